This is an optimization exercise on Yosys and OpenROAD, whose aim is small area, not a production implementation.
In this exercise RTL edits were held to simulation tests only and were not proved equivalent to the original.
Runs are listed by start time; runs that overlapped did not see each other's results, and the first one shown may already differ from the original design.
Not every run is shown, and edits may drop behaviour that the tests do not exercise.
The clock cells of runs 5 to 16 come from the design's own scripts or RTL, not from TritonCTS.
The flow treats the clock pin as an ideal source. Dropping or thinning the clock tree relies on that and would not hold on a real chip.

## design.v

```verilog
`timescale 1ns / 1ps
module sevensegdecoder(Seg,HexVal);
	output 	[0:6] Seg;
	input 	[3:0] HexVal;
	reg 	[0:6] Seg;
	always @(HexVal)
	begin
		case(HexVal)  
			4'h0: Seg = 7'b000_0001;
			4'h1: Seg = 7'b100_1111; 
			4'h2: Seg = 7'b001_0010; 
			4'h3: Seg = 7'b000_0110; 
			4'h4: Seg = 7'b100_1100; 
			4'h5: Seg = 7'b010_0100; 
			4'h6: Seg = 7'b010_0000; 
			4'h7: Seg = 7'b000_1111; 
			4'h8: Seg = 7'b000_0000;
			4'h9: Seg = 7'b000_0100;
			default: Seg = 7'b000_0000;  
		endcase
	end
endmodule
`timescale 1ns / 1ps
module CounterModule(min,sec_msd,sec_lsd,tenable,clk,rst,tick,clr,enable,dswitch);
	output [3:0] min,sec_msd,sec_lsd,tenable;
	input  clk,rst,tick,clr,enable,dswitch;
	wire  dswitch_en,bk_en,mdswitch_en,mbk_en,min_dswitch_en,minbken,lsd_en,msd_en,min_en;
	count_to9 tenth(tenable,clk,rst,tick,clr,enable,dswitch,dswitch_en,bk_en);  
	count_to9 lsdig_second(sec_lsd,clk,rst,tick,clr,lsd_en,dswitch,mdswitch_en,mbk_en);  
	count_to5 msdig_second(sec_msd,clk,rst,tick,clr,msd_en,dswitch,min_dswitch_en,minbken);  
	count_to9 minute(min,clk,rst,tick,clr,min_en,dswitch, , );  
	assign lsd_en = (clr && enable) || dswitch_en || bk_en;
	assign msd_en = (clr && enable) || mdswitch_en || mbk_en;
	assign min_en = (clr && enable) || min_dswitch_en || minbken;
endmodule
module count_to9(count,clk,rst,tick,clr,enable,dswitch,dswitch_en,bk_en);
	output reg [3:0] count;
	output       dswitch_en, bk_en;
	input        clk, rst, tick, clr, enable, dswitch;
	reg    [3:0] count_n;
	always @(posedge clk)
	begin
		if(rst)
			count <= 0;
		else if(tick)
		begin
			if(enable)
				count <= count_n;
			else
				count <= count;
			if(clr)
				count <= 0;
		end
	end
	always @(count or dswitch)
	begin
		if(dswitch)
			count_n=(count==9) ? 0 : count+4'b0001;
		else
			count_n=(count==0) ? 9 : count-4'b0001;
	end
	assign dswitch_en = (count==9) && dswitch && enable;
	assign bk_en = (count==0) && !dswitch && enable;
endmodule
module count_to5(count,clk,rst,tick,clr,enable,dswitch,dswitch_en,bk_en);
	output reg [3:0] count;
	output       dswitch_en, bk_en;
	input        clk, rst, tick, clr, enable, dswitch;
	reg    [3:0] count_n;
	always @(posedge clk)
	begin
		if(rst)
			count <= 0;
		else if(tick)
		begin
			if(enable)
				count <= count_n;
			else
				count <= count;
			if(clr)
				count <= 0;
		end
	end
	always @(count or dswitch)
	begin
		if(dswitch)
			count_n=(count==5) ? 0 : count+4'b0001;
		else
			count_n=(count==0) ? 5 : count-4'b0001;
	end
	assign dswitch_en = (count==5) && dswitch && enable;
	assign bk_en = (count==0) && !dswitch && enable;
endmodule
`timescale 1ns / 1ps
module fourdigitdriver(A, B, C, D, clk, rst, dots, seg, an, dp, flashing);
    input clk, rst;
    input [3:0] A, B, C, D;  
    input [0:3] dots;  
    input flashing;
    output reg [3:0] an;
    output [0:6] seg;
    output reg dp;  
    reg [5:0] refreshCount;
    reg [11:0] flashingCount;
    reg [1:0] switch;
    reg [3:0] Hex;
    reg flashState;
    sevensegdecoder  u1(.Seg(seg[0:6]), .HexVal(Hex));
    always @(posedge clk)
    begin
        if(rst)
        begin
            refreshCount = 0;
            flashingCount = 1;
            switch = 0;
            Hex = 0;
            an = 4'b1111;
            dp = 1;
            flashState = 0;
        end
        else
        begin
        if(flashingCount == 0)  
            flashState = !flashState;
        if(refreshCount == 0)  
           begin
           case(switch)  
                2'b00:
                begin
                    Hex = A;  
                    an = 4'b0111;  
                    if(!dots[0]) dp = 1;  
                    else dp = 0;
                end
                2'b01:
                begin
                    Hex = B;  
                    an = 4'b1011;  
                    if(!dots[1]) dp = 1;  
                    else dp = 0;
                end
                2'b10:
                begin
                    Hex = C;  
                    an = 4'b1101;  
                    if(!dots[2]) dp = 1;  
                    else dp = 0;
                end
                2'b11:
                begin
                    Hex = D;  
                    an = 4'b1110;  
                    if(!dots[3]) dp = 1;  
                    else dp = 0;
                end
            endcase
            switch = switch + 1'b1;  
        end
        if(flashState == 1 && flashing == 1)
            an = 4'b1111;  
        refreshCount = refreshCount + 1'b1;
        flashingCount = flashingCount + 1'b1;
        end
    end
endmodule
`timescale 1ns / 1ps
module TopLevelModule(seg, an, clk, rst, dp, start, stop, dswitch, reset, lap, TimeSet);
    output [0:6] seg;
    output [3:0] an;
    output [0:0] dp;
    input clk, rst, start, stop, dswitch, reset, lap, TimeSet;
    localparam integer TICK_LIMIT = 500;
    wire [0:3] dots = 4'b1010;
    reg tick;
    reg running;
    reg flashing;
    reg started;
    reg countDirection;
    reg resetState;
    reg lapState;
    reg setState;
    reg [3:0] lapA;
    reg [3:0] lapB;
    reg [3:0] lapC;
    reg [3:0] lapD;
    integer count;
    reg n_tick;
    reg n_running;
    reg n_flashing;
    reg n_started;
    reg n_countDirection;
    reg n_resetState;
    reg n_lapState;
    reg n_setState;
    reg [3:0] n_lapA;
    reg [3:0] n_lapB;
    reg [3:0] n_lapC;
    reg [3:0] n_lapD;
    integer n_count;
    reg tick_en;  
    wire [3:0] A;
    wire [3:0] B;
    wire [3:0] C;
    wire [3:0] D;
    always @*
    begin
        n_tick = tick;
        n_running = running;
        n_flashing = flashing;
        n_started = started;
        n_countDirection = countDirection;
        n_resetState = resetState;
        n_lapState = lapState;
        n_setState = setState;
        n_lapA = lapA;
        n_lapB = lapB;
        n_lapC = lapC;
        n_lapD = lapD;
        n_count = count;
        tick_en = 1'b0;
        if(start)
        begin
            n_running = 1'b1;
            n_flashing = 1'b0;
            n_lapState = 1'b0;
        end
        if(stop)
        begin
            n_running = 1'b0;
            n_flashing = 1'b0;
        end
        if(!n_running)  
            n_countDirection = dswitch;  
        if(!n_running)  
            n_resetState = reset;  
        if(reset)
            n_started = 0;
        if(n_resetState)
            n_lapState = 0;
        if(A == 0 && B == 0 && C == 0 && D == 0 && n_started && n_setState == 0)
        begin
            n_running = 0;
            n_flashing = 1;
            n_started = 0;
        end
        if(A != 0 || B != 0 || C != 0 || D != 0)
        begin
            n_started = 1;
            n_flashing = 0;
        end
        if(lap && (n_countDirection == 1'b1))  
            n_lapState = 1'b1;  
        if(!n_lapState)
        begin
            n_lapA = A;
            n_lapB = B;
            n_lapC = C;
            n_lapD = D;
        end
        if(!n_running)
            n_setState = TimeSet;
        if(!n_setState)
            n_count = n_count + 1;  
        else
            n_count = n_count + 5;  
        if(n_count >= TICK_LIMIT)  
        begin
            n_tick = n_tick + 1'b1;
            n_count = 0;
            tick_en = n_tick;  
        end
    end
    always @(posedge clk)
    begin
        if(rst)
        begin
            tick <= 1'b0;
            running <= 1'b0;
            flashing <= 1'b0;
            started <= 1'b0;
            countDirection <= 1'b1;
            resetState <= 1'b0;
            lapState <= 1'b0;
            setState <= 1'b0;
            lapA <= 4'd0;
            lapB <= 4'd0;
            lapC <= 4'd0;
            lapD <= 4'd0;
            count <= 0;
        end
        else
        begin
            tick <= n_tick;
            running <= n_running;
            flashing <= n_flashing;
            started <= n_started;
            countDirection <= n_countDirection;
            resetState <= n_resetState;
            lapState <= n_lapState;
            setState <= n_setState;
            lapA <= n_lapA;
            lapB <= n_lapB;
            lapC <= n_lapC;
            lapD <= n_lapD;
            count <= n_count;
        end
    end
    CounterModule counter(A, B, C, D, clk, rst, tick_en, n_resetState, n_running, n_countDirection);
    fourdigitdriver driver(lapA, lapB, lapC, lapD, clk, rst, dots, seg, an, dp, flashing);
endmodule
```

## run.sh

```bash
#!/bin/bash
# synth_recipe.tcl (not shown) runs the flow's synth.tcl, then flattens the netlist and writes it again
# the make line also repeats each setting of config.mk as NAME=value (left out here)
make -C /OpenROAD-flow-scripts/flow DESIGN_CONFIG=/design/flow/config.mk WORK_HOME=/design/flow/orfs CLKGATE_MAP_FILE= SYNTH_SCRIPT=/design/flow/synth_recipe.tcl finish
```

## config.mk

```make
export PLATFORM = sky130hd
export DESIGN_NAME = TopLevelModule
export DESIGN_NICKNAME = TopLevelModule
export VERILOG_FILES = /design/flow/design.v
export SDC_FILE = /design/flow/constraint.sdc
export NUM_CORES = 4
export LEC_CHECK = 0
export CAP_MARGIN = 20
export CORE_MARGIN = 2
export CORE_UTILIZATION = 40
export PLACE_DENSITY = 0.6
export SLEW_MARGIN = 20
```

## constraint.sdc

```tcl
create_clock -name core_clock -period 10.0 [get_ports {clk}]
set_input_delay 2.0000 -clock core_clock [delete_from_list [all_inputs] [get_ports {clk}]]
set_output_delay 2.0000 -clock core_clock [all_outputs]
set_load 0.01 [all_outputs]
```

==> insert_results.sql, run 1 <==
INSERT INTO impl_metrics (metric_group, metric, value, unit) VALUES
('status', 'run_status', 'no timing/DRC/antenna violations', ''),
('route', 'viasPerCell', '5.46', ''),
('clock_tree', 'clock_tree.buffer_depth', '2', ''),
('global_routing', 'largest_net_degree_at_the_start_of_global_routing', '61', ''),
('route', 'route.vias.total', '4719', ''),
('critical_path', 'critical_path_class', 'in -> reg', ''),
('critical_path', 'reg2reg_setup_slack', '4.68', 'ns'),
('route', 'route.final.wire_length', '12200', 'µm'),
('clock_tree', 'tritoncts', 'built', ''),
('logic_synthesis', 'yosysUniqueCellTypes', '74', ''),
('route', 'detail_route.iter0.violations', '249', ''),
('logic_synthesis', 'postSynthNetCount', '717', ''),
('timing', 'grt_setup_unrepaired', 'false', ''),
('global_routing', 'globalRoute.totalOverflow', '0', ''),
('final_layout', 'multi_input_comb_area', '3310', 'µm²'),
('floorplanning', 'placement_rows', '43', ''),
('floorplanning', 'dieWidth', '124', 'µm'),
('logic_synthesis', 'postSynth.asyncResetShare', '0', '%'),
('final_layout', 'fin_nets', '706', ''),
('final_layout', 'fraction_of_final_layout_cells_sized_beyond_drive_strength_1', '7.30', '%'),
('final_layout', 'post_layout_nonfiller_instances', '865', ''),
('timing', 'maxSlewViolCount', '0', ''),
('critical_path', 'crit_path_end_kind', 'flip-flop', ''),
('timing', 'fmax', '148', 'MHz'),
('timing', 'setup_tns', '0', 'ns'),
('timing', 'timing.final.hold_violations', '0', ''),
('route', 'route.antenna.remaining_nets', '0', ''),
('placed_design', 'dp_hpwl', '8640', 'µm'),
('clock_tree', 'cts_made_buffers', '9', ''),
('logic_synthesis', 'post_syn_area', '5770', 'µm²'),
('clock_tree', 'clkLatencyLatePin', '0.36', 'ns'),
('final_layout', 'ff_latch_area', '2180', 'µm²'),
('timing', 'setup_viol', '0', ''),
('clock_tree', 'post_cts.repair.setup_buffers', '0', ''),
('floorplanning', 'start_util', '41.2', '%'),
('logic_synthesis', 'synth-edff-count', '0', ''),
('route', 'detailedRoute.firstPassIterationCount', '5', ''),
('clock_tree', 'cts_resized', '0', ''),
('logic_synthesis', 'ys_seq_area_share', '37.8', '%'),
('placed_design', 'place_ws', '2.89', 'ns'),
('critical_path', 'cp.arrival', '7.03', 'ns'),
('placed_design', 'placement.io_buffers', '19', ''),
('route', 'drcViolationCount', '0', ''),
('final_layout', 'filler_cell_count', '1367', ''),
('floorplanning', 'die_footprint', '15400', 'µm²'),
('final_layout', 'n_antenna_cell', '0', ''),
('timing', 'hold_slack', '0.421', 'ns'),
('timing', 'min_period', '6.76', 'ns'),
('logic_synthesis', 'synth_area_per_inst', '8.35', 'µm²'),
('global_routing', 'global_route_wire_length_before_repair', '20400', 'µm'),
('final_layout', 'area_growth_syn_to_layout', '9.89', '%'),
('worst_hold_path', 'hold_path_class', 'reg -> reg', ''),
('floorplanning', 'io_pins', '20', ''),
('floorplanning', 'design.core.area', '14000', 'µm²'),
('logic_synthesis', 'yosys_warnings', '5', ''),
('run', 'cap_violations', '0', ''),
('placed_design', 'place.gp.congestion', '0.893', ''),
('global_routing', 'antenna_found_initial', '0', ''),
('logic_synthesis', 'register_bit_count_reported_by_yosys', '109', ''),
('clock_tree', 'cts_hold_repair.buffers', '0', ''),
('timing', 'tightestPinTransition', '1.04', 'ns'),
('critical_path', 'required', '10.28', 'ns'),
('critical_path', 'crit_path_max_fanout', '30', ''),
('clock_tree', 'clkSinkCount', '109', ''),
('clock_tree', 'h-tree-depth', '3', ''),
('route', 'wl_per_cell', '14.1', 'µm'),
('clock_tree', 'root_buffer_cell', 'sky130_fd_sc_hd__clkbuf_16', ''),
('timing', 'fin_worst_skew', '0.00882', 'ns'),
('timing', 'slew_headroom', '30.4', '%'),
('placed_design', 'post-place-cells', '849', ''),
('logic_synthesis', 'syn-instance-count', '691', ''),
('clock_tree', 'cts.reportedPaths.clkPinSlew', '0.07', 'ns'),
('global_routing', 'groute.usage.overall', '16.6', '%'),
('logic_synthesis', 'ys_dominant_reg_cell', 'sky130_fd_sc_hd__dfxtp_1', ''),
('timing', 'setup_ws', '3.24', 'ns'),
('critical_path', 'worst_setup_path_start_kind', 'input port', ''),
('global_routing', 'grt_pass1_vias', '4329', ''),
('floorplanning', 'die_height', '124', 'µm'),
('timing', 'final_min_period_over_clock_period', '67.6', '%');
## sequential cells by signal, summed over array words and instances (netlist names), 2 cells and up
register                    cells
counter.minute.count            4
lapD                            4
driver.an                       4
count                          32
lapB                            4
counter.tenth.count             4
driver.refreshCount             6
driver.switch                   2
lapC                            4
driver.Hex                      4
counter.msdig_second.count      4
seg                             7
driver.flashingCount           12
counter.lsdig_second.count      4
lapA                            4
## cells in the final DEF (no fill, tap or decap), types with 4 or more instances in the layout
cell                              instances
sky130_fd_sc_hd__nor2_1                 121
sky130_fd_sc_hd__dfxtp_1                109
sky130_fd_sc_hd__nand2_1                 48
sky130_fd_sc_hd__a21oi_1                 33
sky130_fd_sc_hd__xor2_1                  30
sky130_fd_sc_hd__mux2i_1                 26
sky130_fd_sc_hd__xnor2_1                 25
sky130_fd_sc_hd__nand3_1                 24
sky130_fd_sc_hd__o21ai_0                 22
sky130_fd_sc_hd__inv_1                   21
sky130_fd_sc_hd__ha_1                    18
sky130_fd_sc_hd__clkdlybuf4s50_1         18
sky130_fd_sc_hd__nand4_1                 16
sky130_fd_sc_hd__nor3_1                  15
sky130_fd_sc_hd__nor4_1                   9
sky130_fd_sc_hd__o211ai_1                 9
sky130_fd_sc_hd__clkbuf_16                9
sky130_fd_sc_hd__and3_1                   8
sky130_fd_sc_hd__mux2_2                   7
sky130_fd_sc_hd__a31oi_1                  7
sky130_fd_sc_hd__and2_1                   7
sky130_fd_sc_hd__nor2b_1                  6
sky130_fd_sc_hd__nand2b_1                 6
sky130_fd_sc_hd__o22ai_1                  6
sky130_fd_sc_hd__a222oi_1                 4
sky130_fd_sc_hd__o31ai_1                  4
sky130_fd_sc_hd__inv_6                    4
## area by class of cell
type	instances	area share [%]
clock buffers	9	3.55
clock inverters	7	1.64
inverters	22	1.30
multi-input cells	516	52.2
flip-flops and latches	109	34.4
well taps	180	3.55
repair buffers	22	3.28
## cells in the mapped netlist (6+ instances only)
| library cell | instances | share of area [%] |
|---|---|---|
| sky130_fd_sc_hd__xnor2_1 | 25 | 3.8 |
| sky130_fd_sc_hd__a21oi_1 | 33 | 2.9 |
| sky130_fd_sc_hd__o211ai_1 | 9 | 1.2 |
| sky130_fd_sc_hd__nand2b_1 | 6 | 0.65 |
| sky130_fd_sc_hd__and2_1 | 7 | 0.76 |
| sky130_fd_sc_hd__o21ai_0 | 22 | 1.9 |
| sky130_fd_sc_hd__nand4_1 | 16 | 1.7 |
| sky130_fd_sc_hd__nor4_1 | 9 | 0.98 |
| sky130_fd_sc_hd__and3_1 | 8 | 0.87 |
| sky130_fd_sc_hd__clkbuf_1 | 28 | 1.8 |
| sky130_fd_sc_hd__nor2_1 | 121 | 7.9 |
| sky130_fd_sc_hd__nor2b_1 | 6 | 0.65 |
| sky130_fd_sc_hd__mux2_2 | 7 | 1.4 |
| sky130_fd_sc_hd__nor3_1 | 15 | 1.3 |
| sky130_fd_sc_hd__nand2_1 | 48 | 3.1 |
| sky130_fd_sc_hd__o22ai_1 | 6 | 0.65 |
| sky130_fd_sc_hd__buf_2 | 8 | 0.69 |
| sky130_fd_sc_hd__mux2i_1 | 26 | 4.5 |
| sky130_fd_sc_hd__ha_1 | 18 | 3.9 |
| sky130_fd_sc_hd__xor2_1 | 30 | 4.6 |
| sky130_fd_sc_hd__dfxtp_1 | 109 | 38 |
| sky130_fd_sc_hd__nand3_1 | 24 | 2.1 |
| sky130_fd_sc_hd__a31oi_1 | 7 | 0.76 |
| sky130_fd_sc_hd__inv_1 | 21 | 1.4 |
## stage by stage
stage               util [%]  area [µm²]
finish                  45.3        6340
CTS                     45.3        6340
floorplan                  -        5770
global route            45.3        6340
global placement        43.0        6010
detailed placement      43.0        6010
## cell families (layout without fill, tap and decap cells)
family                   count (synthesis)  after routing  share of synthesized area, %
multiplexers                            36             36                          6.66
XOR/XNOR                                55             55                          8.35
buffers and inverters                   66             60                          4.75
AO/OA/AOI/OAI                          114            114                          13.0
flip-flops                             109            109                          37.8
AND/OR/NAND/NOR                        293            293                          25.5
adder cells (fa/ha/maj)                 18             18                          3.91
## worst max-delay path, cell delays in order
cell,delay [ns]
sky130_fd_sc_hd__clkdlybuf4s50_1,0.47
sky130_fd_sc_hd__o21bai_1,0.43
sky130_fd_sc_hd__a21o_1,0.21
sky130_fd_sc_hd__mux2_2,0.36
sky130_fd_sc_hd__ha_1,0.44
sky130_fd_sc_hd__a31oi_1,0.22
sky130_fd_sc_hd__or3_4,0.45
sky130_fd_sc_hd__nor2_1,0.32
sky130_fd_sc_hd__xnor2_1,0.19
sky130_fd_sc_hd__nand4_1,0.14
sky130_fd_sc_hd__or4b_4,0.56
sky130_fd_sc_hd__o21ai_2,0.23
sky130_fd_sc_hd__nand2_1,0.64
sky130_fd_sc_hd__nor3b_2,0.35
## per-layer routing
metal | track usage, % | wire length [µm] | vias to the layer above
li1 | - | - | 2385
met1 | 21.6 | 5890 | 2233
met2 | 27.0 | 5500 | 81
met3 | 3.07 | 470 | 20
met4 | 6.95 | 311 | 0
met5 | 0 | 0 | -
## path summary, 6_finish.rpt
| kind | start | endpoint | cells past startpoint |
|---|---|---|---|
| max | start | count[3] | 14 |
| min reg2reg | driver.flashingCount[0] | driver.flashingCount[0] | 1 |
| min | driver.flashingCount[0] | driver.flashingCount[0] | 1 |
| max reg2reg | counter.minute.count[0] | count[3] | 15 |
Power of run 1 is not shown: the default activity estimate is doubtful for this run.
==> inputs of run 2 (changes only) <==
==> design.v (replaced) <==
`timescale 1ns / 1ps
module sevensegdecoder(Seg,HexVal);
	output 	[0:6] Seg;
	input 	[3:0] HexVal;
	wire h3 = HexVal[3], h2 = HexVal[2], h1 = HexVal[1], h0 = HexVal[0];
	wire one  = ~h3 & ~h2 & ~h1 & h0;
	wire four = h2 & ~h1 & ~h0;
	wire svn  = h2 & h1 & h0;
	assign Seg[0] = one | four;                     
	assign Seg[1] = h2 & (h1 ^ h0);                 
	assign Seg[2] = ~h2 & h1 & ~h0;                 
	assign Seg[3] = one | four | svn;               
	assign Seg[4] = h0 | (h2 & ~h1);                
	assign Seg[5] = (~h2 & h1) | (h1 & h0) | (~h3 & ~h2 & h0);  
	assign Seg[6] = (~h3 & ~h2 & ~h1) | svn;        
endmodule
`timescale 1ns / 1ps
module TopLevelModule(seg, an, clk, rst, dp, start, stop, dswitch, reset, lap, TimeSet);
    output [0:6] seg;
    output [3:0] an;
    output [0:0] dp;
    input clk, rst, start, stop, dswitch, reset, lap, TimeSet;
    reg       tick, running, flashing, started, countDirection, resetState, lapState, setState;
    reg [8:0] count;                  
    reg [3:0] A, C, D;
    reg [2:0] B;
    reg [3:0] lapA, lapC, lapD;
    reg [2:0] lapB;
    reg [12:0] ph;
    reg        blank;
    reg [3:0]  Hex;
    wire zero = (A == 0) && (B == 0) && (C == 0) && (D == 0);
    wire r1   = stop ? 1'b0 : (start ? 1'b1 : running);
    wire n_countDirection = r1 ? countDirection : dswitch;
    wire n_resetState     = r1 ? resetState : reset;
    wire st1  = reset ? 1'b0 : started;
    wire zstop = zero && st1 && !setState;
    wire n_running  = r1 && !zstop;
    wire n_flashing = zero && (zstop || (!(start || stop) && flashing));
    wire n_started  = !zero || (st1 && !zstop);
    wire n_lapState = (lap && n_countDirection) || (!n_resetState && !start && lapState);
    wire n_setState = n_running ? setState : TimeSet;
    wire [8:0] sum = count + (n_setState ? 9'd5 : 9'd1);
    wire wrap = (sum >= 9'd500);
    wire tick_en = wrap && !tick;
    reg [3:0] nA, nC, nD;
    reg [2:0] nB;
    always @* begin
        nA = A; nB = B; nC = C; nD = D;
        if (n_resetState) begin
            nA = 0; nB = 0; nC = 0; nD = 0;
        end else if (n_running) begin
            if (n_countDirection) begin
                nD = (D == 9) ? 4'd0 : D + 4'd1;
                if (D == 9) begin
                    nC = (C == 9) ? 4'd0 : C + 4'd1;
                    if (C == 9) begin
                        nB = (B == 5) ? 3'd0 : B + 3'd1;
                        if (B == 5)
                            nA = (A == 9) ? 4'd0 : A + 4'd1;
                    end
                end
            end else begin
                nD = (D == 0) ? 4'd9 : D - 4'd1;
                if (D == 0) begin
                    nC = (C == 0) ? 4'd9 : C - 4'd1;
                    if (C == 0) begin
                        nB = (B == 0) ? 3'd5 : B - 3'd1;
                        if (B == 0)
                            nA = (A == 0) ? 4'd9 : A - 4'd1;
                    end
                end
            end
        end
    end
    wire [12:0] ph_n = ph + 13'd1;
    wire load = (ph[5:0] == 6'd0);
    wire [1:0] sel = ph[7:6];
    wire [1:0] slot = ph[7:6] - {1'b0, load};   
    reg [3:0] digit;
    always @* begin
        case (sel)
            2'd0: digit = lapA;
            2'd1: digit = {1'b0, lapB};
            2'd2: digit = lapC;
            default: digit = lapD;
        endcase
    end
    always @(posedge clk) begin
        if (rst) begin
            tick <= 1'b0;
            running <= 1'b0;
            flashing <= 1'b0;
            started <= 1'b0;
            countDirection <= 1'b1;
            resetState <= 1'b0;
            lapState <= 1'b0;
            setState <= 1'b0;
            count <= 9'd0;
            A <= 0; B <= 0; C <= 0; D <= 0;
            lapA <= 0; lapB <= 0; lapC <= 0; lapD <= 0;
            ph <= 13'd0;
            blank <= 1'b1;
            Hex <= 4'd0;
        end else begin
            running <= n_running;
            flashing <= n_flashing;
            started <= n_started;
            countDirection <= n_countDirection;
            resetState <= n_resetState;
            lapState <= n_lapState;
            setState <= n_setState;
            if (wrap) begin
                count <= 9'd0;
                tick <= !tick;
            end else
                count <= sum;
            if (tick_en) begin
                A <= nA; B <= nB; C <= nC; D <= nD;
            end
            if (!n_lapState) begin
                lapA <= A; lapB <= B; lapC <= C; lapD <= D;
            end
            ph <= ph_n;
            if (load) begin
                Hex <= digit;
                blank <= flashing && ph_n[12];
            end else
                blank <= blank || (flashing && ph_n[12]);
        end
    end
    sevensegdecoder u1(.Seg(seg), .HexVal(Hex));
    assign an = blank ? 4'b1111 : ~(4'b1000 >> slot);
    assign dp = slot[0];
endmodule
==> insert_results.sql, run 2 <==
INSERT INTO impl_metrics (metric_group, metric, value, unit) VALUES
('logic_synthesis', 'ys_dominant_reg_cell', 'sky130_fd_sc_hd__dfxtp_1', ''),
('clock_tree', 'cts_resized', '0', ''),
('global_routing', 'global_route_wire_length_before_repair', '12800', 'µm'),
('logic_synthesis', 'post_syn_area', '3560', 'µm²'),
('final_layout', 'top_register', 'ph', ''),
('clock_tree', 'cts.reportedPaths.clkPinSlew', '0.07', 'ns'),
('final_layout', 'highest_count_cells_in_the_layout_ignoring_fill_and_taps', '68 x sky130_fd_sc_hd__nor2_1, 65 x sky130_fd_sc_hd__dfxtp_1, 29 x sky130_fd_sc_hd__nand2_1', ''),
('logic_synthesis', 'post-synth-top-area-cell', 'sky130_fd_sc_hd__dfxtp_1', ''),
('critical_path', 'critical_path_class', 'in -> reg', ''),
('critical_path', 'crit_chain', 'clkdlybuf4s50_1 > o21bai_1 > a21oi_1 > mux2_2 > ha_1 > a31oi_1 > a21oi_1 > or4_4 > or2_1 > or3_4 > a21oi_2', ''),
('logic_synthesis', 'postSynthNetCount', '443', ''),
('route', 'detailedRoute.firstPassIterationCount', '4', ''),
('logic_synthesis', 'yosysUniqueCellTypes', '57', ''),
('timing', 'setup_ws', '4.26', 'ns'),
('critical_path', 'crit_path_max_incr_delay', '0.72', 'ns'),
('route', 'route.final.wire_length', '7530', 'µm'),
('logic_synthesis', 'postSynth.asyncResetShare', '0', '%'),
('critical_path', 'crit_path_max_fanout', '11', ''),
('route', 'route.antenna.remaining_nets', '0', ''),
('logic_synthesis', 'register_bit_count_reported_by_yosys', '65', ''),
('worst_hold_path', 'worst_hold_path.num_cells', '1', ''),
('final_layout', 'most_common_cell_after_layout_fill_and_taps_aside', 'sky130_fd_sc_hd__nor2_1', ''),
('critical_path', 'cp.arrival', '6.01', 'ns'),
('placed_design', 'dpl_cell_area', '3770', 'µm²'),
('critical_path', 'cp_delay_by_family_top', 'compound AO/OA/AOI/OAI gates', ''),
('timing', 'final_min_period_over_clock_period', '57.4', '%'),
('timing', 'min_period', '5.74', 'ns'),
('critical_path', 'required', '10.28', 'ns'),
('critical_path', 'worst_setup_path_start_kind', 'input port', ''),
('floorplanning', 'placement_rows', '34', ''),
('timing', 'grt_setup_unrepaired', 'false', ''),
('logic_synthesis', 'synth_area_leaders', 'sky130_fd_sc_hd__dfxtp_1 37%, sky130_fd_sc_hd__mux2i_1 7.3%, sky130_fd_sc_hd__nor2_1 7.2%, sky130_fd_sc_hd__xnor2_1 3.7%, sky130_fd_sc_hd__a21oi_1 3.2%', ''),
('critical_path', 'timing.critical_path.depth', '11', ''),
('placed_design', 'place_ws', '3.93', 'ns'),
('timing', 'hold_slack', '0.473', 'ns'),
('logic_synthesis', 'netlist.area_leader.share', '36.5', '%'),
('route', 'route.vias.total', '2931', ''),
('clock_tree', 'post_cts.repair.setup_buffers', '0', ''),
('clock_tree', 'root_buffer_cell', 'sky130_fd_sc_hd__clkbuf_8', ''),
('critical_path', 'worst_path_max_delay_cell', 'sky130_fd_sc_hd__o21bai_1', ''),
('clock_tree', 'clkLatencyLatePin', '0.35', 'ns'),
('timing', 'timing.final.hold_violations', '0', ''),
('status', 'run_status', 'no timing/DRC/antenna violations', ''),
('floorplanning', 'dieWidth', '98.4', 'µm'),
('placed_design', 'place.gp.congestion', '0.875', ''),
('floorplanning', 'die_height', '98.4', 'µm'),
('final_layout', 'filler_cell_count', '882', ''),
('clock_tree', 'h-tree-depth', '3', ''),
('clock_tree', 'cts_hold_repair.buffers', '0', ''),
('final_layout', 'n_antenna_cell', '0', ''),
('clock_tree', 'clkSinkCount', '65', ''),
('clock_tree', 'cts_made_buffers', '9', ''),
('global_routing', 'antenna_found_initial', '0', ''),
('clock_tree', 'clock_tree.buffer_depth', '2', ''),
('timing', 'setup_viol', '0', ''),
('final_layout', 'ff_latch_area', '1300', 'µm²'),
('logic_synthesis', 'ys_seq_area_share', '36.5', '%'),
('floorplanning', 'die_footprint', '9680', 'µm²'),
('logic_synthesis', 'synth-edff-count', '0', ''),
('timing', 'fin_worst_skew', '0.00676', 'ns'),
('final_layout', 'multi_input_comb_area', '2080', 'µm²'),
('timing', 'setup_tns', '0', 'ns'),
('critical_path', 'crit_buf_inv', '1', ''),
('timing', 'tightestPinTransition', '0.909', 'ns'),
('critical_path', 'reg2regPathDepth', '12', ''),
('global_routing', 'grt_pass1_vias', '2634', ''),
('floorplanning', 'io_pins', '20', ''),
('worst_hold_path', 'hold_path_class', 'reg -> reg', ''),
('floorplanning', 'design.core.area', '8680', 'µm²'),
('clock_tree', 'tritoncts', 'built', ''),
('route', 'drcViolationCount', '0', ''),
('final_layout', 'area_growth_syn_to_layout', '10.3', '%'),
('critical_path', 'cell_seen_most_often_among_critical_path_stages', 'sky130_fd_sc_hd__a21oi_1', ''),
('global_routing', 'largest_net_degree_at_the_start_of_global_routing', '51', ''),
('final_layout', 'largest_register_ff_count', '13', ''),
('global_routing', 'groute.usage.overall', '16.5', '%'),
('final_layout', 'fraction_of_final_layout_cells_sized_beyond_drive_strength_1', '9.22', '%'),
('global_routing', 'globalRoute.totalOverflow', '0', ''),
('route', 'viasPerCell', '5.41', ''),
('logic_synthesis', 'syn-instance-count', '428', ''),
('logic_synthesis', 'synth_area_per_inst', '8.33', 'µm²'),
('timing', 'maxSlewViolCount', '0', ''),
('critical_path', 'crit_path_end_kind', 'flip-flop', ''),
('timing', 'fmax', '174', 'MHz'),
('run', 'cap_violations', '0', ''),
('logic_synthesis', 'yosys_warnings', '1', ''),
('placed_design', 'dp_hpwl', '5210', 'µm'),
('route', 'wl_per_cell', '13.9', 'µm'),
('final_layout', 'fin_nets', '446', ''),
('final_layout', 'design_area', '3930', 'µm²'),
('logic_synthesis', 'post-synth-top-count-cell', 'sky130_fd_sc_hd__nor2_1', ''),
('logic_synthesis', 'synth.top_cells.by_count', '68 x sky130_fd_sc_hd__nor2_1, 65 x sky130_fd_sc_hd__dfxtp_1, 29 x sky130_fd_sc_hd__nand2_1', ''),
('floorplanning', 'start_util', '41.1', '%'),
('route', 'detail_route.iter0.violations', '211', ''),
('placed_design', 'placement.io_buffers', '19', ''),
('timing', 'slew_headroom', '39.3', '%');
run 2: changes by cell type after synthesis, sizes merged, moves of 11 or more:
cell   change
nand4     -12
dfxtp     -44
nand3     -12
xor2      -19
nor2      -55
ha        -11
nand2     -20
run 2: worst register-to-register path, cell delays in order (launching register included):
cell	delay (ns)
sky130_fd_sc_hd__dfxtp_1	0.44
sky130_fd_sc_hd__nor3_1	0.28
sky130_fd_sc_hd__nand4_1	0.21
sky130_fd_sc_hd__nor2_1	0.23
sky130_fd_sc_hd__a21oi_1	0.11
sky130_fd_sc_hd__mux2_2	0.33
sky130_fd_sc_hd__ha_1	0.37
sky130_fd_sc_hd__a31oi_1	0.44
sky130_fd_sc_hd__a21oi_1	0.13
sky130_fd_sc_hd__or4_4	0.56
sky130_fd_sc_hd__or2_1	0.35
sky130_fd_sc_hd__or3_4	0.42
sky130_fd_sc_hd__a21oi_2	0.12
run 2: path summary, 6_finish.rpt:
kind | start | end | slack [ns]
worst min register to register | ph[0] | ph[0] | 0.47
worst max-delay path | start | D[1] | 4.26
worst max register to register | C[0] | D[1] | 5.93
worst min-delay path | ph[0] | ph[0] | 0.47
run 2: cells by family after synthesis:
group / share of synthesized area (%)
multiplexers: 12.0
AND/OR/NAND/NOR: 23.6
XOR/XNOR: 6.39
flip-flops: 36.5
adder cells (fa/ha/maj): 2.46
AO/OA/AOI/OAI: 13.9
buffers and inverters: 5.09
run 2: cell type report:
type | count | share of cell area [%]
Inverter | 13 | 1.24
Clock buffer | 9 | 3.15
Timing Repair Buffer | 22 | 5.28
Multi-Input combinational cell | 320 | 52.9
Tap cell | 108 | 3.44
Sequential cell | 65 | 33.1
Clock inverter | 5 | 0.859
run 2: routing by layer:
metal  part of all wire [%]  track usage, %  vias up
li1                       -               -     1493
met1                     47            21.0     1367
met2                     46            25.9       57
met3                    4.4            4.15       14
met4                    2.4            8.01        0
met5                      0               0        -
run 2: stage by stage:
stage / instances / util, %
6_report: 542 / 45.3
5_1_grt: 542 / 45.3
4_1_cts: 542 / 45.3
3_5_place_dp: 528 / 43.5
3_3_place_gp: 528 / 43.5
2_1_floorplan: 428 / -
Power of run 2 is not shown: the default activity estimate is doubtful for this run.
==> inputs of run 3 (changes only) <==
--- a/config.mk
+++ b/config.mk
@@ -5,6 +5,7 @@
 export SDC_FILE = /design/flow/constraint.sdc
 export NUM_CORES = 4
 export LEC_CHECK = 0
+export ABC_AREA = 1
 export CAP_MARGIN = 20
 export CORE_MARGIN = 2
 export CORE_UTILIZATION = 40
==> insert_results.sql, run 3 <==
INSERT INTO impl_metrics (metric_group, metric, value, unit) VALUES
('timing', 'min_period', '4.59', 'ns'),
('worst_hold_path', 'worst_hold_path.num_cells', '2', ''),
('clock_tree', 'root_buffer_cell', 'sky130_fd_sc_hd__clkbuf_8', ''),
('logic_synthesis', 'synth_area_per_inst', '6.69', 'µm²'),
('critical_path', 'reg2regPathDepth', '19', ''),
('clock_tree', 'h-tree-depth', '3', ''),
('final_layout', 'most_common_cell_after_layout_fill_and_taps_aside', 'sky130_fd_sc_hd__nand2_1', ''),
('worst_hold_path', 'hold_path_class', 'reg -> reg', ''),
('logic_synthesis', 'post-synth-top-area-cell', 'sky130_fd_sc_hd__dfxtp_1', ''),
('timing', 'timing.final.hold_violations', '0', ''),
('clock_tree', 'post_cts.repair.setup_buffers', '0', ''),
('worst_hold_path', 'min_to', 'lapC[0]', ''),
('route', 'drcViolationCount', '0', ''),
('placed_design', 'post-place-cells', '639', ''),
('worst_hold_path', 'hold_path_startpoint', 'lapC[0]', ''),
('critical_path', 'critical_path.reg2reg.startpoint', 'A[1]', ''),
('clock_tree', 'clock_tree.buffer_depth', '2', ''),
('timing', 'setup_viol', '0', ''),
('status', 'run_status', 'no timing/DRC/antenna violations', ''),
('final_layout', 'largest_register_ff_count', '13', ''),
('global_routing', 'largest_net_degree_at_the_start_of_global_routing', '33', ''),
('critical_path', 'cp_delay_by_family_top', 'simple AND/OR/NAND/NOR gates', ''),
('final_layout', 'fin_nets', '557', ''),
('route', 'detailedRoute.firstPassIterationCount', '4', ''),
('floorplanning', 'placement_rows', '34', ''),
('route', 'route.vias.total', '3258', ''),
('final_layout', 'multi_input_comb_area', '1890', 'µm²'),
('global_routing', 'antenna_found_initial', '0', ''),
('timing', 'fmax', '218', 'MHz'),
('clock_tree', 'cts_resized', '0', ''),
('run', 'cap_violations', '0', ''),
('final_layout', 'top_register', 'ph', ''),
('floorplanning', 'die_footprint', '9530', 'µm²'),
('logic_synthesis', 'netlist.area_leader.share', '37.1', '%'),
('clock_tree', 'cts.reportedPaths.clkPinSlew', '0.07', 'ns'),
('logic_synthesis', 'yosysUniqueCellTypes', '37', ''),
('critical_path', 'reg2reg_setup_slack', '6.91', 'ns'),
('timing', 'maxSlewViolCount', '0', ''),
('final_layout', 'highest_count_cells_in_the_layout_ignoring_fill_and_taps', '112 x sky130_fd_sc_hd__nand2_1, 74 x sky130_fd_sc_hd__nor2_1, 65 x sky130_fd_sc_hd__dfxtp_1', ''),
('placed_design', 'placement.io_buffers', '19', ''),
('critical_path', 'cell_seen_most_often_among_critical_path_stages', 'sky130_fd_sc_hd__nand2_1', ''),
('logic_synthesis', 'ys_seq_area_share', '37.1', '%'),
('clock_tree', 'cts_hold_repair.buffers', '0', ''),
('timing', 'hold_slack', '0.453', 'ns'),
('logic_synthesis', 'synth_area_leaders', 'sky130_fd_sc_hd__dfxtp_1 37%, sky130_fd_sc_hd__nand2_1 12%, sky130_fd_sc_hd__nor2_1 7.9%, sky130_fd_sc_hd__inv_1 6.6%, sky130_fd_sc_hd__nand3_1 6.4%', ''),
('logic_synthesis', 'post-synth-top-count-cell', 'sky130_fd_sc_hd__nand2_1', ''),
('floorplanning', 'design.core.area', '8590', 'µm²'),
('clock_tree', 'cts_made_buffers', '9', ''),
('critical_path', 'crit_path_end_kind', 'flip-flop', ''),
('placed_design', 'place.gp.congestion', '0.862', ''),
('route', 'detail_route.iter0.violations', '173', ''),
('critical_path', 'crit_path_max_incr_delay', '0.52', 'ns'),
('route', 'route.final.wire_length', '7810', 'µm'),
('timing', 'setup_tns', '0', 'ns'),
('final_layout', 'area_growth_syn_to_layout', '12.9', '%'),
('final_layout', 'filler_cell_count', '898', ''),
('placed_design', 'dp_hpwl', '5730', 'µm'),
('logic_synthesis', 'synth-edff-count', '0', ''),
('logic_synthesis', 'syn-instance-count', '524', ''),
('clock_tree', 'clkSinkCount', '65', ''),
('logic_synthesis', 'postSynth.asyncResetShare', '0', '%'),
('logic_synthesis', 'yosys_warnings', '1', ''),
('timing', 'fin_worst_skew', '0.00332', 'ns'),
('critical_path', 'worstReg2RegEnd', 'B[1]', ''),
('global_routing', 'globalRoute.totalOverflow', '0', ''),
('global_routing', 'grt_pass1_vias', '2891', ''),
('clock_tree', 'tritoncts', 'built', ''),
('logic_synthesis', 'ys_dominant_reg_cell', 'sky130_fd_sc_hd__dfxtp_1', ''),
('critical_path', 'crit_chain', 'clkdlybuf4s50_1 > inv_2 > nand2_2 > nand2_4 > inv_2 > nand2_2 > o21a_1 > ha_1 > nand3_1 > nand2_2 > nand2_1 > nand2_1 > nand2_1 > nor2_1 > nand3_1 > nor2_2 > nand3_1 > nand2_1 > nor2_1', ''),
('final_layout', 'n_antenna_cell', '0', ''),
('route', 'wl_per_cell', '11.9', 'µm'),
('timing', 'grt_setup_unrepaired', 'false', ''),
('floorplanning', 'start_util', '40.8', '%'),
('timing', 'tightestPinTransition', '0.761', 'ns'),
('critical_path', 'worst_path_max_delay_cell', 'sky130_fd_sc_hd__clkdlybuf4s50_1', ''),
('route', 'viasPerCell', '4.97', ''),
('critical_path', 'crit_buf_inv', '3', ''),
('floorplanning', 'dieWidth', '97.6', 'µm'),
('timing', 'slew_headroom', '49.1', '%'),
('critical_path', 'critical_path_class', 'in -> reg', ''),
('critical_path', 'required', '10.24', 'ns'),
('floorplanning', 'io_pins', '20', ''),
('final_layout', 'ff_latch_area', '1300', 'µm²'),
('critical_path', 'cp.arrival', '4.83', 'ns'),
('route', 'route.antenna.remaining_nets', '0', ''),
('critical_path', 'startpoint', 'start', ''),
('global_routing', 'global_route_wire_length_before_repair', '13000', 'µm'),
('final_layout', 'post_layout_nonfiller_instances', '655', ''),
('floorplanning', 'die_height', '97.6', 'µm'),
('placed_design', 'place_ws', '5.10', 'ns'),
('final_layout', 'fraction_of_final_layout_cells_sized_beyond_drive_strength_1', '8.41', '%'),
('logic_synthesis', 'postSynthNetCount', '539', ''),
('logic_synthesis', 'post_syn_area', '3510', 'µm²'),
('clock_tree', 'clkLatencyLatePin', '0.34', 'ns'),
('timing', 'setup_ws', '5.41', 'ns'),
('logic_synthesis', 'register_bit_count_reported_by_yosys', '65', ''),
('global_routing', 'groute.usage.overall', '16.8', '%'),
('logic_synthesis', 'synth.top_cells.by_count', '112 x sky130_fd_sc_hd__nand2_1, 74 x sky130_fd_sc_hd__nor2_1, 65 x sky130_fd_sc_hd__dfxtp_1', ''),
('timing', 'final_min_period_over_clock_period', '45.9', '%'),
('critical_path', 'crit_path_max_fanout', '11', ''),
('critical_path', 'worst_setup_path_start_kind', 'input port', '');
==> run 3: logic make-up after synthesis <==
| logic type | count (synthesis) | synth area share, % |
|---|---|---|
| AOI/OAI and AO/OA | 94 | 14.7 |
| xor gates and xnor gates | 9 | 2.25 |
| adders and majority gates | 7 | 2.50 |
| buffers and inverters | 80 | 8.99 |
| DFF | 65 | 37.1 |
| and+or+nand+nor | 269 | 34.5 |
==> run 3: final cells by class <==
cell class / count / share of cell area, %
well taps: 108 / 3.41
inverters: 67 / 6.35
repair buffers: 20 / 4.99
flip-flops and latches: 65 / 32.9
multi-input cells: 379 / 47.8
clock buffers: 12 / 3.92
clock inverters: 4 / 0.695
==> run 3: per-stage QoR <==
stage,instance area (µm²),util [%]
after floorplan,3510,-
after CTS,3960,46.1
after global routing,3960,46.1
after detailed placement,3780,43.9
final,3960,46.1
after global placement,3780,43.9
==> run 3: worst reg2reg max path: cells and delay by family (launching register included) <==
kind / cells / cell delay (ns)
simple gates: 17 / 2.16
flops: 1 / 0.38
compound gates: 1 / 0.11
fa+ha+maj: 1 / 0.35
==> run 3: how the worst max path moves through the flow <==
stage | end | slack, ns | depth (start not counted)
after floorplan | A[1] | 6.02 | 20
after detailed placement | B[0] | 5.10 | 19
after CTS | B[1] | 5.43 | 19
after global routing | B[1] | 5.09 | 19
after global placement | A[2] | 5.14 | 19
final | B[1] | 5.41 | 19
==> run 3: layer usage <==
layer  GRT usage, %  share of wire, %  vias up
met2           26.2                44       55
li1               -                 -     1727
met4           6.52               1.9        0
met3           4.60               3.2        9
met5              0                 0        -
met1           22.0                51     1467
Power of run 3 is not shown: the default activity estimate is doubtful for this run.
==> inputs of run 4 (changes only) <==
==> flow/run.sh (new file) <==
#!/bin/bash
# Own layout flow: the standard ORFS flow, except that
#  - synthesis maps the logic with an area-oriented ABC script (flow/area.abc); every step
#    before ABC is the standard synthesis unchanged, so register names and types are the same;
#  - port buffers are the smallest buffer;
#  - CTS uses fewer, smaller clock buffers and no dummy loads.
# Each tool's output goes to a log file in this folder (and ORFS's own logs under orfs/logs).
set -euo pipefail
W=$(pwd)
ORFS_FLOW=${FLOW_HOME}
ABC_SCRIPT=$W/flow/area.abc

# synthesis script: synth_recipe.tcl with ORFS's synth.tcl patched to use our ABC script
sed "s#log_cmd abc {\*}\$abc_args#log_cmd abc -script $ABC_SCRIPT {*}[lrange \$abc_args 2 end]#" \
  "$ORFS_FLOW/scripts/synth.tcl" > "$W/own_synth.tcl"
grep -q "abc -script $ABC_SCRIPT" "$W/own_synth.tcl"
sed "s#source \$::env(SCRIPTS_DIR)/synth.tcl#source $W/own_synth.tcl#" "$W/synth_recipe.tcl" > "$W/own_synth_recipe.tcl"
grep -q "source $W/own_synth.tcl" "$W/own_synth_recipe.tcl"

RESULTS=$W/orfs/results/$FLOW_PLATFORM/TopLevelModule/base
make -C "$ORFS_FLOW" DESIGN_CONFIG="$W/config.mk" WORK_HOME="$W/orfs" CLKGATE_MAP_FILE= \
  SYNTH_SCRIPT="$W/own_synth_recipe.tcl" \
  BUFFER_PORTS_ARGS="-buffer_cell sky130_fd_sc_hd__buf_1" \
  CTS_ARGS="-sink_clustering_enable -repair_clock_nets -dont_use_dummy_load -buf_list sky130_fd_sc_hd__clkbuf_8 -root_buf sky130_fd_sc_hd__clkbuf_8 -sink_clustering_size 24 -sink_clustering_max_diameter 100" \
  finish > "$W/make_finish.log" 2>&1

: # left out here: write the final layout as DEF
==> flow/area.abc (new file) <==
strash
dc2
dch -f
amap
topo
==> standard.sh (new file) <==
#!/bin/bash
# synth_recipe.tcl (not shown) runs the flow's synth.tcl, then flattens the netlist and writes it again
# the make line also repeats each setting of config.mk as NAME=value (left out here)
make -C /OpenROAD-flow-scripts/flow DESIGN_CONFIG=/design/flow/config.mk WORK_HOME=/design/flow/orfs CLKGATE_MAP_FILE= SYNTH_SCRIPT=/design/flow/synth_recipe.tcl "${@:-finish}"
--- a/config.mk
+++ b/config.mk
@@ -5,7 +5,6 @@
 export SDC_FILE = /design/flow/constraint.sdc
 export NUM_CORES = 4
 export LEC_CHECK = 0
-export ABC_AREA = 1
 export CAP_MARGIN = 20
 export CORE_MARGIN = 2
 export CORE_UTILIZATION = 40
removed: run.sh
==> insert_results.sql, run 4 <==
INSERT INTO impl_metrics (metric_group, metric, value, unit) VALUES
('logic_synthesis', 'synth_area_leaders', 'sky130_fd_sc_hd__dfxtp_1 43%, sky130_fd_sc_hd__nor2_1 9.0%, sky130_fd_sc_hd__clkinv_1 7.1%, sky130_fd_sc_hd__a22oi_1 4.5%, sky130_fd_sc_hd__o21ai_0 4.2%', ''),
('timing', 'slew_headroom', '68.4', '%'),
('final_layout', 'fin_nets', '441', ''),
('clock_tree', 'h-tree-depth', '3', ''),
('logic_synthesis', 'post-synth-top-area-cell', 'sky130_fd_sc_hd__dfxtp_1', ''),
('placed_design', 'dp_hpwl', '4810', 'µm'),
('logic_synthesis', 'synth_area_per_inst', '7.64', 'µm²'),
('final_layout', 'fraction_of_final_layout_cells_sized_beyond_drive_strength_1', '2.83', '%'),
('worst_hold_path', 'min_to', 'ph[0]', ''),
('route', 'wl_per_cell', '12.6', 'µm'),
('global_routing', 'grt_pass1_vias', '2535', ''),
('logic_synthesis', 'syn-instance-count', '394', ''),
('critical_path', 'worst_setup_path_start_kind', 'input port', ''),
('run', 'cap_violations', '0', ''),
('floorplanning', 'placement_rows', '31', ''),
('critical_path', 'required', '10.20', 'ns'),
('floorplanning', 'die_height', '90.8', 'µm'),
('timing', 'setup_tns', '0', 'ns'),
('critical_path', 'critical_path.reg2reg.startpoint', 'D[1]', ''),
('route', 'viasPerCell', '5.24', ''),
('critical_path', 'cp.arrival', '6.84', 'ns'),
('logic_synthesis', 'netlist.area_leader.share', '43.2', '%'),
('clock_tree', 'cts_resized', '0', ''),
('timing', 'final_min_period_over_clock_period', '66.4', '%'),
('timing', 'maxSlewViolCount', '0', ''),
('final_layout', 'n_antenna_cell', '0', ''),
('clock_tree', 'clkSinkCount', '65', ''),
('timing', 'tightestPinTransition', '0.474', 'ns'),
('logic_synthesis', 'post-synth-top-count-cell', 'sky130_fd_sc_hd__nor2_1', ''),
('route', 'route.antenna.remaining_nets', '0', ''),
('critical_path', 'cp_delay_by_family_top', 'simple AND/OR/NAND/NOR gates', ''),
('critical_path', 'crit_path_end_kind', 'flip-flop', ''),
('critical_path', 'crit_path_max_fanout', '6', ''),
('route', 'route.final.wire_length', '6570', 'µm'),
('timing', 'min_period', '6.64', 'ns'),
('timing', 'fin_worst_skew', '0.0257', 'ns'),
('global_routing', 'groute.usage.overall', '16.6', '%'),
('clock_tree', 'clock_tree.buffer_depth', '2', ''),
('logic_synthesis', 'yosys_warnings', '1', ''),
('final_layout', 'final_core_utilization', '46.1', '%'),
('global_routing', 'global_route_wire_length_before_repair', '11300', 'µm'),
('clock_tree', 'cts.reportedPaths.clkPinSlew', '0.06', 'ns'),
('critical_path', 'crit_path_max_incr_delay', '0.41', 'ns'),
('route', 'route.vias.total', '2743', ''),
('critical_path', 'reg2regPathDepth', '27', ''),
('clock_tree', 'root_buffer_cell', 'sky130_fd_sc_hd__clkbuf_8', ''),
('floorplanning', 'start_util', '41.5', '%'),
('floorplanning', 'die_footprint', '8240', 'µm²'),
('floorplanning', 'dieWidth', '90.8', 'µm'),
('placed_design', 'place.gp.congestion', '0.898', ''),
('critical_path', 'startpoint', 'start', ''),
('clock_tree', 'clkLatencyLatePin', '0.35', 'ns'),
('critical_path', 'worstReg2RegEnd', 'A[1]', ''),
('global_routing', 'globalRoute.totalOverflow', '0', ''),
('timing', 'setup_viol', '0', ''),
('timing', 'grt_setup_unrepaired', 'false', ''),
('global_routing', 'antenna_found_initial', '0', ''),
('global_routing', 'largest_net_degree_at_the_start_of_global_routing', '45', ''),
('worst_hold_path', 'worst_hold_path.num_cells', '1', ''),
('final_layout', 'most_common_cell_after_layout_fill_and_taps_aside', 'sky130_fd_sc_hd__nor2_1', ''),
('timing', 'hold_slack', '0.448', 'ns'),
('logic_synthesis', 'ys_seq_area_share', '43.2', '%'),
('final_layout', 'top_register', 'ph', ''),
('critical_path', 'crit_buf_inv', '5', ''),
('logic_synthesis', 'yosysUniqueCellTypes', '33', ''),
('timing', 'timing.final.hold_violations', '0', ''),
('critical_path', 'critical_path_class', 'in -> reg', ''),
('clock_tree', 'cts_hold_repair.buffers', '0', ''),
('critical_path', 'worst_path_max_delay_cell', 'sky130_fd_sc_hd__nor3_1', ''),
('route', 'drcViolationCount', '0', ''),
('logic_synthesis', 'post_syn_area', '3010', 'µm²'),
('final_layout', 'largest_register_ff_count', '13', ''),
('final_layout', 'area_growth_syn_to_layout', '11.1', '%'),
('critical_path', 'reg2reg_setup_slack', '4.35', 'ns'),
('floorplanning', 'design.core.area', '7250', 'µm²'),
('route', 'detailedRoute.firstPassIterationCount', '4', ''),
('logic_synthesis', 'synth.top_cells.by_count', '72 x sky130_fd_sc_hd__nor2_1, 65 x sky130_fd_sc_hd__dfxtp_1, 57 x sky130_fd_sc_hd__clkinv_1', ''),
('status', 'run_status', 'no timing/DRC/antenna violations', ''),
('timing', 'fmax', '151', 'MHz'),
('critical_path', 'crit_chain', 'buf_1 > nor2_1 > nor2_1 > clkinv_1 > or2_0 > a22oi_1 > clkinv_1 > ha_1 > a31oi_1 > nor2_1 > nand2_1 > nor3_1 > xnor2_1 > or4_1 > a211oi_1 > nand2_1 > a21oi_1 > clkinv_1 > nor2b_1 > o211ai_1 > nor3_1 > clkinv_1 > a22oi_1 > nor2_1', ''),
('final_layout', 'highest_count_cells_in_the_layout_ignoring_fill_and_taps', '72 x sky130_fd_sc_hd__nor2_1, 65 x sky130_fd_sc_hd__dfxtp_1, 57 x sky130_fd_sc_hd__clkinv_1', ''),
('clock_tree', 'cts_made_buffers', '9', ''),
('worst_hold_path', 'hold_path_class', 'reg -> reg', ''),
('logic_synthesis', 'postSynth.asyncResetShare', '0', '%'),
('route', 'detail_route.iter0.violations', '114', ''),
('logic_synthesis', 'register_bit_count_reported_by_yosys', '65', ''),
('logic_synthesis', 'synth-edff-count', '0', ''),
('clock_tree', 'post_cts.repair.setup_buffers', '0', ''),
('floorplanning', 'io_pins', '20', ''),
('worst_hold_path', 'hold_path_startpoint', 'ph[0]', ''),
('logic_synthesis', 'ys_dominant_reg_cell', 'sky130_fd_sc_hd__dfxtp_1', ''),
('placed_design', 'placement.io_buffers', '19', ''),
('logic_synthesis', 'postSynthNetCount', '409', ''),
('clock_tree', 'tritoncts', 'built', '');
## run 4: cell count changes after synthesis, moves of 6 or more
cell and change:
sky130_fd_sc_hd__nand2_1 -82, sky130_fd_sc_hd__inv_1 -62, sky130_fd_sc_hd__clkinv_1 +56, sky130_fd_sc_hd__nand3_1 -35, sky130_fd_sc_hd__a22oi_1 +18, sky130_fd_sc_hd__a21oi_1 -16
sky130_fd_sc_hd__o21ai_0 -13, sky130_fd_sc_hd__nor3_1 +12, sky130_fd_sc_hd__a211oi_1 +9, sky130_fd_sc_hd__nand2_2 -8, sky130_fd_sc_hd__nor2_2 -8, sky130_fd_sc_hd__xor2_1 -7
sky130_fd_sc_hd__a221oi_1 +6, sky130_fd_sc_hd__clkbuf_1 -6
## run 4: through the flow
stage	instance area, µm²	cells	worst slack [ns]
floorplan	3010	394	3.83
global placement	3220	514	3.22
detailed placement	3220	514	3.03
CTS	3350	523	3.35
global route	3350	523	2.71
finish	3350	523	3.36
## run 4: worst max-delay path by stage
| stage | depth (start not counted) | slack [ns] | to |
|---|---|---|---|
| floorplan | 23 | 3.83 | A[0] |
| global placement | 24 | 3.22 | A[3] |
| CTS | 24 | 3.35 | A[1] |
| global route | 24 | 2.71 | A[3] |
| detailed placement | 24 | 3.03 | A[1] |
| finish | 24 | 3.36 | A[1] |
## run 4: cell families (layout without fill, tap and decap cells)
| kind of cell | Yosys count | after routing | share of synthesized area [%] |
|---|---|---|---|
| AO/OA/AOI/OAI | 118 | 118 | 25.6 |
| buffers and inverters | 57 | 87 | 7.10 |
| XOR/XNOR | 1 | 1 | 0.291 |
| AND/OR/NAND/NOR | 146 | 146 | 20.9 |
| flip-flops | 65 | 65 | 43.2 |
| adder cells (fa/ha/maj) | 7 | 7 | 2.91 |
## run 4: cell type report
cell class / count / area [µm²]
clock buffer: 9 / 124
fill: 758 / 3910
inverter: 57 / 214
multi-input combinational: 272 / 1500
sequential: 65 / 1300
tap: 99 / 124
timing repair buffer: 21 / 87.6
## run 4: routing by layer
layer / vias to the layer above / part of all wire (%) / track usage [%]
met5: - / 0 / 0
met4: 0 / 1.3 / 7.07
met3: 9 / 3.5 / 2.75
met2: 47 / 45 / 26.9
met1: 1228 / 50 / 22.0
li1: 1459 / - / -
Power of run 4 is not shown: the default activity estimate is doubtful for this run.
==> inputs of run 5 (changes only) <==
==> flow/run.sh (replaced) <==
#!/bin/bash
# Own layout flow: the standard ORFS flow (same make targets, config and SDC), except:
#  - synthesis maps the logic with an area-oriented ABC script (flow/area.abc); every step
#    before ABC is the standard synthesis unchanged, so register names and types are the same;
#  - port buffers are the smallest buffer (buf_1);
#  - the clock tree is one level of clock buffers, one per cluster of flip-flops
#    (flow/clock_buffer.tcl), instead of TritonCTS's
#    H-tree; the rest of the CTS step (placement legalisation, timing repair) is unchanged.
# ORFS's scripts are copied to ./scripts and patched only at those two places.
# Each tool's output goes to a log file in this folder (and ORFS's own logs under orfs/logs).
set -euo pipefail
W=$(pwd)
S=$W/scripts
rm -rf "$S"
cp -r "$FLOW_HOME/scripts" "$S"

# synthesis: ORFS's synth.tcl with our ABC script
sed -i "s#log_cmd abc {\*}\$abc_args#log_cmd abc -script $W/flow/area.abc {*}[lrange \$abc_args 2 end]#" "$S/synth.tcl"
grep -q "abc -script $W/flow/area.abc" "$S/synth.tcl"
# CTS: one clock buffer instead of clock_tree_synthesis
sed -i "s#log_cmd clock_tree_synthesis {\*}\$cts_args#source $W/flow/clock_buffer.tcl#" "$S/cts.tcl"
grep -q "source $W/flow/clock_buffer.tcl" "$S/cts.tcl"

export OWN_CLOCK_BUFFER=${OWN_CLOCK_BUFFER:-sky130_fd_sc_hd__clkbuf_8}
export OWN_CLOCK_CLUSTERS=${OWN_CLOCK_CLUSTERS:-4}
RESULTS=$W/orfs/results/$FLOW_PLATFORM/TopLevelModule/base
make -C "$FLOW_HOME" DESIGN_CONFIG="$W/config.mk" WORK_HOME="$W/orfs" CLKGATE_MAP_FILE= \
  SCRIPTS_DIR="$S" SYNTH_SCRIPT="$W/synth_recipe.tcl" \
  BUFFER_PORTS_ARGS="-buffer_cell sky130_fd_sc_hd__buf_1" \
  finish > "$W/make_finish.log" 2>&1

: # left out here: write the final layout as DEF
==> flow/clock_buffer.tcl (new file) <==
# Replaces TritonCTS's H-tree for this small design: the clock sinks are split into a few
# clusters by location (k-means), and one clock buffer, placed at each cluster's centre, drives
# that cluster. The clock port drives only those buffers.
set block [ord::get_db_block]
set clk_net [$block findNet clk]
set k $::env(OWN_CLOCK_CLUSTERS)
set pins {}
foreach iterm [$clk_net getITerms] {
  set bbox [[$iterm getInst] getBBox]
  lappend pins [list $iterm [expr {([$bbox xMin] + [$bbox xMax]) / 2.0}] \
                            [expr {([$bbox yMin] + [$bbox yMax]) / 2.0}]]
}
set n [llength $pins]
# initial centres: sinks sorted by x+y, spread evenly
set sorted [lsort -real -index 1 $pins]
set centres {}
for {set c 0} {$c < $k} {incr c} {
  set p [lindex $sorted [expr {int(($c + 0.5) * $n / $k)}]]
  lappend centres [list [lindex $p 1] [lindex $p 2]]
}
for {set it 0} {$it < 50} {incr it} {
  set sums {}
  for {set c 0} {$c < $k} {incr c} { lappend sums [list 0.0 0.0 0] }
  set assign {}
  foreach p $pins {
    set best -1; set bd 1e30
    for {set c 0} {$c < $k} {incr c} {
      lassign [lindex $centres $c] cx cy
      set d [expr {abs([lindex $p 1] - $cx) + abs([lindex $p 2] - $cy)}]
      if {$d < $bd} { set bd $d; set best $c }
    }
    lappend assign $best
    lassign [lindex $sums $best] sx sy sn
    lset sums $best [list [expr {$sx + [lindex $p 1]}] [expr {$sy + [lindex $p 2]}] [expr {$sn + 1}]]
  }
  for {set c 0} {$c < $k} {incr c} {
    lassign [lindex $sums $c] sx sy sn
    if {$sn > 0} { lset centres $c [list [expr {$sx / $sn}] [expr {$sy / $sn}]] }
  }
}
for {set c 0} {$c < $k} {incr c} {
  set loads {}
  foreach p $pins a $assign {
    if {$a == $c} {
      set it [lindex $p 0]
      lappend loads [get_pins [[$it getInst] getName]/[[$it getMTerm] getName]]
    }
  }
  if {[llength $loads] == 0} { continue }
  lassign [lindex $centres $c] cx cy
  set cx [ord::dbu_to_microns [expr {int($cx)}]]
  set cy [ord::dbu_to_microns [expr {int($cy)}]]
  set buf [insert_buffer -buffer_cell $::env(OWN_CLOCK_BUFFER) -net clk -load_pins $loads \
    -location [list $cx $cy] -buffer_name clkbuf_leaf_$c -net_name clk_leaf_$c]
  set dbuf [$block findInst [get_full_name $buf]]
  foreach iterm [$dbuf getITerms] {
    if {[$iterm isOutputSignal]} { [$iterm getNet] setSigType CLOCK }
  }
  puts "clock cluster $c: [llength $loads] sinks, buffer [get_full_name $buf] at $cx $cy"
}
==> insert_results.sql, run 5 <==
INSERT INTO impl_metrics (metric_group, metric, value, unit) VALUES
('global_routing', 'largest_net_degree_at_the_start_of_global_routing', '45', ''),
('final_layout', 'fraction_of_final_layout_cells_sized_beyond_drive_strength_1', '1.67', '%'),
('worst_hold_path', 'hold_path_class', 'reg -> reg', ''),
('timing', 'fin_worst_skew', '0.0442', 'ns'),
('logic_synthesis', 'post-synth-top-count-cell', 'sky130_fd_sc_hd__nor2_1', ''),
('final_layout', 'most_common_cell_after_layout_fill_and_taps_aside', 'sky130_fd_sc_hd__nor2_1', ''),
('final_layout', 'filler_cell_count', '758', ''),
('clock_tree', 'cts.reportedPaths.clkPinSlew', '0.10', 'ns'),
('global_routing', 'grt_pass1_vias', '2492', ''),
('timing', 'timing.final.hold_violations', '0', ''),
('timing', 'grt_setup_unrepaired', 'false', ''),
('critical_path', 'cp.arrival', '6.84', 'ns'),
('route', 'detail_route.iter0.violations', '113', ''),
('floorplanning', 'start_util', '41.5', '%'),
('timing', 'maxSlewViolCount', '0', ''),
('route', 'wl_per_cell', '12.6', 'µm'),
('floorplanning', 'design.core.area', '7250', 'µm²'),
('route', 'drcViolationCount', '0', ''),
('critical_path', 'crit_path_max_fanout', '6', ''),
('critical_path', 'critical_path_class', 'in -> reg', ''),
('logic_synthesis', 'yosysUniqueCellTypes', '33', ''),
('logic_synthesis', 'postSynthNetCount', '409', ''),
('floorplanning', 'die_height', '90.8', 'µm'),
('route', 'route.final.wire_length', '6520', 'µm'),
('logic_synthesis', 'post_syn_area', '3010', 'µm²'),
('logic_synthesis', 'synth-edff-count', '0', ''),
('logic_synthesis', 'synth_area_leaders', 'sky130_fd_sc_hd__dfxtp_1 43%, sky130_fd_sc_hd__nor2_1 9.0%, sky130_fd_sc_hd__clkinv_1 7.1%, sky130_fd_sc_hd__a22oi_1 4.5%, sky130_fd_sc_hd__o21ai_0 4.2%', ''),
('final_layout', 'top_register', 'ph', ''),
('timing', 'final_min_period_over_clock_period', '68.4', '%'),
('global_routing', 'groute.usage.overall', '15.4', '%'),
('timing', 'fmax', '146', 'MHz'),
('final_layout', 'area_growth_syn_to_layout', '8.85', '%'),
('logic_synthesis', 'postSynth.asyncResetShare', '0', '%'),
('timing', 'setup_viol', '0', ''),
('route', 'route.antenna.remaining_nets', '0', ''),
('critical_path', 'critical_path.reg2reg.startpoint', 'D[0]', ''),
('logic_synthesis', 'synth.top_cells.by_count', '72 x sky130_fd_sc_hd__nor2_1, 65 x sky130_fd_sc_hd__dfxtp_1, 57 x sky130_fd_sc_hd__clkinv_1', ''),
('final_layout', 'design_area', '3280', 'µm²'),
('placed_design', 'dp_hpwl', '4810', 'µm'),
('final_layout', 'n_antenna_cell', '0', ''),
('route', 'detailedRoute.firstPassIterationCount', '4', ''),
('logic_synthesis', 'ys_dominant_reg_cell', 'sky130_fd_sc_hd__dfxtp_1', ''),
('worst_hold_path', 'worst_hold_path.num_cells', '1', ''),
('run', 'cap_violations', '0', ''),
('final_layout', 'highest_count_cells_in_the_layout_ignoring_fill_and_taps', '72 x sky130_fd_sc_hd__nor2_1, 65 x sky130_fd_sc_hd__dfxtp_1, 57 x sky130_fd_sc_hd__clkinv_1', ''),
('floorplanning', 'dieWidth', '90.8', 'µm'),
('logic_synthesis', 'yosys_warnings', '1', ''),
('worst_hold_path', 'hold_path_startpoint', 'ph[0]', ''),
('critical_path', 'reg2reg_setup_slack', '4.28', 'ns'),
('critical_path', 'required', '10.00', 'ns'),
('critical_path', 'worst_setup_path_start_kind', 'input port', ''),
('clock_tree', 'cts_resized', '0', ''),
('critical_path', 'worstReg2RegEnd', 'A[1]', ''),
('clock_tree', 'clkLatencyLatePin', '0.17', 'ns'),
('timing', 'setup_tns', '0', 'ns'),
('floorplanning', 'io_pins', '20', ''),
('clock_tree', 'cts_hold_repair.buffers', '0', ''),
('final_layout', 'largest_register_ff_count', '13', ''),
('clock_tree', 'post_cts.repair.setup_buffers', '0', ''),
('global_routing', 'antenna_found_initial', '0', ''),
('timing', 'tightestPinTransition', '0.476', 'ns'),
('floorplanning', 'placement_rows', '31', ''),
('logic_synthesis', 'syn-instance-count', '394', ''),
('critical_path', 'crit_path_end_kind', 'flip-flop', ''),
('final_layout', 'fin_nets', '436', ''),
('logic_synthesis', 'ys_seq_area_share', '43.2', '%'),
('critical_path', 'reg2regPathDepth', '27', ''),
('logic_synthesis', 'post-synth-top-area-cell', 'sky130_fd_sc_hd__dfxtp_1', ''),
('timing', 'hold_slack', '0.458', 'ns'),
('global_routing', 'global_route_wire_length_before_repair', '11100', 'µm'),
('floorplanning', 'die_footprint', '8240', 'µm²'),
('placed_design', 'place.gp.congestion', '0.898', ''),
('worst_hold_path', 'min_to', 'ph[0]', ''),
('global_routing', 'globalRoute.totalOverflow', '0', ''),
('route', 'viasPerCell', '5.29', ''),
('timing', 'min_period', '6.84', 'ns'),
('placed_design', 'dpl_cell_area', '3220', 'µm²'),
('placed_design', 'placement.io_buffers', '19', ''),
('status', 'run_status', 'no timing/DRC/antenna violations', ''),
('logic_synthesis', 'register_bit_count_reported_by_yosys', '65', ''),
('timing', 'slew_headroom', '68.2', '%'),
('logic_synthesis', 'synth_area_per_inst', '7.64', 'µm²'),
('logic_synthesis', 'netlist.area_leader.share', '43.2', '%'),
('route', 'route.vias.total', '2742', '');
[run 5: cell counts after synthesis]
Identical to the previous run, type by type.
[run 5: per-stage QoR]
step | cells | util, % | worst slack, ns
after floorplan | 394 | - | 3.83
after global placement | 514 | 44.4 | 3.22
after detailed placement | 514 | 44.4 | 3.03
after CTS | 518 | 45.2 | 3.00
after global routing | 518 | 45.2 | 2.51
final | 518 | 45.2 | 3.16
[run 5: cell families after synthesis]
logic type	count (synthesis)	share of synthesized area (%)
buffers and inverters	57	7.10
XOR/XNOR	1	0.291
AND/OR/NAND/NOR	146	20.9
adder cells (fa/ha/maj)	7	2.91
flip-flops	65	43.2
AO/OA/AOI/OAI	118	25.6
[run 5: layer usage]
layer | global-route usage, % | vias to the layer above | wire, µm
li1 | - | 1452 | -
met1 | 21.2 | 1240 | 3260
met5 | 0 | - | 0
met4 | 1.89 | 0 | 67
met3 | 1.67 | 8 | 248
met2 | 26.6 | 42 | 2950
[run 5: worst max-delay path by stage]
stage,start,cells after the start,slack [ns],end
floorplan,start,23,3.83,A[0]
global placement,start,24,3.22,A[3]
detailed placement,start,24,3.03,A[1]
CTS,start,24,3.00,A[1]
global route,start,24,2.51,A[3]
finish,start,24,3.16,A[1]
[run 5: layout make-up, without the clock buffers]
type                            instances  area (µm²)  share of cell area [%]
Inverter                               57         214                    6.53
Tap cell                               99         124                    3.78
Multi-Input combinational cell        272        1500                    45.6
Timing Repair Buffer                   21        87.6                    2.67
Sequential cell                        65        1300                    39.7
[run 5: critical path, cell delays in order]
cell and delay (ns):
sky130_fd_sc_hd__buf_1 0.12, sky130_fd_sc_hd__nor2_1 0.05, sky130_fd_sc_hd__nor2_1 0.20, sky130_fd_sc_hd__clkinv_1 0.14, sky130_fd_sc_hd__or2_0 0.29, sky130_fd_sc_hd__a22oi_1 0.23
sky130_fd_sc_hd__clkinv_1 0.10, sky130_fd_sc_hd__ha_1 0.33, sky130_fd_sc_hd__a31oi_1 0.12, sky130_fd_sc_hd__nor2_1 0.15, sky130_fd_sc_hd__nand2_1 0.11, sky130_fd_sc_hd__nor3_1 0.23
sky130_fd_sc_hd__xnor2_1 0.11, sky130_fd_sc_hd__or4_1 0.40, sky130_fd_sc_hd__a211oi_1 0.28, sky130_fd_sc_hd__nand2_1 0.13, sky130_fd_sc_hd__a21oi_1 0.30, sky130_fd_sc_hd__clkinv_1 0.21
sky130_fd_sc_hd__nor2b_1 0.22, sky130_fd_sc_hd__o211ai_1 0.23, sky130_fd_sc_hd__nor3_1 0.42, sky130_fd_sc_hd__clkinv_1 0.23, sky130_fd_sc_hd__a22oi_1 0.20, sky130_fd_sc_hd__nor2_1 0.05
Power of run 5 is not shown: the default activity estimate is doubtful for this run.
==> inputs of run 6 (changes only) <==
--- a/flow/run.sh
+++ b/flow/run.sh
@@ -1,6 +1,7 @@
 #!/bin/bash
 # Own layout flow: the standard ORFS flow (same make targets, config and SDC), except:
-#  - synthesis maps the logic with an area-oriented ABC script (flow/area.abc); every step
+#  - synthesis maps the logic with an area-oriented ABC script (flow/area.abc: a timed
+#    &deepsyn AIG search, then area mapping); every step
 #    before ABC is the standard synthesis unchanged, so register names and types are the same;
 #  - port buffers are the smallest buffer (buf_1);
 #  - the clock tree is one level of clock buffers, one per cluster of flip-flops
==> flow/area.abc (replaced) <==
strash
&get -n
&deepsyn -T 60
&put
dch -f
amap
topo
==> insert_results.sql, run 6 <==
INSERT INTO impl_metrics (metric_group, metric, value, unit) VALUES
('critical_path', 'crit_chain', 'buf_1 > nor2_1 > nor2_1 > o21ai_0 > a22oi_1 > clkinv_1 > ha_1 > clkinv_1 > nor2_1 > o21ai_0 > nor2_1 > a21oi_1 > nand4_1 > a211oi_1 > nand2_1 > nor2_1 > clkinv_1 > nor3_1 > clkinv_1 > a211oi_1 > o221ai_1 > a21oi_1 > o21a_1 > nor3_1', ''),
('route', 'm1WireLength', '2850', 'µm'),
('route', 'dr_wl_met3', '158', 'µm'),
('critical_path', 'worstReg2RegEnd', 'A[3]', ''),
('critical_path', 'cell_seen_most_often_among_critical_path_stages', 'sky130_fd_sc_hd__nor2_1', ''),
('logic_synthesis', 'postSynth.asyncResetShare', '0', '%'),
('logic_synthesis', 'synth_area_per_inst', '7.93', 'µm²'),
('logic_synthesis', 'yosys.area_share.simple', '20.5', '%'),
('floorplanning', 'die_footprint', '7650', 'µm²'),
('logic_synthesis', 'yosysUniqueCellTypes', '31', ''),
('floorplanning', 'placement_rows', '30', ''),
('timing', 'maxSlewViolCount', '0', ''),
('critical_path', 'required', '10.02', 'ns'),
('critical_path', 'critical_path_class', 'in -> reg', ''),
('floorplanning', 'design.core.area', '6760', 'µm²'),
('logic_synthesis', 'synth_area_leaders', 'sky130_fd_sc_hd__dfxtp_1 47%, sky130_fd_sc_hd__nor2_1 7.7%, sky130_fd_sc_hd__clkinv_1 6.3%, sky130_fd_sc_hd__o21ai_0 5.4%, sky130_fd_sc_hd__nand2_1 4.4%', ''),
('timing', 'setup_ws', '3.38', 'ns'),
('logic_synthesis', 'post_syn_area', '2790', 'µm²'),
('route', 'route.antenna.remaining_nets', '0', ''),
('critical_path', 'setup.worst_path.end', 'A[3]', ''),
('route', 'drcViolationCount', '0', ''),
('logic_synthesis', 'syn-instance-count', '351', ''),
('critical_path', 'crit_path_end_kind', 'flip-flop', ''),
('route', 'route.vias.total', '2402', ''),
('route', 'route.final.wire_length', '5740', 'µm'),
('logic_synthesis', 'register_bit_count_reported_by_yosys', '65', ''),
('timing', 'grt_setup_unrepaired', 'false', ''),
('critical_path', 'critical_path.reg2reg.startpoint', 'D[0]', ''),
('placed_design', 'dp_hpwl', '4410', 'µm'),
('timing', 'final_min_period_over_clock_period', '66.2', '%'),
('route', 'detail_route.iter0.violations', '121', ''),
('worst_hold_path', 'hold_path_startpoint', 'ph[9]', ''),
('clock_tree', 'cts_hold_repair.buffers', '0', ''),
('logic_synthesis', 'netlist.area_leader.share', '46.7', '%'),
('worst_hold_path', 'hold_path_class', 'reg -> reg', ''),
('floorplanning', 'dieWidth', '87.4', 'µm'),
('logic_synthesis', 'ys_seq_area_share', '46.7', '%'),
('logic_synthesis', 'post-synth-top-count-cell', 'sky130_fd_sc_hd__dfxtp_1', ''),
('route', 'wl_per_cell', '12.6', 'µm'),
('timing', 'min_period', '6.62', 'ns'),
('critical_path', 'worst_setup_path_start_kind', 'input port', ''),
('final_layout', 'n_antenna_cell', '0', ''),
('timing', 'tightestPinTransition', '0.941', 'ns'),
('clock_tree', 'clkLatencyLatePin', '0.17', 'ns'),
('logic_synthesis', 'ys_dominant_reg_cell', 'sky130_fd_sc_hd__dfxtp_1', ''),
('logic_synthesis', 'synth.area.mux_share', '0', '%'),
('logic_synthesis', 'adder_cell_fraction_of_synth_area', '3.14', '%'),
('logic_synthesis', 'postSynthNetCount', '366', ''),
('global_routing', 'globalRoute.totalOverflow', '0', ''),
('floorplanning', 'die_height', '87.4', 'µm'),
('timing', 'setup_viol', '0', ''),
('final_layout', 'highest_count_cells_in_the_layout_ignoring_fill_and_taps', '65 x sky130_fd_sc_hd__dfxtp_1, 57 x sky130_fd_sc_hd__nor2_1, 47 x sky130_fd_sc_hd__clkinv_1', ''),
('timing', 'setup_tns', '0', 'ns'),
('floorplanning', 'start_util', '41.2', '%'),
('final_layout', 'final_core_utilization', '44.8', '%'),
('status', 'run_status', 'no timing/DRC/antenna violations', ''),
('logic_synthesis', 'synth-edff-count', '0', ''),
('logic_synthesis', 'yosys_warnings', '1', ''),
('global_routing', 'global_route_wire_length_before_repair', '9940', 'µm'),
('critical_path', 'crit_buf_inv', '5', ''),
('logic_synthesis', 'post-synth-top-area-cell', 'sky130_fd_sc_hd__dfxtp_1', ''),
('critical_path', 'reg2reg_setup_slack', '4.38', 'ns'),
('route', 'highest_signal_layer', 'met4', ''),
('placed_design', 'placement.io_buffers', '19', ''),
('global_routing', 'grt_pass1_vias', '2153', ''),
('critical_path', 'cp.arrival', '6.64', 'ns'),
('logic_synthesis', 'synth.top_cells.by_count', '65 x sky130_fd_sc_hd__dfxtp_1, 57 x sky130_fd_sc_hd__nor2_1, 47 x sky130_fd_sc_hd__clkinv_1', ''),
('critical_path', 'cp_delay_by_family_top', 'compound AO/OA/AOI/OAI gates', ''),
('timing', 'timing.final.hold_violations', '0', ''),
('final_layout', 'most_common_cell_after_layout_fill_and_taps_aside', 'sky130_fd_sc_hd__dfxtp_1', ''),
('critical_path', 'startpoint', 'start', ''),
('placed_design', 'place.gp.congestion', '0.813', ''),
('clock_tree', 'cts.reportedPaths.clkPinSlew', '0.11', 'ns'),
('run', 'cap_violations', '0', ''),
('timing', 'slew_headroom', '37.0', '%'),
('global_routing', 'groute.usage.overall', '15.5', '%'),
('route', 'route.met2.wl', '2640', 'µm'),
('critical_path', 'crit_path_max_incr_delay', '0.57', 'ns'),
('final_layout', 'area_growth_syn_to_layout', '8.67', '%'),
('critical_path', 'worst_path_max_delay_cell', 'sky130_fd_sc_hd__a211oi_1', ''),
('route', 'detailedRoute.firstPassIterationCount', '4', ''),
('final_layout', 'fin_nets', '393', ''),
('critical_path', 'reg2regPathDepth', '24', ''),
('final_layout', 'largest_register_ff_count', '13', ''),
('logic_synthesis', 'post_synth_xor_area_fraction', '0', '%'),
('logic_synthesis', 'synth_compound_gate_area_share', '23.3', '%'),
('clock_tree', 'cts_resized', '0', ''),
('final_layout', 'top_register', 'ph', ''),
('route', 'viasPerCell', '5.27', ''),
('placed_design', 'place_ws', '3.29', 'ns'),
('timing', 'fmax', '151', 'MHz'),
('clock_tree', 'post_cts.repair.setup_buffers', '0', ''),
('global_routing', 'largest_net_degree_at_the_start_of_global_routing', '20', ''),
('logic_synthesis', 'synth_top_family_by_area', 'compound AO/OA/AOI/OAI gates', ''),
('floorplanning', 'io_pins', '20', ''),
('timing', 'fin_worst_skew', '0.0401', 'ns'),
('critical_path', 'timing.critical_path.depth', '24', ''),
('critical_path', 'crit_path_max_fanout', '6', ''),
('global_routing', 'antenna_found_initial', '0', ''),
('final_layout', 'fraction_of_final_layout_cells_sized_beyond_drive_strength_1', '1.60', '%');
run 6: changes by cell type in the layout (fill, tap and decap cells not counted), sizes merged, moves of 4 or more:
cell / before / now
a22oi: 18 / 5
nor2: 72 / 57
clkinv: 57 / 47
o21ai: 25 / 30
a221oi: 8 / 4
a32o: 0 / 4
a21oi: 23 / 17
run 6: worst min-delay path by stage:
| stage | end | slack (ns) | depth (start not counted) |
|---|---|---|---|
| finish | ph[9] | 0.47 | 2 |
| global placement | lapC[1] | 0.44 | 2 |
| detailed placement | lapC[1] | 0.44 | 2 |
| floorplan | lapA[3] | 0.42 | 2 |
| global route | ph[9] | 0.49 | 2 |
| CTS | lapC[1] | 0.45 | 2 |
run 6: kinds of logic after synthesis:
family	Yosys count
flip-flops	65
AND/OR/NAND/NOR	132
buffers and inverters	47
AO/OA/AOI/OAI	100
adder cells (fa/ha/maj)	7
run 6: worst reg2reg max path, stage by stage (launching register included):
cell and delay (ns):
sky130_fd_sc_hd__dfxtp_1 0.36, sky130_fd_sc_hd__or3_1 0.40, sky130_fd_sc_hd__nor4_1 0.36, sky130_fd_sc_hd__nand2_1 0.22, sky130_fd_sc_hd__o21ai_0 0.36, sky130_fd_sc_hd__a22oi_1 0.17, sky130_fd_sc_hd__clkinv_1 0.07, sky130_fd_sc_hd__ha_1 0.25
sky130_fd_sc_hd__clkinv_1 0.07, sky130_fd_sc_hd__nor2_1 0.03, sky130_fd_sc_hd__o21ai_0 0.21, sky130_fd_sc_hd__nor2_1 0.09, sky130_fd_sc_hd__a21oi_1 0.15, sky130_fd_sc_hd__nand4_1 0.12, sky130_fd_sc_hd__a211oi_1 0.37, sky130_fd_sc_hd__nand2_1 0.15
sky130_fd_sc_hd__nor2_1 0.21, sky130_fd_sc_hd__clkinv_1 0.12, sky130_fd_sc_hd__nor3_1 0.21, sky130_fd_sc_hd__clkinv_1 0.21, sky130_fd_sc_hd__a211oi_1 0.57, sky130_fd_sc_hd__o221ai_1 0.36, sky130_fd_sc_hd__a21oi_1 0.24, sky130_fd_sc_hd__o21a_1 0.15
sky130_fd_sc_hd__nor3_1 0.04
run 6: metrics by stage:
| stage | cell area [µm²] | cells | hold WS, ns |
|---|---|---|---|
| floorplan | 2790 | 351 | 0.425 |
| global placement | 2970 | 452 | 0.437 |
| detailed placement | 2970 | 452 | 0.443 |
| CTS | 3030 | 456 | 0.446 |
| global route | 3030 | 456 | 0.488 |
| finish | 3030 | 456 | 0.470 |
run 6: per-layer routing:
metal	GRT usage [%]	up-vias
met5	0	-
met4	2.10	0
met3	1.33	9
met2	26.2	26
met1	22.1	1070
li1	-	1297
run 6: final cells by class, without the clock buffers:
cell class                 count  area, µm²
fill                         690       3730
tap                           80        100
inverter                      47        176
sequential                    65       1300
timing repair buffer          21       86.3
multi-input combinational    239       1310
Power of run 6 is not shown: the default activity estimate is doubtful for this run.
==> inputs of run 7 (changes only) <==
==> design.v (replaced) <==
`timescale 1ns / 1ps
module sevensegdecoder(Seg,HexVal);
	output 	[0:6] Seg;
	input 	[3:0] HexVal;
	wire h3 = HexVal[3], h2 = HexVal[2], h1 = HexVal[1], h0 = HexVal[0];
	wire one  = ~h3 & ~h2 & ~h1 & h0;
	wire four = h2 & ~h1 & ~h0;
	wire svn  = h2 & h1 & h0;
	assign Seg[0] = one | four;                     
	assign Seg[1] = h2 & (h1 ^ h0);                 
	assign Seg[2] = ~h2 & h1 & ~h0;                 
	assign Seg[3] = one | four | svn;               
	assign Seg[4] = h0 | (h2 & ~h1);                
	assign Seg[5] = (~h2 & h1) | (h1 & h0) | (~h3 & ~h2 & h0);  
	assign Seg[6] = (~h3 & ~h2 & ~h1) | svn;        
endmodule
`timescale 1ns / 1ps
module TopLevelModule(seg, an, clk, rst, dp, start, stop, dswitch, reset, lap, TimeSet);
    output [0:6] seg;
    output [3:0] an;
    output [0:0] dp;
    input clk, rst, start, stop, dswitch, reset, lap, TimeSet;
    localparam integer TICK_LIMIT = 500;
    reg       tick, running, flashing, started, countDirection, resetState, lapState, setState;
    reg [8:0] count;           
    reg [3:0] A, C, D;
    reg [2:0] B;
    reg [3:0] lapA, lapC, lapD;
    reg [2:0] lapB;
    reg [5:0] lo;
    reg [1:0] slot;
    reg [4:0] fl;
    reg       blank;           
    reg [3:0] Hex;             
    wire zA = ~|A, zB = ~|B, zC = ~|C, zD = ~|D;
    wire zero = zA & zB & zC & zD;
    wire r1   = ~stop & (start | running);            
    wire n_countDirection = r1 ? countDirection : dswitch;
    wire n_resetState     = r1 ? resetState : reset;
    wire st1  = ~reset & started;
    wire zstop = zero & st1 & ~setState;               
    wire n_running  = r1 & ~zstop;
    wire n_flashing = zero & (zstop | (~start & ~stop & flashing));
    wire n_started  = ~zero | (st1 & setState);
    wire n_lapState = (lap & n_countDirection) | (~n_resetState & ~start & lapState);
    wire n_setState = n_running ? setState : TimeSet;
    wire [8:0] sum = count + (n_setState ? 9'd5 : 9'd1);
    wire wrap = (sum >= TICK_LIMIT);
    wire tick_en = wrap & ~tick;                       
    wire up = n_countDirection;
    wire clr = tick_en & n_resetState;
    wire sD = tick_en & n_running;
    wire sC = sD & (up ? (D[3] & D[0]) : zD);
    wire sB = sC & (up ? (C[3] & C[0]) : zC);
    wire sA = sB & (up ? (B[2] & B[0]) : zB);
    function [3:0] tog10;   
        input [3:0] q; input u; input z;
        begin
            tog10[0] = 1'b1;
            tog10[1] = u ? (q[0] & ~q[3]) : (~q[0] & ~z);
            tog10[2] = u ? (q[1] & q[0]) : (~q[0] & ~q[1] & (q[2] | q[3]));
            tog10[3] = u ? ((q[2] & q[1] & q[0]) | (q[3] & q[0])) : (~q[0] & ~q[1] & ~q[2]);
        end
    endfunction
    function [2:0] tog6;    
        input [2:0] q; input u; input z;
        begin
            tog6[0] = 1'b1;
            tog6[1] = u ? (q[0] & ~q[2]) : (~q[0] & ~z);
            tog6[2] = u ? ((q[1] & q[0]) | (q[2] & q[0])) : (~q[0] & ~q[1]);
        end
    endfunction
    wire z5 = ~|lo[4:0];
    wire load = z5 & ~lo[5];                           
    wire last = z5 & lo[5];                            
    wire fb = lo[5] ^ lo[4] ^ z5;
    wire [1:0] slot_n = slot + {1'b0, load};
    wire [4:0] fl_n = fl + {4'd0, last & slot[1] & slot[0]};
    reg [3:0] digit;
    always @* begin
        case (slot_n)
            2'd0: digit = lapA;
            2'd1: digit = {1'b0, lapB};
            2'd2: digit = lapC;
            default: digit = lapD;
        endcase
    end
    wire flash_off = flashing & fl_n[4];
    always @(posedge clk) begin
        if (rst) begin
            tick <= 1'b0;
            running <= 1'b0;
            flashing <= 1'b0;
            started <= 1'b0;
            countDirection <= 1'b1;
            resetState <= 1'b0;
            lapState <= 1'b0;
            setState <= 1'b0;
            count <= 9'd0;
            A <= 0; B <= 0; C <= 0; D <= 0;
            lapA <= 0; lapB <= 0; lapC <= 0; lapD <= 0;
            lo <= 6'd0;
            slot <= 2'd3;
            fl <= 5'd0;
            blank <= 1'b1;
            Hex <= 4'd0;
        end else begin
            running <= n_running;
            flashing <= n_flashing;
            started <= n_started;
            countDirection <= n_countDirection;
            resetState <= n_resetState;
            lapState <= n_lapState;
            setState <= n_setState;
            if (wrap) begin
                count <= 9'd0;
                tick <= ~tick;
            end else
                count <= sum;
            if (clr) begin
                A <= 0; B <= 0; C <= 0; D <= 0;
            end else begin
                A <= A ^ ({4{sA}} & tog10(A, up, zA));
                B <= B ^ ({3{sB}} & tog6(B, up, zB));
                C <= C ^ ({4{sC}} & tog10(C, up, zC));
                D <= D ^ ({4{sD}} & tog10(D, up, zD));
            end
            if (~n_lapState) begin
                lapA <= A; lapB <= B; lapC <= C; lapD <= D;
            end
            lo <= {lo[4:0], fb};
            slot <= slot_n;
            fl <= fl_n;
            if (load) Hex <= digit;
            blank <= flash_off | (blank & ~load);
        end
    end
    sevensegdecoder u1(.Seg(seg), .HexVal(Hex));
    assign an = blank ? 4'b1111 : ~(4'b1000 >> slot);
    assign dp = slot[0];
endmodule
==> insert_results.sql, run 7 <==
INSERT INTO impl_metrics (metric_group, metric, value, unit) VALUES
('final_layout', 'fin_nets', '389', ''),
('final_layout', 'fraction_of_final_layout_cells_sized_beyond_drive_strength_1', '1.34', '%'),
('critical_path', 'critical_path_class', 'in -> reg', ''),
('route', 'drcViolationCount', '0', ''),
('timing', 'maxSlewViolCount', '0', ''),
('timing', 'setup_viol', '0', ''),
('global_routing', 'grt_pass1_vias', '2146', ''),
('final_layout', 'top_register', 'count', ''),
('final_layout', 'most_common_cell_after_layout_fill_and_taps_aside', 'sky130_fd_sc_hd__dfxtp_1', ''),
('logic_synthesis', 'ys_seq_area_share', '47.9', '%'),
('final_layout', 'highest_count_cells_in_the_layout_ignoring_fill_and_taps', '65 x sky130_fd_sc_hd__dfxtp_1, 56 x sky130_fd_sc_hd__nor2_1, 50 x sky130_fd_sc_hd__clkinv_1', ''),
('logic_synthesis', 'synth_area_leaders', 'sky130_fd_sc_hd__dfxtp_1 48%, sky130_fd_sc_hd__nor2_1 7.7%, sky130_fd_sc_hd__clkinv_1 6.9%, sky130_fd_sc_hd__nand2_1 5.9%, sky130_fd_sc_hd__o21ai_0 5.7%', ''),
('critical_path', 'reg2reg_setup_slack', '5.11', 'ns'),
('critical_path', 'cp_delay_by_family_top', 'simple AND/OR/NAND/NOR gates', ''),
('floorplanning', 'dieWidth', '86.4', 'µm'),
('timing', 'min_period', '5.93', 'ns'),
('logic_synthesis', 'synth.top_cells.by_count', '65 x sky130_fd_sc_hd__dfxtp_1, 56 x sky130_fd_sc_hd__nor2_1, 50 x sky130_fd_sc_hd__clkinv_1', ''),
('clock_tree', 'post_cts.repair.setup_buffers', '0', ''),
('route', 'route.antenna.remaining_nets', '0', ''),
('route', 'wl_per_cell', '11.4', 'µm'),
('floorplanning', 'placement_rows', '30', ''),
('logic_synthesis', 'post_syn_area', '2720', 'µm²'),
('route', 'route.vias.total', '2286', ''),
('critical_path', 'crit_path_max_incr_delay', '0.41', 'ns'),
('floorplanning', 'design.core.area', '6680', 'µm²'),
('global_routing', 'globalRoute.totalOverflow', '0', ''),
('floorplanning', 'die_footprint', '7470', 'µm²'),
('timing', 'fmax', '169', 'MHz'),
('timing', 'tightestPinTransition', '0.925', 'ns'),
('critical_path', 'cell_seen_most_often_among_critical_path_stages', 'sky130_fd_sc_hd__nor2_1', ''),
('global_routing', 'largest_net_degree_at_the_start_of_global_routing', '22', ''),
('timing', 'fin_worst_skew', '0.0300', 'ns'),
('route', 'detail_route.iter0.violations', '83', ''),
('critical_path', 'worst_setup_path_start_kind', 'input port', ''),
('timing', 'slew_headroom', '37.7', '%'),
('critical_path', 'crit_path_max_fanout', '5', ''),
('global_routing', 'groute.usage.overall', '14.5', '%'),
('global_routing', 'antenna_found_initial', '0', ''),
('route', 'viasPerCell', '5.06', ''),
('final_layout', 'area_growth_syn_to_layout', '8.61', '%'),
('floorplanning', 'start_util', '40.7', '%'),
('final_layout', 'n_antenna_cell', '0', ''),
('logic_synthesis', 'ys_dominant_reg_cell', 'sky130_fd_sc_hd__dfxtp_1', ''),
('critical_path', 'crit_buf_inv', '5', ''),
('placed_design', 'dp_hpwl', '4020', 'µm'),
('placed_design', 'placement.io_buffers', '19', ''),
('clock_tree', 'cts_hold_repair.buffers', '0', ''),
('logic_synthesis', 'netlist.area_leader.share', '47.9', '%'),
('timing', 'setup_tns', '0', 'ns'),
('clock_tree', 'cts.reportedPaths.clkPinSlew', '0.10', 'ns'),
('critical_path', 'worst_path_max_delay_cell', 'sky130_fd_sc_hd__or3_1', ''),
('final_layout', 'ff_latch_area', '1300', 'µm²'),
('logic_synthesis', 'postSynth.asyncResetShare', '0', '%'),
('global_routing', 'global_route_wire_length_before_repair', '9340', 'µm'),
('route', 'detailedRoute.firstPassIterationCount', '4', ''),
('final_layout', 'multi_input_comb_area', '1230', 'µm²'),
('timing', 'timing.final.hold_violations', '0', ''),
('route', 'route.final.wire_length', '5170', 'µm'),
('logic_synthesis', 'postSynthNetCount', '363', ''),
('logic_synthesis', 'post-synth-top-area-cell', 'sky130_fd_sc_hd__dfxtp_1', ''),
('critical_path', 'required', '10.04', 'ns'),
('timing', 'final_min_period_over_clock_period', '59.3', '%'),
('critical_path', 'cp.arrival', '5.96', 'ns'),
('status', 'run_status', 'no timing/DRC/antenna violations', ''),
('clock_tree', 'cts_resized', '0', ''),
('logic_synthesis', 'yosysUniqueCellTypes', '26', ''),
('logic_synthesis', 'register_bit_count_reported_by_yosys', '65', ''),
('worst_hold_path', 'hold_path_class', 'reg -> reg', ''),
('placed_design', 'place.gp.congestion', '0.803', ''),
('final_layout', 'largest_register_ff_count', '9', ''),
('logic_synthesis', 'syn-instance-count', '348', ''),
('critical_path', 'crit_path_end_kind', 'flip-flop', ''),
('timing', 'grt_setup_unrepaired', 'false', ''),
('floorplanning', 'io_pins', '20', ''),
('logic_synthesis', 'post-synth-top-count-cell', 'sky130_fd_sc_hd__dfxtp_1', ''),
('logic_synthesis', 'synth-edff-count', '0', ''),
('logic_synthesis', 'yosys_warnings', '1', ''),
('final_layout', 'filler_cell_count', '701', ''),
('floorplanning', 'die_height', '86.4', 'µm'),
('run', 'cap_violations', '0', ''),
('logic_synthesis', 'synth_area_per_inst', '7.81', 'µm²'),
('clock_tree', 'clkLatencyLatePin', '0.17', 'ns');
[run 7: cell type report, without the clock buffers]
cell class                      instances  area share, %
Multi-Input combinational cell        233           41.6
Tap cell                               80           3.39
Timing Repair Buffer                   20           2.67
Inverter                               50           6.36
Sequential cell                        65           44.1
[run 7: path summary, 6_finish.rpt]
kind | cells after the start | from | endpoint
setup / recovery | 25 | start | A[3]
hold / removal | 2 | lo[0] | lo[1]
setup reg to reg | 29 | C[3] | A[3]
hold reg to reg | 2 | lo[0] | lo[1]
[run 7: worst min-delay path, cell delays in order (launching register included)]
cell and delay (ns):
sky130_fd_sc_hd__dfxtp_1 0.31, sky130_fd_sc_hd__clkinv_1 0.05, sky130_fd_sc_hd__nor2_1 0.04
[run 7: cell families after synthesis]
logic type | Yosys count | synth area share [%]
AO/OA/AOI/OAI | 77 | 18.0
buffers and inverters | 50 | 6.91
flip-flops | 65 | 47.9
adder cells (fa/ha/maj) | 7 | 3.22
AND/OR/NAND/NOR | 149 | 24.0
[run 7: layer usage]
layer | track usage, % | vias up | wire (µm)
li1 | - | 1238 | -
met2 | 25.8 | 29 | 2350
met4 | 1.56 | 0 | 66
met1 | 19.8 | 1014 | 2610
met5 | 0 | - | 0
met3 | 1.24 | 5 | 147
[run 7: metrics by stage]
| step | instance area, µm² | hold WS [ns] | std cells | utilization [%] | setup slack [ns] |
|---|---|---|---|---|---|
| floorplan | 2720 | 0.400 | 348 | - | 4.45 |
| CTS | 2950 | 0.415 | 452 | 44.2 | 3.89 |
| finish | 2950 | 0.431 | 452 | 44.2 | 4.07 |
| global route | 2950 | 0.453 | 452 | 44.2 | 3.47 |
| global placement | 2900 | 0.414 | 448 | 43.3 | 4.08 |
| detailed placement | 2900 | 0.415 | 448 | 43.3 | 3.91 |
Power of run 7 is not shown: the default activity estimate is doubtful for this run.
==> inputs of run 8 (changes only) <==
--- a/flow/run.sh
+++ b/flow/run.sh
@@ -3,6 +3,7 @@
 #  - synthesis maps the logic with an area-oriented ABC script (flow/area.abc: a timed
 #    &deepsyn AIG search, then area mapping); every step
 #    before ABC is the standard synthesis unchanged, so register names and types are the same;
+#    Adders are left to ABC too (ADDER_MAP_FILE empty: no half/full-adder cells mapped first);
 #  - port buffers are the smallest buffer (buf_1);
 #  - the clock tree is one level of clock buffers, one per cluster of flip-flops
 #    (flow/clock_buffer.tcl), instead of TritonCTS's
@@ -26,7 +27,7 @@
 export OWN_CLOCK_CLUSTERS=${OWN_CLOCK_CLUSTERS:-4}
 RESULTS=$W/orfs/results/$FLOW_PLATFORM/TopLevelModule/base
 make -C "$FLOW_HOME" DESIGN_CONFIG="$W/config.mk" WORK_HOME="$W/orfs" CLKGATE_MAP_FILE= \
-  SCRIPTS_DIR="$S" SYNTH_SCRIPT="$W/synth_recipe.tcl" \
+  SCRIPTS_DIR="$S" SYNTH_SCRIPT="$W/synth_recipe.tcl" ADDER_MAP_FILE= \
   BUFFER_PORTS_ARGS="-buffer_cell sky130_fd_sc_hd__buf_1" \
   finish > "$W/make_finish.log" 2>&1
 
==> insert_results.sql, run 8 <==
INSERT INTO impl_metrics (metric_group, metric, value, unit) VALUES
('floorplanning', 'placement_rows', '29', ''),
('logic_synthesis', 'yosys_warnings', '1', ''),
('route', 'drcViolationCount', '0', ''),
('timing', 'fin_worst_skew', '0.0365', 'ns'),
('route', 'route.final.wire_length', '5330', 'µm'),
('route', 'wl_per_cell', '12.0', 'µm'),
('logic_synthesis', 'post-synth-top-area-cell', 'sky130_fd_sc_hd__dfxtp_1', ''),
('logic_synthesis', 'postSynth.asyncResetShare', '0', '%'),
('timing', 'grt_setup_unrepaired', 'false', ''),
('final_layout', 'highest_count_cells_in_the_layout_ignoring_fill_and_taps', '65 x sky130_fd_sc_hd__dfxtp_1, 57 x sky130_fd_sc_hd__clkinv_1, 53 x sky130_fd_sc_hd__nor2_1', ''),
('final_layout', 'top_register', 'count', ''),
('timing', 'setup_tns', '0', 'ns'),
('global_routing', 'grt_pass1_vias', '2137', ''),
('logic_synthesis', 'ys_dominant_reg_cell', 'sky130_fd_sc_hd__dfxtp_1', ''),
('route', 'detailedRoute.firstPassIterationCount', '4', ''),
('logic_synthesis', 'synth.top_cells.by_count', '65 x sky130_fd_sc_hd__dfxtp_1, 57 x sky130_fd_sc_hd__clkinv_1, 53 x sky130_fd_sc_hd__nor2_1', ''),
('route', 'detail_route.iter0.violations', '118', ''),
('logic_synthesis', 'yosysUniqueCellTypes', '31', ''),
('logic_synthesis', 'synth_area_leaders', 'sky130_fd_sc_hd__dfxtp_1 49%, sky130_fd_sc_hd__clkinv_1 8.1%, sky130_fd_sc_hd__nor2_1 7.5%, sky130_fd_sc_hd__o21ai_0 5.1%, sky130_fd_sc_hd__nand2_1 4.0%', ''),
('timing', 'slew_headroom', '43.9', '%'),
('timing', 'setup_viol', '0', ''),
('critical_path', 'crit_path_max_fanout', '5', ''),
('logic_synthesis', 'syn-instance-count', '340', ''),
('critical_path', 'cp.arrival', '6.48', 'ns'),
('final_layout', 'fin_nets', '375', ''),
('placed_design', 'placement.io_buffers', '19', ''),
('floorplanning', 'dieWidth', '85.4', 'µm'),
('final_layout', 'area_growth_syn_to_layout', '8.97', '%'),
('critical_path', 'reg2reg_setup_slack', '4.88', 'ns'),
('logic_synthesis', 'postSynthNetCount', '348', ''),
('global_routing', 'antenna_found_initial', '0', ''),
('placed_design', 'dp_hpwl', '4080', 'µm'),
('clock_tree', 'cts.reportedPaths.clkPinSlew', '0.12', 'ns'),
('critical_path', 'crit_path_end_kind', 'flip-flop', ''),
('global_routing', 'global_route_wire_length_before_repair', '9480', 'µm'),
('timing', 'tightestPinTransition', '0.821', 'ns'),
('final_layout', 'n_antenna_cell', '0', ''),
('final_layout', 'final_core_utilization', '45.2', '%'),
('route', 'route.antenna.remaining_nets', '0', ''),
('final_layout', 'largest_register_ff_count', '9', ''),
('timing', 'fmax', '156', 'MHz'),
('critical_path', 'critical_path.reg2reg.startpoint', 'C[3]', ''),
('logic_synthesis', 'synth-edff-count', '0', ''),
('global_routing', 'groute.usage.overall', '15.0', '%'),
('critical_path', 'worst_setup_path_start_kind', 'input port', ''),
('logic_synthesis', 'synth_area_per_inst', '7.80', 'µm²'),
('critical_path', 'required', '10.06', 'ns'),
('final_layout', 'filler_cell_count', '659', ''),
('final_layout', 'most_common_cell_after_layout_fill_and_taps_aside', 'sky130_fd_sc_hd__dfxtp_1', ''),
('global_routing', 'globalRoute.totalOverflow', '0', ''),
('floorplanning', 'io_pins', '20', ''),
('timing', 'timing.final.hold_violations', '0', ''),
('route', 'viasPerCell', '5.19', ''),
('timing', 'final_min_period_over_clock_period', '64.2', '%'),
('final_layout', 'fraction_of_final_layout_cells_sized_beyond_drive_strength_1', '1.64', '%'),
('critical_path', 'critical_path_class', 'in -> reg', ''),
('timing', 'min_period', '6.42', 'ns'),
('critical_path', 'startpoint', 'start', ''),
('floorplanning', 'die_footprint', '7300', 'µm²'),
('worst_hold_path', 'hold_path_class', 'reg -> reg', ''),
('critical_path', 'worstReg2RegEnd', 'C[2]', ''),
('clock_tree', 'clkLatencyLatePin', '0.17', 'ns'),
('critical_path', 'setup.worst_path.end', 'C[2]', ''),
('critical_path', 'reg2regPathDepth', '26', ''),
('logic_synthesis', 'post-synth-top-count-cell', 'sky130_fd_sc_hd__dfxtp_1', ''),
('status', 'run_status', 'no timing/DRC/antenna violations', ''),
('clock_tree', 'cts_hold_repair.buffers', '0', ''),
('logic_synthesis', 'netlist.area_leader.share', '49.1', '%'),
('floorplanning', 'design.core.area', '6390', 'µm²'),
('logic_synthesis', 'register_bit_count_reported_by_yosys', '65', ''),
('route', 'route.vias.total', '2295', ''),
('global_routing', 'largest_net_degree_at_the_start_of_global_routing', '21', ''),
('run', 'cap_violations', '0', ''),
('logic_synthesis', 'post_syn_area', '2650', 'µm²'),
('timing', 'maxSlewViolCount', '0', ''),
('floorplanning', 'start_util', '41.5', '%'),
('placed_design', 'place.gp.congestion', '0.811', ''),
('clock_tree', 'post_cts.repair.setup_buffers', '0', ''),
('clock_tree', 'cts_resized', '0', ''),
('floorplanning', 'die_height', '85.4', 'µm'),
('logic_synthesis', 'ys_seq_area_share', '49.1', '%');
-- run 8: logic make-up after synthesis --
logic type | count (synthesis) | synth area share, %
and+or+nand+nor | 129 | 21.3
AOI/OAI and AO/OA | 88 | 21.2
DFF | 65 | 49.1
buffers and inverters | 57 | 8.07
xor gates and xnor gates | 1 | 0.330
-- run 8: cell type report, without the clock buffers --
type,count,area (µm²),share of cell area (%)
multi-input combinational,218,1140,39.3
inverter,57,214,7.41
sequential,65,1300,45.0
tap,77,96.3,3.33
timing repair buffer,21,86.3,2.99
-- run 8: worst min-delay path by stage --
stage	startpoint	endpoint	slack (ns)	cells past startpoint
6_report	lo[0]	lo[1]	0.43	2
5_1_grt	lo[1]	lo[2]	0.47	2
4_1_cts	lo[0]	lo[1]	0.42	2
3_5_place_dp	lo[1]	lo[2]	0.42	2
3_3_place_gp	lo[0]	lo[1]	0.42	2
2_1_floorplan	lo[1]	lo[2]	0.40	2
-- run 8: critical path: stages --
cell	delay [ns]
sky130_fd_sc_hd__buf_1	0.09
sky130_fd_sc_hd__o21ai_0	0.30
sky130_fd_sc_hd__clkinv_1	0.22
sky130_fd_sc_hd__a22oi_1	0.24
sky130_fd_sc_hd__clkinv_1	0.11
sky130_fd_sc_hd__nand2_1	0.08
sky130_fd_sc_hd__o21ai_0	0.10
sky130_fd_sc_hd__nand2_1	0.09
sky130_fd_sc_hd__clkinv_1	0.07
sky130_fd_sc_hd__nand2_1	0.12
sky130_fd_sc_hd__o21ai_0	0.12
sky130_fd_sc_hd__a2111oi_0	0.65
sky130_fd_sc_hd__nand4_1	0.26
sky130_fd_sc_hd__nor2_1	0.18
sky130_fd_sc_hd__nand2_1	0.13
sky130_fd_sc_hd__o21ai_0	0.48
sky130_fd_sc_hd__nand3_1	0.25
sky130_fd_sc_hd__o22ai_1	0.27
sky130_fd_sc_hd__clkinv_1	0.11
sky130_fd_sc_hd__o21ai_0	0.11
sky130_fd_sc_hd__nor2_1	0.09
sky130_fd_sc_hd__a22oi_1	0.21
sky130_fd_sc_hd__nor2_1	0.06
sky130_fd_sc_hd__a211oi_1	0.15
-- run 8: through the flow --
step	cells	hold slack (ns)	worst slack [ns]	cell area [µm²]
2_1_floorplan	340	0.400	4.17	2650
3_3_place_gp	438	0.416	3.66	2830
3_5_place_dp	438	0.419	3.42	2830
4_1_cts	442	0.422	3.40	2890
5_1_grt	442	0.467	2.71	2890
6_report	442	0.435	3.58	2890
-- run 8: layer usage --
metal / GRT usage, % / part of all wire, %
met1: 21.1 / 50
met4: 1.30 / 1.0
met2: 25.9 / 46
met5: 0 / 0
met3: 1.46 / 2.9
Power of run 8 is not shown: the default activity estimate is doubtful for this run.
==> inputs of run 9 (changes only) <==
--- a/flow/run.sh
+++ b/flow/run.sh
@@ -1,7 +1,7 @@
 #!/bin/bash
 # Own layout flow: the standard ORFS flow (same make targets, config and SDC), except:
-#  - synthesis maps the logic with an area-oriented ABC script (flow/area.abc: a timed
-#    &deepsyn AIG search, then area mapping); every step
+#  - synthesis maps the logic with an area-oriented ABC script (flow/area.abc: three timed
+#    &deepsyn AIG searches in a row, then area mapping); every step
 #    before ABC is the standard synthesis unchanged, so register names and types are the same;
 #    Adders are left to ABC too (ADDER_MAP_FILE empty: no half/full-adder cells mapped first);
 #  - port buffers are the smallest buffer (buf_1);
==> flow/area.abc (replaced) <==
strash
&get -n
&deepsyn -T 20 -S 1
&deepsyn -T 20 -S 2
&deepsyn -T 20 -S 3
&put
dch -f
amap
topo
==> insert_results.sql, run 9 <==
INSERT INTO impl_metrics (metric_group, metric, value, unit) VALUES
('route', 'viasPerCell', '5.32', ''),
('critical_path', 'cp.arrival', '6.73', 'ns'),
('route', 'route.antenna.remaining_nets', '0', ''),
('critical_path', 'critical_path.reg2reg.startpoint', 'C[2]', ''),
('global_routing', 'groute.usage.overall', '14.0', '%'),
('timing', 'setup_tns', '0', 'ns'),
('placed_design', 'place.gp.congestion', '0.761', ''),
('floorplanning', 'dieWidth', '84.7', 'µm'),
('logic_synthesis', 'yosysUniqueCellTypes', '31', ''),
('logic_synthesis', 'ys_seq_area_share', '50.0', '%'),
('final_layout', 'fraction_of_final_layout_cells_sized_beyond_drive_strength_1', '2.05', '%'),
('logic_synthesis', 'post-synth-top-area-cell', 'sky130_fd_sc_hd__dfxtp_1', ''),
('critical_path', 'required', '10.04', 'ns'),
('status', 'run_status', 'no timing/DRC/antenna violations', ''),
('timing', 'timing.final.hold_violations', '0', ''),
('route', 'route.final.wire_length', '4990', 'µm'),
('critical_path', 'cell_seen_most_often_among_critical_path_stages', 'sky130_fd_sc_hd__nor2_1', ''),
('timing', 'maxSlewViolCount', '0', ''),
('critical_path', 'worst_setup_path_start_kind', 'input port', ''),
('clock_tree', 'post_cts.repair.setup_buffers', '0', ''),
('critical_path', 'crit_path_max_fanout', '5', ''),
('timing', 'fmax', '150', 'MHz'),
('floorplanning', 'start_util', '41.2', '%'),
('floorplanning', 'die_height', '84.7', 'µm'),
('global_routing', 'globalRoute.totalOverflow', '0', ''),
('timing', 'setup_viol', '0', ''),
('timing', 'tightestPinTransition', '0.961', 'ns'),
('logic_synthesis', 'postSynthNetCount', '323', ''),
('route', 'route.vias.total', '2223', ''),
('floorplanning', 'placement_rows', '29', ''),
('worst_hold_path', 'hold_path_class', 'reg -> reg', ''),
('timing', 'min_period', '6.68', 'ns'),
('critical_path', 'crit_path_max_incr_delay', '0.51', 'ns'),
('final_layout', 'n_antenna_cell', '0', ''),
('route', 'wl_per_cell', '11.9', 'µm'),
('critical_path', 'crit_buf_inv', '3', ''),
('timing', 'final_min_period_over_clock_period', '66.8', '%'),
('logic_synthesis', 'yosys_warnings', '1', ''),
('critical_path', 'cp_delay_by_family_top', 'simple AND/OR/NAND/NOR gates', ''),
('final_layout', 'highest_count_cells_in_the_layout_ignoring_fill_and_taps', '65 x sky130_fd_sc_hd__dfxtp_1, 62 x sky130_fd_sc_hd__nor2_1, 38 x sky130_fd_sc_hd__clkinv_1', ''),
('timing', 'slew_headroom', '35.7', '%'),
('logic_synthesis', 'synth_area_leaders', 'sky130_fd_sc_hd__dfxtp_1 50%, sky130_fd_sc_hd__nor2_1 8.9%, sky130_fd_sc_hd__a32o_1 5.8%, sky130_fd_sc_hd__clkinv_1 5.5%, sky130_fd_sc_hd__o21ai_0 3.8%', ''),
('critical_path', 'worst_path_max_delay_cell', 'sky130_fd_sc_hd__a2111oi_0', ''),
('global_routing', 'grt_pass1_vias', '1996', ''),
('floorplanning', 'design.core.area', '6310', 'µm²'),
('critical_path', 'crit_path_end_kind', 'flip-flop', ''),
('critical_path', 'critical_path_class', 'in -> reg', ''),
('final_layout', 'largest_register_ff_count', '9', ''),
('timing', 'grt_setup_unrepaired', 'false', ''),
('critical_path', 'reg2regPathDepth', '33', ''),
('floorplanning', 'die_footprint', '7170', 'µm²'),
('route', 'detailedRoute.firstPassIterationCount', '4', ''),
('logic_synthesis', 'postSynth.asyncResetShare', '0', '%'),
('global_routing', 'largest_net_degree_at_the_start_of_global_routing', '22', ''),
('clock_tree', 'cts_resized', '0', ''),
('final_layout', 'top_register', 'count', ''),
('logic_synthesis', 'synth.top_cells.by_count', '65 x sky130_fd_sc_hd__dfxtp_1, 62 x sky130_fd_sc_hd__nor2_1, 38 x sky130_fd_sc_hd__clkinv_1', ''),
('route', 'detail_route.iter0.violations', '94', ''),
('clock_tree', 'clkLatencyLatePin', '0.16', 'ns'),
('placed_design', 'dp_hpwl', '3730', 'µm'),
('final_layout', 'area_growth_syn_to_layout', '9.42', '%'),
('placed_design', 'placement.io_buffers', '19', ''),
('logic_synthesis', 'syn-instance-count', '315', ''),
('floorplanning', 'io_pins', '20', ''),
('logic_synthesis', 'post_syn_area', '2600', 'µm²'),
('logic_synthesis', 'post-synth-top-count-cell', 'sky130_fd_sc_hd__dfxtp_1', ''),
('logic_synthesis', 'netlist.area_leader.share', '50.0', '%'),
('logic_synthesis', 'register_bit_count_reported_by_yosys', '65', ''),
('logic_synthesis', 'synth_area_per_inst', '8.26', 'µm²'),
('timing', 'fin_worst_skew', '0.0302', 'ns'),
('global_routing', 'global_route_wire_length_before_repair', '8830', 'µm'),
('critical_path', 'startpoint', 'start', ''),
('global_routing', 'antenna_found_initial', '0', ''),
('logic_synthesis', 'synth-edff-count', '0', ''),
('run', 'cap_violations', '0', ''),
('clock_tree', 'cts.reportedPaths.clkPinSlew', '0.10', 'ns'),
('critical_path', 'timing.critical_path.depth', '29', ''),
('route', 'drcViolationCount', '0', ''),
('logic_synthesis', 'ys_dominant_reg_cell', 'sky130_fd_sc_hd__dfxtp_1', ''),
('final_layout', 'fin_nets', '351', ''),
('worst_hold_path', 'worst_hold_path.num_cells', '2', ''),
('clock_tree', 'cts_hold_repair.buffers', '0', ''),
('worst_hold_path', 'hold_path_startpoint', 'lo[0]', ''),
('final_layout', 'filler_cell_count', '634', ''),
('final_layout', 'most_common_cell_after_layout_fill_and_taps_aside', 'sky130_fd_sc_hd__dfxtp_1', '');
run 9: area by class of cell, without the clock buffers:
type / instances / area [µm²] / share of cell area, %
inverter: 38 / 143 / 5.01
multi-input combinational: 212 / 1160 / 40.7
sequential: 65 / 1300 / 45.7
tap: 77 / 96.3 / 3.38
timing repair buffer: 22 / 93.8 / 3.30
run 9: layer usage:
layer / routed length (µm) / track usage (%) / up-vias / share of wire, %
met4: 44 / 1.01 / 0 / 0.88
met1: 2540 / 20.3 / 1012 / 51
met5: 0 / 0 / - / 0
li1: - / - / 1176 / -
met3: 176 / 1.28 / 4 / 3.5
met2: 2220 / 24.0 / 31 / 45
run 9: through the flow:
| stage | hold slack (ns) | cell area (µm²) | std cells | worst slack, ns | util [%] |
|---|---|---|---|---|---|
| 2_1_floorplan | 0.400 | 2600 | 315 | 3.92 | - |
| 3_3_place_gp | 0.408 | 2790 | 414 | 3.37 | 44.2 |
| 3_5_place_dp | 0.418 | 2790 | 414 | 3.11 | 44.2 |
| 4_1_cts | 0.418 | 2850 | 418 | 3.11 | 45.1 |
| 5_1_grt | 0.461 | 2850 | 418 | 2.35 | 45.1 |
| 6_report | 0.428 | 2850 | 418 | 3.32 | 45.1 |
run 9: worst paths after layout:
path,endpoint,slack (ns)
hold / removal,lo[1],0.43
hold reg to reg,lo[1],0.43
setup / recovery,A[2],3.32
setup reg to reg,A[2],4.21
run 9: cell families (layout without fill, tap and decap cells):
family / Yosys count / after routing / share of synthesized area, %
simple gates: 127 / 127 / 21.2
compound gates: 84 / 84 / 23.0
flops: 65 / 65 / 50.0
buf+inv: 38 / 64 / 5.48
xor+xnor: 1 / 1 / 0.337
run 9: worst reg2reg max path: cells and delay by family, from the launching register on:
kind | cells | cell delay, ns
simple gates | 20 | 2.87
compound gates | 9 | 2.01
buf+inv | 4 | 0.47
flops | 1 | 0.34
Power of run 9 is not shown: the default activity estimate is doubtful for this run.
==> inputs of run 10 (changes only) <==
--- a/config.mk
+++ b/config.mk
@@ -5,8 +5,9 @@
 export SDC_FILE = /design/flow/constraint.sdc
 export NUM_CORES = 4
 export LEC_CHECK = 0
-export CAP_MARGIN = 20
+export CAP_MARGIN = 0
 export CORE_MARGIN = 2
 export CORE_UTILIZATION = 40
+export GPL_TIMING_DRIVEN = 0
 export PLACE_DENSITY = 0.6
-export SLEW_MARGIN = 20
+export SLEW_MARGIN = 0
==> insert_results.sql, run 10 <==
INSERT INTO impl_metrics (metric_group, metric, value, unit) VALUES
('timing', 'grt_setup_unrepaired', 'false', ''),
('logic_synthesis', 'postSynth.asyncResetShare', '0', '%'),
('clock_tree', 'clkLatencyLatePin', '0.17', 'ns'),
('floorplanning', 'io_pins', '20', ''),
('logic_synthesis', 'synth.top_cells.by_count', '65 x sky130_fd_sc_hd__dfxtp_1, 56 x sky130_fd_sc_hd__nor2_1, 45 x sky130_fd_sc_hd__clkinv_1', ''),
('floorplanning', 'placement_rows', '29', ''),
('critical_path', 'cp.arrival', '6.58', 'ns'),
('logic_synthesis', 'post-synth-top-area-cell', 'sky130_fd_sc_hd__dfxtp_1', ''),
('logic_synthesis', 'post_syn_area', '2600', 'µm²'),
('logic_synthesis', 'yosysUniqueCellTypes', '30', ''),
('timing', 'tightestPinTransition', '0.922', 'ns'),
('worst_hold_path', 'hold_path_class', 'reg -> reg', ''),
('clock_tree', 'cts_resized', '0', ''),
('critical_path', 'cp_delay_by_family_top', 'simple AND/OR/NAND/NOR gates', ''),
('route', 'route.vias.total', '2218', ''),
('floorplanning', 'die_footprint', '7160', 'µm²'),
('final_layout', 'largest_register_ff_count', '9', ''),
('logic_synthesis', 'ys_seq_area_share', '50.1', '%'),
('clock_tree', 'cts.reportedPaths.clkPinSlew', '0.12', 'ns'),
('timing', 'maxSlewViolCount', '0', ''),
('logic_synthesis', 'register_bit_count_reported_by_yosys', '65', ''),
('logic_synthesis', 'post-synth-top-count-cell', 'sky130_fd_sc_hd__dfxtp_1', ''),
('logic_synthesis', 'yosys_warnings', '1', ''),
('floorplanning', 'design.core.area', '6310', 'µm²'),
('timing', 'slew_headroom', '38.3', '%'),
('critical_path', 'cell_seen_most_often_among_critical_path_stages', 'sky130_fd_sc_hd__nand2_1', ''),
('floorplanning', 'die_height', '84.6', 'µm'),
('global_routing', 'antenna_found_initial', '0', ''),
('floorplanning', 'dieWidth', '84.6', 'µm'),
('placed_design', 'placement.io_buffers', '19', ''),
('run', 'cap_violations', '0', ''),
('timing', 'final_min_period_over_clock_period', '65.1', '%'),
('logic_synthesis', 'synth_area_per_inst', '7.78', 'µm²'),
('logic_synthesis', 'synth_area_leaders', 'sky130_fd_sc_hd__dfxtp_1 50%, sky130_fd_sc_hd__nor2_1 8.1%, sky130_fd_sc_hd__clkinv_1 6.5%, sky130_fd_sc_hd__o21ai_0 6.0%, sky130_fd_sc_hd__nand2_1 5.6%', ''),
('global_routing', 'global_route_wire_length_before_repair', '8700', 'µm'),
('route', 'route.final.wire_length', '4980', 'µm'),
('critical_path', 'critical_path.reg2reg.startpoint', 'C[0]', ''),
('critical_path', 'worst_path_max_delay_cell', 'sky130_fd_sc_hd__a2111oi_0', ''),
('timing', 'timing.final.hold_violations', '0', ''),
('route', 'wl_per_cell', '11.4', 'µm'),
('logic_synthesis', 'netlist.area_leader.share', '50.1', '%'),
('route', 'viasPerCell', '5.10', ''),
('placed_design', 'place.gp.congestion', '0.807', ''),
('final_layout', 'highest_count_cells_in_the_layout_ignoring_fill_and_taps', '65 x sky130_fd_sc_hd__dfxtp_1, 56 x sky130_fd_sc_hd__nor2_1, 45 x sky130_fd_sc_hd__clkinv_1', ''),
('critical_path', 'startpoint', 'start', ''),
('status', 'run_status', 'no timing/DRC/antenna violations', ''),
('logic_synthesis', 'postSynthNetCount', '342', ''),
('timing', 'fin_worst_skew', '0.0347', 'ns'),
('critical_path', 'crit_path_max_incr_delay', '0.61', 'ns'),
('critical_path', 'worst_setup_path_start_kind', 'input port', ''),
('timing', 'setup_tns', '0', 'ns'),
('logic_synthesis', 'ys_dominant_reg_cell', 'sky130_fd_sc_hd__dfxtp_1', ''),
('global_routing', 'globalRoute.totalOverflow', '0', ''),
('logic_synthesis', 'syn-instance-count', '334', ''),
('placed_design', 'dp_hpwl', '3820', 'µm'),
('timing', 'min_period', '6.51', 'ns'),
('timing', 'fmax', '154', 'MHz'),
('worst_hold_path', 'hold_path_startpoint', 'lo[1]', ''),
('clock_tree', 'post_cts.repair.setup_buffers', '0', ''),
('final_layout', 'area_growth_syn_to_layout', '8.86', '%'),
('critical_path', 'crit_buf_inv', '4', ''),
('floorplanning', 'start_util', '41.2', '%'),
('critical_path', 'required', '10.07', 'ns'),
('critical_path', 'crit_path_max_fanout', '4', ''),
('final_layout', 'most_common_cell_after_layout_fill_and_taps_aside', 'sky130_fd_sc_hd__dfxtp_1', ''),
('critical_path', 'critical_path_class', 'in -> reg', ''),
('final_layout', 'fraction_of_final_layout_cells_sized_beyond_drive_strength_1', '1.40', '%'),
('route', 'detail_route.iter0.violations', '82', ''),
('route', 'drcViolationCount', '0', ''),
('timing', 'setup_viol', '0', ''),
('route', 'route.antenna.remaining_nets', '0', ''),
('logic_synthesis', 'synth-edff-count', '0', ''),
('clock_tree', 'cts_hold_repair.buffers', '0', ''),
('global_routing', 'largest_net_degree_at_the_start_of_global_routing', '23', ''),
('route', 'detailedRoute.firstPassIterationCount', '4', ''),
('global_routing', 'grt_pass1_vias', '2036', ''),
('final_layout', 'n_antenna_cell', '0', ''),
('global_routing', 'groute.usage.overall', '13.9', '%'),
('final_layout', 'top_register', 'count', ''),
('final_layout', 'fin_nets', '368', ''),
('critical_path', 'crit_path_end_kind', 'flip-flop', '');
run 10: cell count changes in the layout (fill, tap and decap cells not counted), sizes merged, moves of 3 or more:
cell / before / now
nor3: 17 / 21
o21ai: 20 / 31
nor2: 62 / 56
nand2: 23 / 39
a32o: 15 / 1
o21a: 6 / 2
clkinv: 38 / 45
a31oi: 2 / 5
run 10: cell families after synthesis:
family | count (synthesis) | share of synthesized area [%]
buffers and inverters | 45 | 6.50
flip-flops | 65 | 50.1
AO/OA/AOI/OAI | 79 | 18.9
AND/OR/NAND/NOR | 144 | 24.2
XOR/XNOR | 1 | 0.337
run 10: cell type report, without the clock buffers:
class                           count  area, µm²
Fill cell                         699       3480
Sequential cell                    65       1300
Multi-Input combinational cell    224       1130
Inverter                           45        169
Tap cell                           77       96.3
Timing Repair Buffer               20       78.8
run 10: worst paths after layout:
path	end	slack, ns	cells after the start
worst max register to register	A[3]	4.41	26
worst max-delay path	A[3]	3.49	26
worst min register to register	lo[2]	0.43	2
worst min-delay path	lo[2]	0.43	2
run 10: worst register-to-register path, delay by kind of cell, from the launching register on:
kind                   cells  cell delay [ns]
AOI/OAI and AO/OA          7             1.47
buffers and inverters      2             0.21
and+or+nand+nor           17             3.52
DFF                        1             0.34
run 10: metal layers:
| layer | vias up | global-route usage [%] | routed length (µm) | share of wire, % |
|---|---|---|---|---|
| met2 | 26 | 24.6 | 2270 | 46 |
| met3 | 5 | 0.787 | 156 | 3.1 |
| met4 | 0 | 2.16 | 54 | 1.1 |
| met1 | 996 | 19.1 | 2500 | 50 |
| li1 | 1191 | - | - | - |
| met5 | - | 0 | 0 | 0 |
run 10: through the flow:
step	worst slack (ns)	util, %	std cells	hold slack (ns)	area [µm²]
floorplan	4.14	-	334	0.400	2600
global placement	3.34	43.8	430	0.408	2770
detailed placement	3.35	43.9	431	0.411	2770
CTS	3.34	44.8	435	0.411	2830
global route	2.65	44.8	435	0.446	2830
finish	3.49	44.8	435	0.425	2830
Power of run 10 is not shown: the default activity estimate is doubtful for this run.
==> inputs of run 11 (changes only) <==
--- a/flow/clock_buffer.tcl
+++ b/flow/clock_buffer.tcl
@@ -1,5 +1,5 @@
 # Replaces TritonCTS's H-tree for this small design: the clock sinks are split into a few
-# clusters by location (k-means), and one clock buffer, placed at each cluster's centre, drives
+# clusters by location (k-means with a cap on the cluster size), and one clock buffer, placed at each cluster's centre, drives
 # that cluster. The clock port drives only those buffers.
 set block [ord::get_db_block]
 set clk_net [$block findNet clk]
@@ -18,20 +18,31 @@
   set p [lindex $sorted [expr {int(($c + 0.5) * $n / $k)}]]
   lappend centres [list [lindex $p 1] [lindex $p 2]]
 }
-for {set it 0} {$it < 50} {incr it} {
+# balanced k-means: each cluster takes at most cap sinks, nearest pairs first
+set cap [expr {($n + $k - 1) / $k + 1}]
+for {set it 0} {$it < 30} {incr it} {
+  set pairs {}
+  set i 0
+  foreach p $pins {
+    for {set c 0} {$c < $k} {incr c} {
+      lassign [lindex $centres $c] cx cy
+      lappend pairs [list [expr {abs([lindex $p 1] - $cx) + abs([lindex $p 2] - $cy)}] $i $c]
+    }
+    incr i
+  }
+  set assign [lrepeat $n -1]
+  set count [lrepeat $k 0]
+  foreach pr [lsort -real -index 0 $pairs] {
+    lassign $pr d i c
+    if {[lindex $assign $i] >= 0 || [lindex $count $c] >= $cap} { continue }
+    lset assign $i $c
+    lset count $c [expr {[lindex $count $c] + 1}]
+  }
   set sums {}
   for {set c 0} {$c < $k} {incr c} { lappend sums [list 0.0 0.0 0] }
-  set assign {}
-  foreach p $pins {
-    set best -1; set bd 1e30
-    for {set c 0} {$c < $k} {incr c} {
-      lassign [lindex $centres $c] cx cy
-      set d [expr {abs([lindex $p 1] - $cx) + abs([lindex $p 2] - $cy)}]
-      if {$d < $bd} { set bd $d; set best $c }
-    }
-    lappend assign $best
-    lassign [lindex $sums $best] sx sy sn
-    lset sums $best [list [expr {$sx + [lindex $p 1]}] [expr {$sy + [lindex $p 2]}] [expr {$sn + 1}]]
+  foreach p $pins a $assign {
+    lassign [lindex $sums $a] sx sy sn
+    lset sums $a [list [expr {$sx + [lindex $p 1]}] [expr {$sy + [lindex $p 2]}] [expr {$sn + 1}]]
   }
   for {set c 0} {$c < $k} {incr c} {
     lassign [lindex $sums $c] sx sy sn
==> insert_results.sql, run 11 <==
INSERT INTO impl_metrics (metric_group, metric, value, unit) VALUES
('logic_synthesis', 'yosysUniqueCellTypes', '30', ''),
('timing', 'fmax', '155', 'MHz'),
('timing', 'maxSlewViolCount', '0', ''),
('critical_path', 'cp_delay_by_family_top', 'simple AND/OR/NAND/NOR gates', ''),
('global_routing', 'groute.usage.overall', '14.0', '%'),
('critical_path', 'cell_seen_most_often_among_critical_path_stages', 'sky130_fd_sc_hd__nand2_1', ''),
('final_layout', 'fin_nets', '368', ''),
('route', 'detail_route.iter0.violations', '54', ''),
('logic_synthesis', 'ys_dominant_reg_cell', 'sky130_fd_sc_hd__dfxtp_1', ''),
('logic_synthesis', 'synth-edff-count', '0', ''),
('global_routing', 'grt_pass1_vias', '2035', ''),
('final_layout', 'fraction_of_final_layout_cells_sized_beyond_drive_strength_1', '1.40', '%'),
('critical_path', 'worst_path_max_delay_cell', 'sky130_fd_sc_hd__a2111oi_0', ''),
('logic_synthesis', 'post-synth-top-area-cell', 'sky130_fd_sc_hd__dfxtp_1', ''),
('logic_synthesis', 'synth.area.mux_share', '0', '%'),
('critical_path', 'cp.arrival', '6.54', 'ns'),
('final_layout', 'top_register', 'count', ''),
('route', 'detailedRoute.firstPassIterationCount', '4', ''),
('route', 'wl_per_cell', '11.5', 'µm'),
('worst_hold_path', 'hold_path_class', 'reg -> reg', ''),
('global_routing', 'antenna_found_initial', '0', ''),
('logic_synthesis', 'netlist.area_leader.share', '50.1', '%'),
('logic_synthesis', 'yosys_warnings', '1', ''),
('timing', 'setup_viol', '0', ''),
('clock_tree', 'cts_resized', '0', ''),
('route', 'drcViolationCount', '0', ''),
('clock_tree', 'cts.reportedPaths.clkPinSlew', '0.10', 'ns'),
('timing', 'fin_worst_skew', '0.0195', 'ns'),
('route', 'route.vias.total', '2221', ''),
('global_routing', 'globalRoute.totalOverflow', '0', ''),
('clock_tree', 'post_cts.repair.setup_buffers', '0', ''),
('final_layout', 'area_growth_syn_to_layout', '8.86', '%'),
('logic_synthesis', 'postSynthNetCount', '342', ''),
('placed_design', 'placement.io_buffers', '19', ''),
('logic_synthesis', 'syn-instance-count', '334', ''),
('global_routing', 'largest_net_degree_at_the_start_of_global_routing', '21', ''),
('run', 'cap_violations', '0', ''),
('timing', 'final_min_period_over_clock_period', '64.5', '%'),
('critical_path', 'crit_path_max_incr_delay', '0.58', 'ns'),
('timing', 'min_period', '6.45', 'ns'),
('floorplanning', 'placement_rows', '29', ''),
('logic_synthesis', 'yosys.area_share.simple', '24.2', '%'),
('critical_path', 'required', '10.09', 'ns'),
('route', 'viasPerCell', '5.11', ''),
('timing', 'setup_tns', '0', 'ns'),
('clock_tree', 'cts_hold_repair.buffers', '0', ''),
('floorplanning', 'io_pins', '20', ''),
('logic_synthesis', 'synth_area_per_inst', '7.78', 'µm²'),
('floorplanning', 'die_footprint', '7160', 'µm²'),
('final_layout', 'largest_register_ff_count', '9', ''),
('timing', 'grt_setup_unrepaired', 'false', ''),
('logic_synthesis', 'ys_seq_area_share', '50.1', '%'),
('final_layout', 'highest_count_cells_in_the_layout_ignoring_fill_and_taps', '65 x sky130_fd_sc_hd__dfxtp_1, 56 x sky130_fd_sc_hd__nor2_1, 45 x sky130_fd_sc_hd__clkinv_1', ''),
('floorplanning', 'start_util', '41.2', '%'),
('logic_synthesis', 'postSynth.asyncResetShare', '0', '%'),
('placed_design', 'dp_hpwl', '3820', 'µm'),
('critical_path', 'critical_path_class', 'in -> reg', ''),
('floorplanning', 'die_height', '84.6', 'µm'),
('critical_path', 'crit_buf_inv', '4', ''),
('final_layout', 'n_antenna_cell', '0', ''),
('timing', 'timing.final.hold_violations', '0', ''),
('final_layout', 'most_common_cell_after_layout_fill_and_taps_aside', 'sky130_fd_sc_hd__dfxtp_1', ''),
('logic_synthesis', 'post_syn_area', '2600', 'µm²'),
('placed_design', 'place.gp.congestion', '0.807', ''),
('route', 'route.antenna.remaining_nets', '0', ''),
('logic_synthesis', 'adder_cell_fraction_of_synth_area', '0', '%'),
('floorplanning', 'dieWidth', '84.6', 'µm'),
('floorplanning', 'design.core.area', '6310', 'µm²'),
('logic_synthesis', 'register_bit_count_reported_by_yosys', '65', ''),
('logic_synthesis', 'synth_compound_gate_area_share', '18.9', '%'),
('route', 'route.final.wire_length', '5000', 'µm'),
('critical_path', 'worst_setup_path_start_kind', 'input port', ''),
('logic_synthesis', 'post-synth-top-count-cell', 'sky130_fd_sc_hd__dfxtp_1', ''),
('clock_tree', 'clkLatencyLatePin', '0.16', 'ns'),
('global_routing', 'global_route_wire_length_before_repair', '8760', 'µm'),
('timing', 'slew_headroom', '39.2', '%'),
('critical_path', 'crit_path_end_kind', 'flip-flop', ''),
('logic_synthesis', 'post_synth_xor_area_fraction', '0.337', '%'),
('logic_synthesis', 'synth_area_leaders', 'sky130_fd_sc_hd__dfxtp_1 50%, sky130_fd_sc_hd__nor2_1 8.1%, sky130_fd_sc_hd__clkinv_1 6.5%, sky130_fd_sc_hd__o21ai_0 6.0%, sky130_fd_sc_hd__nand2_1 5.6%', ''),
('logic_synthesis', 'synth.top_cells.by_count', '65 x sky130_fd_sc_hd__dfxtp_1, 56 x sky130_fd_sc_hd__nor2_1, 45 x sky130_fd_sc_hd__clkinv_1', ''),
('timing', 'tightestPinTransition', '0.908', 'ns'),
('final_layout', 'filler_cell_count', '697', ''),
('status', 'run_status', 'no timing/DRC/antenna violations', ''),
('critical_path', 'crit_path_max_fanout', '4', ''),
('logic_synthesis', 'synth_top_family_by_area', 'simple AND/OR/NAND/NOR gates', '');
run 11: cell counts after synthesis:
No cell type changed its count.
run 11: logic make-up (layout without fill, tap and decap cells):
group           after synthesis  in the layout
compound gates               79             79
simple gates                144            144
xor+xnor                      1              1
flops                        65             65
buf+inv                      45             69
run 11: layer usage:
| layer | wire, µm | global-route usage (%) |
|---|---|---|
| met3 | 173 | 1.38 |
| met1 | 2500 | 19.3 |
| met4 | 65 | 1.73 |
| met5 | 0 | 0 |
| met2 | 2270 | 24.7 |
run 11: cell type report, without the clock buffers:
cell class	count	area (µm²)	share of cell area [%]
inverter	45	169	5.97
timing repair buffer	20	78.8	2.79
multi-input combinational	224	1130	39.9
tap	77	96.3	3.41
sequential	65	1300	46.0
run 11: final timing paths:
kind	from	to	slack (ns)	cells past startpoint
worst min register to register	lo[1]	lo[2]	0.42	2
worst min-delay path	lo[1]	lo[2]	0.42	2
worst max register to register	C[0]	A[3]	4.46	26
worst max-delay path	start	A[3]	3.55	26
run 11: metrics by stage:
stage | instance area, µm² | instances | setup WS, ns | hold slack (ns) | util, %
floorplan | 2600 | 334 | 4.14 | 0.400 | -
global placement | 2770 | 430 | 3.34 | 0.408 | 43.8
detailed placement | 2770 | 431 | 3.35 | 0.411 | 43.9
CTS | 2830 | 435 | 3.34 | 0.411 | 44.8
global route | 2830 | 435 | 2.67 | 0.444 | 44.8
finish | 2830 | 435 | 3.55 | 0.422 | 44.8
run 11: worst min-delay path, delay by kind of cell, from the launching register on:
family	cells	cell delay, ns
buf+inv	1	0.04
simple gates	1	0.03
flops	1	0.31
Power of run 11 is not shown: the default activity estimate is doubtful for this run.
==> inputs of run 12 (changes only) <==
--- a/flow/run.sh
+++ b/flow/run.sh
@@ -23,8 +23,8 @@
 sed -i "s#log_cmd clock_tree_synthesis {\*}\$cts_args#source $W/flow/clock_buffer.tcl#" "$S/cts.tcl"
 grep -q "source $W/flow/clock_buffer.tcl" "$S/cts.tcl"
 
-export OWN_CLOCK_BUFFER=${OWN_CLOCK_BUFFER:-sky130_fd_sc_hd__clkbuf_8}
-export OWN_CLOCK_CLUSTERS=${OWN_CLOCK_CLUSTERS:-4}
+export OWN_CLOCK_BUFFER=${OWN_CLOCK_BUFFER:-sky130_fd_sc_hd__clkbuf_16}
+export OWN_CLOCK_CLUSTERS=${OWN_CLOCK_CLUSTERS:-2}
 RESULTS=$W/orfs/results/$FLOW_PLATFORM/TopLevelModule/base
 make -C "$FLOW_HOME" DESIGN_CONFIG="$W/config.mk" WORK_HOME="$W/orfs" CLKGATE_MAP_FILE= \
   SCRIPTS_DIR="$S" SYNTH_SCRIPT="$W/synth_recipe.tcl" ADDER_MAP_FILE= \
==> insert_results.sql, run 12 <==
INSERT INTO impl_metrics (metric_group, metric, value, unit) VALUES
('timing', 'fmax', '155', 'MHz'),
('run', 'cap_violations', '0', ''),
('critical_path', 'worst_setup_path_start_kind', 'input port', ''),
('critical_path', 'cell_seen_most_often_among_critical_path_stages', 'sky130_fd_sc_hd__nand2_1', ''),
('logic_synthesis', 'ys_seq_area_share', '50.1', '%'),
('critical_path', 'crit_path_max_fanout', '4', ''),
('worst_hold_path', 'hold_path_class', 'reg -> reg', ''),
('critical_path', 'reg2regPathDepth', '26', ''),
('critical_path', 'crit_path_max_incr_delay', '0.58', 'ns'),
('placed_design', 'placement.io_buffers', '19', ''),
('route', 'drcViolationCount', '0', ''),
('critical_path', 'critical_path.reg2reg.startpoint', 'C[0]', ''),
('floorplanning', 'start_util', '41.2', '%'),
('logic_synthesis', 'post_syn_area', '2600', 'µm²'),
('logic_synthesis', 'postSynth.asyncResetShare', '0', '%'),
('logic_synthesis', 'synth_area_leaders', 'sky130_fd_sc_hd__dfxtp_1 50%, sky130_fd_sc_hd__nor2_1 8.1%, sky130_fd_sc_hd__clkinv_1 6.5%, sky130_fd_sc_hd__o21ai_0 6.0%, sky130_fd_sc_hd__nand2_1 5.6%', ''),
('route', 'route.final.wire_length', '5030', 'µm'),
('final_layout', 'largest_register_ff_count', '9', ''),
('critical_path', 'reg2reg_setup_slack', '4.44', 'ns'),
('logic_synthesis', 'ys_dominant_reg_cell', 'sky130_fd_sc_hd__dfxtp_1', ''),
('logic_synthesis', 'post-synth-top-count-cell', 'sky130_fd_sc_hd__dfxtp_1', ''),
('logic_synthesis', 'synth_area_per_inst', '7.78', 'µm²'),
('route', 'route.vias.total', '2195', ''),
('logic_synthesis', 'syn-instance-count', '334', ''),
('final_layout', 'n_antenna_cell', '0', ''),
('worst_hold_path', 'min_to', 'lo[2]', ''),
('route', 'detailedRoute.firstPassIterationCount', '4', ''),
('final_layout', 'most_common_cell_after_layout_fill_and_taps_aside', 'sky130_fd_sc_hd__dfxtp_1', ''),
('critical_path', 'critical_path_class', 'in -> reg', ''),
('floorplanning', 'die_footprint', '7160', 'µm²'),
('timing', 'fin_worst_skew', '0.00848', 'ns'),
('critical_path', 'crit_path_end_kind', 'flip-flop', ''),
('clock_tree', 'cts.reportedPaths.clkPinSlew', '0.12', 'ns'),
('final_layout', 'post_layout_nonfiller_instances', '433', ''),
('timing', 'slew_headroom', '38.2', '%'),
('worst_hold_path', 'worst_hold_path.num_cells', '2', ''),
('timing', 'min_period', '6.46', 'ns'),
('final_layout', 'fin_nets', '366', ''),
('timing', 'timing.final.hold_violations', '0', ''),
('critical_path', 'cp.arrival', '6.57', 'ns'),
('timing', 'final_min_period_over_clock_period', '64.6', '%'),
('route', 'viasPerCell', '5.07', ''),
('critical_path', 'startpoint', 'start', ''),
('worst_hold_path', 'hold_path_startpoint', 'lo[1]', ''),
('route', 'route.antenna.remaining_nets', '0', ''),
('global_routing', 'antenna_found_initial', '0', ''),
('final_layout', 'top_register', 'count', ''),
('clock_tree', 'cts_hold_repair.buffers', '0', ''),
('logic_synthesis', 'post-synth-top-area-cell', 'sky130_fd_sc_hd__dfxtp_1', ''),
('route', 'wl_per_cell', '11.6', 'µm'),
('route', 'detail_route.iter0.violations', '90', ''),
('floorplanning', 'die_height', '84.6', 'µm'),
('logic_synthesis', 'register_bit_count_reported_by_yosys', '65', ''),
('critical_path', 'required', '10.11', 'ns'),
('logic_synthesis', 'synth.top_cells.by_count', '65 x sky130_fd_sc_hd__dfxtp_1, 56 x sky130_fd_sc_hd__nor2_1, 45 x sky130_fd_sc_hd__clkinv_1', ''),
('critical_path', 'worst_path_max_delay_cell', 'sky130_fd_sc_hd__a2111oi_0', ''),
('logic_synthesis', 'yosysUniqueCellTypes', '30', ''),
('final_layout', 'fraction_of_final_layout_cells_sized_beyond_drive_strength_1', '0.843', '%'),
('placed_design', 'post-place-cells', '431', ''),
('global_routing', 'globalRoute.totalOverflow', '0', ''),
('global_routing', 'global_route_wire_length_before_repair', '8830', 'µm'),
('floorplanning', 'dieWidth', '84.6', 'µm'),
('logic_synthesis', 'netlist.area_leader.share', '50.1', '%'),
('global_routing', 'grt_pass1_vias', '2049', ''),
('floorplanning', 'io_pins', '20', ''),
('clock_tree', 'post_cts.repair.setup_buffers', '0', ''),
('final_layout', 'filler_cell_count', '696', ''),
('final_layout', 'highest_count_cells_in_the_layout_ignoring_fill_and_taps', '65 x sky130_fd_sc_hd__dfxtp_1, 56 x sky130_fd_sc_hd__nor2_1, 45 x sky130_fd_sc_hd__clkinv_1', ''),
('placed_design', 'place.gp.congestion', '0.807', ''),
('global_routing', 'largest_net_degree_at_the_start_of_global_routing', '35', ''),
('floorplanning', 'placement_rows', '29', ''),
('logic_synthesis', 'synth-edff-count', '0', ''),
('timing', 'tightestPinTransition', '0.923', 'ns'),
('clock_tree', 'clkLatencyLatePin', '0.18', 'ns'),
('logic_synthesis', 'postSynthNetCount', '342', ''),
('timing', 'setup_tns', '0', 'ns'),
('status', 'run_status', 'no timing/DRC/antenna violations', ''),
('global_routing', 'groute.usage.overall', '14.1', '%'),
('timing', 'maxSlewViolCount', '0', ''),
('timing', 'grt_setup_unrepaired', 'false', ''),
('final_layout', 'area_growth_syn_to_layout', '8.67', '%'),
('clock_tree', 'cts_resized', '0', ''),
('placed_design', 'dp_hpwl', '3820', 'µm'),
('floorplanning', 'design.core.area', '6310', 'µm²'),
('timing', 'setup_viol', '0', ''),
('critical_path', 'worstReg2RegEnd', 'A[3]', ''),
('logic_synthesis', 'yosys_warnings', '1', '');
==> run 12: cell counts after synthesis <==
Identical to the previous run, type by type.
==> run 12: cells by family (layout without fill, tap and decap cells) <==
family	count (synthesis)	after routing	synth area share [%]
AND/OR/NAND/NOR	144	144	24.2
AO/OA/AOI/OAI	79	79	18.9
flip-flops	65	65	50.1
buffers and inverters	45	67	6.50
XOR/XNOR	1	1	0.337
==> run 12: layer usage <==
metal  share of wire, %  global-route usage [%]
met5                  0                       0
met4               0.85                    1.01
met3                2.6                   0.688
met2                 46                    25.5
met1                 51                    19.6
==> run 12: area by class of cell, without the clock buffers <==
| cell class | instances | area [µm²] | share of cell area, % |
|---|---|---|---|
| Timing Repair Buffer | 20 | 78.8 | 2.79 |
| Multi-Input combinational cell | 224 | 1130 | 40.0 |
| Sequential cell | 65 | 1300 | 46.1 |
| Inverter | 45 | 169 | 5.98 |
| Tap cell | 77 | 96.3 | 3.41 |
==> run 12: worst max path at each step <==
stage | endpoint | slack [ns] | cells past startpoint
finish | A[3] | 3.54 | 26
global route | A[3] | 2.69 | 26
CTS | A[3] | 3.34 | 26
detailed placement | A[3] | 3.35 | 26
global placement | A[3] | 3.34 | 26
floorplan | A[3] | 4.14 | 25
==> run 12: critical path, delay by kind of cell <==
family	cells	cell delay [ns]
simple gates	14	2.37
buf+inv	4	0.50
compound gates	8	1.74
==> run 12: metrics by stage <==
| stage | hold slack, ns | utilization, % | cell area, µm² | worst slack [ns] |
|---|---|---|---|---|
| 6_report | 0.425 | 44.7 | 2820 | 3.54 |
| 5_1_grt | 0.446 | 44.7 | 2820 | 2.69 |
| 4_1_cts | 0.411 | 44.7 | 2820 | 3.34 |
| 3_5_place_dp | 0.411 | 43.9 | 2770 | 3.35 |
| 3_3_place_gp | 0.408 | 43.8 | 2770 | 3.34 |
| 2_1_floorplan | 0.400 | - | 2600 | 4.14 |
Power of run 12 is not shown: the default activity estimate is doubtful for this run.
==> inputs of run 13 (changes only) <==
--- a/design.v
+++ b/design.v
@@ -44,8 +44,8 @@
     wire n_started  = ~zero | (st1 & setState);
     wire n_lapState = (lap & n_countDirection) | (~n_resetState & ~start & lapState);
     wire n_setState = n_running ? setState : TimeSet;
-    wire [8:0] sum = count + (n_setState ? 9'd5 : 9'd1);
-    wire wrap = (sum >= TICK_LIMIT);
+    wire [8:0] sum = count - (n_setState ? 9'd5 : 9'd1);
+    wire wrap = n_setState ? (count < 9'd5) : (count == 9'd0);    
     wire tick_en = wrap & ~tick;                       
     wire up = n_countDirection;
     wire clr = tick_en & n_resetState;
@@ -96,7 +96,7 @@
             resetState <= 1'b0;
             lapState <= 1'b0;
             setState <= 1'b0;
-            count <= 9'd0;
+            count <= TICK_LIMIT - 1;
             A <= 0; B <= 0; C <= 0; D <= 0;
             lapA <= 0; lapB <= 0; lapC <= 0; lapD <= 0;
             lo <= 6'd0;
@@ -113,7 +113,7 @@
             lapState <= n_lapState;
             setState <= n_setState;
             if (wrap) begin
-                count <= 9'd0;
+                count <= TICK_LIMIT - 1;
                 tick <= ~tick;
             end else
                 count <= sum;
--- a/flow/run.sh
+++ b/flow/run.sh
@@ -1,7 +1,8 @@
 #!/bin/bash
 # Own layout flow: the standard ORFS flow (same make targets, config and SDC), except:
 #  - synthesis maps the logic with an area-oriented ABC script (flow/area.abc: three timed
-#    &deepsyn AIG searches in a row, then area mapping); every step
+#    &deepsyn AIG searches in a row, then area mapping), run several times with different
+#    search seeds, keeping the smallest result (flow/abc_multi.tcl); every step
 #    before ABC is the standard synthesis unchanged, so register names and types are the same;
 #    Adders are left to ABC too (ADDER_MAP_FILE empty: no half/full-adder cells mapped first);
 #  - port buffers are the smallest buffer (buf_1);
@@ -17,14 +18,16 @@
 cp -r "$FLOW_HOME/scripts" "$S"
 
 # synthesis: ORFS's synth.tcl with our ABC script
-sed -i "s#log_cmd abc {\*}\$abc_args#log_cmd abc -script $W/flow/area.abc {*}[lrange \$abc_args 2 end]#" "$S/synth.tcl"
-grep -q "abc -script $W/flow/area.abc" "$S/synth.tcl"
+sed -i "s#log_cmd abc {\*}\$abc_args#source $W/flow/abc_multi.tcl#" "$S/synth.tcl"
+grep -q "source $W/flow/abc_multi.tcl" "$S/synth.tcl"
 # CTS: one clock buffer instead of clock_tree_synthesis
 sed -i "s#log_cmd clock_tree_synthesis {\*}\$cts_args#source $W/flow/clock_buffer.tcl#" "$S/cts.tcl"
 grep -q "source $W/flow/clock_buffer.tcl" "$S/cts.tcl"
 
-export OWN_CLOCK_BUFFER=${OWN_CLOCK_BUFFER:-sky130_fd_sc_hd__clkbuf_16}
-export OWN_CLOCK_CLUSTERS=${OWN_CLOCK_CLUSTERS:-2}
+export OWN_FLOW_DIR=$W/flow
+export OWN_ABC_RUNS=${OWN_ABC_RUNS:-4}
+export OWN_CLOCK_BUFFER=${OWN_CLOCK_BUFFER:-sky130_fd_sc_hd__clkbuf_8}
+export OWN_CLOCK_CLUSTERS=${OWN_CLOCK_CLUSTERS:-4}
 RESULTS=$W/orfs/results/$FLOW_PLATFORM/TopLevelModule/base
 make -C "$FLOW_HOME" DESIGN_CONFIG="$W/config.mk" WORK_HOME="$W/orfs" CLKGATE_MAP_FILE= \
   SCRIPTS_DIR="$S" SYNTH_SCRIPT="$W/synth_recipe.tcl" ADDER_MAP_FILE= \
==> flow/abc_multi.tcl (new file) <==
# Runs ABC several times on the same logic, with the deepsyn search seeded differently each time
# (flow/area.abc with @S1@ @S2@ @S3@ replaced), and keeps the mapping with the smallest cell area.
# Sourced by synth.tcl in place of its single "abc" call; $abc_args and $lib_args come from there.
set own_args [lrange $abc_args 2 end]
set own_dir $::env(OWN_FLOW_DIR)
set own_tmp $::env(OBJECTS_DIR)
set own_template [read [open $own_dir/area.abc]]
design -save own_pre_abc
set own_best 1e18
set own_runs $::env(OWN_ABC_RUNS)
for {set r 0} {$r < $own_runs} {incr r} {
  set script [string map [list @S1@ [expr {3*$r+1}] @S2@ [expr {3*$r+2}] @S3@ [expr {3*$r+3}]] $own_template]
  set f [open $own_tmp/own_abc_$r.script w]
  puts $f $script
  close $f
  design -load own_pre_abc
  log_cmd abc -script $own_tmp/own_abc_$r.script {*}$own_args
  tee -q -o $own_tmp/own_abc_$r.stat stat {*}$lib_args
  set area 1e18
  regexp {Chip area for module[^:]*:\s*([0-9.]+)} [read [open $own_tmp/own_abc_$r.stat]] -> area
  puts "own abc run $r: area $area"
  if {$area < $own_best} {
    set own_best $area
    design -save own_best_abc
  }
}
design -load own_best_abc
puts "own abc: kept area $own_best"
==> flow/area.abc (replaced) <==
strash
&get -n
&deepsyn -T 20 -S @S1@
&deepsyn -T 20 -S @S2@
&deepsyn -T 20 -S @S3@
&put
dch -f
amap
topo
==> insert_results.sql, run 13 <==
INSERT INTO impl_metrics (metric_group, metric, value, unit) VALUES
('final_layout', 'fin_nets', '367', ''),
('timing', 'tightestPinTransition', '0.940', 'ns'),
('worst_hold_path', 'worst_hold_path.num_cells', '1', ''),
('floorplanning', 'io_pins', '20', ''),
('worst_hold_path', 'hold_path_class', 'reg -> reg', ''),
('global_routing', 'global_route_wire_length_before_repair', '9230', 'µm'),
('critical_path', 'worstReg2RegEnd', 'A[3]', ''),
('timing', 'slew_headroom', '37.3', '%'),
('logic_synthesis', 'netlist.area_leader.share', '50.2', '%'),
('logic_synthesis', 'post-synth-top-area-cell', 'sky130_fd_sc_hd__dfxtp_1', ''),
('critical_path', 'critical_path_class', 'in -> reg', ''),
('final_layout', 'highest_count_cells_in_the_layout_ignoring_fill_and_taps', '65 x sky130_fd_sc_hd__dfxtp_1, 62 x sky130_fd_sc_hd__nor2_1, 47 x sky130_fd_sc_hd__clkinv_1', ''),
('floorplanning', 'die_height', '84.5', 'µm'),
('logic_synthesis', 'postSynthNetCount', '342', ''),
('timing', 'timing.final.hold_violations', '0', ''),
('global_routing', 'largest_net_degree_at_the_start_of_global_routing', '22', ''),
('critical_path', 'reg2regPathDepth', '27', ''),
('logic_synthesis', 'yosys_warnings', '1', ''),
('global_routing', 'antenna_found_initial', '0', ''),
('global_routing', 'groute.usage.overall', '14.7', '%'),
('final_layout', 'n_antenna_cell', '0', ''),
('floorplanning', 'start_util', '41.0', '%'),
('logic_synthesis', 'synth_area_leaders', 'sky130_fd_sc_hd__dfxtp_1 50%, sky130_fd_sc_hd__nor2_1 9.0%, sky130_fd_sc_hd__clkinv_1 6.8%, sky130_fd_sc_hd__nand2_1 5.8%, sky130_fd_sc_hd__o21ai_0 4.4%', ''),
('logic_synthesis', 'synth.top_cells.by_count', '65 x sky130_fd_sc_hd__dfxtp_1, 62 x sky130_fd_sc_hd__nor2_1, 47 x sky130_fd_sc_hd__clkinv_1', ''),
('critical_path', 'worst_setup_path_start_kind', 'input port', ''),
('route', 'detail_route.iter0.violations', '123', ''),
('final_layout', 'design_area', '2810', 'µm²'),
('placed_design', 'place.gp.congestion', '0.784', ''),
('logic_synthesis', 'postSynth.asyncResetShare', '0', '%'),
('critical_path', 'cp.arrival', '6.44', 'ns'),
('final_layout', 'top_register', 'count', ''),
('logic_synthesis', 'post-synth-top-count-cell', 'sky130_fd_sc_hd__dfxtp_1', ''),
('route', 'viasPerCell', '5.07', ''),
('timing', 'maxSlewViolCount', '0', ''),
('logic_synthesis', 'synth-edff-count', '0', ''),
('route', 'detailedRoute.firstPassIterationCount', '4', ''),
('clock_tree', 'cts_hold_repair.buffers', '0', ''),
('logic_synthesis', 'synth_area_per_inst', '7.76', 'µm²'),
('timing', 'setup_tns', '0', 'ns'),
('floorplanning', 'die_footprint', '7140', 'µm²'),
('route', 'route.final.wire_length', '5000', 'µm'),
('route', 'wl_per_cell', '11.5', 'µm'),
('critical_path', 'reg2reg_setup_slack', '4.97', 'ns'),
('worst_hold_path', 'hold_path_startpoint', 'count[0]', ''),
('final_layout', 'largest_register_ff_count', '9', ''),
('run', 'cap_violations', '0', ''),
('status', 'run_status', 'no timing/DRC/antenna violations', ''),
('logic_synthesis', 'ys_seq_area_share', '50.2', '%'),
('final_layout', 'most_common_cell_after_layout_fill_and_taps_aside', 'sky130_fd_sc_hd__dfxtp_1', ''),
('timing', 'final_min_period_over_clock_period', '63.7', '%'),
('timing', 'fmax', '157', 'MHz'),
('route', 'drcViolationCount', '0', ''),
('clock_tree', 'cts.reportedPaths.clkPinSlew', '0.11', 'ns'),
('floorplanning', 'design.core.area', '6310', 'µm²'),
('logic_synthesis', 'register_bit_count_reported_by_yosys', '65', ''),
('final_layout', 'area_growth_syn_to_layout', '8.59', '%'),
('critical_path', 'crit_path_end_kind', 'flip-flop', ''),
('floorplanning', 'dieWidth', '84.5', 'µm'),
('critical_path', 'required', '10.07', 'ns'),
('route', 'route.vias.total', '2202', ''),
('clock_tree', 'clkLatencyLatePin', '0.16', 'ns'),
('clock_tree', 'cts_resized', '0', ''),
('global_routing', 'globalRoute.totalOverflow', '0', ''),
('placed_design', 'dpl_cell_area', '2760', 'µm²'),
('timing', 'hold_slack', '0.420', 'ns'),
('logic_synthesis', 'post_syn_area', '2590', 'µm²'),
('route', 'route.antenna.remaining_nets', '0', ''),
('logic_synthesis', 'ys_dominant_reg_cell', 'sky130_fd_sc_hd__dfxtp_1', ''),
('timing', 'fin_worst_skew', '0.0260', 'ns'),
('global_routing', 'grt_pass1_vias', '2100', ''),
('timing', 'setup_viol', '0', ''),
('logic_synthesis', 'yosysUniqueCellTypes', '28', ''),
('timing', 'grt_setup_unrepaired', 'false', ''),
('critical_path', 'crit_path_max_fanout', '4', ''),
('timing', 'min_period', '6.37', 'ns'),
('critical_path', 'critical_path.reg2reg.startpoint', 'A[1]', ''),
('final_layout', 'fraction_of_final_layout_cells_sized_beyond_drive_strength_1', '1.12', '%'),
('logic_synthesis', 'syn-instance-count', '334', ''),
('floorplanning', 'placement_rows', '29', ''),
('clock_tree', 'post_cts.repair.setup_buffers', '0', ''),
('worst_hold_path', 'min_to', 'count[0]', ''),
('placed_design', 'dp_hpwl', '3870', 'µm'),
('placed_design', 'placement.io_buffers', '19', '');
[run 13: critical path: stages]
cell                       delay, ns
sky130_fd_sc_hd__buf_1          0.10
sky130_fd_sc_hd__nor3_1         0.29
sky130_fd_sc_hd__clkinv_1       0.10
sky130_fd_sc_hd__o21ai_0        0.30
sky130_fd_sc_hd__a22oi_1        0.20
sky130_fd_sc_hd__nor2_1         0.11
sky130_fd_sc_hd__o21ai_0        0.13
sky130_fd_sc_hd__nor2_1         0.15
sky130_fd_sc_hd__clkinv_1       0.09
sky130_fd_sc_hd__nor2_1         0.17
sky130_fd_sc_hd__nand2_1        0.12
sky130_fd_sc_hd__nor2_1         0.16
sky130_fd_sc_hd__nand2_1        0.11
sky130_fd_sc_hd__nor2_1         0.18
sky130_fd_sc_hd__nand2_1        0.11
sky130_fd_sc_hd__or2_0          0.24
sky130_fd_sc_hd__nor2_1         0.13
sky130_fd_sc_hd__nand2_1        0.12
sky130_fd_sc_hd__nor2_1         0.19
sky130_fd_sc_hd__nand2_1        0.12
sky130_fd_sc_hd__nor2_1         0.23
sky130_fd_sc_hd__nand2_1        0.13
sky130_fd_sc_hd__nor2_1         0.19
sky130_fd_sc_hd__nand2_1        0.13
sky130_fd_sc_hd__o32a_1         0.35
sky130_fd_sc_hd__a221oi_1       0.26
[run 13: metal layers]
layer,track usage [%],share of wire [%]
met1,20.6,49
met2,25.8,47
met3,1.47,3.0
met4,1.15,0.80
met5,0,0
[run 13: cell families after synthesis]
logic type	count (synthesis)	synth area share [%]
simple gates	143	23.5
compound gates	79	19.5
flops	65	50.2
buf+inv	47	6.81
[run 13: area by class of cell, without the clock buffers]
class | count | area [µm²]
Sequential cell | 65 | 1300
Tap cell | 77 | 96.3
Timing Repair Buffer | 19 | 71.3
Inverter | 47 | 176
Fill cell | 681 | 3500
Multi-Input combinational cell | 222 | 1110
[run 13: how the worst max path moves through the flow]
stage           from  endpoint  slack, ns  cells after the start
6_report       reset      A[3]       3.63                     26
3_3_place_gp   reset      A[3]       3.54                     26
5_1_grt        reset      A[3]       2.95                     26
4_1_cts        reset      A[3]       3.43                     26
3_5_place_dp   reset      A[3]       3.43                     26
2_1_floorplan  reset      C[2]       4.33                     25
[run 13: through the flow]
step | utilization, % | std cells | setup slack [ns]
global placement | 43.7 | 430 | 3.54
CTS | 44.6 | 434 | 3.43
detailed placement | 43.7 | 430 | 3.43
finish | 44.6 | 434 | 3.63
global route | 44.6 | 434 | 2.95
floorplan | - | 334 | 4.33
Power of run 13 is not shown: the default activity estimate is doubtful for this run.
==> inputs of run 14 (changes only) <==
--- a/flow/run.sh
+++ b/flow/run.sh
@@ -1,7 +1,8 @@
 #!/bin/bash
 # Own layout flow: the standard ORFS flow (same make targets, config and SDC), except:
 #  - synthesis maps the logic with an area-oriented ABC script (flow/area.abc: three timed
-#    &deepsyn AIG searches in a row, then area mapping), run several times with different
+#    &deepsyn AIG searches in a row, then area mapping with more area-recovery passes), run
+#    several times with different
 #    search seeds, keeping the smallest result (flow/abc_multi.tcl); every step
 #    before ABC is the standard synthesis unchanged, so register names and types are the same;
 #    Adders are left to ABC too (ADDER_MAP_FILE empty: no half/full-adder cells mapped first);
==> flow/area.abc (replaced) <==
strash
&get -n
&deepsyn -T 20 -S @S1@
&deepsyn -T 20 -S @S2@
&deepsyn -T 20 -S @S3@
&put
dch -f
amap -m -F 20 -A 30
topo
==> insert_results.sql, run 14 <==
INSERT INTO impl_metrics (metric_group, metric, value, unit) VALUES
('clock_tree', 'cts_resized', '0', ''),
('global_routing', 'largest_net_degree_at_the_start_of_global_routing', '21', ''),
('route', 'route.antenna.remaining_nets', '0', ''),
('logic_synthesis', 'synth_area_leaders', 'sky130_fd_sc_hd__dfxtp_1 51%, sky130_fd_sc_hd__nor2_1 8.5%, sky130_fd_sc_hd__clkinv_1 5.7%, sky130_fd_sc_hd__nand2_1 5.4%, sky130_fd_sc_hd__o21ai_0 4.9%', ''),
('final_layout', 'top_register', 'count', ''),
('global_routing', 'antenna_found_initial', '0', ''),
('floorplanning', 'start_util', '40.7', '%'),
('floorplanning', 'die_height', '84.0', 'µm'),
('route', 'route.vias.total', '2169', ''),
('logic_synthesis', 'synth-edff-count', '0', ''),
('logic_synthesis', 'synth_area_per_inst', '7.99', 'µm²'),
('final_layout', 'most_common_cell_after_layout_fill_and_taps_aside', 'sky130_fd_sc_hd__dfxtp_1', ''),
('global_routing', 'globalRoute.totalOverflow', '0', ''),
('global_routing', 'global_route.usage.met3', '0.989', '%'),
('logic_synthesis', 'postSynthNetCount', '328', ''),
('logic_synthesis', 'syn-instance-count', '320', ''),
('timing', 'final_min_period_over_clock_period', '66.0', '%'),
('final_layout', 'area_growth_syn_to_layout', '9.00', '%'),
('route', 'drcViolationCount', '0', ''),
('route', 'viasPerCell', '5.15', ''),
('global_routing', 'groute.usage.overall', '14.3', '%'),
('placed_design', 'dpl_cell_area', '2730', 'µm²'),
('critical_path', 'crit_path_max_fanout', '4', ''),
('final_layout', 'final_core_utilization', '44.4', '%'),
('final_layout', 'highest_count_cells_in_the_layout_ignoring_fill_and_taps', '65 x sky130_fd_sc_hd__dfxtp_1, 58 x sky130_fd_sc_hd__nor2_1, 39 x sky130_fd_sc_hd__clkinv_1', ''),
('timing', 'fin_worst_skew', '0.0161', 'ns'),
('floorplanning', 'design.core.area', '6280', 'µm²'),
('clock_tree', 'cts.reportedPaths.clkPinSlew', '0.10', 'ns'),
('final_layout', 'fraction_of_final_layout_cells_sized_beyond_drive_strength_1', '1.45', '%'),
('logic_synthesis', 'netlist.area_leader.share', '50.9', '%'),
('clock_tree', 'clkLatencyLatePin', '0.16', 'ns'),
('logic_synthesis', 'post-synth-top-count-cell', 'sky130_fd_sc_hd__dfxtp_1', ''),
('route', 'detail_route.iter0.violations', '154', ''),
('logic_synthesis', 'register_bit_count_reported_by_yosys', '65', ''),
('timing', 'min_period', '6.60', 'ns'),
('final_layout', 'largest_register_ff_count', '9', ''),
('worst_hold_path', 'hold_path_class', 'reg -> reg', ''),
('final_layout', 'fin_nets', '354', ''),
('route', 'route.final.wire_length', '4970', 'µm'),
('placed_design', 'place.gp.congestion', '0.797', ''),
('timing', 'grt_setup_unrepaired', 'false', ''),
('timing', 'fmax', '152', 'MHz'),
('logic_synthesis', 'post-synth-top-area-cell', 'sky130_fd_sc_hd__dfxtp_1', ''),
('logic_synthesis', 'ys_dominant_reg_cell', 'sky130_fd_sc_hd__dfxtp_1', ''),
('critical_path', 'crit_path_end_kind', 'flip-flop', ''),
('placed_design', 'dp_hpwl', '3820', 'µm'),
('global_routing', 'grt_busiest_layer', 'met2', ''),
('placed_design', 'placement.io_buffers', '19', ''),
('critical_path', 'cp.arrival', '6.63', 'ns'),
('route', 'detailedRoute.firstPassIterationCount', '4', ''),
('critical_path', 'critical_path_class', 'in -> reg', ''),
('timing', 'maxSlewViolCount', '0', ''),
('clock_tree', 'post_cts.repair.setup_buffers', '0', ''),
('logic_synthesis', 'ys_seq_area_share', '50.9', '%'),
('floorplanning', 'dieWidth', '84.0', 'µm'),
('global_routing', 'grt_util_met2', '26.2', '%'),
('global_routing', 'global_route_wire_length_before_repair', '8910', 'µm'),
('floorplanning', 'placement_rows', '29', ''),
('logic_synthesis', 'yosysUniqueCellTypes', '33', ''),
('final_layout', 'n_antenna_cell', '0', ''),
('route', 'wl_per_cell', '11.8', 'µm'),
('timing', 'setup_tns', '0', 'ns'),
('status', 'run_status', 'no timing/DRC/antenna violations', ''),
('clock_tree', 'cts_hold_repair.buffers', '0', ''),
('timing', 'setup_viol', '0', ''),
('timing', 'tightestPinTransition', '0.924', 'ns'),
('logic_synthesis', 'yosys_warnings', '1', ''),
('critical_path', 'required', '10.03', 'ns'),
('run', 'cap_violations', '0', ''),
('timing', 'slew_headroom', '38.2', '%'),
('critical_path', 'worst_setup_path_start_kind', 'input port', ''),
('floorplanning', 'die_footprint', '7050', 'µm²'),
('timing', 'timing.final.hold_violations', '0', ''),
('global_routing', 'grt_pass1_vias', '2039', ''),
('logic_synthesis', 'postSynth.asyncResetShare', '0', '%'),
('global_routing', 'globalRouteMet1Util', '18.8', '%'),
('logic_synthesis', 'post_syn_area', '2560', 'µm²'),
('final_layout', 'design_area', '2790', 'µm²'),
('logic_synthesis', 'synth.top_cells.by_count', '65 x sky130_fd_sc_hd__dfxtp_1, 58 x sky130_fd_sc_hd__nor2_1, 39 x sky130_fd_sc_hd__clkinv_1', ''),
('floorplanning', 'io_pins', '20', '');
[run 14: cells by family after synthesis]
logic type | after synthesis | synth area share [%]
AND/OR/NAND/NOR | 134 | 22.6
AO/OA/AOI/OAI | 82 | 20.8
flip-flops | 65 | 50.9
buffers and inverters | 39 | 5.72
[run 14: final cells by class, without the clock buffers]
class / instances / area [µm²]
multi-input cells: 216 / 1110
inverters: 39 / 146
well taps: 77 / 96.3
fillers: 661 / 3490
repair buffers: 20 / 78.8
flip-flops and latches: 65 / 1300
[run 14: path summary, 6_finish.rpt]
check | startpoint | end | slack [ns] | cells after the start
max | start | A[2] | 3.40 | 27
min | count[0] | count[0] | 0.41 | 1
max reg2reg | C[0] | A[2] | 4.08 | 29
min reg2reg | count[0] | count[0] | 0.41 | 1
[run 14: worst max-delay path, cell delays in order]
cell and delay (ns):
sky130_fd_sc_hd__buf_1 0.09, sky130_fd_sc_hd__o21ai_0 0.29, sky130_fd_sc_hd__clkinv_1 0.20, sky130_fd_sc_hd__nand2_1 0.14
sky130_fd_sc_hd__a22oi_1 0.12, sky130_fd_sc_hd__nor2_1 0.13, sky130_fd_sc_hd__nor2_1 0.07, sky130_fd_sc_hd__nor2_1 0.17
sky130_fd_sc_hd__nand2_1 0.11, sky130_fd_sc_hd__nor2_1 0.14, sky130_fd_sc_hd__clkinv_1 0.10, sky130_fd_sc_hd__or3_1 0.40
sky130_fd_sc_hd__nor2_1 0.20, sky130_fd_sc_hd__nand2_1 0.12, sky130_fd_sc_hd__nor2_1 0.24, sky130_fd_sc_hd__nand2_1 0.15
sky130_fd_sc_hd__nor4_1 0.50, sky130_fd_sc_hd__clkinv_1 0.22, sky130_fd_sc_hd__nor2_1 0.17, sky130_fd_sc_hd__nand2_1 0.10
sky130_fd_sc_hd__nor3_1 0.21, sky130_fd_sc_hd__nand2_1 0.13, sky130_fd_sc_hd__o21ai_0 0.12, sky130_fd_sc_hd__o21a_1 0.18
sky130_fd_sc_hd__o32ai_1 0.10, sky130_fd_sc_hd__a21oi_1 0.17, sky130_fd_sc_hd__nor2_1 0.05
[run 14: metrics by stage]
stage / setup slack, ns / cells / hold WS [ns]
floorplan: 4.02 / 320 / 0.372
global placement: 3.18 / 416 / 0.383
detailed placement: 3.14 / 417 / 0.387
CTS: 3.13 / 421 / 0.388
global route: 2.62 / 421 / 0.448
finish: 3.40 / 421 / 0.409
[run 14: metal layers]
metal	wire (µm)	part of all wire, %
met5	0	0
met4	93	1.9
met3	164	3.3
met2	2290	46
met1	2430	49
Power of run 14 is not shown: the default activity estimate is doubtful for this run.
==> inputs of run 15 (changes only) <==
==> flow/run.sh (replaced) <==
#!/bin/bash
# Own layout flow: the standard ORFS flow (same make targets, config and SDC), except:
#  - synthesis maps the logic with an area-oriented ABC script (flow/area.abc: three timed
#    &deepsyn AIG searches in a row, then area mapping with more area-recovery passes), run
#    several times with different search seeds, keeping the smallest result
#    (flow/abc_multi.tcl). Every step before ABC is the standard synthesis unchanged, so
#    register names and types are the same. Adders are left to ABC too (ADDER_MAP_FILE
#    empty: no half/full-adder cells are mapped before ABC);
#  - port buffers are the smallest buffer (buf_1);
#  - the clock tree is one level of clock buffers, one per cluster of flip-flops
#    (flow/clock_buffer.tcl), instead of TritonCTS's H-tree; the rest of the CTS step
#    (placement legalisation, timing repair) is unchanged.
# ORFS's scripts are copied to ./scripts and patched only at those two places (synth.tcl's
# abc call and cts.tcl's clock_tree_synthesis call).
# Each tool's output goes to a log file in this folder (and ORFS's own logs under orfs/logs).
set -euo pipefail
W=$(pwd)
S=$W/scripts
rm -rf "$S"
cp -r "$FLOW_HOME/scripts" "$S"

# synthesis: ORFS's synth.tcl with our ABC runs
sed -i "s#log_cmd abc {\*}\$abc_args#source $W/flow/abc_multi.tcl#" "$S/synth.tcl"
grep -q "source $W/flow/abc_multi.tcl" "$S/synth.tcl"
# CTS: a clock buffer per flip-flop cluster instead of clock_tree_synthesis
sed -i "s#log_cmd clock_tree_synthesis {\*}\$cts_args#source $W/flow/clock_buffer.tcl#" "$S/cts.tcl"
grep -q "source $W/flow/clock_buffer.tcl" "$S/cts.tcl"

export OWN_FLOW_DIR=$W/flow
export OWN_ABC_RUNS=${OWN_ABC_RUNS:-4}
export OWN_CLOCK_BUFFER=${OWN_CLOCK_BUFFER:-sky130_fd_sc_hd__clkbuf_8}
export OWN_CLOCK_CLUSTERS=${OWN_CLOCK_CLUSTERS:-4}
RESULTS=$W/orfs/results/$FLOW_PLATFORM/TopLevelModule/base
make -C "$FLOW_HOME" DESIGN_CONFIG="$W/config.mk" WORK_HOME="$W/orfs" CLKGATE_MAP_FILE= \
  SCRIPTS_DIR="$S" SYNTH_SCRIPT="$W/synth_recipe.tcl" ADDER_MAP_FILE= \
  BUFFER_PORTS_ARGS="-buffer_cell sky130_fd_sc_hd__buf_1" \
  finish > "$W/make_finish.log" 2>&1

: # left out here: write the final layout as DEF
--- a/flow/clock_buffer.tcl
+++ b/flow/clock_buffer.tcl
@@ -1,5 +1,6 @@
 # Replaces TritonCTS's H-tree for this small design: the clock sinks are split into a few
-# clusters by location (k-means with a cap on the cluster size), and one clock buffer, placed at each cluster's centre, drives
+# clusters by location (k-means with a cap on the cluster size), and one clock buffer,
+# placed at each cluster's centre, drives
 # that cluster. The clock port drives only those buffers.
 set block [ord::get_db_block]
 set clk_net [$block findNet clk]
==> insert_results.sql, run 15 <==
INSERT INTO impl_metrics (metric_group, metric, value, unit) VALUES
('floorplanning', 'dieWidth', '84.0', 'µm'),
('final_layout', 'largest_register_ff_count', '9', ''),
('route', 'route.vias.total', '2169', ''),
('timing', 'final_min_period_over_clock_period', '66.0', '%'),
('final_layout', 'fraction_of_final_layout_cells_sized_beyond_drive_strength_1', '1.45', '%'),
('timing', 'fmax', '152', 'MHz'),
('floorplanning', 'design.core.area', '6280', 'µm²'),
('route', 'viasPerCell', '5.15', ''),
('global_routing', 'grt_pass1_vias', '2039', ''),
('route', 'detail_route.iter0.violations', '154', ''),
('final_layout', 'n_antenna_cell', '0', ''),
('logic_synthesis', 'ys_dominant_reg_cell', 'sky130_fd_sc_hd__dfxtp_1', ''),
('route', 'dr_wl_met3', '164', 'µm'),
('worst_hold_path', 'hold_path_startpoint', 'count[0]', ''),
('logic_synthesis', 'yosys_warnings', '1', ''),
('floorplanning', 'placement_rows', '29', ''),
('logic_synthesis', 'post-synth-top-count-cell', 'sky130_fd_sc_hd__dfxtp_1', ''),
('critical_path', 'crit_path_end_kind', 'flip-flop', ''),
('final_layout', 'area_growth_syn_to_layout', '9.00', '%'),
('logic_synthesis', 'synth.top_cells.by_count', '65 x sky130_fd_sc_hd__dfxtp_1, 58 x sky130_fd_sc_hd__nor2_1, 39 x sky130_fd_sc_hd__clkinv_1', ''),
('timing', 'timing.final.hold_violations', '0', ''),
('logic_synthesis', 'postSynth.asyncResetShare', '0', '%'),
('logic_synthesis', 'post-synth-top-area-cell', 'sky130_fd_sc_hd__dfxtp_1', ''),
('logic_synthesis', 'synth_area_leaders', 'sky130_fd_sc_hd__dfxtp_1 51%, sky130_fd_sc_hd__nor2_1 8.5%, sky130_fd_sc_hd__clkinv_1 5.7%, sky130_fd_sc_hd__nand2_1 5.4%, sky130_fd_sc_hd__o21ai_0 4.9%', ''),
('timing', 'tightestPinTransition', '0.924', 'ns'),
('critical_path', 'cp.arrival', '6.63', 'ns'),
('timing', 'fin_worst_skew', '0.0161', 'ns'),
('floorplanning', 'die_height', '84.0', 'µm'),
('floorplanning', 'start_util', '40.7', '%'),
('route', 'drcViolationCount', '0', ''),
('logic_synthesis', 'postSynthNetCount', '328', ''),
('global_routing', 'globalRoute.totalOverflow', '0', ''),
('global_routing', 'antenna_found_initial', '0', ''),
('clock_tree', 'cts.reportedPaths.clkPinSlew', '0.10', 'ns'),
('timing', 'setup_ws', '3.40', 'ns'),
('route', 'route.antenna.remaining_nets', '0', ''),
('route', 'detailedRoute.firstPassIterationCount', '4', ''),
('route', 'wl_per_cell', '11.8', 'µm'),
('route', 'route.met2.wl', '2290', 'µm'),
('critical_path', 'startpoint', 'start', ''),
('global_routing', 'global_route_wire_length_before_repair', '8910', 'µm'),
('route', 'route.final.wire_length', '4970', 'µm'),
('clock_tree', 'post_cts.repair.setup_buffers', '0', ''),
('global_routing', 'groute.usage.overall', '14.3', '%'),
('timing', 'slew_headroom', '38.2', '%'),
('final_layout', 'most_common_cell_after_layout_fill_and_taps_aside', 'sky130_fd_sc_hd__dfxtp_1', ''),
('logic_synthesis', 'synth_area_per_inst', '7.99', 'µm²'),
('final_layout', 'fin_nets', '354', ''),
('clock_tree', 'cts_resized', '0', ''),
('route', 'highest_signal_layer', 'met4', ''),
('logic_synthesis', 'post_syn_area', '2560', 'µm²'),
('critical_path', 'required', '10.03', 'ns'),
('route', 'm1WireLength', '2430', 'µm'),
('timing', 'grt_setup_unrepaired', 'false', ''),
('timing', 'setup_tns', '0', 'ns'),
('critical_path', 'critical_path_class', 'in -> reg', ''),
('final_layout', 'highest_count_cells_in_the_layout_ignoring_fill_and_taps', '65 x sky130_fd_sc_hd__dfxtp_1, 58 x sky130_fd_sc_hd__nor2_1, 39 x sky130_fd_sc_hd__clkinv_1', ''),
('placed_design', 'place_ws', '3.14', 'ns'),
('placed_design', 'placement.io_buffers', '19', ''),
('clock_tree', 'cts_hold_repair.buffers', '0', ''),
('floorplanning', 'die_footprint', '7050', 'µm²'),
('critical_path', 'worst_setup_path_start_kind', 'input port', ''),
('global_routing', 'largest_net_degree_at_the_start_of_global_routing', '21', ''),
('critical_path', 'crit_path_max_fanout', '4', ''),
('logic_synthesis', 'register_bit_count_reported_by_yosys', '65', ''),
('timing', 'min_period', '6.60', 'ns'),
('status', 'run_status', 'no timing/DRC/antenna violations', ''),
('run', 'cap_violations', '0', ''),
('placed_design', 'place.gp.congestion', '0.797', ''),
('final_layout', 'top_register', 'count', ''),
('worst_hold_path', 'hold_path_class', 'reg -> reg', ''),
('timing', 'setup_viol', '0', ''),
('logic_synthesis', 'ys_seq_area_share', '50.9', '%'),
('logic_synthesis', 'synth-edff-count', '0', ''),
('logic_synthesis', 'yosysUniqueCellTypes', '33', ''),
('timing', 'maxSlewViolCount', '0', ''),
('clock_tree', 'clkLatencyLatePin', '0.16', 'ns'),
('placed_design', 'dp_hpwl', '3820', 'µm'),
('critical_path', 'critical_path.reg2reg.startpoint', 'C[0]', ''),
('floorplanning', 'io_pins', '20', ''),
('critical_path', 'reg2reg_setup_slack', '4.08', 'ns'),
('logic_synthesis', 'netlist.area_leader.share', '50.9', '%'),
('logic_synthesis', 'syn-instance-count', '320', '');
## run 15: cell counts in the layout (fill, tap and decap cells not counted)
No cell type changed its count.
## run 15: stage by stage
stage	util (%)	hold slack, ns	instances	cell area, µm²
final	44.4	0.409	421	2790
after global routing	44.4	0.448	421	2790
after CTS	44.4	0.388	421	2790
after detailed placement	43.5	0.387	417	2730
after global placement	43.4	0.383	416	2730
after floorplan	-	0.372	320	2560
## run 15: cells by family after synthesis
| logic type | after synthesis | synth area share (%) |
|---|---|---|
| buffers and inverters | 39 | 5.72 |
| flip-flops | 65 | 50.9 |
| AND/OR/NAND/NOR | 134 | 22.6 |
| AO/OA/AOI/OAI | 82 | 20.8 |
## run 15: path summary, 6_finish.rpt
check	to	cells past startpoint
setup / recovery	A[2]	27
hold / removal	count[0]	1
setup reg to reg	A[2]	29
hold reg to reg	count[0]	1
## run 15: area by class of cell, without the clock buffers
cell class | instances | area [µm²]
Fill cell | 661 | 3490
Sequential cell | 65 | 1300
Timing Repair Buffer | 20 | 78.8
Inverter | 39 | 146
Multi-Input combinational cell | 216 | 1110
Tap cell | 77 | 96.3
## run 15: worst max-delay path: stages
cell	delay, ns
sky130_fd_sc_hd__buf_1	0.09
sky130_fd_sc_hd__o21ai_0	0.29
sky130_fd_sc_hd__clkinv_1	0.20
sky130_fd_sc_hd__nand2_1	0.14
sky130_fd_sc_hd__a22oi_1	0.12
sky130_fd_sc_hd__nor2_1	0.13
sky130_fd_sc_hd__nor2_1	0.07
sky130_fd_sc_hd__nor2_1	0.17
sky130_fd_sc_hd__nand2_1	0.11
sky130_fd_sc_hd__nor2_1	0.14
sky130_fd_sc_hd__clkinv_1	0.10
sky130_fd_sc_hd__or3_1	0.40
sky130_fd_sc_hd__nor2_1	0.20
sky130_fd_sc_hd__nand2_1	0.12
sky130_fd_sc_hd__nor2_1	0.24
sky130_fd_sc_hd__nand2_1	0.15
sky130_fd_sc_hd__nor4_1	0.50
sky130_fd_sc_hd__clkinv_1	0.22
sky130_fd_sc_hd__nor2_1	0.17
sky130_fd_sc_hd__nand2_1	0.10
sky130_fd_sc_hd__nor3_1	0.21
sky130_fd_sc_hd__nand2_1	0.13
sky130_fd_sc_hd__o21ai_0	0.12
sky130_fd_sc_hd__o21a_1	0.18
sky130_fd_sc_hd__o32ai_1	0.10
sky130_fd_sc_hd__a21oi_1	0.17
sky130_fd_sc_hd__nor2_1	0.05
## run 15: routing by layer
| layer | vias to the layer above | GRT usage [%] |
|---|---|---|
| met5 | - | 0 |
| met4 | 0 | 2.20 |
| met3 | 9 | 0.989 |
| met2 | 40 | 26.2 |
| met1 | 951 | 18.8 |
| li1 | 1169 | - |
Power of run 15 is not shown: the default activity estimate is doubtful for this run.
==> inputs of run 16 (changes only) <==
--- a/flow/run.sh
+++ b/flow/run.sh
@@ -27,7 +27,7 @@
 grep -q "source $W/flow/clock_buffer.tcl" "$S/cts.tcl"
 
 export OWN_FLOW_DIR=$W/flow
-export OWN_ABC_RUNS=${OWN_ABC_RUNS:-4}
+export OWN_ABC_RUNS=${OWN_ABC_RUNS:-8}
 export OWN_CLOCK_BUFFER=${OWN_CLOCK_BUFFER:-sky130_fd_sc_hd__clkbuf_8}
 export OWN_CLOCK_CLUSTERS=${OWN_CLOCK_CLUSTERS:-4}
 RESULTS=$W/orfs/results/$FLOW_PLATFORM/TopLevelModule/base
==> insert_results.sql, run 16 <==
INSERT INTO impl_metrics (metric_group, metric, value, unit) VALUES
('global_routing', 'antenna_found_initial', '0', ''),
('route', 'route.met2.wl', '2150', 'µm'),
('timing', 'fin_worst_skew', '0.0235', 'ns'),
('placed_design', 'dpl_cell_area', '2720', 'µm²'),
('timing', 'setup_tns', '0', 'ns'),
('final_layout', 'top_register', 'count', ''),
('route', 'detailedRoute.firstPassIterationCount', '4', ''),
('logic_synthesis', 'post_syn_area', '2550', 'µm²'),
('final_layout', 'ff_latch_area', '1300', 'µm²'),
('logic_synthesis', 'post-synth-top-count-cell', 'sky130_fd_sc_hd__dfxtp_1', ''),
('logic_synthesis', 'post-synth-top-area-cell', 'sky130_fd_sc_hd__dfxtp_1', ''),
('final_layout', 'fraction_of_final_layout_cells_sized_beyond_drive_strength_1', '1.17', '%'),
('final_layout', 'largest_register_ff_count', '9', ''),
('timing', 'final_min_period_over_clock_period', '64.9', '%'),
('route', 'route.antenna.remaining_nets', '0', ''),
('critical_path', 'crit_path_max_incr_delay', '0.45', 'ns'),
('logic_synthesis', 'postSynth.asyncResetShare', '0', '%'),
('timing', 'maxSlewViolCount', '0', ''),
('final_layout', 'post_layout_nonfiller_instances', '419', ''),
('placed_design', 'dp_hpwl', '3670', 'µm'),
('logic_synthesis', 'synth_area_leaders', 'sky130_fd_sc_hd__dfxtp_1 51%, sky130_fd_sc_hd__nor2_1 7.3%, sky130_fd_sc_hd__nand2_1 6.2%, sky130_fd_sc_hd__clkinv_1 6.0%, sky130_fd_sc_hd__o21ai_0 5.7%', ''),
('clock_tree', 'cts_resized', '0', ''),
('final_layout', 'final_core_utilization', '44.2', '%'),
('logic_synthesis', 'synth_area_per_inst', '8.01', 'µm²'),
('logic_synthesis', 'synth.top_cells.by_count', '65 x sky130_fd_sc_hd__dfxtp_1, 50 x sky130_fd_sc_hd__nor2_1, 42 x sky130_fd_sc_hd__nand2_1', ''),
('clock_tree', 'cts_hold_repair.buffers', '0', ''),
('final_layout', 'most_common_cell_after_layout_fill_and_taps_aside', 'sky130_fd_sc_hd__dfxtp_1', ''),
('timing', 'min_period', '6.49', 'ns'),
('logic_synthesis', 'yosys_warnings', '1', ''),
('route', 'route.vias.total', '2156', ''),
('critical_path', 'crit_path_max_fanout', '4', ''),
('final_layout', 'n_antenna_cell', '0', ''),
('floorplanning', 'dieWidth', '83.9', 'µm'),
('route', 'm1WireLength', '2480', 'µm'),
('route', 'wl_per_cell', '11.5', 'µm'),
('critical_path', 'cp.arrival', '6.52', 'ns'),
('status', 'run_status', 'no timing/DRC/antenna violations', ''),
('logic_synthesis', 'yosysUniqueCellTypes', '32', ''),
('global_routing', 'largest_net_degree_at_the_start_of_global_routing', '20', ''),
('route', 'highest_signal_layer', 'met4', ''),
('final_layout', 'highest_count_cells_in_the_layout_ignoring_fill_and_taps', '65 x sky130_fd_sc_hd__dfxtp_1, 50 x sky130_fd_sc_hd__nor2_1, 42 x sky130_fd_sc_hd__nand2_1', ''),
('final_layout', 'area_growth_syn_to_layout', '8.72', '%'),
('critical_path', 'required', '10.02', 'ns'),
('global_routing', 'globalRoute.totalOverflow', '0', ''),
('timing', 'slew_headroom', '35.9', '%'),
('logic_synthesis', 'netlist.area_leader.share', '51.0', '%'),
('timing', 'grt_setup_unrepaired', 'false', ''),
('logic_synthesis', 'synth-edff-count', '0', ''),
('critical_path', 'worst_path_max_delay_cell', 'sky130_fd_sc_hd__nor4_1', ''),
('logic_synthesis', 'ys_dominant_reg_cell', 'sky130_fd_sc_hd__dfxtp_1', ''),
('final_layout', 'design_area', '2780', 'µm²'),
('route', 'viasPerCell', '5.15', ''),
('route', 'route.final.wire_length', '4830', 'µm'),
('timing', 'fmax', '154', 'MHz'),
('critical_path', 'cell_seen_most_often_among_critical_path_stages', 'sky130_fd_sc_hd__nor2_1', ''),
('final_layout', 'filler_cell_count', '636', ''),
('floorplanning', 'start_util', '40.7', '%'),
('floorplanning', 'die_footprint', '7040', 'µm²'),
('clock_tree', 'post_cts.repair.setup_buffers', '0', ''),
('floorplanning', 'die_height', '83.9', 'µm'),
('critical_path', 'crit_path_end_kind', 'flip-flop', ''),
('route', 'dr_wl_met3', '157', 'µm'),
('placed_design', 'post-place-cells', '415', ''),
('logic_synthesis', 'register_bit_count_reported_by_yosys', '65', ''),
('route', 'detail_route.iter0.violations', '124', ''),
('timing', 'setup_viol', '0', ''),
('worst_hold_path', 'hold_path_class', 'reg -> reg', ''),
('clock_tree', 'clkLatencyLatePin', '0.16', 'ns'),
('placed_design', 'place.gp.congestion', '0.756', ''),
('logic_synthesis', 'ys_seq_area_share', '51.0', '%'),
('floorplanning', 'design.core.area', '6280', 'µm²'),
('global_routing', 'global_route_wire_length_before_repair', '8450', 'µm'),
('global_routing', 'groute.usage.overall', '13.6', '%'),
('floorplanning', 'placement_rows', '29', ''),
('logic_synthesis', 'syn-instance-count', '319', ''),
('floorplanning', 'io_pins', '20', ''),
('critical_path', 'worst_setup_path_start_kind', 'input port', ''),
('final_layout', 'multi_input_comb_area', '1100', 'µm²'),
('global_routing', 'grt_pass1_vias', '1931', ''),
('logic_synthesis', 'postSynthNetCount', '327', ''),
('critical_path', 'critical_path_class', 'in -> reg', ''),
('final_layout', 'fin_nets', '352', ''),
('run', 'cap_violations', '0', ''),
('timing', 'tightestPinTransition', '0.951', 'ns'),
('placed_design', 'placement.io_buffers', '19', ''),
('clock_tree', 'cts.reportedPaths.clkPinSlew', '0.10', 'ns'),
('timing', 'timing.final.hold_violations', '0', ''),
('route', 'drcViolationCount', '0', '');
==> run 16: cells by family after synthesis <==
kind of cell,after synthesis,synth area share [%]
DFF,65,51.0
and+or+nand+nor,128,21.5
buffers and inverters,41,6.03
AOI/OAI and AO/OA,85,21.5
==> run 16: worst paths after layout <==
| kind | to | cells past startpoint | from | slack (ns) |
|---|---|---|---|---|
| max | B[2] | 25 | reset | 3.51 |
| min | count[0] | 1 | count[0] | 0.41 |
| max reg2reg | B[2] | 24 | D[1] | 4.67 |
| min reg2reg | count[0] | 1 | count[0] | 0.41 |
==> run 16: layout make-up, without the clock buffers <==
class / count / area share, %
well taps: 77 / 3.47
inverters: 41 / 5.54
repair buffers: 19 / 2.57
flip-flops and latches: 65 / 46.9
multi-input cells: 213 / 39.6
==> run 16: per-stage QoR <==
stage               hold WS, ns  setup slack, ns
finish                    0.409             3.51
global route              0.458             2.67
CTS                       0.388             3.35
detailed placement        0.388             3.39
global placement          0.380             3.48
floorplan                 0.372             4.17
==> run 16: layer usage <==
layer	GRT usage (%)	vias to the layer above
li1	-	1158
met3	1.19	4
met2	23.3	25
met5	0	-
met4	1.17	0
met1	19.5	969
==> run 16: worst max-delay path: cells and delay by family <==
family / cells / cell delay (ns)
and+or+nand+nor: 14 / 2.73
AOI/OAI and AO/OA: 6 / 1.20
buffers and inverters: 5 / 0.57
Power of run 16 is not shown: the default activity estimate is doubtful for this run.

[what the ideal ports hide]
In the flow no input, the clock included, has a driving cell. The finished layouts below were timed again as built, in two steps. Step 1 (the two cells are an assumption about what drives the block):
set clk [get_ports {clk}]
set_driving_cell -lib_cell sky130_fd_sc_hd__clkbuf_16 $clk
set_driving_cell -lib_cell sky130_fd_sc_hd__buf_2 [delete_from_list [all_inputs] $clk]
Step 2 times the ports against the registers' clock, not the clock port: input delays grow and output delays shrink by t, the midpoint of the rising clock arrivals with the driver on. Three values: ideal ports, drivers, drivers and shift; two values: the first two.
run	t, ns	slack for setup (ns)	pins driven straight from the clock port
run 1	0.389	3.244 / 3.258 / 2.870	1
run 2	0.377	4.263 / 4.275 / 3.898	1
run 3	0.371	5.412 / 5.420 / 5.049	1
run 4	0.364	3.363 / 3.372 / 3.008	1
run 5	0.212	3.156 / 3.198 / 2.986	4
run 6	0.209	3.383 / 3.418 / 3.209	4
run 7	0.208	4.072 / 4.104 / 3.896	4
run 8	0.211	3.578 / 3.615 / 3.405	4
run 9	0.207	3.315 / 3.350 / 3.143	4
run 10	0.218	3.494 / 3.538 / 3.319	4
run 11	0.211	3.555 / 3.597 / 3.386	4
run 12	0.224	3.541 / 3.571 / 3.348	2
run 13	0.207	3.632 / 3.669 / 3.463	4
run 14	0.206	3.404 / 3.439 / 3.234	4
run 15	0.206	3.404 / 3.439 / 3.234	4
run 16	0.206	3.509 / 3.545 / 3.339	4
After both steps every run listed still meets setup and hold. For run 1, which loses most, drivers alone change the setup slack by +0.014 ns; drivers and shift together by -0.374 ns.
